Source: an optimization exercise on an open RTL-to-GDS flow (aim: small area). Production flows keep margins and buffers that such runs may drop.
At most, simulation tests tie the RTL to the original design; equivalence was not proved.
Order is by start time. A run may have started before the one above it ended, and the first run may already hold edits.
Not every run is shown, and edits may drop behaviour that the tests do not exercise.
For runs 3 and 7 to 10, only the layout was checked, not whether the RTL still works.
In runs 10 to 18 the design's own scripts or RTL, not TritonCTS, make the clock network.
The flow treats the clock pin as an ideal source. Dropping or thinning the clock tree relies on that and would not hold on a real chip.

### flow/design.v
module FSM (
    input car_in,  
    input car_out_deb,
    input [1:0] car_out,  
    input clk,
    input en,
    input rst,
    output reg [2:0] space_count,  
    output reg [1:0] near_slot,  
    output reg door_open,
    output reg door_open_exit,
    output reg full_garage,
    output reg [3:0] state
);
    parameter 
        empty = 4'b0000,
        s1 = 4'b0001, s2 = 4'b0010, s3 = 4'b0011, s4 = 4'b0100,
        s5 = 4'b0101, s6 = 4'b0110, s7 = 4'b0111, s8 = 4'b1000,
        s9 = 4'b1001, s10 = 4'b1010, s11 = 4'b1011, s12 = 4'b1100,
        s13 = 4'b1101, s14 = 4'b1110,
        full = 4'b1111;
    always @(posedge clk or posedge rst) 
    begin
        if(rst)
        begin
            state <= empty;
            full_garage <= 1'b0;
            space_count <= 3'b100;
            door_open <= 1'b0;
            door_open_exit <= 1'b0;
            near_slot <= 2'b00;
        end
        else if (en) begin
        case (state)
            empty: 
            begin
                door_open <= 1'b0;
                door_open_exit <= 1'b0;
                if (car_in) 
                begin
                    space_count <= 3'b011;
                    near_slot <= 2'b01;
                    door_open <= 1'b1;
                    state <= s1;
                end
            end
            s1: 
            begin
                door_open <= 1'b0;
                if (car_in) 
                begin
                    space_count <= 3'b010;
                    near_slot <= 2'b10;
                    door_open <= 1'b1;
                    state <= s3;
                end else if (car_out_deb) 
                begin
                    if (car_out == 2'b00) 
                    begin
                        state <= empty;
                        space_count <= 3'b100;
                        near_slot <= 2'b00;
                        door_open_exit <= 1'b1;
                    end
                end
            end
            s2: 
            begin
                door_open <= 1'b0;
                door_open_exit <= 1'b0;
                if (car_in) 
                begin
                    state <= s3;
                    space_count <= 3'b010;
                    near_slot <= 2'b10;
                    door_open <= 1'b1;
                end else if (car_out_deb) 
                begin
                    if (car_out == 2'b01) 
                    begin
                        state <= empty;
                        space_count <= 3'b100;
                        near_slot <= 2'b00;
                        door_open_exit <= 1'b1;
                    end
                end
            end
            s3: 
            begin
                door_open <= 1'b0;
                if (car_in) 
                begin
                    state <= s7;
                    space_count <= 3'b001;
                    near_slot <= 2'b11;
                    door_open <= 1'b1;
                end else if (car_out_deb) 
                begin
                    if (car_out == 2'b00) 
                    begin
                        state <= s2;
                        space_count <= 3'b011;
                        near_slot <= 2'b00;
                        door_open_exit <= 1'b1;
                    end else if (car_out == 2'b01) 
                    begin
                        state <= s1;
                        space_count <= 3'b011;
                        near_slot <= 2'b01;
                        door_open_exit <= 1'b1;
                    end
                end
            end
            s4: 
            begin
                door_open <= 1'b0;
                door_open_exit <= 1'b0;
                if (car_in) 
                begin
                    state <= s6;
                    space_count <= 3'b010;
                    near_slot <= 2'b00;
                    door_open <= 1'b1;
                end else if (car_out_deb) 
                begin
                    if (car_out == 2'b10) 
                    begin
                        state <= empty;
                        space_count <= 3'b100;
                        near_slot <= 2'b00;
                        door_open_exit <= 1'b1;
                    end
                end
            end
            s5: 
            begin
                door_open <= 1'b0;
                door_open_exit <= 1'b0;
                if (car_in) 
                begin
                    state <= s7;
                    space_count <= 3'b001;
                    near_slot <= 2'b11;
                    door_open <= 1'b1;
                end else if (car_out_deb) 
                begin
                    if (car_out == 2'b00) 
                    begin
                        state <= s4;
                        space_count <= 3'b011;
                        near_slot <= 2'b00;
                        door_open_exit <= 1'b1;
                    end else if (car_out == 2'b10) 
                    begin
                        state <= s1;
                        space_count <= 3'b011;
                        near_slot <= 2'b01;
                        door_open_exit <= 1'b1;
                    end
                end
            end
            s6: 
            begin
                door_open <= 1'b0;
                door_open_exit <= 1'b0;
                if (car_in) 
                begin
                    state <= s7;
                    space_count <= 3'b001;
                    near_slot <= 2'b11;
                    door_open <= 1'b1;
                end else if (car_out_deb) 
                begin
                    if (car_out == 2'b01) 
                    begin
                        state <= s4;
                        space_count <= 3'b011;
                        near_slot <= 2'b00;
                        door_open_exit <= 1'b1;
                    end else if (car_out == 2'b10) 
                    begin
                        state <= s2;
                        space_count <= 3'b011;
                        near_slot <= 2'b00;
                        door_open_exit <= 1'b1;
                    end
                end
            end
            s7: 
            begin
                door_open <= 1'b0;
                door_open_exit <= 1'b0;
                if (car_in) 
                begin
                    state <= full;
                    space_count <= 3'b000;
                    full_garage <= 1'b1;
                    door_open <= 1'b1;   
                end else if (car_out_deb) 
                begin
                    if (car_out == 2'b10) 
                    begin
                        state <= s3;
                        space_count <= 3'b010;
                        near_slot <= 2'b10;
                        door_open_exit <= 1'b1;
                    end else if (car_out == 2'b01) 
                    begin
                        state <= s5;
                        space_count <= 3'b010;
                        near_slot <= 2'b01;
                        door_open_exit <= 1'b1;
                    end else if (car_out == 2'b00) 
                    begin
                        state <= s6;
                        space_count <= 3'b010;
                        near_slot <= 2'b00;
                        door_open_exit <= 1'b1;
                    end
                end
            end
            s8: 
            begin
                door_open <= 1'b0;
                door_open_exit <= 1'b0;
                if (car_in) 
                begin
                    state <= s9;
                    space_count <= 3'b010;
                    near_slot <= 2'b01;
                    door_open <= 1'b1;
                end else if (car_out_deb) 
                begin
                    if (car_out == 2'b11) 
                    begin
                        state <= empty;
                        space_count <= 3'b100;
                        near_slot <= 2'b00;
                        door_open_exit <= 1'b1;
                    end
                end
            end
            s9: 
            begin
                door_open <= 1'b0;
                door_open_exit <= 1'b0;
                if (car_in) 
                begin
                    state <= s11;
                    space_count <= 3'b001;
                    near_slot <= 2'b10;
                    door_open <= 1'b1;
                end else if (car_out_deb) 
                begin
                    if (car_out == 2'b00) 
                    begin
                        state <= s8;
                        space_count <= 3'b011;
                        near_slot <= 2'b00;
                        door_open_exit <= 1'b1;
                    end else if (car_out == 2'b11) 
                    begin
                        state <= s1;
                        space_count <= 3'b011;
                        near_slot <= 2'b01;
                        door_open_exit <= 1'b1;
                    end
                end
            end
            s10: 
            begin
                door_open <= 1'b0;
                door_open_exit <= 1'b0;
                if (car_in) 
                begin
                    state <= s11;
                    space_count <= 3'b001;
                    near_slot <= 2'b10;
                    door_open <= 1'b1;
                end else if (car_out_deb) 
                begin
                    if (car_out == 2'b01) 
                    begin
                        state <= s8;
                        space_count <= 3'b011;
                        near_slot <= 2'b00;
                        door_open_exit <= 1'b1;
                    end else if (car_out == 2'b11) 
                    begin
                        state <= s2;
                        space_count <= 3'b011;
                        near_slot <= 2'b00;
                        door_open_exit <= 1'b1;
                    end
                end
            end
            s11: 
            begin
                door_open <= 1'b0;
                door_open_exit <= 1'b0;
                if (car_in) 
                begin
                    state <= full;
                    full_garage <= 1'b1;
                    door_open <= 1'b1;
                end else if (car_out_deb) 
                begin
                    if (car_out == 2'b00) 
                    begin
                        state <= s10;
                        space_count <= 3'b010;
                        near_slot <= 2'b00;
                        door_open_exit <= 1'b1;
                    end else if (car_out == 2'b01) 
                    begin
                        state <= s9;
                        space_count <= 3'b010;
                        near_slot <= 2'b01;
                        door_open_exit <= 1'b1;
                    end else if (car_out == 2'b11) 
                    begin   
                        state <= s3;
                        space_count <= 3'b010;
                        near_slot <= 2'b10;
                        door_open_exit <= 1'b1;
                    end
                end
            end
            s12: 
            begin
                door_open <= 1'b0;
                door_open_exit <= 1'b0;
                if (car_in) 
                begin
                    state <= s13;
                    space_count <= 3'b001;
                    near_slot <= 2'b01;
                    door_open <= 1'b1;
                end else if (car_out_deb) 
                begin
                    if (car_out == 2'b10) 
                    begin
                        state <= s8;
                        space_count <= 3'b011;
                        near_slot <= 2'b00;
                        door_open_exit <= 1'b1;
                    end else if (car_out == 2'b11) 
                    begin
                        state <= s4;
                        space_count <= 3'b011;
                        near_slot <= 2'b00;
                        door_open_exit <= 1'b1;
                    end
                end
            end
            s13: 
            begin
                door_open <= 1'b0;
                door_open_exit <= 1'b0;
                if (car_in) 
                begin
                    state <= full;
                    space_count <= 3'b000;
                    full_garage <= 1'b1;    
                    door_open <= 1'b1;
                end else if (car_out_deb) 
                begin
                    if (car_out == 2'b00) 
                    begin
                        state <= s12;
                        space_count <= 3'b010;
                        near_slot <= 2'b00;
                        door_open_exit <= 1'b1;
                    end else if (car_out == 2'b10) 
                    begin
                        state <= s9;
                        space_count <= 3'b010;
                        near_slot <= 2'b01;
                        door_open_exit <= 1'b1;
                    end else if (car_out == 2'b11) 
                    begin
                        state <= s5;
                        space_count <= 3'b010;  
                        near_slot <= 2'b01;
                        door_open_exit <= 1'b1;
                    end
                end
            end
            s14: 
            begin
                door_open <= 1'b0;
                door_open_exit <= 1'b0;
                if (car_in) 
                begin
                    state <= full;
                    space_count <= 3'b000;
                    full_garage <= 1'b1;
                    door_open <= 1'b1;
                end else if (car_out_deb) 
                begin
                    if (car_out == 2'b10) 
                    begin
                        state <= s10;
                        space_count <= 3'b010;
                        near_slot <= 2'b00;
                        door_open_exit <= 1'b1;
                    end else if (car_out == 2'b01) 
                    begin
                        state <= s12;
                        space_count <= 3'b010;
                        near_slot <= 2'b01;
                        door_open_exit <= 1'b1;
                    end else if (car_out == 2'b11) 
                    begin
                        state <= s6;
                        space_count <= 3'b010;
                        near_slot <= 2'b00;
                        door_open_exit <= 1'b1;
                    end
                end
            end
            full: 
            begin
                door_open <= 1'b0;
                door_open_exit <= 1'b0;
                if (car_in)
                begin
                    full_garage <= 1'b1;
                end else 
                begin
                    full_garage <= 1'b0;
                end
                if (car_out_deb) 
                begin
                    if (car_out == 2'b00) 
                    begin
                        state <= s14;
                        space_count <= 3'b001;
                        near_slot <= 2'b00;
                        door_open_exit <= 1'b1;
                        full_garage <= 1'b0;
                    end else if (car_out == 2'b01) 
                    begin
                        state <= s13;
                        space_count <= 3'b001;
                        near_slot <= 2'b01;
                        door_open_exit <= 1'b1;
                        full_garage <= 1'b0;
                    end else if (car_out == 2'b10) 
                    begin
                        state <= s11;
                        space_count <= 3'b001;
                        near_slot <= 2'b10;
                        door_open_exit <= 1'b1;
                        full_garage <= 1'b0;
                    end else if (car_out == 2'b11) 
                    begin
                        state <= s7;
                        space_count <= 3'b001;
                        near_slot <= 2'b11;
                        door_open_exit <= 1'b1;
                        full_garage <= 1'b0;
                    end
                end
            end
        endcase
        end
    end
endmodule
module debouncer (
    input clk,
    input en,
    input reset,
    input sig,
    output reg sig_debounced
);
    reg q0 , q1, q2;
    always @(posedge clk or posedge reset) 
    begin
        if (reset)
        begin
            q2 <= 0;
            q1 <= 0;
            q0 <= 0;
            sig_debounced <= 0;
        end
        else if (en)
        begin
            q2 <= q1;
            q1 <= q0;
            q0 <= sig;
            sig_debounced <= q0 && q1 && ~q2;
        end
    end
endmodule
module divider (
    input wire clk,
    input wire reset,
    output reg clk_1kHz,
    output reg clk_250Hz,
    output wire tick_1kHz,    
    output wire tick_250Hz    
);
parameter clkFerq = 40000;  
parameter targetFreq_1kHz = 1000;  
parameter cycle_1kHz = clkFerq / targetFreq_1kHz;
parameter toggles_1kHz = cycle_1kHz / 2;
parameter targetFreq_250Hz = 250;  
parameter cycle_250Hz = clkFerq / targetFreq_250Hz;
parameter toggles_250Hz = cycle_250Hz / 2;
reg [25:0] cnt_1kHz;
reg [25:0] cnt_250Hz;
assign tick_1kHz  = !(cnt_1kHz < cycle_1kHz - 1) && !clk_1kHz;
assign tick_250Hz = !(cnt_250Hz < cycle_250Hz - 1) && !clk_250Hz;
always @(posedge clk or posedge reset) begin
    if (reset) begin
        cnt_1kHz <= 0;
        clk_1kHz <= 0;
        cnt_250Hz <= 0;
        clk_250Hz <= 0;
    end else begin
        if (cnt_1kHz < cycle_1kHz - 1) begin
            cnt_1kHz <= cnt_1kHz + 1;
        end else begin
            cnt_1kHz <= 0;
            clk_1kHz <= ~clk_1kHz;
        end
        if (cnt_250Hz < cycle_250Hz - 1) begin
            cnt_250Hz <= cnt_250Hz + 1;
        end else begin
            cnt_250Hz <= 0;
            clk_250Hz <= ~clk_250Hz;
        end
    end
end
endmodule
module doorFreq(
    input clk,
    input en,
    input rst,  
    input car_in,
    input car_out,
    output reg door_open
);
    parameter CLK_FREQ = 1000;
    parameter TOGGLE_FREQ = 4; 
    parameter TOGGLE_COUNT = CLK_FREQ / (2 * TOGGLE_FREQ);
    parameter TOTAL_TOGGLES = 40;
    reg [25:0] cnt;
    reg [6:0] toggle_counter;
    reg toggling;
    always @(posedge clk or posedge rst) begin
        if (rst) begin
            cnt <= 0;
            toggle_counter <= 0;
            door_open <= 0;
            toggling <= 0;
        end else if (en) begin
            if ((car_in || car_out) && !toggling) begin
                toggling <= 1;
                cnt <= 0;
                toggle_counter <= 0;
                door_open <= 1;
            end
            if (toggling) begin
                if (cnt < TOGGLE_COUNT - 1) begin
                    cnt <= cnt + 1;
                end else begin
                    cnt <= 0;
                    if (toggle_counter < TOTAL_TOGGLES - 1) begin
                        door_open <= ~door_open;
                        toggle_counter <= toggle_counter + 1;
                    end else begin
                        door_open <= 0;
                        toggling <= 0;
								toggle_counter <= 0;
                    end
                end
            end
        end
    end
endmodule
module fullFreq(
    input clk,   
    input en,
    input rst,  
    input full_signal,
    output reg out_signal
);
    parameter TOGGLE_COUNT = 250;
    parameter TOTAL_TOGGLES = 5;
    reg [25:0] cnt;
    reg [2:0] toggle_counter;
    reg toggling;
    always @(posedge clk or posedge rst) begin
        if (rst) begin
            cnt <= 0;
            toggle_counter <= 0;
            out_signal <= 0;
            toggling <= 0;
        end else if (en) begin
            if (full_signal && !toggling) begin
                toggling <= 1;
                cnt <= 0;
                toggle_counter <= 0;
                out_signal <= 1;
            end
            if (toggling) begin
                if (cnt < TOGGLE_COUNT - 1) begin
                    cnt <= cnt + 1;
                end else begin
                    cnt <= 0;
                    if (toggle_counter < TOTAL_TOGGLES - 1) begin
                        out_signal <= ~out_signal;
                        toggle_counter <= toggle_counter + 1;
                    end else begin
                        out_signal <= 0;
                        toggling <= 0;
                    end
                end
            end
        end
    end
endmodule
module sevenSeg(
    input [2:0] data,
    output reg [7:0] seg
);
always @(data)
begin
    case(data)
    3'b000 : seg <= 8'b00111111;
    3'b001 : seg <= 8'b00000110;
    3'b010 : seg <= 8'b01011011;
    3'b011 : seg <= 8'b01001111;
    3'b100 : seg <= 8'b01100110; 
    3'b101 : seg <= 8'b01101101;
    3'b110 : seg <= 8'b01111101;
    3'b111 : seg <= 8'b00000111;
    endcase
end
endmodule
module segmentDivider(
    input clk,
    input en,
    input rst,
    input [2:0] space_count,
    input [1:0] near_slot,
    output reg [7:0] seg_data,
    output reg [4:0] seg_select
);
wire [7:0] seg1;
wire [7:0] seg2;
sevenSeg f1(.data(space_count[2:0]), .seg(seg1));  
sevenSeg f2(.data({1'b0, near_slot[1:0]}), .seg(seg2));  
always @(posedge clk or posedge rst) begin
    if (rst) begin
        seg_select <= 5'b00001;
        seg_data <= 8'b00000000;
    end
    else if (en)
    begin
        if (space_count == 0) begin
            if (seg_select == 5'b00001) begin
                seg_select <= 5'b00100;
                seg_data <= seg1;
            end else if (seg_select == 5'b00100) begin
                seg_select <= 5'b00001;
                seg_data <= 8'b01000000;
            end
        end
        else begin
            if (seg_select == 5'b00001) begin
                seg_select <= 5'b00100;
                seg_data <= seg1;
            end else if (seg_select == 5'b00100) begin
                seg_select <= 5'b00001;
                seg_data <= seg2;
            end
        end
    end
end
endmodule
module main(
    input car_in,  
    input [2:0] car_out,  
    input clk_in,
    input rst,
    output wire door_open,
    output wire full_signal,
    output wire [3:0] state,
    output wire [4:0] seg_select,
    output wire [7:0] seg_data,
	 output tmp
);
    wire full_garage;
    wire car_in_deb;
    wire car_out_deb;
    wire door_open_first;
    wire door_open_exit;
    wire clk_1kHz;
    wire clk_250hz;
    wire tick_1kHz;
    wire tick_250hz;
    wire [2:0] space_count;  
    wire [1:0] near_slot;  
	 assign tmp = rst;
    divider f1(
        .clk(clk_in),
        .reset(rst),
        .clk_1kHz(clk_1kHz),   
        .clk_250Hz(clk_250hz),   
        .tick_1kHz(tick_1kHz),
        .tick_250Hz(tick_250hz)
    );
    debouncer f2(
        .clk(clk_in),
        .en(tick_1kHz),
        .reset(rst),
        .sig(~car_in),
        .sig_debounced(car_in_deb)
    );
    debouncer f3(
        .clk(clk_in),
        .en(tick_1kHz),
        .reset(rst),
        .sig(~car_out[2]),
        .sig_debounced(car_out_deb)
    );
    doorFreq f4(
        .clk(clk_in),
        .en(tick_1kHz),
        .rst(rst),
        .car_in(door_open_first),
        .car_out(door_open_exit),
        .door_open(door_open)
    );
    segmentDivider f5(
        .clk(clk_in),
        .en(tick_250hz),
        .rst(rst),
        .space_count(space_count),
        .near_slot(near_slot),
        .seg_data(seg_data),
        .seg_select(seg_select)
    );
    fullFreq f6(
        .clk(clk_in),
        .en(tick_1kHz),
        .rst(rst),
        .full_signal(full_garage),
        .out_signal(full_signal)
    );
    FSM f7(
        .car_in(car_in_deb),
        .car_out_deb(car_out_deb),
        .car_out(car_out[1:0]),
        .clk(clk_in),
        .en(tick_1kHz),
        .rst(rst),
        .space_count(space_count),
        .near_slot(near_slot),
        .door_open(door_open_first),
        .door_open_exit(door_open_exit),
        .full_garage(full_garage),
        .state(state)
    );
endmodule
### flow/run.sh
#!/bin/bash
# synth_recipe.tcl (not shown) runs the flow's synth.tcl, then flattens the netlist and writes it again
# the make line also repeats each setting of config.mk as NAME=value (left out here)
make -C /OpenROAD-flow-scripts/flow DESIGN_CONFIG=/design/flow/config.mk WORK_HOME=/design/flow/orfs CLKGATE_MAP_FILE= SYNTH_SCRIPT=/design/flow/synth_recipe.tcl finish
### flow/config.mk
export PLATFORM = sky130hd
export DESIGN_NAME = main
export DESIGN_NICKNAME = main
export VERILOG_FILES = /design/flow/design.v
export SDC_FILE = /design/flow/constraint.sdc
export NUM_CORES = 4
export LEC_CHECK = 0
export CAP_MARGIN = 20
export CORE_MARGIN = 2
export CORE_UTILIZATION = 40
export SLEW_MARGIN = 20
### flow/constraint.sdc
create_clock -name core_clock -period 10.0 [get_ports {clk_in}]
set_input_delay 2.0000 -clock core_clock [delete_from_list [all_inputs] [get_ports {clk_in}]]
set_output_delay 2.0000 -clock core_clock [all_outputs]
set_load 0.01 [all_outputs]
==> results.txt, run 1 <==
- Setup CP Type: in -> out
- CTS Hold Bufs: 0
- CP startpoint: rst
- Fmax: 195.2 MHz
- Post-Route WL: 17780 µm
- Gr usage total: 16.97%
- Vias per cell: 5.559
- N_diodes: 0
- Final Hold Vio Count: 0
- Worst path max stage delay: 0.57 ns
- Layout cell share with drive strength beyond 1: 7.246%
- Post-CTS sizing: 0
- Core Area: 0.01953 mm²
- RSZ-0062 raised after global routing: false
- Total gr overflow: 0
- Die W: 145.2 µm
- Global-route wire length before repair: 29880 µm
- Worst-case clock buffer depth: 2
- Die height: 145.2 µm
- Leading area contributor after synthesis: dfrtp_1
- Critical Path AT: 3.12 ns
- EDFF count, synth: 0
- Worst path most repeated cell: clkdlybuf4s50_1
- Final layout net count: 909
- Async set-reset flop share out of synthesis: 100.0%
- Syn Inst Count: 852
- Worst-path cell chain: clkdlybuf4s50_1 > clkdlybuf4s50_1
- Area of the multi-input gates: 0.004021 mm²
- Layout area overhead: 13.29%
- Clock Skews: 0.01422 ns
- WL/cell: 15.30 µm
- Post-synth top area share: 46.12%
- Status: finished clean
- Die footprint: 0.02109 mm²
- Endpoints failing setup: 0
- Post-Synthesis Cell Area: 0.007976 mm²
- Fin Setup TNS: 0 ns
- Filler cells: 1902
- DRC errors left: 0
- Hpwl dp: 11610 µm
- Crit path max-delay cell type: clkdlybuf4s50_1
- Top post-synthesis cells by area: dfrtp_1 (46%), nor2_1 (4.4%), nand2_1 (3.7%)
- Warnings from Yosys: 7
- Initial DRC count: 612
- Worst hold start: f3.q2
- Worst-margin pin slew: 1.064 ns
- Crit end category: output port
- Max Fanout on Critical Path: 2
- Largest net degree at the start of global routing: 85
- Clock Latency Late Sink: 0.42 ns
- Root Driver: clkbuf_16
- Delay-heaviest family, CP: buffers and inverters
- Most used DFF post-synth: dfrtp_1
- H-Tree Depth: 4
- Pins Over Slew Limit: 0
- Initial antenna violation count: 0
- Min Tclk post-route: 5.123 ns
- Vias in the first global route: 6074
- # rows: 51
- Worst Setup Start Kind: primary input
- Post-synthesis register bit count: 149
- Clock-pin slew on the worst setup and hold paths: 0.06 ns
- Syn Area/Cell: 9.362 µm²
- Synth cell types: 83
- Slew HR: 28.09%
- # IOs: 26
- Maxcap violations: 0
- Worst r2r src: f7.state[0]
- Register area share after synthesis: 46.78%
- Clock tree from TritonCTS: done
- Drt first pass iters: 5
- Worst endpoint required time: 8.00 ns
- Num CTS Buffers: 17
- Initial Utilization: 40.85%
- CP bufs+invs: 2
- Most frequent cells in the layout: dfrtp_1 (147), nor2_1 (93), nand2_1 (78)
- Reg area: 0.003731 mm²
- Vias: 6460
- Most common cell after layout, fill and taps aside: dfrtp_1
- Clk sinks: 149
- Min-delay worst type: reg -> reg
- IO Port Bufs: 21
- Crit share post-route: 51.23%
- RePlAce Congestion: 0.9161
- Post-CTS Setup Bufs: 0
- Antenna Nets Post-Route: 0
-- per-layer routing --
| metal | up-vias | GRT usage (%) | wire length, µm |
|---|---|---|---|
| met4 | 0 | 6.716 | 335 |
| met1 | 3104 | 23.89 | 8476 |
| li1 | 3130 | - | - |
| met3 | 31 | 3.270 | 890 |
| met5 | - | 0 | 0 |
| met2 | 195 | 25.85 | 8072 |
-- cells by family (layout without fill, tap and decap cells) --
group           after synthesis  after routing  share of synthesized area (%)
flops                       149            149                          46.78
other cells                   1             42                        0.04701
mux                          10             10                          1.349
simple gates                345            345                          22.10
xor+xnor                     17             17                          1.867
buf+inv                      80             84                          4.863
fa+ha+maj                    19             19                          2.980
compound gates              231            231                          20.02
-- sequential cells by signal, indices dropped and copies added, names as in the netlist, 2 cells and up --
signal	cells
f7.space_count	3
f6.cnt	26
f6.toggle_counter	3
f7.near_slot	2
f1.cnt_250Hz	26
f5.seg_select	2
f4.cnt	26
f4.toggle_counter	7
f7.state	4
f5.seg_data	7
f1.cnt_1kHz	26
-- cell type report --
type | count | area share [%]
clock buffers | 19 | 4.791
clock inverters | 13 | 1.745
inverters | 23 | 1.011
multi-input cells | 664 | 44.50
flip-flops and latches | 149 | 41.29
well taps | 265 | 3.669
repair buffers | 29 | 2.991
-- path summary, 6_finish.rpt --
kind,end,slack (ns),cells after the start
worst max-delay path,tmp,4.88,2
worst min-delay path,f3.sig_debounced,0.45,1
worst max register to register,f7.state[3],7.12,7
worst min register to register,f3.sig_debounced,0.45,1
max in group asynchronous,f4.toggle_counter[0],6.57,3
min in group asynchronous,f6.cnt[18],2.11,2
-- stage by stage --
step | cells | worst slack (ns) | instance area, µm² | hold slack, ns | utilization, %
after floorplan | 893 | 3.995 | 8130 | 0.4251 | -
after global placement | 1130 | 4.880 | 8443 | 0.4390 | 43.24
after detailed placement | 1130 | 4.858 | 8443 | 0.4394 | 43.24
after CTS | 1162 | 4.870 | 9034 | 0.4513 | 46.26
after global routing | 1162 | 4.862 | 9036 | 0.4756 | 46.28
final | 1162 | 4.877 | 9036 | 0.4507 | 46.28
-- cells in the mapped netlist (16+ instances only) --
master / n
dfrtp_1: 147
nor2_1: 94
nand2_1: 78
o21ai_0: 52
a21oi_1: 37
a31oi_1: 27
nand3_1: 27
inv_1: 23
and3_1: 22
buf_2: 19
ha_1: 19
nor2b_1: 18
clkbuf_1: 17
nor3_1: 16
Power of run 1 is not shown: the default activity estimate is doubtful for this run.
==> run 2, diff against run 1 <==
==> flow/design.v (replaced) <==
module main(
    input car_in,
    input [2:0] car_out,
    input clk_in,
    input rst,
    output wire door_open,
    output wire full_signal,
    output reg [3:0] state,
    output wire [4:0] seg_select,
    output reg [7:0] seg_data,
    output tmp
);
    assign tmp = rst;
    reg [8:0] dv;
    wire c40 = &dv[5:0];
    wire [8:0] dv_inc = dv + 9'd1;
    always @(posedge clk_in or posedge rst)
        if (rst) dv <= 9'd24;
        else     dv <= {dv_inc[8:5], dv_inc[4:3] | {2{c40}}, dv_inc[2:0]};
    wire t1 = c40 & ~dv[6];
    wire t2 = c40 & dv[6] & dv[7] & ~dv[8];
    reg [2:0] qi, qo;
    reg di, dx;
    always @(posedge clk_in or posedge rst)
        if (rst) begin
            qi <= 3'b000; qo <= 3'b000; di <= 1'b0; dx <= 1'b0;
        end else if (t1) begin
            qi <= {qi[1:0], ~car_in};
            qo <= {qo[1:0], ~car_out[2]};
            di <= qi[0] & qi[1] & ~qi[2];
            dx <= qo[0] & qo[1] & ~qo[2];
        end
    reg [1:0] ls;
    reg dexit;
    wire [1:0] spot = car_out[1:0];
    wire is_full = &state;
    wire entry = di & ~is_full;
    wire occ = state[spot];
    wire exitv = dx & (is_full | ~di) & occ;
    reg [1:0] ebit;
    always @* begin
        casez (state)
            4'b???0: ebit = (state == 4'b0100) ? 2'd1 : 2'd0;
            4'b??01: ebit = 2'd1;
            4'b?011: ebit = 2'd2;
            default: ebit = 2'd3;
        endcase
    end
    reg [3:0] nstate;
    always @* begin
        nstate = state;
        if (entry) nstate = state | (4'b0001 << ebit);
        else if (exitv) nstate = state & ~(4'b0001 << spot);
    end
    wire dfirst_n = entry;
    wire dexit_n = exitv | (dexit & ~state[3] & ~state[2] & state[0]);
    wire fg_n = di & (&nstate);
    always @(posedge clk_in or posedge rst)
        if (rst) begin
            state <= 4'b0000; ls <= 2'b00; dexit <= 1'b0;
        end else if (t1) begin
            state <= nstate;
            dexit <= dexit_n;
            if (entry) ls <= ebit;
            else if (exitv) ls <= spot;
        end
    reg [1:0] near;
    always @* begin
        casez (state)
            4'b1100, 4'b1111: near = ls;
            4'b0001, 4'b0101, 4'b1001, 4'b1101: near = 2'd1;
            4'b0011, 4'b1011: near = 2'd2;
            4'b0111: near = 2'd3;
            default: near = 2'd0;
        endcase
    end
    wire [2:0] space = is_full ? {2'b00, ls == 2'd2}
                     : 3'd4 - (state[0] + state[1] + state[2] + state[3]);
    reg [6:0] dc;
    reg [5:0] dt;
    wire d_act = dt[5] | dt[4];
    wire d_start = ~d_act & (dt[0] | dexit);
    wire dc_c = d_act & (&dc);
    wire [6:0] dc_inc = dc + 7'd1;
    wire [5:0] dt_inc = dt + 6'd1;
    always @(posedge clk_in or posedge rst)
        if (rst) begin
            dc <= 7'd3; dt <= 6'd0;
        end else if (t1) begin
            if (d_act) begin
                if (&dc) begin
                    dc <= 7'd3;
                    dt <= dt_inc | {5'b0, (&dt) & dfirst_n};
                end else
                    dc <= dc_inc;
            end else if (d_start)
                dt <= 6'd24;
            else
                dt <= {5'b0, dfirst_n};
        end
    assign door_open = d_act & ~dt[0];
    reg [7:0] fc;
    reg [2:0] ft;
    wire f_act = ft[2] | (ft[1] & ft[0]);
    wire [7:0] fc_inc = fc + 8'd1;
    wire [2:0] ft_inc = ft + 3'd1;
    always @(posedge clk_in or posedge rst)
        if (rst) begin
            fc <= 8'd6; ft <= 3'd0;
        end else if (t1) begin
            if (f_act) begin
                if (&fc) begin
                    fc <= 8'd6;
                    ft <= ft_inc | {2'b0, (&ft) & fg_n};
                end else
                    fc <= fc_inc;
            end else if (ft[0])
                ft <= 3'd3;
            else
                ft <= {2'b0, fg_n};
        end
    assign full_signal = f_act & ft[0];
    reg sel;
    reg [2:0] sd;
    always @(posedge clk_in or posedge rst)
        if (rst) begin
            sel <= 1'b0; sd <= 3'd7;
        end else if (t2) begin
            sel <= ~sel;
            if (~sel)              sd <= space;
            else if (space == 3'd0) sd <= 3'd5;
            else                   sd <= {1'b0, near};
        end
    assign seg_select = {2'b00, sel, 1'b0, ~sel};
    always @* begin
        case (sd)
            3'd0: seg_data = 8'b00111111;
            3'd1: seg_data = 8'b00000110;
            3'd2: seg_data = 8'b01011011;
            3'd3: seg_data = 8'b01001111;
            3'd4: seg_data = 8'b01100110;
            3'd5: seg_data = 8'b01000000;
            default: seg_data = 8'b00000000;
        endcase
    end
endmodule
==> run 2 against run 1 <==
Net effect:
- non-clock buffer count decreased by 7
- synthesized area decreased by 63%
- critical endpoint unchanged
- clock-buffer cell count decreased by 12
- largest cell class unchanged
- global-route usage decreased by 1.8 points
- still clean
- clock skew decreased by 0.0042 ns
- setup slack improved by 0.10 ns
- critical path depth unchanged
- first-iteration DRC count decreased by 78%
==> results.txt, run 2 <==
- Status: finished clean
- Clk sinks: 52
- N_diodes: 0
- RePlAce Congestion: 0.8547
- CTS Hold Bufs: 0
- Slew HR: 52.71%
- Initial Utilization: 41.14%
- H-Tree Depth: 2
- RSZ-0062 raised after global routing: false
- Initial DRC count: 133
- Async set-reset flop share out of synthesis: 100.0%
- Crit share post-route: 50.23%
- Vias: 2252
- Root Driver: clkbuf_8
- Min Tclk post-route: 5.023 ns
- Final Hold Vio Count: 0
- Hpwl dp: 3975 µm
- Clock Latency Late Sink: 0.31 ns
- Die footprint: 0.008167 mm²
- Post-Synthesis Cell Area: 0.002984 mm²
- Filler cells: 721
- Worst-path cell chain: clkdlybuf4s50_1 > clkdlybuf4s50_1
- Fin Setup TNS: 0 ns
- Largest register FFs: 9
- Clock Skews: 0.009967 ns
- Reg area: 0.001313 mm²
- Most common cell after layout, fill and taps aside: dfrtp_1
- Crit end category: output port
- Worst-case clock buffer depth: 2
- Post-CTS sizing: 0
- Maxcap violations: 0
- Fmax: 199.1 MHz
- Worst path most repeated cell: clkdlybuf4s50_1
- Most frequent cells after synthesis: dfrtp_1 (43), nand2_1 (38), nand3_1 (18)
- WP depth: 2
- Pins Over Slew Limit: 0
- Global-route wire length before repair: 10290 µm
- # rows: 31
- Delay-heaviest family, CP: buffers and inverters
- Cell with the most instances after synthesis: dfrtp_1
- Top post-synthesis cells by area: dfrtp_1 (36%), dfstp_2 (7.9%), nand2_1 (4.8%)
- DRC errors left: 0
- Minimum hold slack: 0.4547 ns
- Core Area: 0.007253 mm²
- Largest registers: dv: 9 flops, fc: 8 flops, dc: 7 flops
- Syn Area/Cell: 9.720 µm²
- Layout area overhead: 10.61%
- Vias in the first global route: 2134
- Area of the multi-input gates: 0.001493 mm²
- Post-Route WL: 5728 µm
- Antenna Nets Post-Route: 0
- Endpoints failing setup: 0
- Layout cell share with drive strength beyond 1: 12.15%
- Synth cell types: 64
- R2r worst-path depth: 8
- WL/cell: 13.64 µm
- Total gr overflow: 0
- Post-synthesis register bit count: 52
- Worst Setup Start Kind: primary input
- Post-CTS Setup Bufs: 0
- Vias per cell: 5.362
- Die W: 90.37 µm
- # IOs: 26
- Critical Path AT: 3.02 ns
- Setup CP Type: in -> out
- EDFF count, synth: 0
- Post-synth top area share: 36.06%
- Max Fanout on Critical Path: 2
- Worst-margin pin slew: 0.7056 ns
- Gr usage total: 15.22%
- Worst path max stage delay: 0.54 ns
- Clock tree from TritonCTS: done
- Initial antenna violation count: 0
- Register area share after synthesis: 43.98%
- Drt first pass iters: 4
- Most used DFF post-synth: dfrtp_1
- Worst hold stages: 1
- Syn Inst Count: 307
- IO Port Bufs: 21
- Biggest register: dv
- Warnings from Yosys: 1
- Worst endpoint required time: 8.00 ns
- Min-delay worst type: reg -> reg
- Clock-pin slew on the worst setup and hold paths: 0.09 ns
- CP bufs+invs: 2
- Crit path max-delay cell type: clkdlybuf4s50_1
- Final layout net count: 336
- Most frequent cells in the layout: dfrtp_1 (43), nand2_1 (38), clkdlybuf4s50_1 (21)
- Largest net degree at the start of global routing: 53
- Die height: 90.37 µm
- Num CTS Buffers: 5
- Leading area contributor after synthesis: dfrtp_1
run 2: cell families after synthesis:
group	share of synthesized area (%)
AO/OA/AOI/OAI	16.98
XOR/XNOR	3.816
adder cells (fa/ha/maj)	5.115
buffers and inverters	6.373
flip-flops	43.98
multiplexers	3.983
other	0.1257
AND/OR/NAND/NOR	19.62
run 2: final cells by class:
| type | count | share of cell area (%) |
|---|---|---|
| sequential | 52 | 39.76 |
| multi-input combinational | 223 | 45.22 |
| timing repair buffer | 22 | 6.596 |
| clock buffer | 7 | 2.616 |
| clock inverter | 1 | 0.2274 |
| tap | 99 | 3.753 |
| inverter | 16 | 1.820 |
run 2: worst paths after layout:
kind,endpoint,from,slack [ns]
max in group asynchronous,qo[0],rst,7.35
min in group asynchronous,sel,rst,2.21
setup / recovery,tmp,rst,4.98
hold / removal,dx,qo[2],0.45
hold reg to reg,dx,qo[2],0.45
setup reg to reg,sd[0],state[1],7.43
run 2: layer usage:
metal | global-route usage [%] | vias to the layer above | share of wire, %
li1 | - | 1127 | -
met1 | 21.78 | 1076 | 51
met2 | 23.06 | 40 | 44
met3 | 3.005 | 9 | 3.5
met4 | 5.256 | 0 | 1.6
met5 | 0 | - | 0
run 2: stage by stage:
step                      std cells  instance area, µm²  utilization [%]  worst slack [ns]
after global placement          412                3207            44.21             4.971
after global routing            420                3301            45.51             4.951
after floorplan                 310                2995                -             5.881
after detailed placement        412                3207            44.21             4.974
after CTS                       420                3301            45.51             4.974
final                           420                3301            45.51             4.977
Power of run 2 is not shown: the default activity estimate is doubtful for this run.
==> run 3, diff against run 2 <==
--- a/flow/design.v
+++ b/flow/design.v
@@ -19,19 +19,20 @@
         else     dv <= {dv_inc[8:5], dv_inc[4:3] | {2{c40}}, dv_inc[2:0]};
     wire t1 = c40 & ~dv[6];
     wire t2 = c40 & dv[6] & dv[7] & ~dv[8];
-    reg [2:0] qi, qo;
-    reg di, dx;
+    reg ai, ax;
+    reg [1:0] mi, mx;
     always @(posedge clk_in or posedge rst)
         if (rst) begin
-            qi <= 3'b000; qo <= 3'b000; di <= 1'b0; dx <= 1'b0;
+            ai <= 1'b0; ax <= 1'b0; mi <= 2'b00; mx <= 2'b00;
         end else if (t1) begin
-            qi <= {qi[1:0], ~car_in};
-            qo <= {qo[1:0], ~car_out[2]};
-            di <= qi[0] & qi[1] & ~qi[2];
-            dx <= qo[0] & qo[1] & ~qo[2];
+            ai <= ~car_in;
+            ax <= ~car_out[2];
+            mi <= {ai & ~mi[0], ai & (mi[1] | mi[0])};
+            mx <= {ax & ~mx[0], ax & (mx[1] | mx[0])};
         end
+    wire di = mi[1] & mi[0];
+    wire dx = mx[1] & mx[0];
     reg [1:0] ls;
-    reg dexit;
     wire [1:0] spot = car_out[1:0];
     wire is_full = &state;
     wire entry = di & ~is_full;
@@ -52,17 +53,24 @@
         if (entry) nstate = state | (4'b0001 << ebit);
         else if (exitv) nstate = state & ~(4'b0001 << spot);
     end
-    wire dfirst_n = entry;
-    wire dexit_n = exitv | (dexit & ~state[3] & ~state[2] & state[0]);
+    wire s13 = ~state[3] & ~state[2] & state[0];
+    wire ns13 = ~nstate[3] & ~nstate[2] & nstate[0];
+    wire dexit_n = exitv | (ls[0] & s13);
+    wire dreq_n = entry | dexit_n;
     wire fg_n = di & (&nstate);
     always @(posedge clk_in or posedge rst)
         if (rst) begin
-            state <= 4'b0000; ls <= 2'b00; dexit <= 1'b0;
+            state <= 4'b0000;
         end else if (t1) begin
             state <= nstate;
-            dexit <= dexit_n;
-            if (entry) ls <= ebit;
-            else if (exitv) ls <= spot;
+        end
+    always @(posedge clk_in)
+        if (t1) begin
+            if (entry) ls[1] <= ebit[1];
+            else if (exitv) ls[1] <= spot[1];
+            if (ns13) ls[0] <= dexit_n;
+            else if (entry) ls[0] <= ebit[0];
+            else if (exitv) ls[0] <= spot[0];
         end
     reg [1:0] near;
     always @* begin
@@ -79,8 +87,6 @@
     reg [6:0] dc;
     reg [5:0] dt;
     wire d_act = dt[5] | dt[4];
-    wire d_start = ~d_act & (dt[0] | dexit);
-    wire dc_c = d_act & (&dc);
     wire [6:0] dc_inc = dc + 7'd1;
     wire [5:0] dt_inc = dt + 6'd1;
     always @(posedge clk_in or posedge rst)
@@ -90,13 +96,13 @@
             if (d_act) begin
                 if (&dc) begin
                     dc <= 7'd3;
-                    dt <= dt_inc | {5'b0, (&dt) & dfirst_n};
+                    dt <= dt_inc | {5'b0, (&dt) & dreq_n};
                 end else
                     dc <= dc_inc;
-            end else if (d_start)
+            end else if (dt[0])
                 dt <= 6'd24;
             else
-                dt <= {5'b0, dfirst_n};
+                dt <= {5'b0, dreq_n};
         end
     assign door_open = d_act & ~dt[0];
     reg [7:0] fc;
==> flow/flow/run.sh (new file) <==
#!/bin/bash
# Standard ORFS layout with smaller port buffers and a lighter clock tree.
set -euo pipefail
export BUFFER_PORTS_ARGS="-buffer_cell sky130_fd_sc_hd__buf_1"
export CTS_ARGS="-sink_clustering_enable -repair_clock_nets -dont_use_dummy_load -buf_list sky130_fd_sc_hd__clkbuf_8 -sink_clustering_size 16 -sink_clustering_max_diameter 60"
bash standard.sh > standard_flow.log 2>&1
==> flow/standard.sh (new file) <==
#!/bin/bash
# synth_recipe.tcl (not shown) runs the flow's synth.tcl, then flattens the netlist and writes it again
# the make line also repeats each setting of config.mk as NAME=value (left out here)
make -C /OpenROAD-flow-scripts/flow DESIGN_CONFIG=/design/flow/config.mk WORK_HOME=/design/flow/orfs CLKGATE_MAP_FILE= SYNTH_SCRIPT=/design/flow/synth_recipe.tcl "${@:-finish}"
--- a/flow/config.mk
+++ b/flow/config.mk
@@ -5,6 +5,7 @@
 export SDC_FILE = /design/flow/constraint.sdc
 export NUM_CORES = 4
 export LEC_CHECK = 0
+export ABC_CLOCK_PERIOD_IN_PS = 50000
 export CAP_MARGIN = 20
 export CORE_MARGIN = 2
 export CORE_UTILIZATION = 40
removed: flow/run.sh
==> run 3 against run 2 <==
Net effect:
- still clean
- worst hold slack worse by 0.014 ns
- routed wire length shrank 5.8%
- core utilization decreased by 1.3 points
- fmax up 18%
- synthesized cell count fell by 2.6%
- sequential cell count down 3
- critical path type unchanged
- critical endpoint unchanged
==> results.txt, run 3 <==
- Final layout net count: 329
- Most used DFF post-synth: dfrtp_1
- Num CTS Buffers: 5
- Vias per cell: 5.410
- Finished Cell Area: 0.003007 mm²
- Fin Setup TNS: 0 ns
- Synth Area in Compound Gates: 16.56%
- Post-CTS sizing: 0
- Gr usage total: 15.07%
- Worst r2r src: state[2]
- Area of placed instances: 0.002937 mm²
- Antenna Nets Post-Route: 0
- Clock-pin slew on the worst setup and hold paths: 0.07 ns
- Worst hold start: dv[0]
- Largest family of logic cells by synthesized area: simple AND/OR/NAND/NOR gates
- Crit end category: output port
- RePlAce Congestion: 0.8325
- Biggest register: dv
- Vias: 2202
- Post-synthesis register bit count: 49
- Slew HR: 31.38%
- Syn Inst Count: 299
- Fmax: 234.3 MHz
- Leading area contributor after synthesis: dfrtp_1
- Layout area overhead: 6.705%
- Top post-synthesis cells by area: dfrtp_1 (34%), dfstp_2 (8.4%), nand2_1 (4.5%)
- RSZ-0062 raised after global routing: false
- Max Fanout on Critical Path: 2
- Crit share post-route: 42.68%
- Min-delay worst type: reg -> reg
- Clock Latency Late Sink: 0.30 ns
- Delay-heaviest family, CP: buffers and inverters
- Maxcap violations: 0
- Synth cell types: 55
- Worst-case clock buffer depth: 2
- Largest registers: dv: 9 flops, fc: 8 flops, dc: 7 flops
- Worst-margin pin slew: 1.021 ns
- Root Driver: clkbuf_8
- Status: finished clean
- IO Port Bufs: 21
- Post-Synth XOR/XNOR Area: 4.663%
- Die height: 87.93 µm
- Worst path max stage delay: 0.16 ns
- WL/cell: 13.25 µm
- Filler cells: 637
- H-Tree Depth: 2
- # IOs: 26
- Worst-path cell chain: buf_1 > buf_1
- Synth Area in Simple Gates: 21.40%
- Drt first pass iters: 4
- CP bufs+invs: 2
- Initial DRC count: 141
- CTS Hold Bufs: 0
- Worst endpoint required time: 8.00 ns
- Total gr overflow: 0
- Largest register FFs: 9
- Vias in the first global route: 2019
- Min Tclk post-route: 4.268 ns
- Clock Skews: 0.01977 ns
- Syn Area/Cell: 9.424 µm²
- Hpwl dp: 3800 µm
- Most common cell after layout, fill and taps aside: dfrtp_1
- CP startpoint: rst
- Post-synth top area share: 33.75%
- Critical Path AT: 2.27 ns
- Global-route wire length before repair: 9294 µm
- Core Area: 0.006794 mm²
- Post-CTS Setup Bufs: 0
- Die W: 87.93 µm
- Largest net degree at the start of global routing: 48
- Clk sinks: 49
- Final Hold Vio Count: 0
- Async set-reset flop share out of synthesis: 95.92%
- Die footprint: 0.007732 mm²
- Worst Setup Start Kind: primary input
- Initial Utilization: 41.47%
- N_diodes: 0
- Post-Synthesis Cell Area: 0.002818 mm²
- Pins Over Slew Limit: 0
- Cell with the most instances after synthesis: dfrtp_1
- Warnings from Yosys: 1
- Setup CP Type: in -> out
- Crit path max-delay cell type: buf_1
- EDFF count, synth: 2
- Endpoints failing setup: 0
- Synth Area in Adders: 4.707%
- Layout cell share with drive strength beyond 1: 9.325%
- DRC errors left: 0
- Post-synthesis mux area share: 3.020%
- Worst path most repeated cell: buf_1
- Clock tree from TritonCTS: done
- Register area share after synthesis: 44.27%
- Most frequent cells in the layout: dfrtp_1 (38), nand2_1 (34), a21oi_1 (23)
- Most frequent cells after synthesis: dfrtp_1 (38), nand2_1 (34), a21oi_1 (23)
- Post-Route WL: 5393 µm
- Initial antenna violation count: 0
- # rows: 30
-- run 3: changes by cell type after synthesis, moves of 5 or more --
cell,delta
a21oi_1,+12
nand4_1,+6
nand3_1,-10
nor2_1,+7
o21ai_1,+7
dfrtp_1,-5
and3_1,+7
-- run 3: cell type report --
class	instances	area, µm²	share of cell area (%)
sequential	49	1247	41.49
multi-input combinational	222	1434	47.69
clock buffer	5	68.82	2.289
inverter	13	50.05	1.665
tap	96	120.1	3.995
timing repair buffer	22	86.33	2.871
-- run 3: worst paths after layout --
path | to | slack, ns | cells after the start
min in group asynchronous | state[3] | 1.81 | 2
setup / recovery | tmp | 5.73 | 2
max in group asynchronous | dv[5] | 7.68 | 2
hold / removal | dv[0] | 0.44 | 1
hold reg to reg | dv[0] | 0.44 | 1
setup reg to reg | sd[0] | 7.21 | 9
-- run 3: through the flow --
step	util, %	hold WS, ns	worst slack, ns	cells
2_1_floorplan	-	0.4139	5.881	302
3_3_place_gp	43.22	0.4376	5.739	402
3_5_place_dp	43.22	0.4349	5.743	402
4_1_cts	44.24	0.4455	5.743	407
5_1_grt	44.25	0.4769	5.689	407
6_report	44.25	0.4410	5.732	407
-- run 3: metal layers --
layer | vias up | share of wire (%) | GRT usage, %
li1 | 1091 | - | -
met1 | 1039 | 49 | 21.01
met2 | 67 | 46 | 24.10
met3 | 5 | 4.7 | 2.828
met4 | 0 | 1.2 | 4.196
met5 | - | 0 | 0
-- run 3: logic make-up after synthesis --
family | Yosys count
flip-flops | 49
other | 1
buffers and inverters | 31
multiplexers | 7
AND/OR/NAND/NOR | 111
adder cells (fa/ha/maj) | 10
XOR/XNOR | 15
AO/OA/AOI/OAI | 75
Power of run 3 is not shown: the default activity estimate is doubtful for this run.
==> run 4, diff against run 3 <==
==> flow/design.v (replaced) <==
module main(
    input car_in,
    input [2:0] car_out,
    input clk_in,
    input rst,
    output wire door_open,
    output wire full_signal,
    output reg [3:0] state,
    output wire [4:0] seg_select,
    output reg [7:0] seg_data,
    output tmp
);
    assign tmp = rst;
    reg [8:0] dv;
    wire c40 = &dv[5:0];
    wire [8:0] dv_inc = dv + 9'd1;
    always @(posedge clk_in or posedge rst)
        if (rst) dv <= 9'd24;
        else     dv <= {dv_inc[8:5], dv_inc[4:3] | {2{c40}}, dv_inc[2:0]};
    wire t1 = c40 & ~dv[6];
    wire t2 = c40 & dv[6] & dv[7] & ~dv[8];
    reg ai, ax;
    reg [1:0] mi, mx;
    always @(posedge clk_in or posedge rst)
        if (rst) begin
            ai <= 1'b0; ax <= 1'b0; mi <= 2'b00; mx <= 2'b00;
        end else if (t1) begin
            ai <= ~car_in;
            ax <= ~car_out[2];
            mi <= {ai & ~mi[0], ai & (mi[1] | mi[0])};
            mx <= {ax & ~mx[0], ax & (mx[1] | mx[0])};
        end
    wire di = mi[1] & mi[0];
    wire dx = mx[1] & mx[0];
    reg [1:0] ls;
    wire [1:0] spot = car_out[1:0];
    wire s0 = state[0], s1 = state[1], s2 = state[2], s3 = state[3];
    wire is_full = &state;
    wire entry = di & ~is_full;
    wire exitv = dx & (is_full | ~di) & state[spot];
    wire E = t1 & entry;
    wire X = t1 & exitv;
    wire q4 = ~s3 & s2 & ~s1 & ~s0;           
    wire [3:0] setc = {s2 & s1 & s0, s1 & s0, s0 | q4, ~q4};
    wire [3:0] clr = {spot == 2'd3, spot == 2'd2, spot == 2'd1, spot == 2'd0};
    wire [3:0] nstate = (state | ({4{E}} & setc)) & ~({4{X}} & clr);
    wire s13 = ~s3 & ~s2 & s0;
    wire dreq_n = entry | exitv | (ls[0] & s13);
    wire fg_n = di & (&nstate);
    always @(posedge clk_in or posedge rst)
        if (rst) state <= 4'b0000;
        else     state <= nstate;
    always @(posedge clk_in) begin
        if (E) ls[1] <= ~(s3 & s2);
        if (E) ls[0] <= s0 & (s2 | (ls[0] & ~s1));
        else if (X) ls[0] <= spot[0] | ~(s3 & s2);
    end
    reg [1:0] near;
    always @* begin
        casez (state)
            4'b1100: near = {1'b0, ls[0]};
            4'b1111: near = ls;
            4'b0001, 4'b0101, 4'b1001, 4'b1101: near = 2'd1;
            4'b0011, 4'b1011: near = 2'd2;
            4'b0111: near = 2'd3;
            default: near = 2'd0;
        endcase
    end
    reg [2:0] space;
    always @* begin
        case (state)
            4'b0000: space = 3'd4;
            4'b0001, 4'b0010, 4'b0100, 4'b1000: space = 3'd3;
            4'b0011, 4'b0101, 4'b0110, 4'b1001, 4'b1010, 4'b1100: space = 3'd2;
            4'b1111: space = {2'b00, ls == 2'd2};
            default: space = 3'd1;
        endcase
    end
    reg [6:0] dc;
    reg [5:0] dt;
    wire d_act = dt[5] | dt[4];
    wire [7:0] dcc;
    wire [6:0] dtc;
    assign dcc[0] = t1 & d_act;
    assign dtc[0] = dcc[7];
    genvar i;
    generate
        for (i = 0; i < 7; i = i + 1) begin : g_dc
            assign dcc[i+1] = dcc[i] & dc[i];
        end
        for (i = 0; i < 6; i = i + 1) begin : g_dt
            assign dtc[i+1] = dtc[i] & dt[i];
        end
    endgenerate
    wire [6:0] dc_n = (dc ^ dcc[6:0]) | {5'b0, dcc[7], dcc[7]};
    wire d_idle_tick = t1 & ~d_act;
    wire [5:0] dt_n = d_idle_tick ? (dt[0] ? 6'd24 : {5'b0, dreq_n})
                                  : ((dt ^ dtc[5:0]) | {5'b0, dtc[6] & dreq_n});
    always @(posedge clk_in or posedge rst)
        if (rst) begin
            dc <= 7'd3; dt <= 6'd0;
        end else begin
            dc <= dc_n; dt <= dt_n;
        end
    assign door_open = d_act & ~dt[0];
    reg [7:0] fc;
    reg [2:0] ft;
    wire f_act = ft[2] | (ft[1] & ft[0]);
    wire [8:0] fcc;
    wire [3:0] ftc;
    assign fcc[0] = t1 & f_act;
    assign ftc[0] = fcc[8];
    generate
        for (i = 0; i < 8; i = i + 1) begin : g_fc
            assign fcc[i+1] = fcc[i] & fc[i];
        end
        for (i = 0; i < 3; i = i + 1) begin : g_ft
            assign ftc[i+1] = ftc[i] & ft[i];
        end
    endgenerate
    wire [7:0] fc_n = (fc ^ fcc[7:0]) | {5'b0, fcc[8], fcc[8], 1'b0};
    wire f_idle_tick = t1 & ~f_act;
    wire [2:0] ft_n = f_idle_tick ? (ft[0] ? 3'd3 : {2'b0, fg_n})
                                  : ((ft ^ ftc[2:0]) | {2'b0, ftc[3] & fg_n});
    always @(posedge clk_in or posedge rst)
        if (rst) begin
            fc <= 8'd6; ft <= 3'd0;
        end else begin
            fc <= fc_n; ft <= ft_n;
        end
    assign full_signal = f_act & ft[0];
    reg sel;
    reg [2:0] sd;
    always @(posedge clk_in or posedge rst)
        if (rst) begin
            sel <= 1'b0; sd <= 3'd7;
        end else if (t2) begin
            sel <= ~sel;
            if (~sel)               sd <= space;
            else if (space == 3'd0) sd <= 3'd5;
            else                    sd <= {1'b0, near};
        end
    assign seg_select = {2'b00, sel, 1'b0, ~sel};
    always @* begin
        case (sd)
            3'd0: seg_data = 8'b00111111;
            3'd1: seg_data = 8'b00000110;
            3'd2: seg_data = 8'b01011011;
            3'd3: seg_data = 8'b01001111;
            3'd4: seg_data = 8'b01100110;
            3'd5: seg_data = 8'b01000000;
            default: seg_data = 8'b00000000;
        endcase
    end
endmodule
==> flow/flow/run.sh (replaced) <==
#!/bin/bash
# ORFS layout as standard.sh runs it, with three changes:
#  - synthesis maps logic with an area-oriented ABC script (flow/abc_area.script);
#    the rest of the standard synthesis, and so every register, is unchanged
#  - port buffers use the smallest buffer cell
#  - a lighter clock tree (no dummy loads, clkbuf_8 leaves)
set -euo pipefail
WD=$(pwd)
rm -rf "$WD/scripts_mod"
cp -r "$FLOW_HOME/scripts" "$WD/scripts_mod"
cp "$WD/flow/abc_area.script" "$WD/scripts_mod/abc_area.script"
export BUFFER_PORTS_ARGS="-buffer_cell sky130_fd_sc_hd__buf_1"
export CTS_ARGS="-sink_clustering_enable -repair_clock_nets -dont_use_dummy_load -buf_list sky130_fd_sc_hd__clkbuf_8 -sink_clustering_size 16 -sink_clustering_max_diameter 60"
bash standard.sh SCRIPTS_DIR="$WD/scripts_mod" finish > "$WD/standard_flow.log" 2>&1
==> flow/flow/abc_area.script (new file) <==
strash
balance
rewrite
refactor
balance
rewrite
rewrite -z
balance
refactor -z
rewrite -z
balance
balance
rewrite
refactor
balance
rewrite
rewrite -z
balance
refactor -z
rewrite -z
balance
dch -f
map -a
strash
dch -f
map -a
topo
dnsize -c
--- a/flow/config.mk
+++ b/flow/config.mk
@@ -5,7 +5,7 @@
 export SDC_FILE = /design/flow/constraint.sdc
 export NUM_CORES = 4
 export LEC_CHECK = 0
-export ABC_CLOCK_PERIOD_IN_PS = 50000
+export ABC_AREA = 1
 export CAP_MARGIN = 20
 export CORE_MARGIN = 2
 export CORE_UTILIZATION = 40
==> run 4 against run 3 <==
Net effect:
- first-iteration DRC count down 30%
- critical path type is now reg -> reg
- final cell count down 17%
- synthesized area down 16%
- clock skew down 0.014 ns
- final area down 15%
- global-route usage down 1.6 points
- die area down 15%
- fmax down 3.1%
==> results.txt, run 4 <==
- EDFF count, synth: 2
- RSZ-0062 raised after global routing: false
- FF-to-FF setup slack: 5.59 ns
- Drt first pass iters: 4
- Post-CTS sizing: 0
- Async set-reset flop share out of synthesis: 95.92%
- R2r worst-path depth: 22
- Final setup margin: 5.593 ns
- Num CTS Buffers: 5
- # rows: 28
- N_diodes: 0
- Syn Inst Count: 245
- Vias per cell: 4.841
- Post-CTS Setup Bufs: 0
- Most used DFF post-synth: dfrtp_1
- Clock-pin slew on the worst setup and hold paths: 0.08 ns
- Post-Route WL: 3941 µm
- DP Worst Slack: 5.529 ns
- Initial antenna violation count: 0
- Layout cell share with drive strength beyond 1: 7.197%
- Status: finished clean
- Largest register FFs: 9
- Layout area overhead: 7.466%
- Worst hold start: dv[7]
- Final Hold Vio Count: 0
- Post-synthesis register bit count: 49
- Initial DRC count: 98
- Slew HR: 50.17%
- Initial Utilization: 40.68%
- Warnings from Yosys: 1
- Core Area: 0.005851 mm²
- Die height: 81.13 µm
- Root Driver: clkbuf_8
- Synth cell types: 25
- Most frequent cells in the layout: dfrtp_1 (38), nor2_1 (37), clkinv_1 (32)
- Worst R2R End: dt[0]
- Worst endpoint required time: 10.21 ns
- Global-route wire length before repair: 6810 µm
- Vias in the first global route: 1566
- Post-Synthesis Cell Area: 0.002380 mm²
- WL/cell: 11.63 µm
- Gr usage total: 13.51%
- Critical Path AT: 4.61 ns
- Biggest register: dv
- Syn Area/Cell: 9.713 µm²
- Crit end category: flip-flop
- # IOs: 26
- Hold Path Sink: dv[7]
- Vias: 1641
- Total gr overflow: 0
- Setup CP Type: reg -> reg
- Clk sinks: 49
- Maxcap violations: 0
- Endpoints failing setup: 0
- Clock Latency Late Sink: 0.30 ns
- Register area share after synthesis: 52.42%
- RePlAce Congestion: 0.7921
- Worst Setup Start Kind: flip-flop
- Most common cell after layout, fill and taps aside: dfrtp_1
- H-Tree Depth: 2
- Die footprint: 0.006582 mm²
- Fmax: 226.9 MHz
- Cell with the most instances after synthesis: dfrtp_1
- Crit share post-route: 44.07%
- Top post-synthesis cells by area: dfrtp_1 (40%), ha_1 (13%), dfstp_2 (9.9%)
- Largest registers: dv: 9 flops, fc: 8 flops, dc: 7 flops
- Leading area contributor after synthesis: dfrtp_1
- Clock tree from TritonCTS: done
- Worst r2r src: dv[0]
- Worst-margin pin slew: 0.7417 ns
- Largest net degree at the start of global routing: 48
- Fin Setup TNS: 0 ns
- Hpwl dp: 2977 µm
- Antenna Nets Post-Route: 0
- Die W: 81.13 µm
- Clock Skews: 0.006124 ns
- DRC errors left: 0
- Min Tclk post-route: 4.407 ns
- Post-synth top area share: 39.96%
- Final layout net count: 297
- Worst hold stages: 1
- Pins Over Slew Limit: 0
- Min-delay worst type: reg -> reg
- Worst-case clock buffer depth: 2
- IO Port Bufs: 21
- Most frequent cells after synthesis: dfrtp_1 (38), nor2_1 (37), clkinv_1 (32)
- Max Fanout on Critical Path: 12
- CTS Hold Bufs: 0
==> run 4: cell count changes after synthesis, sizes merged, moves of 7 or more <==
cell,change
clkinv,+32
inv,-13
a21oi,-8
ha,+16
nor2,+19
and3,-14
o21ai,-12
xnor2,-8
nand2,-7
==> run 4: metrics by stage <==
stage	utilization (%)	cells	instance area, µm²	hold slack (ns)
2_1_floorplan	-	248	2391	0.4418
3_3_place_gp	42.54	334	2489	0.4630
5_1_grt	43.71	339	2557	0.4881
6_report	43.71	339	2557	0.4730
4_1_cts	43.71	339	2557	0.4776
3_5_place_dp	42.54	334	2489	0.4612
==> run 4: cell type report <==
cell class	instances	area [µm²]
sequential	49	1247
tap	75	93.84
fill	566	3293
inverter	32	120.1
clock buffer	5	68.82
multi-input combinational	156	940.9
timing repair buffer	22	86.33
==> run 4: logic make-up (layout without fill, tap and decap cells) <==
kind of cell / after synthesis / in the layout / share of synthesized area [%]
AOI/OAI and AO/OA: 44 / 44 / 10.57
xor gates and xnor gates: 4 / 4 / 1.472
adders and majority gates: 25 / 25 / 13.14
buffers and inverters: 43 / 59 / 8.518
DFF: 49 / 49 / 52.42
other: 1 / 4 / 0.1576
and+or+nand+nor: 79 / 79 / 13.72
==> run 4: worst max path at each step <==
stage,start,to,slack [ns]
global route,dv[0],dt[0],5.06
finish,dv[0],dt[0],5.59
detailed placement,dv[0],dt[0],5.53
global placement,rst,tmp,5.76
floorplan,rst,tmp,5.88
CTS,dv[0],dt[0],5.51
==> run 4: critical path: stages, from the launching register on <==
cell and delay, ns:
dfrtp_1 0.39, ha_1 0.20, nand3_1 0.15, nor2_1 0.13
clkinv_1 0.09, nor2_1 0.56, clkinv_1 0.44, nor2_1 0.18
ha_1 0.16, ha_1 0.15, ha_1 0.15, ha_1 0.15
ha_1 0.15, ha_1 0.14, ha_1 0.17, ha_1 0.15
ha_1 0.14, ha_1 0.13, ha_1 0.13, ha_1 0.14
ha_1 0.14, a21oi_1 0.06, o21ai_0 0.20
==> run 4: routing by layer <==
layer	vias up	wire [µm]	GRT usage, %
met5	-	0	0
met4	0	56	4.576
met3	5	137	2.667
met2	31	1757	21.74
met1	765	1989	18.25
li1	840	-	-
Power of run 4 is not shown: the default activity estimate is doubtful for this run.
==> run 5, diff against run 4 <==
==> flow/flow/run.sh (replaced) <==
#!/bin/bash
# Standard ORFS layout with smaller port buffers and a lighter clock tree.
set -euo pipefail
export BUFFER_PORTS_ARGS="-buffer_cell sky130_fd_sc_hd__buf_1"
export CTS_ARGS="-sink_clustering_enable -repair_clock_nets -dont_use_dummy_load -buf_list sky130_fd_sc_hd__clkbuf_8 -sink_clustering_size 16 -sink_clustering_max_diameter 60"
bash standard.sh > standard_flow.log 2>&1
--- a/flow/config.mk
+++ b/flow/config.mk
@@ -5,7 +5,7 @@
 export SDC_FILE = /design/flow/constraint.sdc
 export NUM_CORES = 4
 export LEC_CHECK = 0
-export ABC_AREA = 1
+export ABC_CLOCK_PERIOD_IN_PS = 50000
 export CAP_MARGIN = 20
 export CORE_MARGIN = 2
 export CORE_UTILIZATION = 40
removed: flow/flow/abc_area.script
==> run 5 against run 4 <==
Net effect:
- sequential cell count stayed put
- sequential share of layout area is 1.8 points lower
- critical endpoint is now tmp
- fmax is 3.3% higher
- critical path type is now in -> out
- global-route usage is 0.87 points lower
- non-clock buffer count is 1 lower
==> results.txt, run 5 <==
- Synth Area in Adders: 12.33%
- Initial DRC count: 48
- Core Area: 0.006241 mm²
- Post-synthesis register bit count: 49
- Maxcap violations: 0
- Vias per cell: 5.172
- Die footprint: 0.006993 mm²
- EDFF count, synth: 2
- Clock tree from TritonCTS: done
- Largest registers: dv: 9 flops, fc: 8 flops, dc: 7 flops
- Final setup margin: 5.734 ns
- N_diodes: 0
- Vias in the first global route: 1629
- R2r worst-path depth: 18
- Die height: 83.63 µm
- Initial Utilization: 40.64%
- Worst R2R End: dt[0]
- Antenna Nets Post-Route: 0
- Largest net degree at the start of global routing: 48
- Final layout net count: 282
- Fin Setup TNS: 0 ns
- Clock Latency Late Sink: 0.29 ns
- Syn Inst Count: 241
- Post-Route WL: 4111 µm
- Final Hold Vio Count: 0
- Worst hold stages: 1
- Register area share after synthesis: 49.19%
- Final core occ: 42.56%
- Most frequent cells in the layout: dfrtp_1 (38), nand2_1 (26), ha_1 (25)
- Drt first pass iters: 4
- Warnings from Yosys: 1
- FF-to-FF setup slack: 6.04 ns
- Clock-pin slew on the worst setup and hold paths: 0.07 ns
- Crit share post-route: 42.66%
- Synth Area in Simple Gates: 16.38%
- Slew HR: 46.19%
- Post-Synth XOR/XNOR Area: 2.763%
- Clock Skews: 0.01704 ns
- IO Port Bufs: 21
- Pins Over Slew Limit: 0
- Hpwl dp: 2887 µm
- Worst-case clock buffer depth: 2
- Cell with the most instances after synthesis: dfrtp_1
- Fmax: 234.4 MHz
- Synth Area in Compound Gates: 10.56%
- Most used DFF post-synth: dfrtp_1
- DRC errors left: 0
- Crit path max-delay cell type: buf_1
- Hold Path Sink: dv[7]
- Layout area overhead: 4.736%
- Die W: 83.63 µm
- Most common cell after layout, fill and taps aside: dfrtp_1
- # rows: 29
- Endpoints failing setup: 0
- WL/cell: 12.61 µm
- Delay-heaviest family, CP: buffers and inverters
- Setup CP Type: in -> out
- Post-synthesis mux area share: 2.072%
- Largest family of logic cells by synthesized area: simple AND/OR/NAND/NOR gates
- Worst-path cell chain: buf_1 > buf_1
- Initial antenna violation count: 0
- Root Driver: clkbuf_8
- RSZ-0062 raised after global routing: false
- Biggest register: dv
- Status: finished clean
- Clk sinks: 49
- Min Tclk post-route: 4.266 ns
- Worst Setup Start Kind: primary input
- Top post-synthesis cells by area: dfrtp_1 (37%), ha_1 (12%), dfstp_2 (9.3%)
- Post-CTS sizing: 0
- Total gr overflow: 0
- Layout cell share with drive strength beyond 1: 9.639%
- Worst-margin pin slew: 0.8062 ns
- Vias: 1686
- Max Fanout on Critical Path: 2
- Most frequent cells after synthesis: dfrtp_1 (38), nand2_1 (26), ha_1 (25)
- Post-Synthesis Cell Area: 0.002536 mm²
- Crit end category: output port
- Num CTS Buffers: 5
- Leading area contributor after synthesis: dfrtp_1
- # IOs: 26
- Filler cells: 624
- Critical Path AT: 2.27 ns
- CP bufs+invs: 2
- Worst path most repeated cell: buf_1
- H-Tree Depth: 2
- Syn Area/Cell: 10.52 µm²
- Synth cell types: 47
- Worst r2r src: dv[0]
- Gr usage total: 12.63%
- Largest register FFs: 9
- DP Worst Slack: 5.741 ns
- RePlAce Congestion: 0.6902
- Min-delay worst type: reg -> reg
- Async set-reset flop share out of synthesis: 95.92%
- Global-route wire length before repair: 7389 µm
- Post-synth top area share: 37.49%
- Worst endpoint required time: 8.00 ns
- Worst hold start: dv[7]
- Post-CTS Setup Bufs: 0
- Worst path max stage delay: 0.16 ns
- CTS Hold Bufs: 0
[run 5: cell count changes in the layout (fill, tap and decap cells not counted), sizes merged, moves of 3 or more]
cell,change
and3,+3
inv,+7
nor2,-17
a21oi,-6
mux2i,+3
nand3b,+5
nand2b,+4
clkinv,-31
xnor2,+4
and2,+6
[run 5: logic make-up after synthesis]
kind of cell | Yosys count
flops | 49
other cells | 1
buf+inv | 29
mux | 4
xor+xnor | 8
fa+ha+maj | 25
simple gates | 83
compound gates | 42
[run 5: metal layers]
| metal | global-route usage, % | wire [µm] | up-vias |
|---|---|---|---|
| met5 | 0 | 0 | - |
| li1 | - | - | 831 |
| met1 | 17.04 | 1960 | 818 |
| met4 | 2.639 | 14 | 0 |
| met2 | 20.65 | 1943 | 35 |
| met3 | 3.264 | 192 | 2 |
[run 5: area by class of cell]
cell class	count	area [µm²]	area share (%)
Clock buffer	5	68.82	2.591
Tap cell	77	96.34	3.627
Inverter	8	31.28	1.178
Timing Repair Buffer	21	78.83	2.967
Multi-Input combinational cell	166	1134	42.68
Sequential cell	49	1247	46.96
[run 5: worst max path at each step]
stage / endpoint / start / slack, ns / cells after the start
after CTS: tmp / rst / 5.74 / 2
after global placement: tmp / rst / 5.74 / 2
after global routing: dt[5] / dv[0] / 5.70 / 17
after floorplan: tmp / rst / 5.88 / 1
after detailed placement: tmp / rst / 5.74 / 2
final: tmp / rst / 5.73 / 2
[run 5: through the flow]
| stage | instances | instance area, µm² | hold slack, ns |
|---|---|---|---|
| after floorplan | 244 | 2547 | 0.4366 |
| after global placement | 321 | 2586 | 0.4627 |
| after detailed placement | 321 | 2586 | 0.4674 |
| after CTS | 326 | 2655 | 0.4772 |
| after global routing | 326 | 2656 | 0.4986 |
| final | 326 | 2656 | 0.4739 |
Power of run 5 is not shown: the default activity estimate is doubtful for this run.
==> run 6, diff against run 5 <==
==> flow/flow/run.sh (replaced) <==
#!/bin/bash
# ORFS layout as standard.sh runs it, with three changes:
#  - synthesis maps logic with an area-oriented ABC script (flow/abc_area.script);
#    and no separate adder mapping (ADDER_MAP_FILE empty); the rest of the standard synthesis, and so every register, is unchanged
#  - port buffers use the smallest buffer cell
#  - a lighter clock tree (no dummy loads, clkbuf_8 leaves)
set -euo pipefail
WD=$(pwd)
rm -rf "$WD/scripts_mod"
cp -r "$FLOW_HOME/scripts" "$WD/scripts_mod"
cp "$WD/flow/abc_area.script" "$WD/scripts_mod/abc_area.script"
export BUFFER_PORTS_ARGS="-buffer_cell sky130_fd_sc_hd__buf_1"
export CTS_ARGS="-sink_clustering_enable -repair_clock_nets -dont_use_dummy_load -buf_list sky130_fd_sc_hd__clkbuf_8 -sink_clustering_size 16 -sink_clustering_max_diameter 60"
bash standard.sh SCRIPTS_DIR="$WD/scripts_mod" ADDER_MAP_FILE= finish > "$WD/standard_flow.log" 2>&1
==> flow/flow/abc_area.script (new file) <==
strash
balance
rewrite
refactor
balance
rewrite
rewrite -z
balance
refactor -z
rewrite -z
balance
balance
rewrite
refactor
balance
rewrite
rewrite -z
balance
refactor -z
rewrite -z
balance
dch -f
amap
topo
dnsize -c
--- a/flow/config.mk
+++ b/flow/config.mk
@@ -5,7 +5,7 @@
 export SDC_FILE = /design/flow/constraint.sdc
 export NUM_CORES = 4
 export LEC_CHECK = 0
-export ABC_CLOCK_PERIOD_IN_PS = 50000
+export ABC_AREA = 1
 export CAP_MARGIN = 20
 export CORE_MARGIN = 2
 export CORE_UTILIZATION = 40
==> run 6 against run 5 <==
Net effect:
- synthesized area fell by 8.7%
- core utilization rose by 2.4 points
- via count rose by 3.3%
- critical path depth did not move
- fmax rose by 0.61%
- synthesized cell count rose by 9.1%
- final area fell by 6.3%
- routed wire length fell by 0.78%
- clock skew fell by 0.013 ns
==> results.txt, run 6 <==
- Delay-heaviest family, CP: buffers and inverters
- Hpwl dp: 2971 µm
- Setup CP Type: in -> out
- Largest register FFs: 9
- Root Driver: clkbuf_8
- Crit path max-delay cell type: buf_1
- Vias: 1741
- Biggest register: dv
- Initial antenna violation count: 0
- Worst R2R End: dt[0]
- Post-Route WL: 4079 µm
- Clock tree from TritonCTS: done
- Initial Utilization: 41.80%
- CTS Hold Bufs: 0
- N_diodes: 0
- Clock Skews: 0.004265 ns
- Global-route wire length before repair: 7376 µm
- Antenna Nets Post-Route: 0
- Worst-case clock buffer depth: 2
- Worst Setup Start Kind: primary input
- Worst path max stage delay: 0.15 ns
- Async set-reset flop share out of synthesis: 95.92%
- Area of the multi-input gates: 888.4 µm²
- DP Worst Slack: 5.757 ns
- Post-CTS Setup Bufs: 0
- RePlAce Congestion: 0.8221
- Most frequent cells in the layout: nor2_1 (68), dfrtp_1 (38), clkinv_1 (29)
- Maxcap violations: 0
- Initial DRC count: 153
- Worst-margin pin slew: 0.7086 ns
- Endpoints failing setup: 0
- WL/cell: 11.52 µm
- Top post-synthesis cells by area: dfrtp_1 (41%), nor2_1 (11%), dfstp_2 (10%)
- Vias in the first global route: 1675
- Most frequent cells after synthesis: nor2_1 (68), dfrtp_1 (38), clkinv_1 (29)
- RSZ-0062 raised after global routing: false
- Met3 WL: 128 µm
- Worst hold start: dv[8]
- H-Tree Depth: 2
- Die W: 80.09 µm
- Fin Setup TNS: 0 ns
- Final layout net count: 290
- Filler cells: 575
- Num CTS Buffers: 5
- DRC errors left: 0
- Worst-path cell chain: buf_1 > buf_1
- Worst path most repeated cell: buf_1
- Post-CTS sizing: 0
- Final Hold Vio Count: 0
- Syn Area/Cell: 8.806 µm²
- Die footprint: 0.006414 mm²
- Most common cell after layout, fill and taps aside: nor2_1
- Register area share after synthesis: 53.86%
- Gr usage total: 14.61%
- Largest registers: dv: 9 flops, fc: 8 flops, dc: 7 flops
- Post-synth top area share: 41.06%
- Crit share post-route: 42.41%
- Largest net degree at the start of global routing: 48
- Max Fanout on Critical Path: 2
- Min-delay worst type: reg -> reg
- Post-Synthesis Cell Area: 0.002316 mm²
- Drt first pass iters: 4
- Die height: 80.09 µm
- Hold Path Sink: dv[8]
- Layout cell share with drive strength beyond 1: 5.319%
- Warnings from Yosys: 1
- IO Port Bufs: 21
- Most used DFF post-synth: dfrtp_1
- Clock-pin slew on the worst setup and hold paths: 0.08 ns
- Highest Signal Layer: met4
- Met2 wire length: 1819 µm
- Clock Latency Late Sink: 0.29 ns
- CP bufs+invs: 2
- Crit end category: output port
- Leading area contributor after synthesis: dfrtp_1
- # rows: 27
- Syn Inst Count: 263
- Layout area overhead: 7.510%
- Status: finished clean
- Worst endpoint required time: 8.00 ns
- # IOs: 26
- FF-to-FF setup slack: 5.83 ns
- Worst hold stages: 2
- Fmax: 235.8 MHz
- EDFF count, synth: 2
- Clk sinks: 49
- Wl on met1: 2066 µm
- Worst r2r src: dv[3]
- Synth cell types: 30
- Final setup margin: 5.759 ns
- Vias per cell: 4.918
- R2r worst-path depth: 17
- Slew HR: 52.58%
- Min Tclk post-route: 4.241 ns
- Post-synthesis register bit count: 49
- Minimum hold slack: 0.4734 ns
- Total gr overflow: 0
- Cell with the most instances after synthesis: nor2_1
- Reg area: 0.001247 mm²
- Pins Over Slew Limit: 0
- Critical Path AT: 2.24 ns
- Core Area: 0.005540 mm²
- Final core occ: 44.94%
==> run 6: how the worst max path moves through the flow <==
stage	start	endpoint	slack [ns]	cells past startpoint
after detailed placement	rst	tmp	5.76	2
after global placement	rst	tmp	5.75	2
final	rst	tmp	5.76	2
after floorplan	rst	tmp	5.88	1
after CTS	rst	tmp	5.76	2
after global routing	dv[3]	dt[0]	5.33	17
==> run 6: final cells by class <==
cell class,count,share of cell area [%]
clock buffer,5,2.764
tap,72,3.618
inverter,29,4.372
multi-input combinational,177,35.68
timing repair buffer,22,3.467
sequential,49,50.10
==> run 6: tightest hold or removal path, stage by stage, from the launching register on <==
cell and delay, ns:
dfrtp_1 0.35, nand2_1 0.05, nand2_1 0.05
==> run 6: through the flow <==
step / std cells / instance area [µm²]
after floorplan: 266 / 2327
after global placement: 349 / 2421
after detailed placement: 349 / 2421
after CTS: 354 / 2490
after global routing: 354 / 2490
final: 354 / 2490
==> run 6: layer usage <==
layer	track usage, %	vias up
li1	-	917
met1	20.01	792
met2	22.67	25
met3	3.146	7
met4	5.593	0
met5	0	-
==> run 6: logic make-up after synthesis <==
group	count (synthesis)	share of synthesized area, %
compound gates	56	15.45
buf+inv	40	8.266
flops	49	53.86
other cells	1	0.1619
simple gates	117	22.26
Power of run 6 is not shown: the default activity estimate is doubtful for this run.
==> run 7, diff against run 6 <==
--- a/flow/design.v
+++ b/flow/design.v
@@ -11,24 +11,33 @@
     output tmp
 );
     assign tmp = rst;
-    reg [8:0] dv;
-    wire c40 = &dv[5:0];
-    wire [8:0] dv_inc = dv + 9'd1;
+    reg [5:0] dl;
+    reg [2:0] dk;
+    wire c40 = ~dl[0] & ~dl[1] & ~dl[4] & ~dl[5];
     always @(posedge clk_in or posedge rst)
-        if (rst) dv <= 9'd24;
-        else     dv <= {dv_inc[8:5], dv_inc[4:3] | {2{c40}}, dv_inc[2:0]};
-    wire t1 = c40 & ~dv[6];
-    wire t2 = c40 & dv[6] & dv[7] & ~dv[8];
+        if (rst) begin
+            dl <= 6'd25; dk <= 3'd0;
+        end else begin
+            dl <= {dl[4:0], dl[5] ^ dl[0] ^ c40};
+            dk <= dk + {2'b0, c40};
+        end
+    wire t1 = c40 & ~dk[0];
+    wire t2 = c40 & dk[0] & dk[1] & ~dk[2];
     reg ai, ax;
     reg [1:0] mi, mx;
     always @(posedge clk_in or posedge rst)
         if (rst) begin
-            ai <= 1'b0; ax <= 1'b0; mi <= 2'b00; mx <= 2'b00;
+            ai <= 1'b0; ax <= 1'b0; mi[0] <= 1'b0; mx[0] <= 1'b0;
         end else if (t1) begin
             ai <= ~car_in;
             ax <= ~car_out[2];
-            mi <= {ai & ~mi[0], ai & (mi[1] | mi[0])};
-            mx <= {ax & ~mx[0], ax & (mx[1] | mx[0])};
+            mi[0] <= ai & (mi[1] | mi[0]);
+            mx[0] <= ax & (mx[1] | mx[0]);
+        end
+    always @(posedge clk_in)
+        if (t1) begin
+            mi[1] <= ai & ~mi[0];
+            mx[1] <= ax & ~mx[0];
         end
     wire di = mi[1] & mi[0];
     wire dx = mx[1] & mx[0];
@@ -92,16 +101,18 @@
             assign dtc[i+1] = dtc[i] & dt[i];
         end
     endgenerate
-    wire [6:0] dc_n = (dc ^ dcc[6:0]) | {5'b0, dcc[7], dcc[7]};
+    wire [6:0] dc_n = d_act ? ((dc ^ dcc[6:0]) | {5'b0, dcc[7], dcc[7]}) : 7'd3;
     wire d_idle_tick = t1 & ~d_act;
     wire [5:0] dt_n = d_idle_tick ? (dt[0] ? 6'd24 : {5'b0, dreq_n})
                                   : ((dt ^ dtc[5:0]) | {5'b0, dtc[6] & dreq_n});
     always @(posedge clk_in or posedge rst)
         if (rst) begin
-            dc <= 7'd3; dt <= 6'd0;
+            dt[5:4] <= 2'b00; dt[0] <= 1'b0;
         end else begin
-            dc <= dc_n; dt <= dt_n;
+            dt[5:4] <= dt_n[5:4]; dt[0] <= dt_n[0];
         end
+    always @(posedge clk_in) dt[3:1] <= dt_n[3:1];
+    always @(posedge clk_in) dc <= dc_n;
     assign door_open = d_act & ~dt[0];
     reg [7:0] fc;
     reg [2:0] ft;
@@ -118,16 +129,18 @@
             assign ftc[i+1] = ftc[i] & ft[i];
         end
     endgenerate
-    wire [7:0] fc_n = (fc ^ fcc[7:0]) | {5'b0, fcc[8], fcc[8], 1'b0};
+    wire [7:0] fc_n = f_act ? ((fc ^ fcc[7:0]) | {5'b0, fcc[8], fcc[8], 1'b0}) : 8'd6;
     wire f_idle_tick = t1 & ~f_act;
     wire [2:0] ft_n = f_idle_tick ? (ft[0] ? 3'd3 : {2'b0, fg_n})
                                   : ((ft ^ ftc[2:0]) | {2'b0, ftc[3] & fg_n});
     always @(posedge clk_in or posedge rst)
         if (rst) begin
-            fc <= 8'd6; ft <= 3'd0;
+            ft[2] <= 1'b0; ft[0] <= 1'b0;
         end else begin
-            fc <= fc_n; ft <= ft_n;
+            ft[2] <= ft_n[2]; ft[0] <= ft_n[0];
         end
+    always @(posedge clk_in) ft[1] <= ft_n[1];
+    always @(posedge clk_in) fc <= fc_n;
     assign full_signal = f_act & ft[0];
     reg sel;
     reg [2:0] sd;
==> flow/flow/run.sh (replaced) <==
#!/bin/bash
# ORFS layout as standard.sh runs it, with these changes:
#  - synthesis maps logic with an area-oriented ABC script (flow/abc_area.script)
#    and without the separate adder mapping (ADDER_MAP_FILE empty); the rest of
#    the standard synthesis, and so every register, is unchanged
#  - port buffers use the smallest buffer cell
#  - one tie cell drives all constant outputs
#  - a lighter clock tree (no dummy loads, clkbuf_16 leaves)
set -euo pipefail
WD=$(pwd)
rm -rf "$WD/scripts_mod"
cp -r "$FLOW_HOME/scripts" "$WD/scripts_mod"
cp "$WD/flow/abc_area.script" "$WD/scripts_mod/abc_area.script"
export BUFFER_PORTS_ARGS="-buffer_cell sky130_fd_sc_hd__buf_1"
export CTS_ARGS="-sink_clustering_enable -repair_clock_nets -dont_use_dummy_load -buf_list sky130_fd_sc_hd__clkbuf_16 -sink_clustering_size 50 -sink_clustering_max_diameter 300"
bash standard.sh SCRIPTS_DIR="$WD/scripts_mod" ADDER_MAP_FILE= SKIP_REPAIR_TIE_FANOUT=1 finish > "$WD/standard_flow.log" 2>&1
--- a/flow/flow/abc_area.script
+++ b/flow/flow/abc_area.script
@@ -19,7 +19,9 @@
 refactor -z
 rewrite -z
 balance
-dch -f
-amap
+&get -n
+&dch -f
+&nf -R 1000
+&put
 topo
 dnsize -c
==> run 7 against run 6 <==
Net effect:
- critical endpoint unchanged
- via count shrank 5.9%
- first-iteration DRC count shrank 49%
- still clean
- synthesized cell count shrank 12%
- sequential cell count is the same
- fmax is essentially flat
==> results.txt, run 7 <==
- CP bufs+invs: 2
- Worst-case clock buffer depth: 2
- Hpwl dp: 2743 µm
- Global-route wire length before repair: 6969 µm
- Die W: 77.52 µm
- Min-delay worst type: reg -> reg
- Slew HR: 39.93%
- Fin Setup TNS: 0 ns
- Crit end category: output port
- Clock Skews: 0.009311 ns
- Vias: 1638
- H-Tree Depth: 2
- Clock Latency Late Sink: 0.28 ns
- Post-Route WL: 3797 µm
- Post-synth top area share: 23.15%
- Num CTS Buffers: 5
- Syn Area/Cell: 9.319 µm²
- Gr usage total: 14.45%
- Leading area contributor after synthesis: dfrtp_1
- Most used DFF post-synth: dfrtp_1
- Initial Utilization: 41.80%
- Final core occ: 45.98%
- Max Fanout on Critical Path: 2
- Vias per cell: 5.151
- Async set-reset flop share out of synthesis: 53.06%
- Clock tree from TritonCTS: done
- Layout cell share with drive strength beyond 1: 5.242%
- Vias in the first global route: 1568
- Grt met1 use: 19.35%
- Worst path max stage delay: 0.15 ns
- Delay-heaviest family, CP: buffers and inverters
- Most common cell after layout, fill and taps aside: a21oi_1
- Post-CTS Setup Bufs: 0
- CTS Hold Bufs: 0
- Min Tclk post-route: 4.241 ns
- Warnings from Yosys: 1
- Most frequent cells in the layout: a21oi_1 (28), nor2_1 (24), nand2_1 (23)
- Critical Path AT: 2.24 ns
- Maxcap violations: 0
- Worst Setup Start Kind: primary input
- Worst-margin pin slew: 0.8955 ns
- # rows: 26
- IO Port Bufs: 21
- Setup CP Type: in -> out
- Cell with the most instances after synthesis: a21oi_1
- Endpoints failing setup: 0
- Clk sinks: 49
- Crit path max-delay cell type: buf_1
- Post-CTS sizing: 0
- Clock-pin slew on the worst setup and hold paths: 0.06 ns
- Syn Inst Count: 232
- Post-synthesis register bit count: 49
- Fmax: 235.8 MHz
- Most frequent cells after synthesis: a21oi_1 (28), nor2_1 (24), nand2_1 (23)
- DRC errors left: 0
- RSZ-0062 raised after global routing: false
- Initial antenna violation count: 0
- RePlAce Congestion: 0.8050
- Biggest register: fc
- Final layout net count: 256
- Status: finished clean
- Layout area overhead: 10.01%
- Synth cell types: 34
- Register area share after synthesis: 53.59%
- Worst path most repeated cell: buf_1
- Pins Over Slew Limit: 0
- Total gr overflow: 0
- Antenna Nets Post-Route: 0
- Worst endpoint required time: 8.00 ns
- GRT met3 Usage: 3.488%
- Die footprint: 0.006009 mm²
- Drt first pass iters: 4
- Worst-path cell chain: buf_1 > buf_1
- WL/cell: 11.94 µm
- EDFF count, synth: 4
- Crit share post-route: 42.41%
- Most Crowded Layer GR: met2
- # IOs: 26
- Root Driver: clkbuf_16
- Core Area: 0.005172 mm²
- Initial DRC count: 78
- Largest net degree at the start of global routing: 27
- Post-Synthesis Cell Area: 0.002162 mm²
- Largest registers: fc: 8 flops, dc: 7 flops
- Final Hold Vio Count: 0
- GR Util met2: 22.78%
- Die height: 77.52 µm
- N_diodes: 0
- Largest register FFs: 8
- Top post-synthesis cells by area: dfrtp_1 (23%), dfxtp_1 (18%), dfstp_2 (7.3%)
## run 7: through the flow
stage / area, µm² / std cells / worst slack (ns) / hold slack [ns]
final: 2379 / 318 / 5.759 / 0.3513
after CTS: 2379 / 318 / 5.754 / 0.3544
after global routing: 2379 / 318 / 5.720 / 0.3536
after detailed placement: 2253 / 313 / 5.754 / 0.3395
after global placement: 2253 / 313 / 5.755 / 0.3384
after floorplan: 2162 / 232 / 5.881 / 0.3330
## run 7: cells by family after synthesis
family | count (synthesis) | share of synthesized area, %
simple gates | 83 | 18.11
compound gates | 66 | 17.30
flops | 49 | 53.59
buf+inv | 22 | 5.729
xor+xnor | 10 | 4.051
mux | 1 | 1.042
other cells | 1 | 0.1734
## run 7: area by class of cell
class	count	area (µm²)
clock buffers	5	125.1
fillers	496	2794
inverters	11	41.29
multi-input cells	161	879.6
flip-flops and latches	49	1159
well taps	70	87.58
repair buffers	22	86.33
## run 7: worst paths after layout
kind / slack (ns) / from / depth (start not counted) / end
worst min-delay path: 0.35 / dl[2] / 0 / dl[3]
worst max register to register: 6.51 / dl[1] / 12 / dt[0]
max in group asynchronous: 7.79 / rst / 2 / mx[0]
worst min register to register: 0.35 / dl[2] / 0 / dl[3]
min in group asynchronous: 1.78 / rst / 2 / sel
worst max-delay path: 5.76 / rst / 2 / tmp
## run 7: layer usage
layer	wire, µm	vias to the layer above	part of all wire (%)
met1	1878	747	49
met2	1652	45	44
li1	-	839	-
met3	204	7	5.4
met5	0	-	0
met4	61	0	1.6
Power of run 7 is not shown: the default activity estimate is doubtful for this run.
==> run 8, diff against run 7 <==
==> flow/flow/run.sh (replaced) <==
#!/bin/bash
# ORFS layout as standard.sh runs it, with these changes:
#  - synthesis maps logic with an area-oriented ABC script (flow/abc_area.script)
#    and without the separate adder mapping (ADDER_MAP_FILE empty); the rest of
#    the standard synthesis, and so every register, is unchanged
#  - port buffers use the smallest buffer cell
#  - one tie cell drives all constant outputs
#  - a lighter clock tree (no dummy loads, clkbuf_8 leaves)
set -euo pipefail
WD=$(pwd)
rm -rf "$WD/scripts_mod"
cp -r "$FLOW_HOME/scripts" "$WD/scripts_mod"
cp "$WD/flow/abc_area.script" "$WD/scripts_mod/abc_area.script"
export BUFFER_PORTS_ARGS="-buffer_cell sky130_fd_sc_hd__buf_1"
export CTS_ARGS="-sink_clustering_enable -repair_clock_nets -dont_use_dummy_load -buf_list sky130_fd_sc_hd__clkbuf_8 -sink_clustering_size 16 -sink_clustering_max_diameter 60"
bash standard.sh SCRIPTS_DIR="$WD/scripts_mod" ADDER_MAP_FILE= SKIP_REPAIR_TIE_FANOUT=1 finish > "$WD/standard_flow.log" 2>&1
==> run 8 against run 7 <==
Net effect:
- critical path type unchanged
- critical endpoint unchanged
- via count up 0.49%
- final cell count stayed put
- fmax is essentially flat
- worst hold slack barely moved
- non-clock buffer count stayed put
- routed wire length is essentially flat
- still clean
==> results.txt, run 8 <==
- Placed cells: 313
- Synth cell types: 34
- Hpwl dp: 2743 µm
- Worst endpoint required time: 8.00 ns
- Largest register FFs: 8
- Total gr overflow: 0
- Async set-reset flop share out of synthesis: 53.06%
- Num CTS Buffers: 5
- Final Hold Vio Count: 0
- Largest registers: fc: 8 flops, dc: 7 flops
- Syn Inst Count: 232
- Post-synth top area share: 23.15%
- Delay-heaviest family, CP: buffers and inverters
- Clock Latency Late Sink: 0.29 ns
- Area of placed instances: 0.002253 mm²
- Drt first pass iters: 4
- Worst-margin pin slew: 0.9101 ns
- Leading area contributor after synthesis: dfrtp_1
- Die W: 77.52 µm
- CTS Hold Bufs: 0
- Post-Layout Cell Count: 318
- Warnings from Yosys: 1
- Critical Path AT: 2.24 ns
- Die height: 77.52 µm
- Most common cell after layout, fill and taps aside: a21oi_1
- Post-synthesis register bit count: 49
- Vias in the first global route: 1574
- Status: finished clean
- Post-CTS sizing: 0
- DRC errors left: 0
- Area of the multi-input gates: 879.6 µm²
- Final layout net count: 256
- Initial antenna violation count: 0
- Root Driver: clkbuf_8
- Gr usage total: 14.57%
- Crit share post-route: 42.41%
- Filler cells: 502
- Register area share after synthesis: 53.59%
- H-Tree Depth: 2
- Core Area: 0.005172 mm²
- # rows: 26
- Initial DRC count: 70
- Vias: 1646
- Global-route wire length before repair: 7038 µm
- Final setup margin: 5.759 ns
- Clk sinks: 49
- Setup CP Type: in -> out
- Finished Cell Area: 0.002322 mm²
- Largest net degree at the start of global routing: 27
- Most frequent cells after synthesis: a21oi_1 (28), nor2_1 (24), nand2_1 (23)
- Crit end category: output port
- Most used DFF post-synth: dfrtp_1
- Post-Synthesis Cell Area: 0.002162 mm²
- EDFF count, synth: 4
- # IOs: 26
- Worst path max stage delay: 0.15 ns
- Die footprint: 0.006009 mm²
- Initial Utilization: 41.80%
- Clock Skews: 0.01648 ns
- Top post-synthesis cells by area: dfrtp_1 (23%), dfxtp_1 (18%), dfstp_2 (7.3%)
- Crit path max-delay cell type: buf_1
- Layout cell share with drive strength beyond 1: 5.242%
- Post-CTS Setup Bufs: 0
- Slew HR: 38.95%
- Syn Area/Cell: 9.319 µm²
- Vias per cell: 5.176
- N_diodes: 0
- Worst Setup Start Kind: primary input
- DP Worst Slack: 5.754 ns
- IO Port Bufs: 21
- Antenna Nets Post-Route: 0
- Clock-pin slew on the worst setup and hold paths: 0.08 ns
- Reg area: 0.001159 mm²
- Min-delay worst type: reg -> reg
- Endpoints failing setup: 0
- Layout area overhead: 7.408%
- Clock tree from TritonCTS: done
- Min Tclk post-route: 4.241 ns
- RSZ-0062 raised after global routing: false
- Pins Over Slew Limit: 0
- Most frequent cells in the layout: a21oi_1 (28), nor2_1 (24), nand2_1 (23)
- Max Fanout on Critical Path: 2
- WL/cell: 11.93 µm
- Maxcap violations: 0
- Fmax: 235.8 MHz
- Worst path most repeated cell: buf_1
- RePlAce Congestion: 0.8050
- Worst-case clock buffer depth: 2
- Biggest register: fc
- FF-to-FF setup slack: 6.49 ns
- CP bufs+invs: 2
- Worst-path cell chain: buf_1 > buf_1
- Fin Setup TNS: 0 ns
- Cell with the most instances after synthesis: a21oi_1
- Post-Route WL: 3795 µm
## run 8: final cells by class
cell class | count | share of cell area (%)
Clock buffer | 5 | 2.963
Inverter | 11 | 1.778
Multi-Input combinational cell | 161 | 37.88
Sequential cell | 49 | 49.89
Tap cell | 70 | 3.772
Timing Repair Buffer | 22 | 3.718
## run 8: worst paths after layout
| check | start | endpoint | cells past startpoint |
|---|---|---|---|
| max | rst | tmp | 2 |
| max in group asynchronous | rst | mx[0] | 2 |
| min | dl[3] | dl[4] | 0 |
| min reg2reg | dl[3] | dl[4] | 0 |
| min in group asynchronous | rst | sel | 2 |
| max reg2reg | dl[1] | dt[0] | 12 |
## run 8: layer usage
layer	vias up	routed length [µm]	track usage, %
li1	836	-	-
met1	767	1901	19.44
met2	36	1675	23.13
met3	7	159	3.488
met4	0	57	5.357
met5	-	0	0
## run 8: cell families (layout without fill, tap and decap cells)
group / after synthesis / in the layout / synth area share (%)
AOI/OAI and AO/OA: 66 / 66 / 17.30
xor gates and xnor gates: 10 / 10 / 4.051
buffers and inverters: 22 / 38 / 5.729
DFF: 49 / 49 / 53.59
muxes: 1 / 1 / 1.042
other: 1 / 1 / 0.1734
and+or+nand+nor: 83 / 83 / 18.11
## run 8: worst register-to-register path, cell delays in order (launching register included)
cell,delay (ns)
dfrtp_1,0.41
nor4_1,0.59
nor2b_1,0.21
buf_4,0.23
and4_1,0.25
and2_0,0.24
and3_1,0.22
and2_0,0.26
and3_1,0.22
and2_0,0.28
nand4_1,0.19
o22ai_1,0.20
a22o_1,0.14
## run 8: metrics by stage
step | utilization [%] | hold slack [ns]
6_report | 44.90 | 0.3513
4_1_cts | 44.90 | 0.3568
2_1_floorplan | - | 0.3330
3_5_place_dp | 43.57 | 0.3395
5_1_grt | 44.90 | 0.3492
3_3_place_gp | 43.57 | 0.3384
Power of run 8 is not shown: the default activity estimate is doubtful for this run.
==> run 9, diff against run 8 <==
--- a/flow/config.mk
+++ b/flow/config.mk
@@ -8,5 +8,5 @@
 export ABC_AREA = 1
 export CAP_MARGIN = 20
 export CORE_MARGIN = 2
-export CORE_UTILIZATION = 40
+export CORE_UTILIZATION = 70
 export SLEW_MARGIN = 20
==> run 9 against run 8 <==
Net effect:
- critical path depth did not move
- setup slack got worse by 0.0059 ns
- clock skew fell by 0.0057 ns
- still clean
- routed wire length rose by 1.8%
- synthesized cell count did not move
- worst hold slack improved by 0.0040 ns
- global-route usage rose by 10 points
- core utilization rose by 31 points
==> results.txt, run 9 <==
- Status: finished clean
- Crit path max-delay cell type: buf_1
- Final setup margin: 5.753 ns
- Drt first pass iters: 5
- DP Worst Slack: 5.755 ns
- Clock Latency Late Sink: 0.29 ns
- Vias per cell: 6.000
- Worst path most repeated cell: buf_1
- Post-synth top area share: 23.15%
- Min-delay worst type: reg -> reg
- Most common cell after layout, fill and taps aside: a21oi_1
- Post-Layout Cell Count: 281
- Placed cells: 276
- Maxcap violations: 0
- Post-Route WL: 3863 µm
- Worst hold start: dl[3]
- N_diodes: 0
- Syn Inst Count: 232
- Fin Setup TNS: 0 ns
- Gr usage total: 24.80%
- Hold Path Sink: dl[4]
- Vias: 1686
- Core Area: 0.003003 mm²
- Total gr overflow: 0
- Clock-pin slew on the worst setup and hold paths: 0.08 ns
- Largest register FFs: 8
- Clk sinks: 49
- RSZ-0062 raised after global routing: false
- Initial Utilization: 72.00%
- Layout area overhead: 5.266%
- Slew HR: 41.22%
- Die W: 59.58 µm
- Worst Setup Start Kind: primary input
- Biggest register: fc
- Endpoints failing setup: 0
- Pins Over Slew Limit: 0
- Vias in the first global route: 1580
- Initial antenna violation count: 0
- EDFF count, synth: 4
- Max Fanout on Critical Path: 2
- RePlAce Congestion: 0.9136
- Post-CTS sizing: 0
- Clock Skews: 0.01081 ns
- H-Tree Depth: 2
- Antenna Nets Post-Route: 0
- Crit share post-route: 42.47%
- Worst-path cell chain: buf_1 > buf_1
- Final layout net count: 256
- Critical Path AT: 2.25 ns
- Worst-margin pin slew: 0.8762 ns
- Num CTS Buffers: 5
- R2r worst-path depth: 12
- Post-CTS Setup Bufs: 0
- Worst path max stage delay: 0.15 ns
- Post-Synthesis Cell Area: 0.002162 mm²
- Leading area contributor after synthesis: dfrtp_1
- Worst r2r src: dl[1]
- Final Hold Vio Count: 0
- Most frequent cells after synthesis: a21oi_1 (28), nor2_1 (24), nand2_1 (23)
- DRC errors left: 0
- Top post-synthesis cells by area: dfrtp_1 (23%), dfxtp_1 (18%), dfstp_2 (7.3%)
- # rows: 20
- Layout cell share with drive strength beyond 1: 5.242%
- Most used DFF post-synth: dfrtp_1
- Initial DRC count: 148
- Setup CP Type: in -> out
- Most frequent cells in the layout: a21oi_1 (28), nor2_1 (24), nand2_1 (23)
- Register area share after synthesis: 53.59%
- Warnings from Yosys: 1
- Synth cell types: 34
- Filler cells: 229
- Die footprint: 0.003549 mm²
- CP bufs+invs: 2
- WL/cell: 13.75 µm
- Crit end category: output port
- Worst R2R End: dt[0]
- Cell with the most instances after synthesis: a21oi_1
- Largest net degree at the start of global routing: 27
- CTS Hold Bufs: 0
- Syn Area/Cell: 9.319 µm²
- Root Driver: clkbuf_8
- Worst endpoint required time: 8.00 ns
- IO Port Bufs: 21
- Largest registers: fc: 8 flops, dc: 7 flops
- Worst-case clock buffer depth: 2
- Worst hold stages: 0
- Min Tclk post-route: 4.247 ns
- Async set-reset flop share out of synthesis: 53.06%
- Fmax: 235.5 MHz
- Clock tree from TritonCTS: done
- Die height: 59.58 µm
- Global-route wire length before repair: 6658 µm
- Delay-heaviest family, CP: buffers and inverters
- Hpwl dp: 2746 µm
- FF-to-FF setup slack: 6.47 ns
- Post-synthesis register bit count: 49
- # IOs: 26
[run 9: cell counts after synthesis]
Identical to the previous run, type by type.
[run 9: layout make-up]
type                            instances  area, µm²  area share [%]
Sequential cell                        49       1159           50.91
Clock buffer                            5      68.82           3.024
Tap cell                               33      41.29           1.814
Timing Repair Buffer                   22      86.33           3.793
Multi-Input combinational cell        161      879.6           38.65
Inverter                               11      41.29           1.814
[run 9: cell families (layout without fill, tap and decap cells)]
kind of cell,count (synthesis),in the layout,synth area share [%]
flops,49,49,53.59
other cells,1,1,0.1734
compound gates,66,66,17.30
simple gates,83,83,18.11
mux,1,1,1.042
buf+inv,22,38,5.729
xor+xnor,10,10,4.051
[run 9: metrics by stage]
step	util (%)	area (µm²)	hold WS, ns
after floorplan	-	2162	0.3330
after detailed placement	73.50	2207	0.3501
after global placement	73.50	2207	0.3390
after CTS	75.79	2276	0.3549
final	75.79	2276	0.3553
after global routing	75.79	2276	0.3573
[run 9: worst max path at each step]
stage          slack, ns  start  depth (start not counted)   to
2_1_floorplan       5.88    rst                          1  tmp
5_1_grt             5.70    rst                          2  tmp
6_report            5.75    rst                          2  tmp
4_1_cts             5.75    rst                          2  tmp
3_5_place_dp        5.76    rst                          2  tmp
3_3_place_gp        5.75    rst                          2  tmp
[run 9: routing by layer]
| metal | track usage [%] | part of all wire (%) | vias to the layer above |
|---|---|---|---|
| li1 | - | - | 838 |
| met3 | 5.895 | 4.8 | 4 |
| met1 | 31.07 | 44 | 792 |
| met5 | 0 | 0 | - |
| met2 | 43.64 | 51 | 52 |
| met4 | 5.397 | 0.72 | 0 |
Power of run 9 is not shown: the default activity estimate is doubtful for this run.
==> run 10, diff against run 9 <==
==> flow/flow/run.sh (replaced) <==
#!/bin/bash
# ORFS layout as standard.sh runs it, with these changes:
#  - synthesis maps logic with an area-oriented ABC script (flow/abc_area.script)
#    and without the separate adder mapping (ADDER_MAP_FILE empty); the rest of
#    the standard synthesis, and so every register, is unchanged
#  - port buffers use the smallest buffer cell
#  - one tie cell drives all constant outputs
#  - the clock tree is a few leaf clock buffers driven by the clock port, one per
#    group of nearby flip-flops (flow/kbuf.tcl, run in place of
#    clock_tree_synthesis through ORFS's PRE_CTS_TCL hook)
set -euo pipefail
WD=$(pwd)
rm -rf "$WD/scripts_mod"
cp -r "$FLOW_HOME/scripts" "$WD/scripts_mod"
cp "$WD/flow/abc_area.script" "$WD/scripts_mod/abc_area.script"
export BUFFER_PORTS_ARGS="-buffer_cell sky130_fd_sc_hd__buf_1"
export PRE_CTS_TCL="$WD/flow/kbuf.tcl"
export CLK_BUF=sky130_fd_sc_hd__clkbuf_8
export CLK_GROUPS=3
bash standard.sh SCRIPTS_DIR="$WD/scripts_mod" ADDER_MAP_FILE= SKIP_REPAIR_TIE_FANOUT=1 finish > "$WD/standard_flow.log" 2>&1
==> flow/flow/kbuf.tcl (new file) <==
# Clock tree of a few leaf buffers: the flip-flops are split into
# $::env(CLK_GROUPS) groups by position (k-means) and each group gets one
# $::env(CLK_BUF) placed at its centroid; the clock port drives the leaf
# buffers directly. Runs in place of clock_tree_synthesis.
proc clock_tree_synthesis {args} {
  set cell $::env(CLK_BUF)
  set k $::env(CLK_GROUPS)
  set block [ord::get_db_block]
  set master [[ord::get_db] findMaster $cell]
  set clk_name [get_full_name [lindex [sta::get_property [lindex [sta::all_clocks] 0] sources] 0]]
  set clknet [$block findNet $clk_name]
  set sinks {}
  foreach it [$clknet getITerms] {
    set bb [[$it getInst] getBBox]
    lappend sinks [list $it [expr {([$bb xMin] + [$bb xMax]) / 2.0}] [expr {([$bb yMin] + [$bb yMax]) / 2.0}]]
  }
  set n [llength $sinks]
  # k-means, seeded with sinks spread along the sorted x order
  set sorted [lsort -real -index 1 $sinks]
  set cx {}; set cy {}
  for {set j 0} {$j < $k} {incr j} {
    set s [lindex $sorted [expr {int(($j + 0.5) * $n / $k)}]]
    lappend cx [lindex $s 1]; lappend cy [lindex $s 2]
  }
  for {set iter 0} {$iter < 50} {incr iter} {
    set assign {}
    foreach s $sinks {
      set best 0; set bd 1e30
      for {set j 0} {$j < $k} {incr j} {
        set d [expr {abs([lindex $s 1] - [lindex $cx $j]) + abs([lindex $s 2] - [lindex $cy $j])}]
        if {$d < $bd} { set bd $d; set best $j }
      }
      lappend assign $best
    }
    set nx {}; set ny {}
    for {set j 0} {$j < $k} {incr j} {
      set sx 0.0; set sy 0.0; set c 0
      foreach s $sinks a $assign { if {$a == $j} { set sx [expr {$sx + [lindex $s 1]}]; set sy [expr {$sy + [lindex $s 2]}]; incr c } }
      if {$c > 0} { lappend nx [expr {$sx / $c}]; lappend ny [expr {$sy / $c}] } else { lappend nx [lindex $cx $j]; lappend ny [lindex $cy $j] }
    }
    set cx $nx; set cy $ny
  }
  for {set j 0} {$j < $k} {incr j} {
    set net [odb::dbNet_create $block clknet_${j}_$clk_name]
    set inst [odb::dbInst_create $block $master clkbuf_${j}_$clk_name]
    [$inst findITerm A] connect $clknet
    [$inst findITerm X] connect $net
    $net setSigType CLOCK
    set c 0
    foreach s $sinks a $assign {
      if {$a == $j} { set it [lindex $s 0]; $it disconnect; $it connect $net; incr c }
    }
    $inst setLocation [expr {int([lindex $cx $j])}] [expr {int([lindex $cy $j])}]
    $inst setPlacementStatus PLACED
    puts "clock buffer $j ($cell) drives $c clock pins"
  }
  $clknet setSigType CLOCK
  set_propagated_clock [sta::all_clocks]
}
==> run 10 against run 9 <==
Net effect:
- worst hold slack improved by 0.016 ns
- via count fell by 1.9%
- sequential share of layout area increased by 0.62 points
- final cell count is 0.71% lower
- fmax about the same
- routed wire length fell by 3.2%
- die area stayed put
- sequential cell count stayed put
- synthesized cell count unchanged
- synthesized area unchanged
- core utilization decreased by 0.92 points
- register-to-register slack better by 0.02 ns
- critical path type unchanged
- critical endpoint unchanged
==> results.txt, run 10 <==
- Status: finished clean
- Layout cell share with drive strength beyond 1: 4.472%
- Min Tclk post-route: 4.246 ns
- Largest registers: fc: 8 flops, dc: 7 flops
- RePlAce Congestion: 0.9136
- Critical Path AT: 2.25 ns
- Initial Utilization: 72.00%
- Die height: 59.58 µm
- Antenna Nets Post-Route: 0
- CP startpoint: rst
- Post-CTS sizing: 0
- Pins Over Slew Limit: 0
- Post-CTS Setup Bufs: 0
- Worst R2R End: dt[0]
- Final layout net count: 254
- N_diodes: 0
- Syn Inst Count: 232
- Worst path max stage delay: 0.15 ns
- Most used DFF post-synth: dfrtp_1
- Warnings from Yosys: 1
- Synth cell types: 34
- Worst-path cell chain: buf_1 > buf_1
- Endpoints failing setup: 0
- Post-synth top area share: 23.15%
- Most frequent cells after synthesis: a21oi_1 (28), nor2_1 (24), nand2_1 (23)
- Most frequent cells in the layout: a21oi_1 (28), nor2_1 (24), nand2_1 (23)
- WP depth: 2
- FF-to-FF setup slack: 6.49 ns
- Leading area contributor after synthesis: dfrtp_1
- Max Fanout on Critical Path: 2
- Die footprint: 0.003549 mm²
- Gr usage total: 22.73%
- IO Port Bufs: 21
- Worst path most repeated cell: buf_1
- Global-route wire length before repair: 6486 µm
- Clock Skews: 0.02781 ns
- Register area share after synthesis: 53.59%
- RSZ-0062 raised after global routing: false
- EDFF count, synth: 4
- Cell with the most instances after synthesis: a21oi_1
- Slew HR: 41.58%
- Final Hold Vio Count: 0
- Most common cell after layout, fill and taps aside: a21oi_1
- Crit share post-route: 42.46%
- Top post-synthesis cells by area: dfrtp_1 (23%), dfxtp_1 (18%), dfstp_2 (7.3%)
- Layout area overhead: 3.993%
- Syn Area/Cell: 9.319 µm²
- Clock Latency Late Sink: 0.16 ns
- Worst endpoint required time: 8.00 ns
- Delay-heaviest family, CP: buffers and inverters
- CTS Hold Bufs: 0
- CP bufs+invs: 2
- Area of the multi-input gates: 879.6 µm²
- Async set-reset flop share out of synthesis: 53.06%
- Finished Cell Area: 0.002248 mm²
- Worst r2r src: dl[1]
- Maxcap violations: 0
- Biggest register: fc
- Clock-pin slew on the worst setup and hold paths: 0.11 ns
- Worst hold stages: 0
- Filler cells: 232
- # IOs: 26
- Fmax: 235.5 MHz
- Vias in the first global route: 1578
- Min-delay worst type: reg -> reg
- Largest net degree at the start of global routing: 27
- Area of placed instances: 0.002207 mm²
- DRC errors left: 0
- Worst Setup Start Kind: primary input
- Drt first pass iters: 4
- R2r worst-path depth: 12
- Total gr overflow: 0
- Setup CP Type: in -> out
- Hpwl dp: 2746 µm
- Initial antenna violation count: 0
- Post-synthesis register bit count: 49
- CP endpoint: tmp
- Reg area: 0.001159 mm²
- Crit end category: output port
- Vias per cell: 5.928
- Vias: 1654
- # rows: 20
- Largest register FFs: 8
- Initial DRC count: 150
- Post-Synthesis Cell Area: 0.002162 mm²
- Post-Route WL: 3741 µm
- WL/cell: 13.41 µm
- Core Area: 0.003003 mm²
- Die W: 59.58 µm
- Worst-margin pin slew: 0.8709 ns
- Fin Setup TNS: 0 ns
- Crit path max-delay cell type: buf_1
[run 10: cell counts after synthesis]
Identical to the previous run, type by type.
[run 10: cell families (layout without fill, tap and decap cells)]
kind of cell	after synthesis	after routing	synth area share [%]
simple gates	83	83	18.11
compound gates	66	66	17.30
flops	49	49	53.59
buf+inv	22	36	5.729
xor+xnor	10	10	4.051
other cells	1	1	0.1734
mux	1	1	1.042
[run 10: per-layer routing]
layer	up-vias	global-route usage (%)	part of all wire, %
li1	833	-	-
met1	780	29.91	43
met2	38	42.70	52
met3	3	1.528	4.3
met4	0	1.905	0.53
met5	-	0	0
[run 10: worst min-delay path by stage]
stage          slack, ns   from    end
2_1_floorplan       0.33  dl[2]  dl[3]
3_3_place_gp        0.34  dl[2]  dl[3]
3_5_place_dp        0.35  dl[2]  dl[3]
4_1_cts             0.37  dl[2]  dl[3]
5_1_grt             0.39  dl[2]  dl[3]
6_report            0.37  dl[2]  dl[3]
[run 10: stage by stage]
step	instances	setup slack [ns]	util, %	hold slack, ns
3_5_place_dp	276	5.755	73.50	0.3501
4_1_cts	279	5.754	74.88	0.3742
5_1_grt	279	5.699	74.88	0.3876
3_3_place_gp	276	5.751	73.50	0.3390
2_1_floorplan	232	5.881	-	0.3330
6_report	279	5.754	74.88	0.3710
[run 10: final cells by class]
cell class,instances,share of cell area (%)
sequential,49,51.53
buffer,3,1.836
tap,33,1.836
inverter,11,1.836
timing repair buffer,22,3.840
multi-input combinational,161,39.12
Power of run 10 is not shown: the default activity estimate is doubtful for this run.
==> run 11, diff against run 10 <==
--- a/flow/design.v
+++ b/flow/design.v
@@ -64,27 +64,6 @@
         if (E) ls[0] <= s0 & (s2 | (ls[0] & ~s1));
         else if (X) ls[0] <= spot[0] | ~(s3 & s2);
     end
-    reg [1:0] near;
-    always @* begin
-        casez (state)
-            4'b1100: near = {1'b0, ls[0]};
-            4'b1111: near = ls;
-            4'b0001, 4'b0101, 4'b1001, 4'b1101: near = 2'd1;
-            4'b0011, 4'b1011: near = 2'd2;
-            4'b0111: near = 2'd3;
-            default: near = 2'd0;
-        endcase
-    end
-    reg [2:0] space;
-    always @* begin
-        case (state)
-            4'b0000: space = 3'd4;
-            4'b0001, 4'b0010, 4'b0100, 4'b1000: space = 3'd3;
-            4'b0011, 4'b0101, 4'b0110, 4'b1001, 4'b1010, 4'b1100: space = 3'd2;
-            4'b1111: space = {2'b00, ls == 2'd2};
-            default: space = 3'd1;
-        endcase
-    end
     reg [6:0] dc;
     reg [5:0] dt;
     wire d_act = dt[5] | dt[4];
@@ -142,27 +121,33 @@
     always @(posedge clk_in) ft[1] <= ft_n[1];
     always @(posedge clk_in) fc <= fc_n;
     assign full_signal = f_act & ft[0];
+    wire ge3 = (s0 & s1 & (s2 | s3)) | (s2 & s3 & (s0 | s1));    
+    wire nz = s0 | s1 | s2 | s3;
+    wire ex2 = nz & ~ge3 & ~(s0 ^ s1 ^ s2 ^ s3);                   
+    wire ls2 = ls[1] & ~ls[0];
+    wire [2:0] dsp = {~ge3, ~ex2, (nz & ~ge3) | (is_full & ~ls2)};
+    wire q12 = s3 & s2 & ~s1 & ~s0;
+    wire n1 = is_full ? ls[1] : (s0 & s1);
+    wire n0 = (is_full | q12) ? ls[0] : (s0 & ~(s1 & ~s2));
+    wire [2:0] dnr = (is_full & ~ls2) ? 3'b100 : {n1, ~n1 | n0, ~n0 | n1};
     reg sel;
-    reg [2:0] sd;
+    reg [2:0] sg;
     always @(posedge clk_in or posedge rst)
         if (rst) begin
-            sel <= 1'b0; sd <= 3'd7;
+            sel <= 1'b0; sg <= 3'b000;
         end else if (t2) begin
             sel <= ~sel;
-            if (~sel)               sd <= space;
-            else if (space == 3'd0) sd <= 3'd5;
-            else                    sd <= {1'b0, near};
+            sg <= sel ? dnr : dsp;
         end
     assign seg_select = {2'b00, sel, 1'b0, ~sel};
     always @* begin
-        case (sd)
-            3'd0: seg_data = 8'b00111111;
-            3'd1: seg_data = 8'b00000110;
-            3'd2: seg_data = 8'b01011011;
-            3'd3: seg_data = 8'b01001111;
-            3'd4: seg_data = 8'b01100110;
-            3'd5: seg_data = 8'b01000000;
-            default: seg_data = 8'b00000000;
-        endcase
+        seg_data[7] = 1'b0;
+        seg_data[6] = sg[2];
+        seg_data[5] = sg[1] & (sg[2] ^ sg[0]);
+        seg_data[4] = sg[0] & ~(sg[2] & sg[1]);
+        seg_data[3] = sg[0];
+        seg_data[2] = sg[1];
+        seg_data[1] = sg[1] | sg[0];
+        seg_data[0] = sg[0];
     end
 endmodule
==> flow/flow/run.sh (replaced) <==
#!/bin/bash
# ORFS layout as standard.sh runs it, with these changes:
#  - synthesis maps logic with area-oriented ABC scripts (flow/abc/*.script)
#    and without the separate adder mapping (ADDER_MAP_FILE empty): the
#    synthesis is run once per script and the script giving the smallest
#    cell area (synthesis buffers excluded) is used for the layout. The rest of
#    the standard synthesis, and so every register, is unchanged.
#  - port buffers use the smallest buffer cell
#  - one tie cell drives all constant outputs
#  - the clock tree is a few leaf buffers driven by the clock port, one per
#    group of nearby flip-flops (flow/kbuf.tcl, run in place of
#    clock_tree_synthesis through ORFS's PRE_CTS_TCL hook)
# Each tool's output goes to a log file in this folder.
set -euo pipefail
WD=$(pwd)
rm -rf "$WD/scripts_mod"
cp -r "$FLOW_HOME/scripts" "$WD/scripts_mod"

best=""
best_area=""
for s in "$WD"/flow/abc/*.script; do
  k=$(basename "$s" .script)
  rm -rf "$WD/try_$k" "$WD/scripts_$k"
  cp -r "$WD/scripts_mod" "$WD/scripts_$k"
  cp "$s" "$WD/scripts_$k/abc_area.script"
  bash standard.sh SCRIPTS_DIR="$WD/scripts_$k" ADDER_MAP_FILE= WORK_HOME="$WD/try_$k" synth > "$WD/synth_try_$k.log" 2>&1 &
done
wait
for s in "$WD"/flow/abc/*.script; do
  k=$(basename "$s" .script)
  stat="$WD/try_$k/reports/$FLOW_PLATFORM/main/base/synth_stat.txt"
  [[ -f "$stat" ]] || continue
  a=$(awk '/sky130_fd_sc_hd__/ && !/__buf_|__clkbuf_/ {a+=$2} END {printf "%.4f", a}' "$stat")
  echo "script $k: area $a" >> "$WD/synth_choice.log"
  if [[ -z "$best" ]] || awk -v a="$a" -v b="$best_area" 'BEGIN {exit !(a < b)}'; then
    best=$k; best_area=$a
  fi
done
echo "chosen: $best ($best_area)" >> "$WD/synth_choice.log"
cp "$WD/flow/abc/$best.script" "$WD/scripts_mod/abc_area.script"
rm -rf "$WD"/try_* "$WD"/scripts_s*

export BUFFER_PORTS_ARGS="-buffer_cell sky130_fd_sc_hd__buf_1"
export PRE_CTS_TCL="$WD/flow/kbuf.tcl"
export CLK_BUF=sky130_fd_sc_hd__clkbuf_8
export CLK_GROUPS=3
bash standard.sh SCRIPTS_DIR="$WD/scripts_mod" ADDER_MAP_FILE= SKIP_REPAIR_TIE_FANOUT=1 finish > "$WD/standard_flow.log" 2>&1
==> flow/flow/abc/s0.script (new file) <==
strash
balance
rewrite
refactor
balance
rewrite
rewrite -z
balance
refactor -z
rewrite -z
balance
balance
rewrite
refactor
balance
rewrite
rewrite -z
balance
refactor -z
rewrite -z
balance
&get -n
&dch -f
&nf -R 1000
&put
topo
dnsize -c
==> flow/flow/abc/s1.script (new file) <==
strash
balance
rewrite
refactor
balance
rewrite
rewrite -z
balance
refactor -z
rewrite -z
balance
balance
rewrite
refactor
balance
rewrite
rewrite -z
balance
refactor -z
rewrite -z
balance
dch -f
amap
topo
dnsize -c
==> flow/flow/abc/s2.script (new file) <==
strash
balance
rewrite
refactor
balance
rewrite
rewrite -z
balance
refactor -z
rewrite -z
balance
balance
rewrite
refactor
balance
rewrite
rewrite -z
balance
refactor -z
rewrite -z
balance
&get -n
&dc2
&dch -f
&nf -R 1000
&put
topo
dnsize -c
==> flow/flow/abc/s3.script (new file) <==
strash
balance
rewrite
refactor
balance
rewrite
rewrite -z
balance
refactor -z
rewrite -z
balance
&get -n
&dch -f
&nf -R 1000
&put
topo
dnsize -c
==> flow/flow/abc/s4.script (new file) <==
strash
dc2
balance
rewrite
refactor
balance
rewrite
rewrite -z
balance
refactor -z
rewrite -z
balance
dch -f
amap
topo
dnsize -c
==> flow/flow/abc/s5.script (new file) <==
strash
balance
rewrite
refactor
balance
rewrite
rewrite -z
balance
refactor -z
rewrite -z
balance
balance
rewrite
refactor
balance
rewrite
rewrite -z
balance
refactor -z
rewrite -z
balance
balance
rewrite
refactor
balance
rewrite
rewrite -z
balance
refactor -z
rewrite -z
balance
dch -f
amap
topo
dnsize -c
removed: flow/flow/abc_area.script
==> run 11 against run 10 <==
Net effect:
- core utilization grew 0.21 points
- worst hold slack got worse by 0.011 ns
- final area shrank 0.56%
- synthesized cell count shrank 2.6%
- synthesized area decreased by 0.58%
- largest cell class unchanged
- highest routed layer unchanged
==> results.txt, run 11 <==
- Status: finished clean
- Largest register FFs: 8
- Worst path most repeated cell: buf_1
- Cell with the most instances after synthesis: nor2_1
- Layout cell share with drive strength beyond 1: 3.333%
- Delay-heaviest family, CP: buffers and inverters
- Worst-margin pin slew: 0.8968 ns
- Slew HR: 39.85%
- Largest net degree at the start of global routing: 27
- CTS Hold Bufs: 0
- Clock Latency Late Sink: 0.16 ns
- Min-delay worst type: reg -> reg
- Crit share post-route: 42.42%
- Finished Cell Area: 0.002236 mm²
- N_diodes: 0
- Clock Skews: 0.008798 ns
- Worst hold start: dl[3]
- Warnings from Yosys: 1
- EDFF count, synth: 4
- Crit path max-delay cell type: buf_1
- Drt first pass iters: 4
- Clock-pin slew on the worst setup and hold paths: 0.09 ns
- Hpwl dp: 2709 µm
- Post-synth top area share: 26.78%
- Total gr overflow: 0
- Worst-path cell chain: buf_1 > buf_1
- Max Fanout on Critical Path: 2
- Final layout net count: 248
- CP bufs+invs: 2
- Antenna Nets Post-Route: 0
- Fin Setup TNS: 0 ns
- Initial antenna violation count: 0
- Setup CP Type: in -> out
- Most common cell after layout, fill and taps aside: nor2_1
- Vias in the first global route: 1414
- IO Port Bufs: 21
- Biggest register: fc
- Post-Layout Cell Count: 273
- RSZ-0062 raised after global routing: false
- Placed cells: 270
- WL/cell: 13.21 µm
- Post-Synthesis Cell Area: 0.002150 mm²
- Most frequent cells in the layout: nor2_1 (29), a21oi_1 (25), dfrtp_1 (23)
- Hold Path Sink: dl[4]
- Post-synthesis register bit count: 49
- Die height: 59.42 µm
- Crit end category: output port
- Final Hold Vio Count: 0
- Worst hold stages: 0
- Endpoints failing setup: 0
- Vias per cell: 5.897
- Most frequent cells after synthesis: nor2_1 (29), a21oi_1 (25), dfrtp_1 (23)
- Core Area: 0.002978 mm²
- Critical Path AT: 2.24 ns
- Leading area contributor after synthesis: dfrtp_1
- RePlAce Congestion: 0.8039
- # IOs: 26
- Filler cells: 240
- Largest registers: fc: 8 flops, dc: 7 flops
- DRC errors left: 0
- Post-Route WL: 3605 µm
- Worst r2r src: dl[1]
- Async set-reset flop share out of synthesis: 53.06%
- R2r worst-path depth: 12
- Initial DRC count: 80
- DP Worst Slack: 5.755 ns
- Syn Area/Cell: 9.511 µm²
- Top post-synthesis cells by area: dfrtp_1 (27%), dfxtp_1 (18%), a21oi_1 (5.8%)
- Die W: 59.42 µm
- Worst Setup Start Kind: primary input
- Maxcap violations: 0
- Fmax: 235.7 MHz
- Register area share after synthesis: 53.73%
- Global-route wire length before repair: 5968 µm
- Vias: 1610
- Syn Inst Count: 226
- Pins Over Slew Limit: 0
- Area of placed instances: 0.002195 mm²
- # rows: 20
- Gr usage total: 21.09%
- Post-CTS sizing: 0
- Min Tclk post-route: 4.242 ns
- Layout area overhead: 4.016%
- Worst endpoint required time: 8.00 ns
- Post-CTS Setup Bufs: 0
- Most used DFF post-synth: dfrtp_1
- Worst R2R End: dt[0]
- Worst path max stage delay: 0.15 ns
- Die footprint: 0.003530 mm²
- Initial Utilization: 72.18%
- Synth cell types: 38
- FF-to-FF setup slack: 6.55 ns
- Final setup margin: 5.758 ns
## run 11: changes by cell type after synthesis, moves of 3 or more
cell      change
nor2_1        +5
o21ai_0       -5
nand2_1       -4
a21oi_1       -3
clkinv_1      -3
dfrtp_1       +3
dfstp_2       -3
## run 11: through the flow
step	utilization, %	hold slack (ns)
after floorplan	-	0.3330
after global placement	73.70	0.3414
after detailed placement	73.70	0.3462
after CTS	75.08	0.3607
after global routing	75.08	0.3620
final	75.08	0.3602
## run 11: logic make-up (layout without fill, tap and decap cells)
| kind of cell | count (synthesis) | count (layout) | synth area share, % |
|---|---|---|---|
| AND/OR/NAND/NOR | 85 | 85 | 18.74 |
| AO/OA/AOI/OAI | 60 | 60 | 16.47 |
| flip-flops | 49 | 49 | 53.73 |
| other | 1 | 1 | 0.1745 |
| buffers and inverters | 19 | 33 | 5.239 |
| XOR/XNOR | 10 | 10 | 4.075 |
| multiplexers | 2 | 2 | 1.571 |
## run 11: how the worst max path moves through the flow
stage               from  endpoint  slack (ns)  depth (start not counted)
floorplan            rst       tmp        5.88                          1
global placement     rst       tmp        5.75                          2
detailed placement   rst       tmp        5.76                          2
CTS                  rst       tmp        5.75                          2
global route         rst       tmp        5.73                          2
finish               rst       tmp        5.76                          2
## run 11: cell type report
| type | instances | area (µm²) | area share, % |
|---|---|---|---|
| timing repair buffer | 22 | 86.33 | 3.861 |
| tap | 33 | 41.29 | 1.847 |
| buffer | 3 | 41.29 | 1.847 |
| multi-input combinational | 158 | 882.1 | 39.45 |
| inverter | 8 | 30.03 | 1.343 |
| sequential | 49 | 1155 | 51.65 |
## run 11: metal layers
metal  vias to the layer above  track usage (%)  wire [µm]
met4                         0            3.247         46
met1                       764            28.65       1659
met3                         4            1.528        128
met2                        34            37.68       1769
met5                         -                0          0
li1                        808                -          -
Power of run 11 is not shown: the default activity estimate is doubtful for this run.
==> run 12, diff against run 11 <==
--- a/flow/config.mk
+++ b/flow/config.mk
@@ -6,7 +6,7 @@
 export NUM_CORES = 4
 export LEC_CHECK = 0
 export ABC_AREA = 1
-export CAP_MARGIN = 20
+export CAP_MARGIN = 0
 export CORE_MARGIN = 2
 export CORE_UTILIZATION = 70
-export SLEW_MARGIN = 20
+export SLEW_MARGIN = 0
==> run 12 against run 11 <==
Net effect:
- still clean on timing, DRC and antenna
- sequential cell count did not move
- final cell count did not move
- first-iteration DRC count did not move
- sequential share of layout area did not move
- fmax did not move
- die area did not move
- largest cell class unchanged
==> results.txt, run 12 <==
- Post-CTS sizing: 0
- IO Port Bufs: 21
- CTS Hold Bufs: 0
- Initial Utilization: 72.18%
- Initial DRC count: 80
- Register area share after synthesis: 53.73%
- Total gr overflow: 0
- Layout area overhead: 4.016%
- Critical Path AT: 2.24 ns
- Worst path max stage delay: 0.15 ns
- Async set-reset flop share out of synthesis: 53.06%
- Hold Path Sink: dl[4]
- Most frequent cells in the layout: nor2_1 (29), a21oi_1 (25), dfrtp_1 (23)
- N_diodes: 0
- Delay-heaviest family, CP: buffers and inverters
- RePlAce Congestion: 0.8039
- Leading area contributor after synthesis: dfrtp_1
- Initial antenna violation count: 0
- Post-CTS Setup Bufs: 0
- FF-to-FF setup slack: 6.55 ns
- # IOs: 26
- Post-Synthesis Cell Area: 0.002150 mm²
- Largest net degree at the start of global routing: 27
- Worst endpoint required time: 8.00 ns
- Syn Area/Cell: 9.511 µm²
- Worst hold start: dl[3]
- Largest register FFs: 8
- Layout cell share with drive strength beyond 1: 3.333%
- Maxcap violations: 0
- Final Hold Vio Count: 0
- Die W: 59.42 µm
- Most used DFF post-synth: dfrtp_1
- Largest registers: fc: 8 flops, dc: 7 flops
- Status: finished clean
- Clock-pin slew on the worst setup and hold paths: 0.09 ns
- Worst path most repeated cell: buf_1
- Hpwl dp: 2709 µm
- Min Tclk post-route: 4.242 ns
- Cell with the most instances after synthesis: nor2_1
- DRC errors left: 0
- Most common cell after layout, fill and taps aside: nor2_1
- Crit path max-delay cell type: buf_1
- Clock Latency Late Sink: 0.16 ns
- Top post-synthesis cells by area: dfrtp_1 (27%), dfxtp_1 (18%), a21oi_1 (5.8%)
- Filler cells: 240
- WL/cell: 13.21 µm
- Fmax: 235.7 MHz
- Vias: 1610
- Syn Inst Count: 226
- Most frequent cells after synthesis: nor2_1 (29), a21oi_1 (25), dfrtp_1 (23)
- Pins Over Slew Limit: 0
- Crit end category: output port
- Worst r2r src: dl[1]
- Final layout net count: 248
- Worst-path cell chain: buf_1 > buf_1
- Vias in the first global route: 1414
- Vias per cell: 5.897
- RSZ-0062 raised after global routing: false
- Post-Route WL: 3605 µm
- Post-synth top area share: 26.78%
- Synth cell types: 38
- Antenna Nets Post-Route: 0
- Clock Skews: 0.008798 ns
- Setup CP Type: in -> out
- Crit share post-route: 42.42%
- Global-route wire length before repair: 5968 µm
- Die footprint: 0.003530 mm²
- Minimum hold slack: 0.3602 ns
- Worst R2R End: dt[0]
- Post-Layout Cell Count: 273
- Slew HR: 39.85%
- Endpoints failing setup: 0
- Worst hold stages: 0
- Worst-margin pin slew: 0.8968 ns
- CP bufs+invs: 2
- # rows: 20
- Biggest register: fc
- Drt first pass iters: 4
- Warnings from Yosys: 1
- Core Area: 0.002978 mm²
- Worst Setup Start Kind: primary input
- Fin Setup TNS: 0 ns
- Min-delay worst type: reg -> reg
- R2r worst-path depth: 12
- Max Fanout on Critical Path: 2
- Placed cells: 270
- Die height: 59.42 µm
- EDFF count, synth: 4
- Post-synthesis register bit count: 49
- Gr usage total: 21.09%
run 12: cell families after synthesis:
group                     Yosys count  synth area share [%]
and+or+nand+nor                    85                 18.74
AOI/OAI and AO/OA                  60                 16.47
DFF                                49                 53.73
buffers and inverters              19                 5.239
xor gates and xnor gates           10                 4.075
muxes                               2                 1.571
other                               1                0.1745
run 12: metal layers:
metal | track usage (%) | part of all wire [%] | vias up | wire [µm]
met5 | 0 | 0 | - | 0
met4 | 3.247 | 1.3 | 0 | 46
met3 | 1.528 | 3.6 | 4 | 128
met2 | 37.68 | 49 | 34 | 1769
met1 | 28.65 | 46 | 764 | 1659
li1 | - | - | 808 | -
run 12: metrics by stage:
stage	area [µm²]	util, %	setup slack [ns]
6_report	2236	75.08	5.758
5_1_grt	2236	75.08	5.727
4_1_cts	2236	75.08	5.753
3_5_place_dp	2195	73.70	5.755
3_3_place_gp	2195	73.70	5.752
2_1_floorplan	2150	-	5.881
run 12: how the worst max path moves through the flow:
stage | to | start | cells after the start
5_1_grt | tmp | rst | 2
3_3_place_gp | tmp | rst | 2
2_1_floorplan | tmp | rst | 1
3_5_place_dp | tmp | rst | 2
4_1_cts | tmp | rst | 2
6_report | tmp | rst | 2
run 12: worst reg2reg max path, cell delays in order (launching register included):
cell	delay [ns]
dfrtp_1	0.41
nor4_1	0.55
nor2b_1	0.21
buf_4	0.24
and4_1	0.26
and2_0	0.24
and3_1	0.22
and2_0	0.24
and3_1	0.23
and2_0	0.27
nand4_1	0.20
o22ai_1	0.20
a22o_1	0.14
run 12: layout make-up:
cell class | count | area (µm²) | share of cell area, %
sequential | 49 | 1155 | 51.65
multi-input combinational | 158 | 882.1 | 39.45
timing repair buffer | 22 | 86.33 | 3.861
buffer | 3 | 41.29 | 1.847
tap | 33 | 41.29 | 1.847
inverter | 8 | 30.03 | 1.343
Power of run 12 is not shown: the default activity estimate is doubtful for this run.
==> run 13, diff against run 12 <==
--- a/flow/config.mk
+++ b/flow/config.mk
@@ -6,7 +6,8 @@
 export NUM_CORES = 4
 export LEC_CHECK = 0
 export ABC_AREA = 1
-export CAP_MARGIN = 0
+export CAP_MARGIN = 20
 export CORE_MARGIN = 2
 export CORE_UTILIZATION = 70
-export SLEW_MARGIN = 0
+export GPL_TIMING_DRIVEN = 0
+export SLEW_MARGIN = 20
==> run 13 against run 12 <==
Net effect:
- fmax down 2.1%
- routed wire length up 1.6%
- sequential share of layout area down 1.7 points
- via count up 1.7%
- first-iteration DRC count down 5.0%
- synthesized area unchanged
- clock skew up 0.012 ns
- die area unchanged
- sequential cell count unchanged
- setup slack worse by 0.090 ns
- critical path depth up 1
- synthesized cell count unchanged
- critical path type unchanged
==> results.txt, run 13 <==
- Top post-synthesis cells by area: dfrtp_1 (27%), dfxtp_1 (18%), a21oi_1 (5.8%)
- Hpwl dp: 2754 µm
- Layout area overhead: 7.625%
- Minimum hold slack: 0.3669 ns
- Leading area contributor after synthesis: dfrtp_1
- N_diodes: 0
- Setup CP Type: in -> out
- Placed cells: 280
- Global-route wire length before repair: 6258 µm
- Worst endpoint required time: 8.00 ns
- RSZ-0062 raised after global routing: false
- Filler cells: 204
- EDFF count, synth: 4
- Total gr overflow: 0
- Worst path max stage delay: 0.13 ns
- Initial Utilization: 72.18%
- Final Hold Vio Count: 0
- RePlAce Congestion: 0.8713
- Min-delay worst type: reg -> reg
- Clock Latency Late Sink: 0.16 ns
- Area of the multi-input gates: 884.6 µm²
- Cell with the most instances after synthesis: nor2_1
- # rows: 20
- Crit path max-delay cell type: buf_1
- Crit share post-route: 43.32%
- Vias in the first global route: 1517
- Drt first pass iters: 4
- Die footprint: 0.003530 mm²
- Post-CTS Setup Bufs: 0
- Post-CTS sizing: 0
- Final layout net count: 258
- Endpoints failing setup: 0
- Worst hold stages: 0
- Clock Skews: 0.02056 ns
- IO Port Bufs: 21
- Vias per cell: 5.784
- Max Fanout on Critical Path: 2
- Vias: 1637
- Core Area: 0.002978 mm²
- Min Tclk post-route: 4.332 ns
- Status: finished clean
- Post-synthesis register bit count: 49
- Pins Over Slew Limit: 0
- Warnings from Yosys: 1
- Slew HR: 41.17%
- FF-to-FF setup slack: 6.14 ns
- Most common cell after layout, fill and taps aside: nor2_1
- # IOs: 26
- Biggest register: fc
- Reg area: 0.001155 mm²
- Worst-path cell chain: buf_1 > buf_4 > buf_1
- Most frequent cells in the layout: nor2_1 (29), a21oi_1 (25), dfrtp_1 (23)
- Antenna Nets Post-Route: 0
- Post-Synthesis Cell Area: 0.002150 mm²
- Clock-pin slew on the worst setup and hold paths: 0.10 ns
- Worst Setup Start Kind: primary input
- Syn Inst Count: 226
- Die height: 59.42 µm
- Register area share after synthesis: 53.73%
- Largest net degree at the start of global routing: 27
- Maxcap violations: 0
- Fmax: 230.9 MHz
- Async set-reset flop share out of synthesis: 53.06%
- Crit end category: output port
- Critical Path AT: 2.33 ns
- Post-synth top area share: 26.78%
- R2r worst-path depth: 11
- Worst path most repeated cell: buf_1
- Die W: 59.42 µm
- DRC errors left: 0
- Initial antenna violation count: 0
- Final core occ: 77.69%
- Gr usage total: 22.16%
- Most used DFF post-synth: dfrtp_1
- WL/cell: 12.94 µm
- Worst-margin pin slew: 0.8770 ns
- Initial DRC count: 76
- Most frequent cells after synthesis: nor2_1 (29), a21oi_1 (25), dfrtp_1 (23)
- Post-Layout Cell Count: 283
- Fin Setup TNS: 0 ns
- Synth cell types: 38
- Layout cell share with drive strength beyond 1: 7.600%
- Largest register FFs: 8
- Syn Area/Cell: 9.511 µm²
- Post-Route WL: 3663 µm
- Largest registers: fc: 8 flops, dc: 7 flops
- CTS Hold Bufs: 0
## run 13: cell types whose count changed in the layout (fill, tap and decap cells not counted), sizes merged
cell  change
buf      +10
## run 13: area by class of cell
| cell class | instances | area share (%) |
|---|---|---|
| timing repair buffer | 21 | 3.407 |
| buffer | 14 | 5.354 |
| multi-input combinational | 158 | 38.24 |
| tap | 33 | 1.785 |
| sequential | 49 | 49.92 |
| inverter | 8 | 1.298 |
## run 13: kinds of logic after synthesis
| group | share of synthesized area [%] |
|---|---|
| AOI/OAI and AO/OA | 16.47 |
| buffers and inverters | 5.239 |
| DFF | 53.73 |
| other | 0.1745 |
| muxes | 1.571 |
| xor gates and xnor gates | 4.075 |
| and+or+nand+nor | 18.74 |
## run 13: final timing paths
check | end | start
max | tmp | rst
min in group asynchronous | mi[0] | rst
min | dl[3] | dl[2]
max reg2reg | dt[0] | dl[1]
max in group asynchronous | state[1] | rst
min reg2reg | dl[3] | dl[2]
## run 13: per-layer routing
metal  global-route usage [%]  wire length (µm)  vias to the layer above
li1                         -                 -                      830
met1                    27.93              1638                      767
met2                    40.97              1841                       34
met3                    2.402               136                        6
met4                    4.221                46                        0
met5                        0                 0                        -
## run 13: per-stage QoR
stage	cell area [µm²]	setup WS, ns
2_1_floorplan	2150	5.881
3_3_place_gp	2270	5.665
3_5_place_dp	2270	5.668
4_1_cts	2311	5.666
5_1_grt	2313	5.635
6_report	2313	5.668
## run 13: worst max-delay path: cells and delay by family
family / cells / cell delay, ns
buffers and inverters: 3 / 0.32
Power of run 13 is not shown: the default activity estimate is doubtful for this run.
==> run 14, diff against run 13 <==
--- a/flow/flow/run.sh
+++ b/flow/flow/run.sh
@@ -42,6 +42,6 @@
 
 export BUFFER_PORTS_ARGS="-buffer_cell sky130_fd_sc_hd__buf_1"
 export PRE_CTS_TCL="$WD/flow/kbuf.tcl"
-export CLK_BUF=sky130_fd_sc_hd__clkbuf_8
+export CLK_BUF=sky130_fd_sc_hd__buf_6
 export CLK_GROUPS=3
 bash standard.sh SCRIPTS_DIR="$WD/scripts_mod" ADDER_MAP_FILE= SKIP_REPAIR_TIE_FANOUT=1 finish > "$WD/standard_flow.log" 2>&1
--- a/flow/config.mk
+++ b/flow/config.mk
@@ -9,5 +9,4 @@
 export CAP_MARGIN = 20
 export CORE_MARGIN = 2
 export CORE_UTILIZATION = 70
-export GPL_TIMING_DRIVEN = 0
 export SLEW_MARGIN = 20
==> run 14 against run 13 <==
Net effect:
- first-iteration DRC count up 13%
- core utilization down 2.9 points
- clock skew fell by 0.010 ns
- via count is 2.4% lower
- final area down 3.7%
- synthesized cell count is the same
- die area unchanged
- worst hold slack got worse by 0.0058 ns
- critical endpoint unchanged
==> results.txt, run 14 <==
- Status: finished clean
- Met2 wire length: 1759 µm
- Biggest register: fc
- Largest registers: fc: 8 flops, dc: 7 flops
- Worst-path cell chain: buf_1 > buf_1
- Post-synthesis mux area share: 1.572%
- Drt first pass iters: 4
- Met3 WL: 151 µm
- Pins Over Slew Limit: 0
- Fin Setup TNS: 0 ns
- Layout cell share with drive strength beyond 1: 3.333%
- Post-Synth XOR/XNOR Area: 4.075%
- Most frequent cells in the layout: nor2_1 (29), a21oi_1 (25), dfrtp_1 (23)
- N_diodes: 0
- Worst Setup Start Kind: primary input
- Async set-reset flop share out of synthesis: 53.06%
- Clock-pin slew on the worst setup and hold paths: 0.10 ns
- Post-synth top area share: 26.78%
- Vias in the first global route: 1426
- Synth Area in Adders: 0%
- Most frequent cells after synthesis: nor2_1 (29), a21oi_1 (25), dfrtp_1 (23)
- Endpoints failing setup: 0
- Cell with the most instances after synthesis: nor2_1
- Most used DFF post-synth: dfrtp_1
- Hpwl dp: 2709 µm
- Register area share after synthesis: 53.73%
- Min Tclk post-route: 4.242 ns
- Worst endpoint required time: 8.00 ns
- Clock Skews: 0.01025 ns
- Top post-synthesis cells by area: dfrtp_1 (27%), dfxtp_1 (18%), a21oi_1 (5.8%)
- Min-delay worst type: reg -> reg
- RSZ-0062 raised after global routing: false
- Post-CTS sizing: 0
- Worst path most repeated cell: buf_1
- Finished Cell Area: 0.002228 mm²
- CTS Hold Bufs: 0
- Slew HR: 40.35%
- Final layout net count: 248
- Initial DRC count: 86
- CP bufs+invs: 2
- Most common cell after layout, fill and taps aside: nor2_1
- Max Fanout on Critical Path: 2
- Leading area contributor after synthesis: dfrtp_1
- Initial Utilization: 72.18%
- Global-route wire length before repair: 5968 µm
- EDFF count, synth: 4
- Layout area overhead: 3.667%
- Fmax: 235.7 MHz
- Core Area: 0.002978 mm²
- Synth cell types: 38
- Crit path max-delay cell type: buf_1
- Delay-heaviest family, CP: buffers and inverters
- Syn Area/Cell: 9.511 µm²
- Total gr overflow: 0
- Die W: 59.42 µm
- Critical Path AT: 2.24 ns
- Warnings from Yosys: 1
- WL/cell: 13.14 µm
- Setup CP Type: in -> out
- Final setup margin: 5.758 ns
- Gr usage total: 21.09%
- Die footprint: 0.003530 mm²
- Vias per cell: 5.850
- IO Port Bufs: 21
- Crit end category: output port
- Die height: 59.42 µm
- Initial antenna violation count: 0
- Highest Signal Layer: met4
- Vias: 1597
- Area of placed instances: 0.002195 mm²
- Crit share post-route: 42.42%
- # IOs: 26
- DP Worst Slack: 5.755 ns
- Largest register FFs: 8
- DRC errors left: 0
- Synth Area in Compound Gates: 16.47%
- Clock Latency Late Sink: 0.13 ns
- Wl on met1: 1630 µm
- # rows: 20
- Post-synthesis register bit count: 49
- Maxcap violations: 0
- Antenna Nets Post-Route: 0
- Worst path max stage delay: 0.15 ns
- Post-Synthesis Cell Area: 0.002150 mm²
- Post-Route WL: 3588 µm
- Filler cells: 242
- Synth Area in Simple Gates: 18.74%
- Final Hold Vio Count: 0
- Syn Inst Count: 226
- Largest net degree at the start of global routing: 27
- RePlAce Congestion: 0.8039
- Post-CTS Setup Bufs: 0
- Worst-margin pin slew: 0.8893 ns
- Largest family of logic cells by synthesized area: simple AND/OR/NAND/NOR gates
[run 14: changes by cell type in the layout (fill, tap and decap cells not counted)]
cell      previous run  this run
buf_4               11         1
buf_6                0         3
nor2b_2              1         0
clkbuf_8             3         0
nor2b_1              5         6
[run 14: cells by family (layout without fill, tap and decap cells)]
group                  Yosys count  after routing
AND/OR/NAND/NOR                 85             85
AO/OA/AOI/OAI                   60             60
flip-flops                      49             49
buffers and inverters           19             33
XOR/XNOR                        10             10
multiplexers                     2              2
other                            1              1
[run 14: final timing paths]
path	from	to	slack, ns	cells past startpoint
max in group asynchronous	rst	sel	7.66	2
setup / recovery	rst	tmp	5.76	2
hold reg to reg	dl[3]	dl[4]	0.36	0
hold / removal	dl[3]	dl[4]	0.36	0
setup reg to reg	dl[1]	dt[0]	6.57	12
min in group asynchronous	rst	state[0]	1.92	2
[run 14: cell type report]
| type | count | area [µm²] | area share (%) |
|---|---|---|---|
| Buffer | 3 | 33.78 | 1.516 |
| Inverter | 8 | 30.03 | 1.348 |
| Multi-Input combinational cell | 158 | 882.1 | 39.58 |
| Sequential cell | 49 | 1155 | 51.82 |
| Tap cell | 33 | 41.29 | 1.853 |
| Timing Repair Buffer | 22 | 86.33 | 3.874 |
[run 14: per-stage QoR]
stage	std cells	hold WS [ns]	utilization, %
2_1_floorplan	226	0.3330	-
3_3_place_gp	270	0.3414	73.70
3_5_place_dp	270	0.3462	73.70
4_1_cts	273	0.3617	74.83
5_1_grt	273	0.3633	74.83
6_report	273	0.3611	74.83
[run 14: layer usage]
metal | vias to the layer above | GRT usage [%]
met4 | 0 | 3.247
met2 | 37 | 38.15
li1 | 807 | -
met1 | 749 | 28.22
met5 | - | 0
met3 | 4 | 1.528
Power of run 14 is not shown: the default activity estimate is doubtful for this run.
==> run 15, diff against run 14 <==
--- a/flow/design.v
+++ b/flow/design.v
@@ -60,7 +60,7 @@
         if (rst) state <= 4'b0000;
         else     state <= nstate;
     always @(posedge clk_in) begin
-        if (E) ls[1] <= ~(s3 & s2);
+        ls[1] <= ~(s3 & s2 & ~(s1 & s0 & ls[1]));
         if (E) ls[0] <= s0 & (s2 | (ls[0] & ~s1));
         else if (X) ls[0] <= spot[0] | ~(s3 & s2);
     end
==> flow/flow/abc/s00.script (new file) <==
strash
balance
rewrite
refactor
balance
rewrite
rewrite -z
balance
refactor -z
rewrite -z
balance
balance
rewrite
refactor
balance
rewrite
rewrite -z
balance
refactor -z
rewrite -z
balance
&get -n
&dch -f
&nf -R 1000
&put
topo
dnsize -c
==> flow/flow/abc/s01.script (new file) <==
strash
balance
rewrite
refactor
balance
rewrite
rewrite -z
balance
refactor -z
rewrite -z
balance
balance
rewrite
refactor
balance
rewrite
rewrite -z
balance
refactor -z
rewrite -z
balance
dch -f
amap
topo
dnsize -c
==> flow/flow/abc/s02.script (new file) <==
strash
balance
rewrite
refactor
balance
rewrite
rewrite -z
balance
refactor -z
rewrite -z
balance
balance
rewrite
refactor
balance
rewrite
rewrite -z
balance
refactor -z
rewrite -z
balance
&get -n
&dc2
&put
&get -n
&dch -f
&nf -R 1000
&put
topo
dnsize -c
==> flow/flow/abc/s03.script (new file) <==
strash
balance
rewrite
refactor
balance
rewrite
rewrite -z
balance
refactor -z
rewrite -z
balance
&get -n
&dch -f
&nf -R 1000
&put
topo
dnsize -c
==> flow/flow/abc/s04.script (new file) <==
strash
dc2
balance
rewrite
refactor
balance
rewrite
rewrite -z
balance
refactor -z
rewrite -z
balance
dch -f
amap
topo
dnsize -c
==> flow/flow/abc/s05.script (new file) <==
strash
balance
rewrite
refactor
balance
rewrite
rewrite -z
balance
refactor -z
rewrite -z
balance
balance
rewrite
refactor
balance
rewrite
rewrite -z
balance
refactor -z
rewrite -z
balance
balance
rewrite
refactor
balance
rewrite
rewrite -z
balance
refactor -z
rewrite -z
balance
dch -f
amap
topo
dnsize -c
==> flow/flow/abc/s06.script (new file) <==
strash
dc2
&get -n
&dch -f
&nf -R 1000
&put
topo
dnsize -c
==> flow/flow/abc/s07.script (new file) <==
strash
balance
rewrite
refactor
balance
rewrite
rewrite -z
balance
refactor -z
rewrite -z
balance
ifraig
balance
rewrite
refactor
balance
rewrite
rewrite -z
balance
refactor -z
rewrite -z
balance
&get -n
&dch -f
&nf -R 1000
&put
topo
dnsize -c
==> flow/flow/abc/s08.script (new file) <==
strash
balance
rewrite
refactor
balance
rewrite
rewrite -z
balance
refactor -z
rewrite -z
balance
&get -n
&dch -f
&nf -R 1000 -E 100
&put
topo
dnsize -c
==> flow/flow/abc/s09.script (new file) <==
strash
balance
rewrite
refactor
balance
rewrite
rewrite -z
balance
refactor -z
rewrite -z
balance
balance
rewrite
refactor
balance
rewrite
rewrite -z
balance
refactor -z
rewrite -z
balance
balance
rewrite
refactor
balance
rewrite
rewrite -z
balance
refactor -z
rewrite -z
balance
&get -n
&dch -f
&nf -R 1000
&put
topo
dnsize -c
==> flow/flow/abc/s10.script (new file) <==
strash
&get -n
&dch -f
&nf -R 1000
&put
topo
dnsize -c
==> flow/flow/abc/s11.script (new file) <==
strash
balance
rewrite
refactor
balance
rewrite
rewrite -z
balance
refactor -z
rewrite -z
balance
dc2
balance
rewrite
refactor
balance
rewrite
rewrite -z
balance
refactor -z
rewrite -z
balance
&get -n
&dch -f
&nf -R 1000
&put
topo
dnsize -c
removed: flow/flow/abc/s0.script
removed: flow/flow/abc/s1.script
removed: flow/flow/abc/s2.script
removed: flow/flow/abc/s3.script
removed: flow/flow/abc/s4.script
removed: flow/flow/abc/s5.script
==> run 15 against run 14 <==
Net effect:
- still clean on timing, DRC and antenna
- critical endpoint unchanged
- final area fell by 0.95%
- synthesized area fell by 0.99%
- fmax barely moved
- sequential cell count did not move
==> results.txt, run 15 <==
- Status: finished clean
- Crit share post-route: 42.43%
- Fin Setup TNS: 0 ns
- Drt first pass iters: 4
- Vias: 1608
- Post-synth top area share: 27.04%
- Setup CP Type: in -> out
- Leading area contributor after synthesis: dfrtp_1
- Die footprint: 0.003498 mm²
- FF-to-FF setup slack: 6.37 ns
- Antenna Nets Post-Route: 0
- Initial DRC count: 111
- Largest net degree at the start of global routing: 27
- IO Port Bufs: 21
- Reg area: 0.001145 mm²
- Cell with the most instances after synthesis: nor2_1
- Async set-reset flop share out of synthesis: 53.06%
- Gr usage total: 22.24%
- Top post-synthesis cells by area: dfrtp_1 (27%), dfxtp_1 (19%), a21oi_1 (5.6%)
- Die W: 59.14 µm
- Crit end category: output port
- Core Area: 0.002978 mm²
- Most common cell after layout, fill and taps aside: nor2_1
- WL/cell: 13.64 µm
- Worst hold stages: 0
- RePlAce Congestion: 0.8459
- Largest registers: fc: 8 flops, dc: 7 flops
- DRC errors left: 0
- Clock Skews: 0.01206 ns
- Initial antenna violation count: 0
- Hpwl dp: 2754 µm
- Worst-path cell chain: buf_1 > buf_1
- Syn Inst Count: 221
- Post-CTS sizing: 0
- Final layout net count: 243
- # rows: 20
- # IOs: 26
- Total gr overflow: 0
- Synth cell types: 39
- EDFF count, synth: 3
- Min-delay worst type: reg -> reg
- Most frequent cells in the layout: nor2_1 (26), a21oi_1 (24), dfrtp_1 (23)
- Critical Path AT: 2.24 ns
- Warnings from Yosys: 1
- Biggest register: fc
- Register area share after synthesis: 53.79%
- Largest register FFs: 8
- Post-CTS Setup Bufs: 0
- Endpoints failing setup: 0
- Vias in the first global route: 1541
- Worst path max stage delay: 0.15 ns
- Post-Layout Cell Count: 268
- Layout area overhead: 3.704%
- Max Fanout on Critical Path: 2
- Slew HR: 40.15%
- Post-synthesis register bit count: 49
- Initial Utilization: 71.47%
- Pins Over Slew Limit: 0
- Placed cells: 265
- CTS Hold Bufs: 0
- Post-Synthesis Cell Area: 0.002128 mm²
- Syn Area/Cell: 9.630 µm²
- Most frequent cells after synthesis: nor2_1 (26), a21oi_1 (24), dfrtp_1 (23)
- Global-route wire length before repair: 6258 µm
- Filler cells: 233
- Vias per cell: 6.000
- Delay-heaviest family, CP: buffers and inverters
- R2r worst-path depth: 11
- Most used DFF post-synth: dfrtp_1
- Die height: 59.14 µm
- Final Hold Vio Count: 0
- Fmax: 235.7 MHz
- Layout cell share with drive strength beyond 1: 3.404%
- Min Tclk post-route: 4.243 ns
- Worst path most repeated cell: buf_1
- Area of the multi-input gates: 874.6 µm²
- RSZ-0062 raised after global routing: false
- Maxcap violations: 0
- Worst Setup Start Kind: primary input
- N_diodes: 0
- Clock-pin slew on the worst setup and hold paths: 0.11 ns
- Worst endpoint required time: 8.00 ns
- CP bufs+invs: 2
- Crit path max-delay cell type: buf_1
- Clock Latency Late Sink: 0.13 ns
- Worst-margin pin slew: 0.8923 ns
- WP depth: 2
- Post-Route WL: 3655 µm
[run 15: metal layers]
metal | routed length [µm] | share of wire, % | global-route usage, % | vias up
li1 | - | - | - | 798
met1 | 1591 | 44 | 26.96 | 765
met2 | 1864 | 51 | 42.38 | 39
met3 | 153 | 4.2 | 2.183 | 6
met4 | 46 | 1.3 | 4.870 | 0
met5 | 0 | 0 | 0 | -
[run 15: final timing paths]
kind,from,to
setup / recovery,rst,tmp
min in group asynchronous,rst,dl[2]
hold / removal,dl[3],dl[4]
max in group asynchronous,rst,ft[0]
hold reg to reg,dl[3],dl[4]
setup reg to reg,dl[1],ft[0]
[run 15: kinds of logic (layout without fill, tap and decap cells)]
| kind of cell | count (synthesis) | count (layout) | synth area share (%) |
|---|---|---|---|
| AND/OR/NAND/NOR | 78 | 78 | 17.81 |
| AO/OA/AOI/OAI | 63 | 63 | 17.40 |
| flip-flops | 49 | 49 | 53.79 |
| buffers and inverters | 18 | 32 | 5.115 |
| XOR/XNOR | 10 | 10 | 4.116 |
| multiplexers | 2 | 2 | 1.587 |
| other | 1 | 1 | 0.1762 |
[run 15: per-stage QoR]
step / cell area [µm²] / worst slack [ns] / hold slack (ns) / util (%)
2_1_floorplan: 2128 / 5.881 / 0.3330 / -
3_3_place_gp: 2173 / 5.753 / 0.3384 / 72.98
3_5_place_dp: 2173 / 5.756 / 0.3448 / 72.98
4_1_cts: 2207 / 5.752 / 0.3658 / 74.12
5_1_grt: 2207 / 5.714 / 0.3686 / 74.12
6_report: 2207 / 5.757 / 0.3631 / 74.12
[run 15: cell type report]
cell class | count | share of cell area [%]
buffer | 3 | 1.531
inverter | 7 | 1.190
multi-input combinational | 154 | 39.63
sequential | 49 | 51.87
tap | 33 | 1.871
timing repair buffer | 22 | 3.912
Power of run 15 is not shown: the default activity estimate is doubtful for this run.
==> run 16, diff against run 15 <==
--- a/flow/design.v
+++ b/flow/design.v
@@ -41,7 +41,7 @@
         end
     wire di = mi[1] & mi[0];
     wire dx = mx[1] & mx[0];
-    reg [1:0] ls;
+    reg lf;
     wire [1:0] spot = car_out[1:0];
     wire s0 = state[0], s1 = state[1], s2 = state[2], s3 = state[3];
     wire is_full = &state;
@@ -54,15 +54,14 @@
     wire [3:0] clr = {spot == 2'd3, spot == 2'd2, spot == 2'd1, spot == 2'd0};
     wire [3:0] nstate = (state | ({4{E}} & setc)) & ~({4{X}} & clr);
     wire s13 = ~s3 & ~s2 & s0;
-    wire dreq_n = entry | exitv | (ls[0] & s13);
+    wire dreq_n = entry | exitv | (lf & s13);
     wire fg_n = di & (&nstate);
     always @(posedge clk_in or posedge rst)
         if (rst) state <= 4'b0000;
         else     state <= nstate;
     always @(posedge clk_in) begin
-        ls[1] <= ~(s3 & s2 & ~(s1 & s0 & ls[1]));
-        if (E) ls[0] <= s0 & (s2 | (ls[0] & ~s1));
-        else if (X) ls[0] <= spot[0] | ~(s3 & s2);
+        if (E) lf <= s0 & ~s2 & (s1 | lf);
+        else if (X) lf <= spot[0] | ~(s3 & s2);
     end
     reg [6:0] dc;
     reg [5:0] dt;
@@ -124,12 +123,11 @@
     wire ge3 = (s0 & s1 & (s2 | s3)) | (s2 & s3 & (s0 | s1));    
     wire nz = s0 | s1 | s2 | s3;
     wire ex2 = nz & ~ge3 & ~(s0 ^ s1 ^ s2 ^ s3);                   
-    wire ls2 = ls[1] & ~ls[0];
-    wire [2:0] dsp = {~ge3, ~ex2, (nz & ~ge3) | (is_full & ~ls2)};
+    wire [2:0] dsp = {~ge3, ~ex2, (nz & ~ge3) | (is_full & ~lf)};
     wire q12 = s3 & s2 & ~s1 & ~s0;
-    wire n1 = is_full ? ls[1] : (s0 & s1);
-    wire n0 = (is_full | q12) ? ls[0] : (s0 & ~(s1 & ~s2));
-    wire [2:0] dnr = (is_full & ~ls2) ? 3'b100 : {n1, ~n1 | n0, ~n0 | n1};
+    wire n1 = is_full | (s0 & s1);
+    wire n0 = ~is_full & (q12 ? lf : (s0 & ~(s1 & ~s2)));
+    wire [2:0] dnr = (is_full & ~lf) ? 3'b100 : {n1, ~n1 | n0, ~n0 | n1};
     reg sel;
     reg [2:0] sg;
     always @(posedge clk_in or posedge rst)
--- a/flow/config.mk
+++ b/flow/config.mk
@@ -7,6 +7,6 @@
 export LEC_CHECK = 0
 export ABC_AREA = 1
 export CAP_MARGIN = 20
-export CORE_MARGIN = 2
-export CORE_UTILIZATION = 70
+export CORE_AREA = 2.5 2.5 59.5 59.5
+export DIE_AREA = 0 0 62 62
 export SLEW_MARGIN = 20
==> run 16 against run 15 <==
Net effect:
- still clean on timing, DRC and antenna
- clock skew grew 0.0078 ns
- routed wire length shrank 1.1%
- final cell count grew 1.9%
- critical endpoint unchanged
- highest routed layer unchanged
==> results.txt, run 16 <==
- Final layout net count: 237
- N_diodes: 0
- Post-Route WL: 3616 µm
- DRC errors left: 0
- Syn Inst Count: 216
- RSZ-0062 raised after global routing: false
- Clock-pin slew on the worst setup and hold paths: 0.11 ns
- Slew HR: 38.74%
- Min-delay worst type: reg -> reg
- IO Port Bufs: 21
- Largest register FFs: 8
- Die height: 62 µm
- Post-CTS sizing: 0
- Layout area overhead: 4.072%
- Post-Synthesis Cell Area: 0.002090 mm²
- Layout cell share with drive strength beyond 1: 3.057%
- Setup CP Type: in -> out
- Worst hold stages: 0
- Worst Setup Start Kind: primary input
- Core Area: 0.003078 mm²
- Die W: 62 µm
- Gr usage total: 19.97%
- Initial Utilization: 67.89%
- Pins Over Slew Limit: 0
- Most used DFF post-synth: dfrtp_1
- Crit path max-delay cell type: buf_1
- Antenna Nets Post-Route: 0
- EDFF count, synth: 3
- Warnings from Yosys: 1
- Post-CTS Setup Bufs: 0
- Worst r2r src: dl[1]
- Maxcap violations: 0
- Syn Area/Cell: 9.674 µm²
- Total gr overflow: 0
- Async set-reset flop share out of synthesis: 54.17%
- # IOs: 26
- Max Fanout on Critical Path: 2
- Wl on met1: 1585 µm
- Critical Path AT: 2.24 ns
- Crit share post-route: 42.42%
- Vias in the first global route: 1433
- Post-synthesis register bit count: 48
- Most frequent cells after synthesis: nor2_1 (30), dfrtp_1 (23), a21oi_1 (22)
- Post-synth top area share: 27.54%
- Fmax: 235.8 MHz
- Worst hold start: dl[3]
- Min Tclk post-route: 4.242 ns
- Initial antenna violation count: 0
- Clock Skews: 0.01986 ns
- Delay-heaviest family, CP: buffers and inverters
- Worst R2R End: dt[0]
- Final Hold Vio Count: 0
- CTS Hold Bufs: 0
- FF-to-FF setup slack: 6.24 ns
- Most frequent cells in the layout: nor2_1 (30), dfrtp_1 (23), a21oi_1 (22)
- Global-route wire length before repair: 5947 µm
- Status: finished clean
- Initial DRC count: 128
- Worst path most repeated cell: buf_1
- Worst-path cell chain: buf_1 > buf_1
- RePlAce Congestion: 0.8732
- Register area share after synthesis: 53.83%
- Most common cell after layout, fill and taps aside: nor2_1
- # rows: 20
- Met3 WL: 184 µm
- Worst endpoint required time: 8.00 ns
- Vias per cell: 5.667
- Worst-margin pin slew: 0.9132 ns
- R2r worst-path depth: 13
- Hold Path Sink: dl[4]
- Cell with the most instances after synthesis: nor2_1
- Vias: 1547
- Fin Setup TNS: 0 ns
- Hpwl dp: 2650 µm
- Leading area contributor after synthesis: dfrtp_1
- Synth cell types: 37
- Highest Signal Layer: met4
- Largest net degree at the start of global routing: 27
- Drt first pass iters: 4
- WL/cell: 13.25 µm
- Biggest register: fc
- Endpoints failing setup: 0
- Crit end category: output port
- Top post-synthesis cells by area: dfrtp_1 (28%), dfxtp_1 (18%), nor2_1 (5.4%)
- CP bufs+invs: 2
- Filler cells: 245
- Worst path max stage delay: 0.15 ns
- Clock Latency Late Sink: 0.14 ns
- Die footprint: 0.003844 mm²
- Met2 wire length: 1806 µm
- Largest registers: fc: 8 flops, dc: 7 flops
==> run 16: cell types whose count changed after synthesis, sizes merged, moves of 2 or more <==
cell / delta
nand2: -4
nor2: +4
and2: -3
a21oi: -2
a221oi: +2
a31oi: +2
clkinv: -2
nor3b: +2
o21ai: -2
==> run 16: worst max path at each step <==
stage / to / depth (start not counted) / slack [ns] / start
after detailed placement: tmp / 2 / 5.75 / rst
after global placement: tmp / 2 / 5.76 / rst
after global routing: tmp / 2 / 5.68 / rst
final: tmp / 2 / 5.76 / rst
after floorplan: tmp / 1 / 5.88 / rst
after CTS: tmp / 2 / 5.75 / rst
==> run 16: metal layers <==
metal / up-vias / GRT usage [%]
met4: 0 / 3.951
met2: 44 / 37.50
met3: 5 / 1.863
met5: - / 0
met1: 720 / 24.86
li1: 778 / -
==> run 16: cell type report <==
type / count / area (µm²) / area share [%]
inverter: 5 / 18.77 / 0.8631
sequential: 48 / 1125 / 51.73
timing repair buffer: 21 / 78.83 / 3.625
multi-input combinational: 152 / 863.3 / 39.70
tap: 44 / 55.05 / 2.532
buffer: 3 / 33.78 / 1.554
==> run 16: cells by family (layout without fill, tap and decap cells) <==
group / Yosys count / in the layout / share of synthesized area, %
compound gates: 60 / 60 / 16.65
simple gates: 77 / 77 / 17.78
flops: 48 / 48 / 53.83
buf+inv: 16 / 29 / 4.850
mux: 3 / 3 / 2.096
other cells: 1 / 1 / 0.1795
xor+xnor: 11 / 11 / 4.611
==> run 16: metrics by stage <==
stage               hold slack, ns  utilization [%]  setup slack [ns]  cells  instance area, µm²
floorplan                   0.3330                -             5.881    216                2090
global placement            0.3363            69.55             5.756    270                2141
detailed placement          0.3403            69.55             5.752    270                2141
CTS                         0.3668            70.65             5.752    273                2175
global route                0.3697            70.65             5.680    273                2175
finish                      0.3637            70.65             5.758    273                2175
Power of run 16 is not shown: the default activity estimate is doubtful for this run.
==> run 17, diff against run 16 <==
--- a/flow/design.v
+++ b/flow/design.v
@@ -52,7 +52,8 @@
     wire q4 = ~s3 & s2 & ~s1 & ~s0;           
     wire [3:0] setc = {s2 & s1 & s0, s1 & s0, s0 | q4, ~q4};
     wire [3:0] clr = {spot == 2'd3, spot == 2'd2, spot == 2'd1, spot == 2'd0};
-    wire [3:0] nstate = (state | ({4{E}} & setc)) & ~({4{X}} & clr);
+    wire dxe = dx & (is_full | ~di);
+    wire [3:0] nstate = (state | ({4{E}} & setc)) & ~({4{t1 & dxe}} & clr);
     wire s13 = ~s3 & ~s2 & s0;
     wire dreq_n = entry | exitv | (lf & s13);
     wire fg_n = di & (&nstate);
==> run 17 against run 16 <==
Net effect:
- still clean
- setup slack lost 0.0053 ns
- worst hold slack improved by 0.0066 ns
- synthesized cell count is 0.93% higher
==> results.txt, run 17 <==
- Async set-reset flop share out of synthesis: 54.17%
- Layout cell share with drive strength beyond 1: 3.030%
- Post-Route WL: 3646 µm
- Global-route wire length before repair: 5989 µm
- Crit share post-route: 42.47%
- CP bufs+invs: 2
- Final layout net count: 239
- Vias: 1576
- DRC errors left: 0
- Post-CTS Setup Bufs: 0
- Initial antenna violation count: 0
- Die height: 62 µm
- Worst hold start: dl[3]
- Syn Inst Count: 218
- Biggest register: fc
- Post-synthesis register bit count: 48
- Largest register FFs: 8
- Delay-heaviest family, CP: buffers and inverters
- Die W: 62 µm
- Fmax: 235.5 MHz
- Hold Path Sink: dl[4]
- Vias per cell: 5.731
- Vias in the first global route: 1364
- Total gr overflow: 0
- RePlAce Congestion: 0.8496
- R2r worst-path depth: 12
- Register area share after synthesis: 54.16%
- Post-Synthesis Cell Area: 0.002077 mm²
- Final Hold Vio Count: 0
- Gr usage total: 20.03%
- N_diodes: 0
- # IOs: 26
- Most common cell after layout, fill and taps aside: nor2_1
- Hpwl dp: 2714 µm
- Min-delay worst type: reg -> reg
- FF-to-FF setup slack: 6.26 ns
- GRT met3 Usage: 1.242%
- GR Util met2: 36.31%
- Worst hold stages: 0
- Most frequent cells in the layout: nor2_1 (32), a21oi_1 (23), dfrtp_1 (23)
- Core Area: 0.003078 mm²
- EDFF count, synth: 3
- Worst path max stage delay: 0.15 ns
- Filler cells: 262
- Drt first pass iters: 4
- Worst Setup Start Kind: primary input
- Warnings from Yosys: 1
- Initial Utilization: 67.48%
- Worst R2R End: dt[0]
- Post-synth top area share: 27.71%
- Grt met1 use: 27.36%
- Min Tclk post-route: 4.247 ns
- Status: finished clean
- Crit end category: output port
- Post-CTS sizing: 0
- Worst path most repeated cell: buf_1
- Final core occ: 70.24%
- Pins Over Slew Limit: 0
- Leading area contributor after synthesis: dfrtp_1
- Layout area overhead: 4.096%
- Most used DFF post-synth: dfrtp_1
- IO Port Bufs: 21
- Worst-path cell chain: buf_1 > buf_1
- Largest net degree at the start of global routing: 27
- Clock Skews: 0.01410 ns
- # rows: 20
- Largest registers: fc: 8 flops, dc: 7 flops
- Clock-pin slew on the worst setup and hold paths: 0.11 ns
- Area of the multi-input gates: 843.3 µm²
- Synth cell types: 34
- WL/cell: 13.26 µm
- Die footprint: 0.003844 mm²
- Clock Latency Late Sink: 0.14 ns
- Maxcap violations: 0
- Crit path max-delay cell type: buf_1
- Worst r2r src: dl[1]
- Antenna Nets Post-Route: 0
- Most frequent cells after synthesis: nor2_1 (32), a21oi_1 (23), dfrtp_1 (23)
- Syn Area/Cell: 9.527 µm²
- Setup CP Type: in -> out
- Fin Setup TNS: 0 ns
- RSZ-0062 raised after global routing: false
- CTS Hold Bufs: 0
- Slew HR: 37.75%
- Initial DRC count: 141
- Endpoints failing setup: 0
- Max Fanout on Critical Path: 2
- Worst endpoint required time: 8.00 ns
- Top post-synthesis cells by area: dfrtp_1 (28%), dfxtp_1 (18%), nor2_1 (5.8%)
- Cell with the most instances after synthesis: nor2_1
- Reg area: 0.001125 mm²
- Worst-margin pin slew: 0.9279 ns
- Critical Path AT: 2.25 ns
- Most Crowded Layer GR: met2
-- run 17: kinds of logic (layout without fill, tap and decap cells) --
kind of cell | count (synthesis) | count (layout) | synth area share, %
DFF | 48 | 48 | 54.16
muxes | 1 | 1 | 1.084
xor gates and xnor gates | 10 | 10 | 4.217
buffers and inverters | 18 | 31 | 5.241
AOI/OAI and AO/OA | 56 | 56 | 15.96
other | 1 | 1 | 0.1805
and+or+nand+nor | 84 | 84 | 19.16
-- run 17: final cells by class --
type	instances	area share [%]
plain buffers	3	1.563
inverters	7	1.215
multi-input cells	152	39.00
flip-flops and latches	48	52.03
well taps	44	2.546
repair buffers	21	3.646
-- run 17: worst max-delay path by stage --
stage	to	slack (ns)	cells past startpoint	startpoint
detailed placement	tmp	5.75	2	rst
CTS	tmp	5.75	2	rst
floorplan	tmp	5.88	1	rst
global placement	tmp	5.75	2	rst
global route	tmp	5.70	2	rst
finish	tmp	5.75	2	rst
-- run 17: worst register-to-register path, cell delays in order, from the launching register on --
cell and delay (ns):
dfrtp_1 0.41, nor4_1 0.64, nand2b_1 0.34, clkinv_1 0.29, and3_1 0.27, and3_1 0.26
and3_1 0.22, and2_0 0.25, and3_1 0.22, and2_0 0.28, nand4_1 0.18, o22ai_1 0.19
a22o_1 0.14
-- run 17: metrics by stage --
| step | setup slack, ns | instance area (µm²) | cells | hold WS (ns) |
|---|---|---|---|---|
| final | 5.753 | 2162 | 275 | 0.3704 |
| after global routing | 5.703 | 2162 | 275 | 0.3739 |
| after CTS | 5.748 | 2162 | 275 | 0.3717 |
| after detailed placement | 5.750 | 2128 | 272 | 0.3479 |
| after global placement | 5.753 | 2128 | 272 | 0.3371 |
| after floorplan | 5.881 | 2077 | 218 | 0.3330 |
-- run 17: per-layer routing --
metal  routed length (µm)  share of wire (%)
met4                   25               0.69
met5                    0                  0
met2                 1787                 49
met3                  142                3.9
met1                 1691                 46
Power of run 17 is not shown: the default activity estimate is doubtful for this run.
==> run 18, diff against run 17 <==
--- a/flow/flow/run.sh
+++ b/flow/flow/run.sh
@@ -7,10 +7,6 @@
 #    the standard synthesis, and so every register, is unchanged.
 #  - port buffers use the smallest buffer cell
 #  - one tie cell drives all constant outputs
-#  - the clock tree is a few leaf buffers driven by the clock port, one per
-#    group of nearby flip-flops (flow/kbuf.tcl, run in place of
-#    clock_tree_synthesis through ORFS's PRE_CTS_TCL hook)
-# Each tool's output goes to a log file in this folder.
 set -euo pipefail
 WD=$(pwd)
 rm -rf "$WD/scripts_mod"
@@ -42,6 +38,6 @@
 
 export BUFFER_PORTS_ARGS="-buffer_cell sky130_fd_sc_hd__buf_1"
 export PRE_CTS_TCL="$WD/flow/kbuf.tcl"
-export CLK_BUF=sky130_fd_sc_hd__buf_6
-export CLK_GROUPS=3
+export CLK_CANDIDATES="sky130_fd_sc_hd__buf_4:4 sky130_fd_sc_hd__buf_8:2 sky130_fd_sc_hd__buf_6:3 sky130_fd_sc_hd__clkbuf_8:3 sky130_fd_sc_hd__buf_6:4 sky130_fd_sc_hd__clkbuf_16:4"
+export CLK_SLEW_TARGET_PS=118
 bash standard.sh SCRIPTS_DIR="$WD/scripts_mod" ADDER_MAP_FILE= SKIP_REPAIR_TIE_FANOUT=1 finish > "$WD/standard_flow.log" 2>&1
==> flow/flow/abc/s12.script (new file) <==
strash
balance
rewrite
refactor
balance
rewrite
rewrite -z
balance
refactor -z
rewrite -z
balance
&get -n
&dch -f
&nf -R 1000 -C 32 -F 8
&put
topo
dnsize -c
==> flow/flow/abc/s13.script (new file) <==
strash
balance
rewrite
refactor
balance
rewrite
rewrite -z
balance
refactor -z
rewrite -z
balance
resub -K 8
balance
rewrite
refactor
balance
rewrite
rewrite -z
balance
refactor -z
rewrite -z
balance
&get -n
&dch -f
&nf -R 1000
&put
topo
dnsize -c
==> flow/flow/abc/s14.script (new file) <==
strash
balance
rewrite
refactor
balance
rewrite
rewrite -z
balance
refactor -z
rewrite -z
balance
balance
rewrite
refactor
balance
rewrite
rewrite -z
balance
refactor -z
rewrite -z
balance
resub -K 10 -N 2
balance
rewrite
refactor
balance
rewrite
rewrite -z
balance
refactor -z
rewrite -z
balance
&get -n
&dch -f
&nf -R 1000
&put
topo
dnsize -c
==> flow/flow/abc/s15.script (new file) <==
strash
balance
rewrite
refactor
balance
rewrite
rewrite -z
balance
refactor -z
rewrite -z
balance
&get -n
&st
&if -K 4 -a
&mfs
&st
&put
balance
rewrite
refactor
balance
rewrite
rewrite -z
balance
refactor -z
rewrite -z
balance
&get -n
&dch -f
&nf -R 1000
&put
topo
dnsize -c
==> flow/flow/kbuf.tcl (replaced) <==
proc kbuf_groups {sinks k} {
  set n [llength $sinks]
  set cap [expr {($n + $k - 1) / $k}]
  set sorted [lsort -real -index 1 $sinks]
  set cx {}; set cy {}
  for {set j 0} {$j < $k} {incr j} {
    set s [lindex $sorted [expr {int(($j + 0.5) * $n / $k)}]]
    lappend cx [lindex $s 1]; lappend cy [lindex $s 2]
  }
  set assign {}
  for {set iter 0} {$iter < 30} {incr iter} {
    # capacity-limited assignment, shortest distances first
    set pairs {}
    set i 0
    foreach s $sinks {
      for {set j 0} {$j < $k} {incr j} {
        lappend pairs [list [expr {abs([lindex $s 1] - [lindex $cx $j]) + abs([lindex $s 2] - [lindex $cy $j])}] $i $j]
      }
      incr i
    }
    set pairs [lsort -real -index 0 $pairs]
    set assign [lrepeat $n -1]
    set count [lrepeat $k 0]
    foreach p $pairs {
      lassign $p d i j
      if {[lindex $assign $i] >= 0 || [lindex $count $j] >= $cap} continue
      lset assign $i $j
      lset count $j [expr {[lindex $count $j] + 1}]
    }
    set nx {}; set ny {}
    for {set j 0} {$j < $k} {incr j} {
      set sx 0.0; set sy 0.0; set c 0
      foreach s $sinks a $assign { if {$a == $j} { set sx [expr {$sx + [lindex $s 1]}]; set sy [expr {$sy + [lindex $s 2]}]; incr c } }
      if {$c > 0} { lappend nx [expr {$sx / $c}]; lappend ny [expr {$sy / $c}] } else { lappend nx [lindex $cx $j]; lappend ny [lindex $cy $j] }
    }
    set cx $nx; set cy $ny
  }
  return [list $assign $cx $cy]
}

proc kbuf_worst_slew {} {
  estimate_parasitics -placement
  set worst 0.0
  foreach pin [get_pins -hierarchical */CLK] {
    set s [get_property $pin slew_max]
    if {$s > $worst} { set worst $s }
  }
  # slew_max is in ns here
  return [expr {$worst * 1000.0}]
}

proc clock_tree_synthesis {args} {
  set block [ord::get_db_block]
  set clk_name [get_full_name [lindex [sta::get_property [lindex [sta::all_clocks] 0] sources] 0]]
  set clknet [$block findNet $clk_name]
  set sinks {}
  foreach it [$clknet getITerms] {
    set bb [[$it getInst] getBBox]
    lappend sinks [list $it [expr {([$bb xMin] + [$bb xMax]) / 2.0}] [expr {([$bb yMin] + [$bb yMax]) / 2.0}]]
  }
  set_propagated_clock [sta::all_clocks]
  $clknet setSigType CLOCK
  set cands $::env(CLK_CANDIDATES)
  set last [expr {[llength $cands] - 1}]
  set idx 0
  foreach cand $cands {
    lassign [split $cand :] cell k
    set master [[ord::get_db] findMaster $cell]
    lassign [kbuf_groups $sinks $k] assign cx cy
    set insts {}; set nets {}
    for {set j 0} {$j < $k} {incr j} {
      set net [odb::dbNet_create $block clknet_${j}_$clk_name]
      set inst [odb::dbInst_create $block $master clkbuf_${j}_$clk_name]
      [$inst findITerm A] connect $clknet
      [$inst findITerm X] connect $net
      $net setSigType CLOCK
      set c 0
      foreach s $sinks a $assign {
        if {$a == $j} { set it [lindex $s 0]; $it disconnect; $it connect $net; incr c }
      }
      $inst setLocation [expr {int([lindex $cx $j])}] [expr {int([lindex $cy $j])}]
      $inst setPlacementStatus PLACED
      lappend insts $inst; lappend nets $net
      puts "clock buffer $j ($cell) drives $c clock pins"
    }
    set w [kbuf_worst_slew]
    puts "clock tree $cand: estimated worst clock-pin slew $w"
    if {$w <= $::env(CLK_SLEW_TARGET_PS) || $idx == $last} { puts "clock tree kept: $cand"; return }
    # undo and try the next candidate
    foreach s $sinks { set it [lindex $s 0]; $it disconnect; $it connect $clknet }
    foreach inst $insts { odb::dbInst_destroy $inst }
    foreach net $nets { odb::dbNet_destroy $net }
    incr idx
  }
}
==> run 18 against run 17 <==
Net effect:
- core utilization decreased by 0.16 points
- via count increased by 1.6%
- sequential cell count unchanged
==> results.txt, run 18 <==
- Min Tclk post-route: 4.242 ns
- Crit end category: output port
- Post-Layout Cell Count: 275
- RePlAce Congestion: 0.8211
- Most used DFF post-synth: dfrtp_1
- Vias: 1601
- Post-CTS Setup Bufs: 0
- Most frequent cells in the layout: nor2_1 (27), a21oi_1 (25), dfrtp_1 (23)
- # rows: 20
- Leading area contributor after synthesis: dfrtp_1
- Register area share after synthesis: 54.19%
- Most common cell after layout, fill and taps aside: nor2_1
- Vias in the first global route: 1500
- Antenna Nets Post-Route: 0
- Global-route wire length before repair: 5996 µm
- Crit share post-route: 42.42%
- Worst r2r src: dl[1]
- Largest net degree at the start of global routing: 27
- Total gr overflow: 0
- Syn Inst Count: 217
- Post-synth top area share: 27.73%
- Worst Setup Start Kind: primary input
- R2r worst-path depth: 12
- Synth cell types: 33
- Endpoints failing setup: 0
- DRC errors left: 0
- Post-synthesis register bit count: 48
- Hpwl dp: 2723 µm
- Final layout net count: 239
- Filler cells: 249
- Warnings from Yosys: 1
- Initial antenna violation count: 0
- Clock-pin slew on the worst setup and hold paths: 0.10 ns
- Worst hold start: dl[2]
- Worst path most repeated cell: buf_1
- # IOs: 26
- Delay-heaviest family, CP: buffers and inverters
- Max Fanout on Critical Path: 2
- Core Area: 0.003078 mm²
- Drt first pass iters: 4
- Post-CTS sizing: 0
- Syn Area/Cell: 9.566 µm²
- Top post-synthesis cells by area: dfrtp_1 (28%), dfxtp_1 (18%), a21oi_1 (6.0%)
- Gr usage total: 20.14%
- Worst-path cell chain: buf_1 > buf_1
- Fmax: 235.8 MHz
- Clock Latency Late Sink: 0.14 ns
- Post-Route WL: 3729 µm
- WL/cell: 13.56 µm
- Initial Utilization: 67.44%
- Hold Path Sink: dl[3]
- Largest register FFs: 8
- Layout area overhead: 3.918%
- CP bufs+invs: 2
- FF-to-FF setup slack: 6.35 ns
- Area of placed instances: 0.002127 mm²
- Placed cells: 271
- Die height: 62 µm
- Worst endpoint required time: 8.00 ns
- Fin Setup TNS: 0 ns
- CTS Hold Bufs: 0
- Cell with the most instances after synthesis: nor2_1
- Pins Over Slew Limit: 0
- N_diodes: 0
- RSZ-0062 raised after global routing: false
- Most frequent cells after synthesis: nor2_1 (27), a21oi_1 (25), dfrtp_1 (23)
- Worst path max stage delay: 0.15 ns
- Setup CP Type: in -> out
- Clock Skews: 0.006988 ns
- Status: finished clean
- Biggest register: fc
- Largest registers: fc: 8 flops, dc: 7 flops
- IO Port Bufs: 21
- Min-delay worst type: reg -> reg
- Async set-reset flop share out of synthesis: 54.17%
- Finished Cell Area: 0.002157 mm²
- Worst R2R End: dt[0]
- Initial DRC count: 180
- Final core occ: 70.08%
- Crit path max-delay cell type: buf_1
- Vias per cell: 5.822
- Post-Synthesis Cell Area: 0.002076 mm²
- EDFF count, synth: 3
- Maxcap violations: 0
- Final Hold Vio Count: 0
- Slew HR: 40.55%
- Die W: 62 µm
- Worst hold stages: 0
- Critical Path AT: 2.24 ns
- Worst-margin pin slew: 0.8863 ns
- Layout cell share with drive strength beyond 1: 3.463%
- Die footprint: 0.003844 mm²
[run 18: area by class of cell]
type / count / area, µm² / share of cell area (%)
inverter: 7 / 26.28 / 1.218
multi-input combinational: 151 / 842.1 / 39.04
timing repair buffer: 21 / 78.83 / 3.654
sequential: 48 / 1125 / 52.15
tap: 44 / 55.05 / 2.552
buffer: 4 / 30.03 / 1.392
[run 18: metrics by stage]
step	hold WS, ns	setup slack (ns)
2_1_floorplan	0.3330	5.881
5_1_grt	0.3703	5.678
3_3_place_gp	0.3396	5.756
6_report	0.3635	5.758
4_1_cts	0.3682	5.755
3_5_place_dp	0.3433	5.755
[run 18: worst max-delay path by stage]
stage	startpoint	depth (start not counted)	to	slack, ns
2_1_floorplan	rst	1	tmp	5.88
3_3_place_gp	rst	2	tmp	5.76
3_5_place_dp	rst	2	tmp	5.75
4_1_cts	rst	2	tmp	5.75
5_1_grt	rst	2	tmp	5.68
6_report	rst	2	tmp	5.76
[run 18: layer usage]
layer | share of wire [%] | vias to the layer above | routed length, µm | global-route usage (%)
met5 | 0 | - | 0 | 0
met4 | 0 | 0 | 0 | 4.255
met3 | 6.5 | 0 | 241 | 1.863
met2 | 50 | 57 | 1853 | 38.69
met1 | 44 | 760 | 1633 | 24.19
li1 | - | 784 | - | -
[run 18: logic make-up (layout without fill, tap and decap cells)]
logic type             after synthesis  after routing  synth area share (%)
XOR/XNOR                            10             10                 4.220
multiplexers                         1              1                 1.085
other                                1              1                0.1807
AO/OA/AOI/OAI                       61             61                 17.18
buffers and inverters               18             32                 5.244
AND/OR/NAND/NOR                     78             78                 17.90
flip-flops                          48             48                 54.19
Power of run 18 is not shown: the default activity estimate is doubtful for this run.

==> port drivers added, routing unchanged <==
Ports are ideal in the flow. The routed layouts listed here were re-timed in OpenROAD. Step 1, drivers: a clkbuf_16 drives clk_in and a buf_2 each remaining input, both assumed. Step 2 adds t to the input delays and takes it off the output delays; t is the mean of the earliest and latest rising clock arrival at the registers after step 1. Input paths then give back, and output paths get back, about the clock's delay inside the block. a / b / c = no drivers / after step 1 / after step 2; a / b = the first two.
run | shift t [ns] | setup slack, ns | worst setup path after step 2
run 1 | 0.448 | 4.877 / 4.854 / 4.742 | input to register
run 2 | 0.329 | 4.977 / 4.949 / 4.949 | input to output
run 3 | 0.318 | 5.732 / 5.709 / 5.709 | input to output
run 4 | 0.320 | 5.593 / 5.593 / 5.593 | register to register
run 5 | 0.305 | 5.734 / 5.712 / 5.712 | input to output
run 6 | 0.319 | 5.759 / 5.736 / 5.736 | input to output
run 7 | 0.305 | 5.759 / 5.736 / 5.736 | input to output
run 8 | 0.308 | 5.759 / 5.736 / 5.736 | input to output
run 9 | 0.309 | 5.753 / 5.729 / 5.729 | input to output
run 10 | 0.193 | 5.754 / 5.730 / 5.730 | input to output
run 11 | 0.195 | 5.758 / 5.734 / 5.734 | input to output
run 12 | 0.195 | 5.758 / 5.734 / 5.734 | input to output
run 13 | 0.192 | 5.668 / 5.643 / 5.643 | input to output
run 14 | 0.176 | 5.758 / 5.734 / 5.734 | input to output
run 15 | 0.175 | 5.757 / 5.734 / 5.734 | input to output
run 16 | 0.174 | 5.758 / 5.737 / 5.737 | input to output
run 17 | 0.173 | 5.753 / 5.730 / 5.730 | input to output
run 18 | 0.185 | 5.758 / 5.735 / 5.735 | input to output
After both steps setup and hold are still met in every run listed. The setup slack of run 1, which loses most, moves by -0.023 ns with the drivers and by -0.135 ns with both steps.
